Source: an optimization exercise on an open RTL-to-GDS flow (aim: small area). Production flows keep margins and buffers that such runs may drop.
Where RTL was checked, it was by simulation tests only, not by an equivalence proof against the original.
Runs are listed by start time; runs that overlapped did not see each other's results, and the first one shown may already differ from the original design.
Not every run is shown, and edits may drop behaviour that the tests do not exercise.
Only the layout flow was run in runs 9 and 10; the RTL was not checked for function there.

--- flow/design.v ---
module vgalab1(
  input clk,             
  input rst_n,           
  input key_jump_n,      
  input key_restart_n,   
  input sw_gray,         
  output [0:6] HEX0, HEX1,   
  output VGA_HS,
  output VGA_VS,
  output VGA_BLANK,
  output [9:0] VGA_R,
  output [9:0] VGA_G,
  output [9:0] VGA_B
);
wire [9:0]	mVGA_R;
wire [9:0]	mVGA_G;
wire [9:0]	mVGA_B;
wire [9:0]	mCoord_X;
wire [9:0]	mCoord_Y;
wire [9:0] r, g, b;
background background(key_jump_n, clk, rst_n, key_restart_n, mCoord_X, mCoord_Y, r, g, b, HEX0, HEX1);
wire [9:0] gray = (mCoord_X<80 || mCoord_X>560? 10'h000:
	(mCoord_Y/15)<<5 | (mCoord_X-80)/15);
wire s = sw_gray;
assign mVGA_R = (s? gray: r);
assign mVGA_G = (s? gray: g);
assign mVGA_B = (s? gray: b);
vga_sync u1(
   .iCLK(clk),
   .iRST_N(rst_n),
   .iRed(mVGA_R),
   .iGreen(mVGA_G),
   .iBlue(mVGA_B),
   .px(mCoord_X),
   .py(mCoord_Y),
   .VGA_R(VGA_R),
   .VGA_G(VGA_G),
   .VGA_B(VGA_B),
   .VGA_H_SYNC(VGA_HS),
   .VGA_V_SYNC(VGA_VS),
   .VGA_BLANK(VGA_BLANK)
);
endmodule
module background #(
	parameter [25:0] TREE_DIV = 26'd200,     
	parameter [25:0] MONKEY_DIV = 26'd1200   
) (input jump, input clk, input rst_n, input reset, input [9:0] x, input [9:0] y,
	output [9:0] red, output [9:0] green, output [9:0] blue, output [0:6] HEX0, output [0:6] HEX1);
reg [2:0] idx;
reg [25:0] sclk;
reg [25:0] sclkk;
reg [25:0] sclkkk;
reg [25:0] sclkkkk;
reg tree1_clk;
reg tree2_clk;
reg tree3_clk;
reg hit;
reg disappear1;
reg disappear2;
reg disappear3;
wire [9:0] tree1_height_bin;
wire [9:0] tree2_height_bin;
wire [9:0] tree3_height_bin;
integer tree1_height;
integer tree2_height;
integer tree3_height;
integer tree1_x_left;
integer tree1_x_right;
integer tree2_x_left;
integer tree2_x_right;
integer tree3_x_left;
integer tree3_x_right;
integer banana1_left;
integer	banana1_right;
integer	banana1_top;
integer banana1_bottom;
integer banana2_left;
integer banana2_right;
integer banana2_top;
integer banana2_bottom;
integer banana3_left;
integer banana3_right;
integer banana3_top;
integer banana3_bottom;
integer monkey;
integer monkey_x;
reg [3:0] scoreFirst;
reg [3:0] scoreSecond;
wire tree1_rise = (sclk == TREE_DIV - 1) && (tree1_x_left <= 0) && !tree1_clk;
wire tree2_rise = (sclkk == TREE_DIV - 1) && (tree2_x_left <= 0) && !tree2_clk;
wire tree3_rise = (sclkkk == TREE_DIV - 1) && (tree3_x_left <= 0) && !tree3_clk;
always @(posedge clk or negedge rst_n)
	if (!rst_n) begin
		sclk <= 0;
		tree1_clk <= 1;
		tree1_x_left <= 120;
		tree1_x_right <= 200;
	end
	else if (sclk == TREE_DIV - 1)
			begin
				sclk <= 0;
				if (tree1_x_left <= 0) 
					begin 
					tree1_clk <= 1;
					tree1_x_left <= 640;
					end
				else if (tree1_x_right <= 0) 
					begin
					tree1_clk <= 0;
					tree1_x_right <= 640;
					end
				else begin
					tree1_clk <= 0;
					tree1_x_left <= tree1_x_left - 1;
					tree1_x_right <= tree1_x_right - 1; end
	end
	else sclk <= sclk + 1;
	random1 tree1 (clk, rst_n, tree1_rise, tree1_height_bin);
always @(posedge clk or negedge rst_n)
	if (!rst_n) begin
		sclkk <= 0;
		tree2_clk <= 1;
		tree2_x_left <= 330;
		tree2_x_right <= 410;
	end
	else if (sclkk == TREE_DIV - 1)
			begin
				sclkk <= 0;
				if (tree2_x_left <= 0) begin 
					tree2_x_left <= 640;
					tree2_clk <= 1; end
				else if (tree2_x_right <= 0) begin
					tree2_x_right <= 640;
					tree2_clk <= 0; end
				else begin
					tree2_x_left <= tree2_x_left - 1;
					tree2_x_right <= tree2_x_right - 1; 
					tree2_clk <= 0; end
	end
	else sclkk <= sclkk + 1;
	random2 tree2 (clk, rst_n, tree2_rise, tree2_height_bin);
always @(posedge clk or negedge rst_n)
	if (!rst_n) begin
		sclkkk <= 0;
		tree3_clk <= 1;
		tree3_x_left <= 544;
		tree3_x_right <= 628;
	end
	else if (sclkkk == TREE_DIV - 1)
			begin
				sclkkk <= 0;
				if (tree3_x_left <= 0) begin
					tree3_x_left <= 640;
					tree3_clk <= 1; end
				else if (tree3_x_right <= 0) begin
					tree3_x_right <= 640;
					tree3_clk <= 0; end
				else begin
					tree3_x_left <= tree3_x_left - 1;
					tree3_x_right <= tree3_x_right - 1; 
					tree3_clk <= 0; end
	end
	else sclkkk <= sclkkk + 1;
	random3 tree3 (clk, rst_n, tree3_rise, tree3_height_bin);
	always @* begin
		tree1_height = tree1_height_bin;
		tree2_height = tree2_height_bin;
		tree3_height = tree3_height_bin; end
	integer m, mx;
	reg h, d1, d2, d3;
	reg [3:0] sf, ss;
	always @(posedge clk or negedge rst_n)
		if (!rst_n) begin
			sclkkkk <= 0;
			monkey <= 85;
			monkey_x <= 305;
			hit <= 0;
			disappear1 <= 0;
			disappear2 <= 0;
			disappear3 <= 0;
			scoreFirst <= 0;
			scoreSecond <= 0;
		end
		else if (sclkkkk == MONKEY_DIV - 1)
				begin
				sclkkkk <= 0;
				m = monkey; mx = monkey_x; h = hit;
				d1 = disappear1; d2 = disappear2; d3 = disappear3;
				sf = scoreFirst; ss = scoreSecond;
				if (!jump && !hit)
					m = m - 10;
				else if (!reset) begin
					m = 85;
					h = 0;
					sf = 0; 
					ss = 0;
					mx = 305; end
				else if (m - 30 <= 50) begin
					m = 80;
					h = 1; end
				else if (m >= 400) begin
					m = 400;
					h = 1; end
				else if (tree1_x_left <= mx && tree1_x_right >= mx + 30 && tree1_height <= m) begin
					m = m;
					mx = tree1_x_left -30;
					h = 1; end
				else if (tree2_x_left <= mx && tree2_x_right >= mx + 30 && tree2_height <= m) begin
					m = m;
					mx = tree2_x_left -30;
					h = 1; end
				else if (tree3_x_left <= mx && tree3_x_right >= mx + 30 && tree3_height <= m) begin
					m = m;
					mx = tree3_x_left -30;
					h = 1; end
				else
					m = m + 5;
				if (tree1_x_right > 5)
					if (!hit && banana1_left <= mx && banana1_right >= mx + 30 && m >= banana1_top && !d1) begin
						d1 = 1;
						sf = scoreFirst + 1'b1;
						if (scoreFirst == 4'b1010) begin
							ss = scoreSecond + 1'b1;
							sf = 0; end end
				if (tree1_x_right < 5)
					d1 = 0;
				if (tree2_x_right > 5 )
					if ( !hit && banana2_left <= mx && banana2_right >= mx + 30 && m >= banana2_top && !d2) begin
						d2 = 1;
						sf = scoreFirst + 1'b1;
						if (scoreFirst == 4'b1010) begin
							ss = scoreSecond + 1'b1;
							sf = 0; end end
				if (tree2_x_right < 5)
					d2 = 0;
				if (tree3_x_right > 5)
					if (!hit &&  banana3_left <= mx && banana3_right >= mx + 30 && m >= banana3_top && !d3) begin
						d3 = 1;
						sf = scoreFirst + 1'b1;
						if (scoreFirst == 4'b1010) begin
							ss = scoreSecond + 1'b1;
							sf = 0; end end
				if (tree3_x_right < 5)
					d3 = 0;
				monkey <= m;
				monkey_x <= mx;
				hit <= h;
				disappear1 <= d1;
				disappear2 <= d2;
				disappear3 <= d3;
				scoreFirst <= sf;
				scoreSecond <= ss;
				end
		else sclkkkk <= sclkkkk + 1;
	BCD DisplayScoreFirst(scoreFirst, HEX0);
	BCD DisplayScoreSecond(scoreSecond, HEX1);
	always @* begin
		banana1_left = tree1_x_left + 20;
		banana1_right = tree1_x_right - 20;
		banana1_bottom = tree1_height - 30;
		banana1_top = tree1_height - 60;
		banana2_left = tree2_x_left + 20;
		banana2_right = tree2_x_right - 20;
		banana2_bottom = tree2_height - 30;
		banana2_top = tree2_height - 60;
		banana3_left = tree3_x_left + 20;
		banana3_right = tree3_x_right - 20;
		banana3_bottom = tree3_height - 30;
		banana3_top = tree3_height - 60;
	end
	always @*
	begin
		idx = 3'd6;  
		if (x >= 0 && x <= 640 && y >= 0 & y <= 480) idx = 3'd6;  
		if (x >= 0 && x <= 640 && y >= 400 && y <= 480) idx = 3'd2;  
		if (x >= 0 && x <= 640 && y >= 0 && y <= 50) idx = 3'd4;  
		else if (x >= monkey_x && x <= monkey_x + 30 && y >= monkey -30 && y <= monkey ) idx = 3'd5;  
		else if (x >= banana1_left && x <= banana1_right && y <= banana1_bottom && y >= banana1_top)
			if (disappear1) idx = 3'd6;
			else idx = 3'd3;
		else if (x >= tree1_x_left && x <= tree1_x_right && y >= tree1_height && y <= 400) idx = 3'd0;  
		else if (x >= banana2_left && x <= banana2_right && y <= banana2_bottom && y >= banana2_top)
			if (disappear2) idx = 3'd6;
			else idx = 3'd3;
	   else if (x >= tree2_x_left && x <= tree2_x_right && y >= tree2_height && y <= 400) idx = 3'd0;  
		else if (x >= banana3_left && x <= banana3_right && y <= banana3_bottom && y >= banana3_top)
			if (disappear3) idx = 3'd6;
			else idx = 3'd3;
		else if (x >= tree3_x_left && x <= tree3_x_right && y >= tree3_height && y <= 400) idx = 3'd0;  
		if (hit) begin 
			if (x >= 30 && x <= 610 && y >= 50 && y <= 450) idx = 3'd0;
			if (x >= 130 && x <=510 && y <= 400 && y >= 100) begin
				idx = 3'd7; 
				if (x >= 130 && x <= 170 && y <= 350 && y >= 100) idx = 3'd0;
				if (x >= 240 && x <= 410 && y >= 200 && y <= 250) idx = 3'd0;
				if (x >= 290 && x <= 337 && y >= 150 && y <= 350) idx = 3'd0;
				if (x >= 460 && x <= 560 && y <= 350 && y >= 100) idx = 3'd0; end
			end
	end
assign red = (idx[0]? 10'h3ff: 10'h000);
assign green = (idx[1]? 10'h3ff: 10'h000);
assign blue = (idx[2]? 10'h3ff: 10'h000);
endmodule
module random1(clk, rst_n, ccc, height);
  input clk, rst_n, ccc;
  output reg [9:0] height;
  reg [0:3] fib;
  always @ ( posedge clk or negedge rst_n )
    if (!rst_n) fib <= 4'b1111;
    else if (ccc) fib <= {fib[3]^fib[2], fib[0:2]};
  always @* begin
    case (fib)
      0 : height = 10'b0100101100;
      1 : height = 10'b0011011100;
      2 : height = 10'b0010101010;
      3 : height = 10'b0100100010;
      4 : height = 10'b0011111010;
      5 : height = 10'b0010110100;
      6 : height = 10'b0110000110;
      7 : height = 10'b0101010100;
      8 : height = 10'b0100110001;
      9 : height = 10'b0010010110;
      10 : height = 10'b0110010000;
      11 : height = 10'b0011011110;
      12 : height = 10'b0101001101;
      13 : height = 10'b0010100110;
      14 : height = 10'b0100010100;
      15 : height = 10'b0011000111;
    endcase
  end
endmodule
module random2(clk, rst_n, ccc, height);
  input clk, rst_n, ccc;
  output reg [9:0] height;
  reg [0:3] fib;
  always @ ( posedge clk or negedge rst_n )
    if (!rst_n) fib <= 4'b1111;
    else if (ccc) fib <= {fib[3]^fib[2], fib[0:2]};
  always @* begin
    case (fib)
      0 : height = 10'b0011000111;
      1 : height = 10'b0011011110;
      2 : height = 10'b0010101010;
      3 : height = 10'b0011111010;
      4 : height = 10'b0010010110;
      5 : height = 10'b0110010000;
      6 : height = 10'b0100110001;
      7 : height = 10'b0010100110;
      8 : height = 10'b0010110100;
      9 : height = 10'b0101010100;
      10 : height = 10'b0100100010;
      11 : height = 10'b0100101100;
      12 : height = 10'b0110000110;
      13 : height = 10'b0011011100;
      14 : height = 10'b0100010100;
      15 : height = 10'b0101001101;
    endcase
  end
endmodule
module random3(clk, rst_n, ccc, height);
  input clk, rst_n, ccc;
  output reg [9:0] height;
  reg [0:3] fib;
  always @ ( posedge clk or negedge rst_n )
    if (!rst_n) fib <= 4'b1111;
    else if (ccc) fib <= {fib[3]^fib[2], fib[0:2]};
  always @* begin
    case (fib)
      0 : height = 10'b0010111111;
      1 : height = 10'b0110010000;
      2 : height = 10'b0100010001;
      3 : height = 10'b0011110100;
      4 : height = 10'b0110000110;
      5 : height = 10'b0101000000;
      6 : height = 10'b0010110010;
      7 : height = 10'b0010100110;
      8 : height = 10'b0010110100;
      9 : height = 10'b0011001000;
      10 : height = 10'b0100100010;
      11 : height = 10'b0110000110;
      12 : height = 10'b0011011110;
      13 : height = 10'b0100100100;
      14 : height = 10'b0100110111;
      15 : height = 10'b0101010100;
    endcase
  end
endmodule
module BCD(m, Display0);
	input [3:0] m;
	output [0:6] Display0;
	assign Display0 [0:6] = (m[3:0] == 4'b0000) ? 7'b0000001:  
									(m[3:0] == 4'b0001) ? 7'b1001111:  
									(m[3:0] == 4'b0010) ? 7'b0010010:  
									(m[3:0] == 4'b0011) ? 7'b0000110:  
									(m[3:0] == 4'b0100) ? 7'b1001100:  
									(m[3:0] == 4'b0101) ? 7'b0100100:  
									(m[3:0] == 4'b0110) ? 7'b0100000:  
									(m[3:0] == 4'b0111) ? 7'b0001111:  
									(m[3:0] == 4'b1000) ? 7'b0000000: 7'b0000100;  
endmodule
module vga_sync(
   input iCLK,  
   input iRST_N,
   input [9:0] iRed,
   input [9:0] iGreen,
   input [9:0] iBlue,
   output [9:0] px,
   output [9:0] py,
   output  [9:0] VGA_R,
   output  [9:0] VGA_G,
   output  [9:0] VGA_B,
   output reg VGA_H_SYNC,
   output reg VGA_V_SYNC,
   output VGA_BLANK
);
assign	VGA_BLANK	=	VGA_H_SYNC & VGA_V_SYNC;
reg [9:0] h_count, v_count;
assign px = h_count;
assign py = v_count;
parameter H_SYNC_TOTAL = 800;
parameter H_PIXELS =     640;
parameter H_SYNC_START = 659;
parameter H_SYNC_WIDTH =  96;
always@(posedge iCLK or negedge iRST_N)
begin
   if(!iRST_N)
   begin
      h_count <= 10'h000;
      VGA_H_SYNC <= 1'b0;
   end
   else
   begin
      if (h_count < H_SYNC_TOTAL-1) h_count <= h_count + 1'b1;
      else h_count <= 10'h000;
      if (h_count >= H_SYNC_START && 
	h_count < H_SYNC_START+H_SYNC_WIDTH) VGA_H_SYNC <= 1'b0;
      else VGA_H_SYNC <= 1'b1;
   end
end
parameter V_SYNC_TOTAL = 525;
parameter V_PIXELS     = 480;
parameter V_SYNC_START = 493;
parameter V_SYNC_WIDTH =   2;
parameter H_START = 699;
always @(posedge iCLK or negedge iRST_N)
begin
   if (!iRST_N)
   begin
      v_count <= 10'h000;
      VGA_V_SYNC <= 1'b0;
   end
   else if (h_count == H_START)
   begin
      if (v_count < V_SYNC_TOTAL-1) v_count <= v_count + 1'b1;
      else v_count <= 10'h000;
      if (v_count >= V_SYNC_START && 
		v_count < V_SYNC_START+V_SYNC_WIDTH) VGA_V_SYNC <= 1'b0;
      else VGA_V_SYNC <= 1'b1;
   end
end
wire video_h_on = (h_count<H_PIXELS);
wire video_v_on = (v_count<V_PIXELS);
wire video_on = video_h_on & video_v_on;
assign VGA_R = (video_on? iRed: 10'h000);
assign VGA_G = (video_on? iGreen: 10'h000);
assign VGA_B = (video_on? iBlue: 10'h000);
endmodule
--- flow/run.sh ---
#!/bin/bash
# synth_recipe.tcl (not shown) runs the flow's synth.tcl, then flattens the netlist and writes it again
# the make line also repeats each setting of config.mk as NAME=value (left out here)
make -C /OpenROAD-flow-scripts/flow DESIGN_CONFIG=/design/flow/config.mk WORK_HOME=/design/flow/orfs CLKGATE_MAP_FILE= SYNTH_SCRIPT=/design/flow/synth_recipe.tcl finish
--- flow/config.mk ---
export PLATFORM = sky130hd
export DESIGN_NAME = vgalab1
export DESIGN_NICKNAME = vgalab1
export VERILOG_FILES = /design/flow/design.v
export SDC_FILE = /design/flow/constraint.sdc
export NUM_CORES = 4
export LEC_CHECK = 0
export CAP_MARGIN = 20
export CORE_MARGIN = 2
export CORE_UTILIZATION = 40
export SLEW_MARGIN = 20
--- flow/constraint.sdc ---
create_clock -name core_clock -period 12.0 [get_ports {clk}]
set_input_delay 2.4000 -clock core_clock [delete_from_list [all_inputs] [get_ports {clk}]]
set_output_delay 2.4000 -clock core_clock [all_outputs]
set_load 0.01 [all_outputs]
==> out/qor_table.md, run 1 <==
| Parameter | This run | Unit |
| --- | --- | --- |
| Hpwl dp | 161 | mm |
| Layout filler cell count | 12600 | - |
| Unrepaired setup endpoints after global routing | no | - |
| Post-Layout Cell Count | 8043 | - |
| Footprint of the multi-input gates | 0.0381 | mm² |
| #FFs+latches synth | 409 | - |
| Clock-pin slew on the worst setup and hold paths | 70 | ps |
| Number of design-rule violations left by the first detailed-router iteration | 5232 | - |
| TritonCTS clock tree | yes | - |
| Routability cong. | 1.07 | - |
| Initial core utilization | 40.2 | % |
| Most area-hungry cell type in the Yosys netlist | sky130_fd_sc_hd__ha_1 | - |
| Clk sink count | 409 | - |
| Synthesized cell area | 0.0505 | mm² |
| Clk_skew | 29.2 | ps |
| CP max stage delay | 580 | ps |
| Core box area | 0.126 | mm² |
| Post-detailed-placement cell area | 0.0531 | mm² |
| Number of enable flip-flop cells after synthesis | 0 | - |
| Area used by sequential logic in the layout | 0.0103 | mm² |
| H-Tree Level Count | 2 | - |
| Total Negative Setup Slacks | 0 | ps |
| Yosys warning count | 5 | - |
| DRC violation count after routing | 0 | - |
| Row count | 130 | - |
| Global-route wire length before repair | 304 | mm |
| CP Launch Type | flop | - |
| Max Cap Viol | 0 | - |
| List of most frequent post-synthesis cells | 815 x sky130_fd_sc_hd__ha_1, 593 x sky130_fd_sc_hd__nor2_1, 559 x sky130_fd_sc_hd__nand2_1 | - |
| Vias/cell | 6.17 | - |
| End-of-flow core utilization | 44.0 | % |
| Cell with the largest stage delay on the worst path | sky130_fd_sc_hd__dfrtp_1 | - |
| Number of top-level design ports | 52 | - |
| Share of async-settable or async-resettable flops after synthesis | 100 | % |
| Critical path class | flop to flop | - |
| Most frequent cell on the critical path | sky130_fd_sc_hd__a21o_1 | - |
| Count of final setup violators | 0 | - |
| Main synth FF type | sky130_fd_sc_hd__dfrtp_1 | - |
| Post-synthesis cell type count | 119 | - |
| Launch point of the critical path | background.monkey_x[12] | - |
| Maximum clock insertion buffer count | 3 | - |
| First-pass iteration count of the detailed router | 7 | - |
| Latest clock arrival within the worst-skew pair | 690 | ps |
| Routed wirelength normalized by instance count | 25.4 | µm |
| Hold Fails Final Rpt | 0 | - |
| Run status | timing/DRC/antenna clean | - |
| Beginning of the worst register-to-register path | background.monkey_x[12] | - |
| Root buffer selected by CTS | sky130_fd_sc_hd__clkbuf_16 | - |
| Vias in the first global route | 46700 | - |
| Data arrival time of the worst path | 12180 | ps |
| Number of buffers added on ports | 51 | - |
| Maximum number of pins on one net before global-route repair | 144 | - |
| Layout cell share with drive strength beyond 1 | 6.79 | % |
| Transition time at the pin with the least slew margin | 1240 | ps |
| Syn Area/Cell | 7.92 | µm² |
| Die extent in y | 359 | µm |
| Achievable clock frequency | 86.5 | MHz |
| Cell area after layout | 0.0552 | mm² |
| Gr ovfl total | 0 | - |
| Area contributors post-synth | sky130_fd_sc_hd__ha_1 20%, sky130_fd_sc_hd__dfrtp_1 18%, sky130_fd_sc_hd__xnor2_1 7.2% | - |
| Tightest Hold Check Type | flop to flop | - |
| Layout Nets | 7162 | - |
| Final Cycle Share | 96.4 | % |
| Number of buffers inserted for hold repair after clock tree synthesis | 0 | - |
| Num CTS Buffers | 55 | - |
| Final worst path period need | 11570 | ps |
| Horizontal die dimension | 359 | µm |
| Post-synthesis sequential area ratio | 20.4 | % |
| Total number of vias | 49600 | - |
| Critical hold path startpoint | background.sclkkkk[0] | - |
| Library cell with the highest instance count after synthesis | sky130_fd_sc_hd__ha_1 | - |
| Final Max Slew Viols | 0 | - |
| Cell count after placement | 7935 | - |
| Crit path max fanout | 11 | - |
| Die Footprint | 0.129 | mm² |
| Remaining antenna violation count after routing | 0 | - |
| Worst-case headroom to the max-slew limit | 16.3 | % |
| Total routed wirelength | 204 | mm |
| Crit path required time | 12610 | ps |
| Number of cells produced by synthesis | 6379 | - |
| Area added between synthesis and finish | 9.21 | % |
| Antenna violations before repair | 7 | - |
| Portion of synthesized cell area occupied by the leading cell type | 20.2 | % |
| GRT Util Overall | 30.6 | % |
| Type of element capturing the critical path | flop | - |
-- logic make-up (layout without fill, tap and decap cells) --
logic type	count (synthesis)	count (layout)	synth area share, %
xor+xnor	607	607	10.5
fa+ha+maj	817	817	20.2
compound gates	1439	1439	18.6
other cells	1	7	0.00742
buf+inv	579	587	4.45
flops	409	409	20.4
mux	42	42	0.904
simple gates	2485	2485	24.9
-- stage by stage --
| stage | setup WS (ps) | hold WS (ps) |
|---|---|---|
| 2_1_floorplan | 3110 | 424 |
| 5_1_grt | 5.04 | 483 |
| 3_5_place_dp | 549 | 445 |
| 4_1_cts | 460 | 457 |
| 6_report | 433 | 450 |
| 3_3_place_gp | 588 | 440 |
-- critical path, delay by kind of cell, from the launching register on --
family	cells	cell delay, ps
xor gates and xnor gates	1	320
muxes	2	1090
buffers and inverters	4	1210
adders and majority gates	3	860
AOI/OAI and AO/OA	20	4500
DFF	1	580
and+or+nand+nor	11	2920
-- layout by cell type, fill, tap and decap left out, drive strengths merged, types with 20 or more instances in the layout --
cell           count
nand3            250
o21a              83
nand2            560
dfrtp            363
nand2b            75
a21boi            20
clkdlybuf4s50     50
o211ai            39
and2              45
nor2             597
a2111oi           25
or3               83
a21o             165
nor3             207
a22o              21
o21ai            361
dfstp             46
xnor2            416
ha               815
nand4            199
nor4             140
and3              80
a31oi             46
xor2             191
or4               31
a21oi            355
inv              296
o31ai             32
mux2i             22
o22ai             23
nor2b             91
and4              20
or2               28
buf              140
a211oi            57
o21bai            26
nor3b             21
clkbuf            71
-- metal layers --
| layer | global-route usage, % | up-vias | wire, µm |
|---|---|---|---|
| met2 | 48.0 | 2093 | 89100 |
| met3 | 5.53 | 527 | 16600 |
| met4 | 16.0 | 6 | 12300 |
| li1 | - | 23100 | - |
| met1 | 40.0 | 23900 | 85900 |
| met5 | 0 | - | 41 |
-- final cells by class --
cell class                      instances  area share (%)
Inverter                              294            2.00
Multi-Input combinational cell       5392            69.0
Antenna cell                            5          0.0227
Tap cell                             1650            3.74
Clock inverter                         32           0.907
Sequential cell                       409            18.6
Timing Repair Buffer                  190            2.85
Clock buffer                           71            2.80
-- flip-flops by register name (all words and copies together), names as in the netlist, 4 cells and up --
register / cells
background.monkey: 32
background.monkey_x: 32
background.tree1_x_left: 32
background.tree1_x_right: 32
background.tree2_x_left: 32
background.tree2_x_right: 32
background.tree3_x_left: 32
background.tree3_x_right: 32
background.sclk: 26
background.sclkk: 26
background.sclkkk: 26
background.sclkkkk: 26
u1.h_count: 10
u1.v_count: 10
background.scoreFirst: 4
background.scoreSecond: 4
background.tree1.fib: 4
background.tree2.fib: 4
background.tree3.fib: 4
-- worst paths after layout --
kind	depth (start not counted)	end	slack (ps)
worst max-delay path	41	background.scoreFirst[1]	430
min in group asynchronous	1	background.sclkkkk[20]	1710
worst max register to register	41	background.scoreFirst[1]	430
worst min-delay path	1	background.sclkkkk[0]	450
worst min register to register	1	background.sclkkkk[0]	450
max in group asynchronous	3	background.tree2_x_right[9]	7900
-- repair_timing --
action | in CTS | in global routing
endpoints found under the setup margin | 0 | 9
resized for setup | 0 | 2
buffers inserted | 0 | 0
Power of run 1 is not shown: the default activity estimate is doubtful for this run.
==> inputs of run 2 (changes only) <==
==> flow/design.v (replaced) <==
module vgalab1(
  input clk,             
  input rst_n,           
  input key_jump_n,      
  input key_restart_n,   
  input sw_gray,         
  output [0:6] HEX0, HEX1,   
  output VGA_HS,
  output VGA_VS,
  output VGA_BLANK,
  output [9:0] VGA_R,
  output [9:0] VGA_G,
  output [9:0] VGA_B
);
wire [9:0] x, y;
wire [2:0] idx;
wire [9:0] gray;
wire video_on;
vga_sync u1(.clk(clk), .rst_n(rst_n), .h(x), .v(y), .hs(VGA_HS), .vs(VGA_VS));
background background(.clk(clk), .rst_n(rst_n), .jump(key_jump_n), .restart(key_restart_n),
  .x(x), .y(y), .idx(idx), .gray(gray), .video_on(video_on), .HEX0(HEX0), .HEX1(HEX1));
assign VGA_BLANK = VGA_HS & VGA_VS;
assign VGA_R = !video_on ? 10'h000 : sw_gray ? gray : {10{idx[0]}};
assign VGA_G = !video_on ? 10'h000 : sw_gray ? gray : {10{idx[1]}};
assign VGA_B = !video_on ? 10'h000 : sw_gray ? gray : {10{idx[2]}};
endmodule
module background(
	input clk, input rst_n, input jump, input restart,
	input [9:0] x, input [9:0] y,
	output reg [2:0] idx, output [9:0] gray, output video_on,
	output [0:6] HEX0, output [0:6] HEX1);
function automatic ge(input [10:0] a, input [10:0] b);
	integer i; reg r;
	begin
		r = 1'b1;
		for (i = 0; i < 11; i = i + 1) r = (a[i] ^ b[i]) ? a[i] : r;
		ge = r;
	end
endfunction
function automatic [10:0] sub(input [10:0] a, input [10:0] b);
	integer i; reg c; reg p;
	begin
		c = 1'b1;
		for (i = 0; i < 11; i = i + 1) begin
			p = a[i] ^ ~b[i];
			sub[i] = p ^ c;
			c = (a[i] & ~b[i]) | (c & p);
		end
	end
endfunction
function automatic [10:0] add(input [10:0] a, input [10:0] b);
	integer i; reg c; reg p;
	begin
		c = 1'b0;
		for (i = 0; i < 11; i = i + 1) begin
			p = a[i] ^ b[i];
			add[i] = p ^ c;
			c = (a[i] & b[i]) | (c & p);
		end
	end
endfunction
function automatic inr(input [10:0] v, input [10:0] lo, input [10:0] hi);
	inr = !v[10] && ge(v, lo) && ge(hi, v);
endfunction
function automatic [5:0] div15(input [8:0] n);
	reg [5:0] t; reg [1:0] k;
	begin
		t = add({6'd0, n[8:4]}, {7'd0, n[3:0]});
		k = ge(t, 45) ? 2'd3 : ge(t, 30) ? 2'd2 : ge(t, 15) ? 2'd1 : 2'd0;
		div15 = add({6'd0, n[8:4]}, {9'd0, k});
	end
endfunction
wire [10:0] X = {1'b0, x};
wire [10:0] Y = {1'b0, y};
assign video_on = !ge(X, 640) && !ge(Y, 480);
wire [5:0] gy = div15(y[8:0]);
wire [5:0] xa = sub({5'd0, x[9:4]}, 11'd5);
wire [5:0] gx = div15({xa[4:0], x[3:0]});
assign gray = (!ge(X, 80) || ge(X, 561)) ? 10'd0 : ({gy[4:0], 5'd0} | {4'd0, gx});
wire tt = (x == 10'd199) || (x == 10'd399) || (x == 10'd599) || (x == 10'd799);
reg [1:0] lc;  
always @(posedge clk or negedge rst_n)
	if (!rst_n) lc <= 2'd0;
	else if (x == 10'd799) lc <= {lc[0], !lc[0] && !lc[1]};
wire mt = (lc == 2'd1 && x == 10'd399) || (lc == 2'd2 && x == 10'd799);
reg [9:0] s1, s2, s3;
reg [3:0] f1, f2, f3;  
always @(posedge clk or negedge rst_n)
	if (!rst_n) begin
		s1 <= 10'd120; s2 <= 10'd330; s3 <= 10'd544;
		f1 <= 4'hf; f2 <= 4'hf; f3 <= 4'hf;
	end else if (tt) begin
		s1 <= (s1 == 10'd0) ? 10'd641 : sub(s1, 1);
		s2 <= (s2 == 10'd0) ? 10'd641 : sub(s2, 1);
		s3 <= (s3 == 10'd0) ? 10'd641 : sub(s3, 1);
		if (s1 == 10'd0) f1 <= {f1[0] ^ f1[1], f1[3:1]};
		if (s2 == 10'd0) f2 <= {f2[0] ^ f2[1], f2[3:1]};
		if (s3 == 10'd0) f3 <= {f3[0] ^ f3[1], f3[3:1]};
	end
function [8:0] ht1(input [3:0] f);
	case (f)
	0: ht1 = 300; 1: ht1 = 220; 2: ht1 = 170; 3: ht1 = 290;
	4: ht1 = 250; 5: ht1 = 180; 6: ht1 = 390; 7: ht1 = 340;
	8: ht1 = 305; 9: ht1 = 150; 10: ht1 = 400; 11: ht1 = 222;
	12: ht1 = 333; 13: ht1 = 166; 14: ht1 = 276; default: ht1 = 199;
	endcase
endfunction
function [8:0] ht2(input [3:0] f);
	case (f)
	0: ht2 = 199; 1: ht2 = 222; 2: ht2 = 170; 3: ht2 = 250;
	4: ht2 = 150; 5: ht2 = 400; 6: ht2 = 305; 7: ht2 = 166;
	8: ht2 = 180; 9: ht2 = 340; 10: ht2 = 290; 11: ht2 = 300;
	12: ht2 = 390; 13: ht2 = 220; 14: ht2 = 276; default: ht2 = 333;
	endcase
endfunction
function [8:0] ht3(input [3:0] f);
	case (f)
	0: ht3 = 191; 1: ht3 = 400; 2: ht3 = 273; 3: ht3 = 244;
	4: ht3 = 390; 5: ht3 = 320; 6: ht3 = 178; 7: ht3 = 166;
	8: ht3 = 180; 9: ht3 = 200; 10: ht3 = 290; 11: ht3 = 390;
	12: ht3 = 222; 13: ht3 = 292; 14: ht3 = 311; default: ht3 = 340;
	endcase
endfunction
wire [10:0] H1 = {2'd0, ht1(f1)};
wire [10:0] H2 = {2'd0, ht2(f2)};
wire [10:0] H3 = {2'd0, ht3(f3)};
wire n1 = !ge({1'b0, s1}, 561);
wire n2 = !ge({1'b0, s2}, 561);
wire n3 = !ge({1'b0, s3}, 557);
reg [8:0] m;
reg [9:0] mxo;
reg hit, dis1, dis2, dis3;
reg [3:0] sf, ss;
wire [10:0] M = {2'd0, m};
wire [10:0] MX = {1'b0, mxo};
wire [10:0] d1 = sub(MX, {1'b0, s1});
wire [10:0] d2 = sub(MX, {1'b0, s2});
wire [10:0] d3 = sub(MX, {1'b0, s3});
wire col1 = n1 && inr(d1, 30, 80) && ge(M, H1);
wire col2 = n2 && inr(d2, 30, 80) && ge(M, H2);
wire col3 = n3 && inr(d3, 30, 84) && ge(M, H3);
wire mlow = !ge(M, 81);
wire mhigh = ge(M, 400);
wire brA = !jump && !hit;
wire brB = !brA && !restart;
wire brC = !brA && restart && mlow;
wire brD = !brA && restart && !mlow && mhigh;
wire brE = !brA && restart && !mlow && !mhigh && (col1 || col2 || col3);
reg [8:0] mn;
always @* begin
	if (brA) mn = !ge(M, 10) ? m : sub(M, 10);
	else if (brB) mn = 9'd85;
	else if (brC) mn = 9'd80;
	else if (brD) mn = 9'd400;
	else if (brE) mn = m;
	else mn = add(M, 5);
end
wire [10:0] MN60 = add({2'd0, mn}, 60);
wire ben = !hit && !brE;
wire b1 = ben && !dis1 && n1 && inr(d1, 50, 60) && ge(MN60, H1);
wire b2 = ben && !dis2 && n2 && inr(d2, 50, 60) && ge(MN60, H2);
wire b3 = ben && !dis3 && n3 && inr(d3, 50, 64) && ge(MN60, H3);
wire c1 = !n1 && !ge({1'b0, s1}, 566);
wire c2 = !n2 && !ge({1'b0, s2}, 566);
wire c3 = !n3 && !ge({1'b0, s3}, 562);
wire bany = b1 || b2 || b3;
wire sf10 = sf == 4'd10;
always @(posedge clk or negedge rst_n)
	if (!rst_n) begin
		m <= 9'd85;
		mxo <= 10'd335;
		hit <= 1'b0;
		dis1 <= 1'b0; dis2 <= 1'b0; dis3 <= 1'b0;
		sf <= 4'd0; ss <= 4'd0;
	end else if (mt) begin
		m <= mn;
		if (brB) mxo <= 10'd335;
		else if (brE) mxo <= col1 ? s1 : col2 ? s2 : s3;
		if (brB) hit <= 1'b0;
		else if (brC || brD || brE) hit <= 1'b1;
		dis1 <= b1 ? 1'b1 : c1 ? 1'b0 : dis1;
		dis2 <= b2 ? 1'b1 : c2 ? 1'b0 : dis2;
		dis3 <= b3 ? 1'b1 : c3 ? 1'b0 : dis3;
		if (bany) begin
			sf <= sf10 ? 4'd0 : add(sf, 1);
			if (sf10) ss <= add(ss, 1);
		end else if (brB) begin
			sf <= 4'd0; ss <= 4'd0;
		end
	end
BCD DisplayScoreFirst(sf, HEX0);
BCD DisplayScoreSecond(ss, HEX1);
wire [10:0] ex1 = sub(X, {1'b0, s1});
wire [10:0] ex2 = sub(X, {1'b0, s2});
wire [10:0] ex3 = sub(X, {1'b0, s3});
wire tx1 = n1 && inr(ex1, 0, 80);
wire tx2 = n2 && inr(ex2, 0, 80);
wire tx3 = n3 && inr(ex3, 0, 84);
wire bx1 = n1 ? inr(ex1, 20, 60) : (!ge({1'b0, s1}, 581) && inr(ex1, 19, 1023));
wire bx2 = n2 ? inr(ex2, 20, 60) : (!ge({1'b0, s2}, 581) && inr(ex2, 19, 1023));
wire bx3 = n3 ? inr(ex3, 20, 64) : (!ge({1'b0, s3}, 577) && inr(ex3, 19, 1023));
wire [10:0] ey1 = sub(Y, H1);
wire [10:0] ey2 = sub(Y, H2);
wire [10:0] ey3 = sub(Y, H3);
wire y400 = !ge(Y, 401);
wire ty1 = !ey1[10] && y400;
wire ty2 = !ey2[10] && y400;
wire ty3 = !ey3[10] && y400;
wire by1 = ey1[10] && ge(ey1, 11'h7ff - 59) && ge(11'h7ff - 29, ey1);
wire by2 = ey2[10] && ge(ey2, 11'h7ff - 59) && ge(11'h7ff - 29, ey2);
wire by3 = ey3[10] && ge(ey3, 11'h7ff - 59) && ge(11'h7ff - 29, ey3);
wire [10:0] mdx = sub(MX, X);
wire [10:0] mdy = sub(M, Y);
wire mon = ge(MX, 30) && inr(mdx, 0, 30) && ge(M, 30) && inr(mdy, 0, 30);
always @* begin
	idx = 3'd6;
	if (ge(Y, 400)) idx = 3'd2;
	if (!ge(Y, 51)) idx = 3'd4;
	else if (mon) idx = 3'd5;
	else if (bx1 && by1) idx = dis1 ? 3'd6 : 3'd3;
	else if (tx1 && ty1) idx = 3'd0;
	else if (bx2 && by2) idx = dis2 ? 3'd6 : 3'd3;
	else if (tx2 && ty2) idx = 3'd0;
	else if (bx3 && by3) idx = dis3 ? 3'd6 : 3'd3;
	else if (tx3 && ty3) idx = 3'd0;
	if (hit) begin
		if (ge(X, 30) && ge(610, X) && ge(Y, 50) && ge(450, Y)) idx = 3'd0;
		if (ge(X, 130) && ge(510, X) && ge(400, Y) && ge(Y, 100)) begin
			idx = 3'd7;
			if (ge(170, X) && ge(350, Y)) idx = 3'd0;
			if (ge(X, 240) && ge(410, X) && ge(Y, 200) && ge(250, Y)) idx = 3'd0;
			if (ge(X, 290) && ge(337, X) && ge(Y, 150) && ge(350, Y)) idx = 3'd0;
			if (ge(X, 460) && ge(350, Y)) idx = 3'd0;
		end
	end
end
endmodule
module BCD(m, Display0);
	input [3:0] m;
	output [0:6] Display0;
	assign Display0 [0:6] = (m[3:0] == 4'b0000) ? 7'b0000001:  
									(m[3:0] == 4'b0001) ? 7'b1001111:  
									(m[3:0] == 4'b0010) ? 7'b0010010:  
									(m[3:0] == 4'b0011) ? 7'b0000110:  
									(m[3:0] == 4'b0100) ? 7'b1001100:  
									(m[3:0] == 4'b0101) ? 7'b0100100:  
									(m[3:0] == 4'b0110) ? 7'b0100000:  
									(m[3:0] == 4'b0111) ? 7'b0001111:  
									(m[3:0] == 4'b1000) ? 7'b0000000: 7'b0000100;  
endmodule
module vga_sync(
   input clk,
   input rst_n,
   output reg [9:0] h,
   output reg [9:0] v,
   output reg hs,
   output reg vs
);
function automatic [9:0] inc10(input [9:0] a);
   integer i; reg c;
   begin
      c = 1'b1;
      for (i = 0; i < 10; i = i + 1) begin inc10[i] = a[i] ^ c; c = a[i] & c; end
   end
endfunction
function automatic ge10(input [9:0] a, input [9:0] b);
   integer i; reg r;
   begin
      r = 1'b1;
      for (i = 0; i < 10; i = i + 1) r = (a[i] ^ b[i]) ? a[i] : r;
      ge10 = r;
   end
endfunction
wire h_end = h == 10'd799;
wire v_end = v == 10'd524;
wire h_v = h == 10'd699;
always @(posedge clk or negedge rst_n)
   if (!rst_n) begin
      h <= 10'd0;
      hs <= 1'b0;
   end else begin
      h <= h_end ? 10'd0 : inc10(h);
      hs <= !(ge10(h, 10'd659) && ge10(10'd754, h));
   end
always @(posedge clk or negedge rst_n)
   if (!rst_n) begin
      v <= 10'd0;
      vs <= 1'b0;
   end else if (h_v) begin
      v <= v_end ? 10'd0 : inc10(v);
      vs <= !(v == 10'd493 || v == 10'd494);
   end
endmodule
==> out/qor_table.md, run 2 <==
| Parameter | This run | Unit | Change |
| --- | --- | --- | --- |
| Highest-count cells in the layout ignoring fill and taps | 162 x sky130_fd_sc_hd__inv_1, 144 x sky130_fd_sc_hd__nor2_1, 129 x sky130_fd_sc_hd__nand2_1, 129 x sky130_fd_sc_hd__ha_1, 109 x sky130_fd_sc_hd__o21ai_0 | - |  |
| CP Launch Type | flop | - |  |
| TritonCTS clock tree | yes | - |  |
| H-Tree Level Count | 3 | - | +1 |
| Cell count after placement | 1893 | - | -76% |
| Post-synthesis sequential area ratio | 19.5 | % | -0.83 points |
| Maximum number of pins on one net before global-route repair | 61 | - | -58% |
| Most frequent cell on the critical path | sky130_fd_sc_hd__fa_1 | - |  |
| Crit path required time | 9600 | ps | -3010 ps |
| Row count | 65 | - | -50% |
| Horizontal die dimension | 182 | µm | -49% |
| Final Max Slew Viols | 0 | - | unchanged |
| Worst-case headroom to the max-slew limit | 41.5 | % | +25 points |
| Count of final setup violators | 0 | - | unchanged |
| Area contributors post-synth | sky130_fd_sc_hd__fa_1 16%, sky130_fd_sc_hd__dfrtp_1 13%, sky130_fd_sc_hd__ha_1 13% | - |  |
| Number of top-level design ports | 52 | - | unchanged |
| Die Footprint | 0.0330 | mm² | -74% |
| Minimum hold slack | 511 | ps | +61.4 ps |
| Global-route wire length before repair | 62.9 | mm | -79% |
| Most frequent standard cell in the layout excluding fill and tap cells | sky130_fd_sc_hd__inv_1 | - |  |
| Final worst path period need | 10290 | ps | -1280 ps |
| Run status | timing/DRC/antenna clean | - |  |
| First-pass iteration count of the detailed router | 5 | - | -2 |
| Vias in the first global route | 10900 | - | -77% |
| Clock-pin slew on the worst setup and hold paths | 90 | ps | +20 ps |
| Most area-hungry cell type in the Yosys netlist | sky130_fd_sc_hd__fa_1 | - |  |
| Clk_skew | 15.2 | ps | -14.0 ps |
| Core box area | 0.0313 | mm² | -75% |
| Num CTS Buffers | 9 | - | -84% |
| Number of design-rule violations left by the first detailed-router iteration | 968 | - | -81% |
| Diode count | 0 | - | -5 |
| Type of element capturing the critical path | output pin | - |  |
| Post-synthesis cell type count | 94 | - | -21% |
| Routability cong. | 0.957 | - | -11% |
| Layout Nets | 1739 | - | -76% |
| Clk sink count | 97 | - | -76% |
| Maximum clock insertion buffer count | 2 | - | -1 |
| Total number of vias | 11300 | - | -77% |
| Synthesized cell area | 0.0126 | mm² | -75% |
| End-of-flow core utilization | 43.9 | % | about the same |
| Remaining antenna violation count after routing | 0 | - | unchanged |
| Final Cycle Share | 85.7 | % | -11 points |
| Vias/cell | 5.93 | - | -3.9% |
| Total Negative Setup Slacks | 0 | ps | unchanged |
| Root buffer selected by CTS | sky130_fd_sc_hd__clkbuf_16 | - |  |
| #FFs+latches synth | 97 | - | -76% |
| Critical path cell sequence | inv_2, ha_1, nor2b_1, o21a_1, ha_1, fa_1, inv_1, fa_1, inv_1, fa_1, fa_1, fa_1, fa_1, fa_1, fa_1, ha_1, nor4_1, nand3b_1, a211o_1, mux2i_1, a31oi_1, nor2b_1, nor2_1, clkdlybuf4s50_1 | - |  |
| Setup fix buffers added after clock tree synthesis | 0 | - | unchanged |
| Unrepaired setup endpoints after global routing | no | - |  |
| Post-Layout Cell Count | 1909 | - | -76% |
| Number of buffers added on ports | 51 | - | unchanged |
| Critical path class | flop to output pin | - |  |
| Transition time at the pin with the least slew margin | 872 | ps | -372 ps |
| Tightest Hold Check Type | flop to flop | - |  |
| Hold Fails Final Rpt | 0 | - | unchanged |
| Layout cell share with drive strength beyond 1 | 7.50 | % | +0.70 points |
| Hpwl dp | 30.1 | mm | -81% |
| Latest clock arrival within the worst-skew pair | 380 | ps | -310 ps |
| Number of buffers inserted for hold repair after clock tree synthesis | 0 | - | unchanged |
| Initial core utilization | 40.3 | % | +0.093 points |
| Antenna violations before repair | 0 | - | -7 |
| Routed wirelength normalized by instance count | 20.6 | µm | -19% |
| Syn Area/Cell | 8.44 | µm² | +6.6% |
| List of most frequent post-synthesis cells | 162 x sky130_fd_sc_hd__inv_1, 144 x sky130_fd_sc_hd__nor2_1, 129 x sky130_fd_sc_hd__ha_1, 129 x sky130_fd_sc_hd__nand2_1, 109 x sky130_fd_sc_hd__o21ai_0 | - |  |
| Total routed wirelength | 39.3 | mm | -81% |
| Max Cap Viol | 0 | - | unchanged |
| CP max stage delay | 620 | ps | +40 ps |
| Gr ovfl total | 0 | - | unchanged |
| GRT Util Overall | 24.3 | % | -6.2 points |
| Main synth FF type | sky130_fd_sc_hd__dfrtp_1 | - |  |
| Library cell with the highest instance count after synthesis | sky130_fd_sc_hd__inv_1 | - |  |
| Die extent in y | 182 | µm | -49% |
| Share of async-settable or async-resettable flops after synthesis | 100 | % | unchanged |
| Area added between synthesis and finish | 8.93 | % |  |
| Number of cells produced by synthesis | 1496 | - | -77% |
| Yosys warning count | 2 | - | -3 |
| Crit path max fanout | 10 | - | -1 |
| DRC violation count after routing | 0 | - | unchanged |
| Data arrival time of the worst path | 7890 | ps | -4290 ps |
| Number of enable flip-flop cells after synthesis | 0 | - | unchanged |
| Portion of synthesized cell area occupied by the leading cell type | 16.3 | % | -3.9 points |
| Count of cells resized by post-cts repair | 0 | - | unchanged |
| Achievable clock frequency | 97.2 | MHz | +12% |
| Cell with the largest stage delay on the worst path | sky130_fd_sc_hd__dfstp_2 | - |  |
-- run 2: changes by cell type after synthesis, moves of 224 or more --
cell	previous run	this run
sky130_fd_sc_hd__nand3_1	249	25
sky130_fd_sc_hd__dfrtp_1	363	65
sky130_fd_sc_hd__xnor2_1	416	6
sky130_fd_sc_hd__nand2_1	559	129
sky130_fd_sc_hd__o21ai_0	344	109
sky130_fd_sc_hd__nor2_1	593	144
sky130_fd_sc_hd__ha_1	815	129
sky130_fd_sc_hd__a21oi_1	352	61
-- run 2: area by class of cell --
class	count	area (µm²)
clock buffers	9	225
clock inverters	7	109
fillers	3099	17600
inverters	166	623
multi-input cells	1165	9230
flip-flops and latches	97	2470
well taps	402	503
repair buffers	63	598
-- run 2: critical path: cells and delay by family (launching register included) --
family                     cells  cell delay (ps)
adders and majority gates     11             4210
and+or+nand+nor                5             1100
buffers and inverters          4              730
AOI/OAI and AO/OA              3              660
DFF                            1              620
muxes                          1              170
-- run 2: per-stage QoR --
stage / cell area (µm²) / setup WS [ps]
5_1_grt: 13800 / 1240
3_3_place_gp: 13400 / 2030
2_1_floorplan: 12600 / 3130
6_report: 13800 / 1710
4_1_cts: 13800 / 1700
3_5_place_dp: 13400 / 1940
-- run 2: layer usage --
metal | up-vias | track usage (%) | wire length [µm]
met5 | - | 0 | 0
met2 | 366 | 40.7 | 18600
li1 | 5315 | - | -
met3 | 63 | 3.27 | 2130
met1 | 5580 | 33.5 | 17700
met4 | 0 | 5.79 | 838
-- run 2: path summary, 6_finish.rpt --
| check | end | start | cells past startpoint | slack, ps |
|---|---|---|---|---|
| min in group asynchronous | background.m[7] | rst_n | 1 | 2030 |
| worst min register to register | u1.vs | u1.vs | 1 | 510 |
| worst max register to register | background.sf[2] | background.mxo[0] | 37 | 1750 |
| max in group asynchronous | background.s1[8] | rst_n | 2 | 8750 |
| worst max-delay path | VGA_B[6] | background.f1[0] | 24 | 1710 |
| worst min-delay path | u1.vs | u1.vs | 1 | 510 |
-- run 2: logic make-up (layout without fill, tap and decap cells) --
logic type,count (synthesis),count (layout),share of synthesized area [%]
AND/OR/NAND/NOR,522,522,20.6
flip-flops,97,97,19.5
adder cells (fa/ha/maj),235,235,29.4
XOR/XNOR,8,8,0.555
buffers and inverters,234,245,7.43
multiplexers,27,27,2.51
AO/OA/AOI/OAI,373,373,20.1
Power of run 2 is not shown: the default activity estimate is doubtful for this run.
==> inputs of run 3 (changes only) <==
==> flow/design.v (replaced) <==
module vgalab1(
  input clk,             
  input rst_n,           
  input key_jump_n,      
  input key_restart_n,   
  input sw_gray,         
  output [0:6] HEX0, HEX1,   
  output VGA_HS,
  output VGA_VS,
  output VGA_BLANK,
  output [9:0] VGA_R,
  output [9:0] VGA_G,
  output [9:0] VGA_B
);
wire [9:0] x;
wire [5:0] yq;
wire [3:0] yr;
wire [2:0] idx;
wire [9:0] gray;
wire video_on;
vga_sync u1(.clk(clk), .rst_n(rst_n), .h(x), .yq(yq), .yr(yr), .hs(VGA_HS), .vs(VGA_VS));
background background(.clk(clk), .rst_n(rst_n), .jump(key_jump_n), .restart(key_restart_n),
  .x(x), .yq(yq), .yr(yr), .idx(idx), .gray(gray), .video_on(video_on), .HEX0(HEX0), .HEX1(HEX1));
assign VGA_BLANK = VGA_HS & VGA_VS;
assign VGA_R = !video_on ? 10'h000 : sw_gray ? gray : {10{idx[0]}};
assign VGA_G = !video_on ? 10'h000 : sw_gray ? gray : {10{idx[1]}};
assign VGA_B = !video_on ? 10'h000 : sw_gray ? gray : {10{idx[2]}};
endmodule
module background(
	input clk, input rst_n, input jump, input restart,
	input [9:0] x, input [5:0] yq, input [3:0] yr,
	output reg [2:0] idx, output [9:0] gray, output video_on,
	output [0:6] HEX0, output [0:6] HEX1);
function automatic ge(input [10:0] a, input [10:0] b);
	integer i; reg r;
	begin
		r = 1'b1;
		for (i = 0; i < 11; i = i + 1) r = (a[i] ^ b[i]) ? a[i] : r;
		ge = r;
	end
endfunction
function automatic sge(input [10:0] a, input [10:0] b);
	sge = ge({~a[10], a[9:0]}, {~b[10], b[9:0]});
endfunction
function automatic sin(input [10:0] v, input [10:0] lo, input [10:0] hi);
	sin = sge(v, lo) && sge(hi, v);
endfunction
function automatic [10:0] sub(input [10:0] a, input [10:0] b);
	integer i; reg c; reg p;
	begin
		c = 1'b1;
		for (i = 0; i < 11; i = i + 1) begin
			p = a[i] ^ ~b[i];
			sub[i] = p ^ c;
			c = (a[i] & ~b[i]) | (c & p);
		end
	end
endfunction
function automatic [10:0] add(input [10:0] a, input [10:0] b);
	integer i; reg c; reg p;
	begin
		c = 1'b0;
		for (i = 0; i < 11; i = i + 1) begin
			p = a[i] ^ b[i];
			add[i] = p ^ c;
			c = (a[i] & b[i]) | (c & p);
		end
	end
endfunction
function automatic [10:0] pk(input integer v);
	pk = ((v / 15) << 4) | (v % 15);
endfunction
wire [10:0] X = {1'b0, x};
wire [10:0] Y = {1'b0, yq, yr};
assign video_on = !ge(X, 640) && !yq[5];
reg [5:0] gx;
reg [3:0] gr;
always @(posedge clk or negedge rst_n)
	if (!rst_n) begin
		gx <= 6'd0; gr <= 4'd0;
	end else if (x == 10'd79) begin
		gx <= 6'd0; gr <= 4'd0;
	end else if (gr == 4'd14) begin
		gx <= add(gx, 1); gr <= 4'd0;
	end else
		gr <= add(gr, 1);
assign gray = (!ge(X, 80) || ge(X, 561)) ? 10'd0 : ({yq[4:0], 5'd0} | {4'd0, gx});
wire tt = (x == 10'd199) || (x == 10'd399) || (x == 10'd599) || (x == 10'd799);
reg [1:0] lc;  
always @(posedge clk or negedge rst_n)
	if (!rst_n) lc <= 2'd0;
	else if (x == 10'd799) lc <= {lc[0], !lc[0] && !lc[1]};
wire mt = (lc == 2'd1 && x == 10'd399) || (lc == 2'd2 && x == 10'd799);
reg [9:0] s;
reg [4:0] lf;  
always @(posedge clk or negedge rst_n)
	if (!rst_n) begin
		s <= 10'd120;
		lf <= 5'b11110;
	end else if (tt) begin
		s <= (s == 10'd0) ? 10'd641 : sub(s, 1);
		if (s == 10'd0) lf <= {lf[1] ^ lf[2], lf[4:1]};
	end
wire [10:0] S = {1'b0, s};
wire n1 = !ge(S, 561);    
wire a2 = !ge(S, 432);    
wire n2a = !ge(S, 351);   
wire a3 = !ge(S, 218);    
wire n3a = !ge(S, 133);   
reg [4:0] mq;
reg [1:0] mc;
reg [9:0] mxo;
reg hit, dis1, dis2, dis3;
reg [3:0] sf, ss;
wire [10:0] M = {2'd0, mq, mc[1], mc[0], mc[1], mc[0]};
wire [10:0] MX = {1'b0, mxo};
reg ty1, ty2, ty3, by1, by2, by3, my;
reg g01, g02, g03, gA1, gA2, gA3, gH1, gH2, gH3;
wire [1:0] t = x[1:0];
wire usep = (t == 2'd1 && !a2) || (t == 2'd2 && !a3);
wire [3:0] fs = usep ? lf[3:0] : lf[4:1];
reg [8:0] htab;
always @*
	case ({t, fs})
	6'd0: htab = {5'd20, 4'd0};  
	6'd1: htab = {5'd14, 4'd10};  
	6'd2: htab = {5'd11, 4'd5};  
	6'd3: htab = {5'd19, 4'd5};  
	6'd4: htab = {5'd16, 4'd10};  
	6'd5: htab = {5'd12, 4'd0};  
	6'd6: htab = {5'd26, 4'd0};  
	6'd7: htab = {5'd22, 4'd10};  
	6'd8: htab = {5'd20, 4'd5};  
	6'd9: htab = {5'd10, 4'd0};  
	6'd10: htab = {5'd26, 4'd10};  
	6'd11: htab = {5'd14, 4'd12};  
	6'd12: htab = {5'd22, 4'd3};  
	6'd13: htab = {5'd11, 4'd1};  
	6'd14: htab = {5'd18, 4'd6};  
	6'd15: htab = {5'd13, 4'd4};  
	6'd16: htab = {5'd13, 4'd4};  
	6'd17: htab = {5'd14, 4'd12};  
	6'd18: htab = {5'd11, 4'd5};  
	6'd19: htab = {5'd16, 4'd10};  
	6'd20: htab = {5'd10, 4'd0};  
	6'd21: htab = {5'd26, 4'd10};  
	6'd22: htab = {5'd20, 4'd5};  
	6'd23: htab = {5'd11, 4'd1};  
	6'd24: htab = {5'd12, 4'd0};  
	6'd25: htab = {5'd22, 4'd10};  
	6'd26: htab = {5'd19, 4'd5};  
	6'd27: htab = {5'd20, 4'd0};  
	6'd28: htab = {5'd26, 4'd0};  
	6'd29: htab = {5'd14, 4'd10};  
	6'd30: htab = {5'd18, 4'd6};  
	6'd31: htab = {5'd22, 4'd3};  
	6'd32: htab = {5'd12, 4'd11};  
	6'd33: htab = {5'd26, 4'd10};  
	6'd34: htab = {5'd18, 4'd3};  
	6'd35: htab = {5'd16, 4'd4};  
	6'd36: htab = {5'd26, 4'd0};  
	6'd37: htab = {5'd21, 4'd5};  
	6'd38: htab = {5'd11, 4'd13};  
	6'd39: htab = {5'd11, 4'd1};  
	6'd40: htab = {5'd12, 4'd0};  
	6'd41: htab = {5'd13, 4'd5};  
	6'd42: htab = {5'd19, 4'd5};  
	6'd43: htab = {5'd26, 4'd0};  
	6'd44: htab = {5'd14, 4'd12};  
	6'd45: htab = {5'd19, 4'd7};  
	6'd46: htab = {5'd20, 4'd11};  
	6'd47: htab = {5'd22, 4'd10};  
	default: htab = 9'd0;
	endcase
reg [4:0] mqd;
reg [1:0] mcd;
wire [10:0] MD = {2'd0, mqd, mcd[1], mcd[0], mcd[1], mcd[0]};
wire [10:0] ua = (x[2] && t != 2'd3) ? M : Y;
wire [10:0] ub = (t == 2'd3) ? MD : {2'd0, htab};
wire [4:0] ur = sub({7'd0, ua[3:0]}, {7'd0, ub[3:0]});
wire [3:0] urc = ur[4] ? sub({7'd0, ur[3:0]}, 1) : ur[3:0];
wire [6:0] uq = sub({4'd0, ua[9:4]}, {4'd0, ub[9:4]} + ur[4]);
wire [10:0] ud = {uq, urc};
wire ud_ge0 = !uq[6];
wire ud_by = sin(ud, -64, -32);       
wire ud_my = sin(ud, -32, 0) && ge(MD, pk(30));
wire ud_gA = sge(ud, -54);            
wire ud_gH = sge(ud, -70);            
always @(posedge clk or negedge rst_n)
	if (!rst_n) begin
		{ty1, ty2, ty3, by1, by2, by3, my} <= 7'd0;
		{g01, g02, g03, gA1, gA2, gA3, gH1, gH2, gH3} <= 9'd0;
	end else
		case (x[2:0])
		3'd0: begin ty1 <= ud_ge0; by1 <= ud_by; end
		3'd1: begin ty2 <= ud_ge0; by2 <= ud_by; end
		3'd2: begin ty3 <= ud_ge0; by3 <= ud_by; end
		3'd4: begin g01 <= ud_ge0; gA1 <= ud_gA; gH1 <= ud_gH; end
		3'd5: begin g02 <= ud_ge0; gA2 <= ud_gA; gH2 <= ud_gH; end
		3'd6: begin g03 <= ud_ge0; gA3 <= ud_gA; gH3 <= ud_gH; end
		default: my <= ud_my;
		endcase
wire [10:0] d1 = sub(MX, S);
wire col1 = n1 && sin(d1, 30, 80) && g01;
wire col2 = (a2 ? (n2a && sin(d1, 240, 290)) : sin(d1, -402, -352)) && g02;
wire col3 = (a3 ? (n3a && sin(d1, 454, 508)) : sin(d1, -188, -134)) && g03;
wire bd1 = n1 && sin(d1, 50, 60);
wire bd2 = a2 ? (n2a && sin(d1, 260, 270)) : sin(d1, -382, -372);
wire bd3 = a3 ? (n3a && sin(d1, 474, 488)) : sin(d1, -168, -154);
wire colany = col1 || col2 || col3;
wire mlow = !ge(M, pk(81));
wire mhigh = ge(M, pk(400));
wire brA = !jump && !hit;
wire brB = !brA && !restart;
wire brC = !brA && restart && mlow;
wire brD = !brA && restart && !mlow && mhigh;
wire brE = !brA && restart && !mlow && !mhigh && colany;
wire brH = !brA && restart && !mlow && !mhigh && !colany;
reg [4:0] mqn;
reg [1:0] mcn;
always @* begin
	mqn = mq; mcn = mc;
	if (brA) begin
		if (mc == 2'd2) mcn = 2'd0;
		else if (mq != 5'd0) begin mqn = sub(mq, 1); mcn = {mc[0], !mc[0]}; end
	end else if (brB) begin mqn = 5'd5; mcn = 2'd2; end
	else if (brC) begin mqn = 5'd5; mcn = 2'd1; end
	else if (brD) begin mqn = 5'd26; mcn = 2'd2; end
	else if (brH) begin
		if (mc == 2'd2) begin mqn = add(mq, 1); mcn = 2'd0; end
		else mcn = {mc[0], !mc[0]};
	end
	mqd = mt ? mqn : mq;
	mcd = mt ? mcn : mc;
end
wire bok = !hit && (brA || brD || brH);
wire b1 = bok && !dis1 && bd1 && (brA ? gA1 : (brD || gH1));
wire b2 = bok && !dis2 && bd2 && (brA ? gA2 : (brD || gH2));
wire b3 = bok && !dis3 && bd3 && (brA ? gA3 : (brD || gH3));
wire c1 = ge(S, 561) && !ge(S, 566);
wire c2 = ge(S, 351) && !ge(S, 356);
wire c3 = ge(S, 133) && !ge(S, 138);
wire bany = b1 || b2 || b3;
wire sf10 = sf == 4'd10;
wire [9:0] kx = col1 ? 10'd0 : col2 ? (a2 ? 10'd210 : 10'd592) : (a3 ? 10'd424 : 10'd806);
always @(posedge clk or negedge rst_n)
	if (!rst_n) begin
		mxo <= 10'd335;
		hit <= 1'b0;
		dis1 <= 1'b0; dis2 <= 1'b0; dis3 <= 1'b0;
		sf <= 4'd0; ss <= 4'd0;
	end else if (mt) begin
		if (brB) mxo <= 10'd335;
		else if (brE) mxo <= add(S, {1'b0, kx});
		if (brB) hit <= 1'b0;
		else if (brC || brD || brE) hit <= 1'b1;
		dis1 <= b1 ? 1'b1 : c1 ? 1'b0 : dis1;
		dis2 <= b2 ? 1'b1 : c2 ? 1'b0 : dis2;
		dis3 <= b3 ? 1'b1 : c3 ? 1'b0 : dis3;
		if (bany) begin
			sf <= sf10 ? 4'd0 : add(sf, 1);
			if (sf10) ss <= add(ss, 1);
		end else if (brB) begin
			sf <= 4'd0; ss <= 4'd0;
		end
	end
always @(posedge clk or negedge rst_n)
	if (!rst_n) begin
		mq <= 5'd5; mc <= 2'd2;    
	end else begin
		mq <= mqd; mc <= mcd;
	end
BCD DisplayScoreFirst(sf, HEX0);
BCD DisplayScoreSecond(ss, HEX1);
wire [10:0] ex = sub(X, S);
wire tx1 = n1 && sin(ex, 0, 80);
wire tx2 = a2 ? (n2a && sin(ex, 210, 290)) : sin(ex, -432, -352);
wire tx3 = a3 ? (n3a && sin(ex, 424, 508)) : sin(ex, -218, -134);
wire bx1 = n1 ? sin(ex, 20, 60) : (!ge(S, 581) && sge(ex, 19));
wire bx2 = a2 ? (n2a ? sin(ex, 230, 270) : (!ge(S, 371) && sge(ex, 229))) : sin(ex, -412, -372);
wire bx3 = a3 ? (n3a ? sin(ex, 444, 488) : (!ge(S, 153) && sge(ex, 443))) : sin(ex, -198, -154);
wire y400 = !ge(Y, pk(401));
wire [10:0] mdx = sub(MX, X);
wire mon = ge(MX, 30) && sin(mdx, 0, 30) && my;
always @* begin
	idx = 3'd6;
	if (ge(Y, pk(400))) idx = 3'd2;
	if (!ge(Y, pk(51))) idx = 3'd4;
	else if (mon) idx = 3'd5;
	else if (bx1 && by1) idx = dis1 ? 3'd6 : 3'd3;
	else if (tx1 && ty1 && y400) idx = 3'd0;
	else if (bx2 && by2) idx = dis2 ? 3'd6 : 3'd3;
	else if (tx2 && ty2 && y400) idx = 3'd0;
	else if (bx3 && by3) idx = dis3 ? 3'd6 : 3'd3;
	else if (tx3 && ty3 && y400) idx = 3'd0;
	if (hit) begin
		if (ge(X, 30) && ge(610, X) && ge(Y, pk(50)) && ge(pk(450), Y)) idx = 3'd0;
		if (ge(X, 130) && ge(510, X) && ge(pk(400), Y) && ge(Y, pk(100))) begin
			idx = 3'd7;
			if (ge(170, X) && ge(pk(350), Y)) idx = 3'd0;
			if (ge(X, 240) && ge(410, X) && ge(Y, pk(200)) && ge(pk(250), Y)) idx = 3'd0;
			if (ge(X, 290) && ge(337, X) && ge(Y, pk(150)) && ge(pk(350), Y)) idx = 3'd0;
			if (ge(X, 460) && ge(pk(350), Y)) idx = 3'd0;
		end
	end
end
endmodule
module BCD(m, Display0);
	input [3:0] m;
	output [0:6] Display0;
	assign Display0 [0:6] = (m[3:0] == 4'b0000) ? 7'b0000001:  
									(m[3:0] == 4'b0001) ? 7'b1001111:  
									(m[3:0] == 4'b0010) ? 7'b0010010:  
									(m[3:0] == 4'b0011) ? 7'b0000110:  
									(m[3:0] == 4'b0100) ? 7'b1001100:  
									(m[3:0] == 4'b0101) ? 7'b0100100:  
									(m[3:0] == 4'b0110) ? 7'b0100000:  
									(m[3:0] == 4'b0111) ? 7'b0001111:  
									(m[3:0] == 4'b1000) ? 7'b0000000: 7'b0000100;  
endmodule
module vga_sync(
   input clk,
   input rst_n,
   output reg [9:0] h,
   output reg [5:0] yq,
   output reg [3:0] yr,
   output reg hs,
   output reg vs
);
function automatic [9:0] inc(input [9:0] a);
   integer i; reg c;
   begin
      c = 1'b1;
      for (i = 0; i < 10; i = i + 1) begin inc[i] = a[i] ^ c; c = a[i] & c; end
   end
endfunction
function automatic ge(input [9:0] a, input [9:0] b);
   integer i; reg r;
   begin
      r = 1'b1;
      for (i = 0; i < 10; i = i + 1) r = (a[i] ^ b[i]) ? a[i] : r;
      ge = r;
   end
endfunction
wire [9:0] yinc = inc({6'd0, yr});
wire [9:0] yqinc = inc({yq, 4'hf});
always @(posedge clk or negedge rst_n)
   if (!rst_n) begin
      h <= 10'd0;
      hs <= 1'b0;
   end else begin
      h <= (h == 10'd799) ? 10'd0 : inc(h);
      hs <= !(ge(h, 10'd659) && ge(10'd754, h));
   end
always @(posedge clk or negedge rst_n)
   if (!rst_n) begin
      yq <= 6'd0;
      yr <= 4'd0;
      vs <= 1'b0;
   end else if (h == 10'd699) begin
      if (yr == 4'd14) begin
         yr <= 4'd0;
         yq <= (yq == 6'd34) ? 6'd0 : yqinc[9:4];
      end else
         yr <= yinc[3:0];
      vs <= !(yq == 6'd32 && (yr == 4'd13 || yr == 4'd14));
   end
endmodule
==> out/qor_table.md, run 3 <==
| Parameter | This run | Unit | Change |
| --- | --- | --- | --- |
| Run status | timing/DRC/antenna clean | - |  |
| Area added between synthesis and finish | 9.33 | % |  |
| Number of cells traversed by the worst hold path | 2 | - | +1 |
| Hpwl dp | 23.8 | mm | -21% |
| Number of cells produced by synthesis | 1283 | - | -14% |
| Hold Fails Final Rpt | 0 | - | unchanged |
| Beginning of the worst register-to-register path | background.s[1] | - |  |
| Number of buffers added on ports | 51 | - | unchanged |
| List of most frequent post-synthesis cells | 144 x sky130_fd_sc_hd__nand2_1, 129 x sky130_fd_sc_hd__nor2_1, 91 x sky130_fd_sc_hd__o21ai_0 | - |  |
| Gr ovfl total | 0 | - | unchanged |
| Die Footprint | 0.0269 | mm² | -18% |
| R2R Setup Slk | 1430 | ps | -320 ps |
| Clk_skew | 9.95 | ps | -5.23 ps |
| Number of design-rule violations left by the first detailed-router iteration | 996 | - | +2.9% |
| Hold endpoint | background.gA3 | - |  |
| H-Tree Level Count | 3 | - | unchanged |
| Type of element capturing the critical path | flop | - |  |
| Vias in the first global route | 9318 | - | -15% |
| Yosys warning count | 2 | - | unchanged |
| Data arrival time of the worst path | 10860 | ps | +2970 ps |
| CP Launch Type | flop | - |  |
| Post-synthesis sequential area ratio | 23.1 | % | +3.6 points |
| Number of buffers inserted for hold repair after clock tree synthesis | 0 | - | unchanged |
| Final Cycle Share | 88.1 | % | +2.4 points |
| Clk sink count | 94 | - | -3.1% |
| Syn Area/Cell | 7.99 | µm² | -5.3% |
| Antenna violations before repair | 0 | - | unchanged |
| Routability cong. | 0.943 | - | -1.5% |
| Number of enable flip-flop cells after synthesis | 0 | - | unchanged |
| Maximum clock insertion buffer count | 2 | - | unchanged |
| Core box area | 0.0252 | mm² | -20% |
| Transition time at the pin with the least slew margin | 913 | ps | +41.7 ps |
| Die extent in y | 164 | µm | -9.7% |
| GRT Util Overall | 23.9 | % | -0.45 points |
| Setup fix buffers added after clock tree synthesis | 0 | - | unchanged |
| Kind of cell adding the most delay to the critical path | adder cells | - |  |
| Latest clock arrival within the worst-skew pair | 360 | ps | -20 ps |
| Synthesized cell area | 0.0103 | mm² | -19% |
| Horizontal die dimension | 164 | µm | -9.7% |
| Reg2reg end | background.my | - |  |
| Tightest Hold Check Type | flop to flop | - |  |
| Crit path max fanout | 7 | - | -3 |
| Crit path required time | 12290 | ps | +2690 ps |
| Most frequent cell on the critical path | sky130_fd_sc_hd__fa_1 | - |  |
| Layout cell share with drive strength beyond 1 | 7.90 | % | +0.40 points |
| Final worst path period need | 10570 | ps | +287 ps |
| Unrepaired setup endpoints after global routing | no | - |  |
| Total routed wirelength | 31.3 | mm | -20% |
| Share of async-settable or async-resettable flops after synthesis | 100 | % | unchanged |
| Routed wirelength normalized by instance count | 19.5 | µm | -5.6% |
| Area contributors post-synth | sky130_fd_sc_hd__dfrtp_1 19%, sky130_fd_sc_hd__fa_1 8.2%, sky130_fd_sc_hd__ha_1 8.2% | - |  |
| DRC violation count after routing | 0 | - | unchanged |
| Root buffer selected by CTS | sky130_fd_sc_hd__clkbuf_16 | - |  |
| Remaining antenna violation count after routing | 0 | - | unchanged |
| CP max stage delay | 560 | ps | -60 ps |
| Post-synthesis cell type count | 103 | - | +9.6% |
| Most area-hungry cell type in the Yosys netlist | sky130_fd_sc_hd__dfrtp_1 | - |  |
| Achievable clock frequency | 94.6 | MHz | -2.7% |
| Global-route wire length before repair | 50.9 | mm | -19% |
| Cells on worst reg2reg path | 42 | - | +14% |
| Count of final setup violators | 0 | - | unchanged |
| Most frequent standard cell in the layout excluding fill and tap cells | sky130_fd_sc_hd__nand2_1 | - |  |
| Leading registers by flop count | background.mxo (10), background.s (10), u1.h (10) | - |  |
| Number of top-level design ports | 52 | - | unchanged |
| Total number of vias | 9758 | - | -14% |
| #FFs+latches synth | 94 | - | -3.1% |
| Row count | 58 | - | -11% |
| Final Max Slew Viols | 0 | - | unchanged |
| Num CTS Buffers | 9 | - | unchanged |
| Critical hold path startpoint | background.gA3 | - |  |
| Library cell with the highest instance count after synthesis | sky130_fd_sc_hd__nand2_1 | - |  |
| Main synth FF type | sky130_fd_sc_hd__dfrtp_1 | - |  |
| Count of cells resized by post-cts repair | 0 | - | unchanged |
| Vias/cell | 6.06 | - | +2.2% |
| Clock-pin slew on the worst setup and hold paths | 80 | ps | about the same |
| Worst path bufs/invs | 7 | - | +3 |
| Maximum number of pins on one net before global-route repair | 54 | - | -11% |
| Max Cap Viol | 0 | - | unchanged |
| Portion of synthesized cell area occupied by the leading cell type | 18.8 | % | +2.5 points |
| Highest-count cells in the layout ignoring fill and taps | 144 x sky130_fd_sc_hd__nand2_1, 129 x sky130_fd_sc_hd__nor2_1, 91 x sky130_fd_sc_hd__o21ai_0 | - |  |
| First-pass iteration count of the detailed router | 6 | - | +1 |
| Critical path class | flop to flop | - |  |
| TritonCTS clock tree | yes | - |  |
| Layout Nets | 1388 | - | -20% |
| Total Negative Setup Slacks | 0 | ps | unchanged |
| Cell with the largest stage delay on the worst path | sky130_fd_sc_hd__nor4b_1 | - |  |
| Diode count | 0 | - | unchanged |
| Initial core utilization | 40.7 | % | +0.39 points |
| Worst-case headroom to the max-slew limit | 39.0 | % | -2.5 points |
[run 3: changes by cell type after synthesis, sizes merged, moves of 10 or more]
cell,before,now
ha,129,67
o21ai,114,99
nand3,26,44
o211ai,19,9
or3,23,5
nand2,129,145
dfrtp,65,77
nor2,145,130
inv,163,84
dfstp,32,17
fa,103,42
a211oi,8,22
[run 3: final cells by class]
| cell class | instances | area (µm²) |
|---|---|---|
| Fill cell | 2473 | 14000 |
| Tap cell | 330 | 413 |
| Clock inverter | 6 | 77.6 |
| Clock buffer | 10 | 239 |
| Timing Repair Buffer | 59 | 568 |
| Multi-Input combinational cell | 1024 | 7220 |
| Inverter | 86 | 323 |
| Sequential cell | 94 | 2370 |
[run 3: worst reg2reg max path, delay by kind of cell (launching register included)]
| family | cells | cell delay, ps |
|---|---|---|
| AO/OA/AOI/OAI | 6 | 870 |
| adder cells (fa/ha/maj) | 20 | 6580 |
| buffers and inverters | 7 | 580 |
| flip-flops | 1 | 520 |
| multiplexers | 1 | 350 |
| AND/OR/NAND/NOR | 8 | 1620 |
[run 3: how the worst max path moves through the flow]
stage | start | to | slack, ps | cells after the start
after detailed placement | background.s[1] | background.my | 1490 | 42
after CTS | background.s[1] | background.my | 1440 | 40
final | background.s[1] | background.my | 1430 | 42
after floorplan | background.mxo[0] | background.my | 2220 | 44
after global routing | background.s[1] | background.my | 610 | 42
after global placement | background.s[1] | background.my | 1690 | 40
[run 3: cell families (layout without fill, tap and decap cells)]
family | count (synthesis) | in the layout | share of synthesized area (%)
multiplexers | 34 | 34 | 3.56
AO/OA/AOI/OAI | 350 | 350 | 23.6
XOR/XNOR | 13 | 13 | 1.11
flip-flops | 94 | 94 | 23.1
buffers and inverters | 165 | 161 | 6.51
AND/OR/NAND/NOR | 517 | 517 | 25.6
adder cells (fa/ha/maj) | 110 | 110 | 16.5
[run 3: stage by stage]
step	setup slack (ps)	util, %	instance area, µm²	hold WS (ps)	instances
2_1_floorplan	2220	-	10300	450	1283
3_3_place_gp	1690	43.3	10900	472	1593
3_5_place_dp	1490	43.3	10900	474	1593
4_1_cts	1440	44.5	11200	490	1609
5_1_grt	607	44.5	11200	532	1609
6_report	1430	44.5	11200	486	1609
[run 3: per-layer routing]
| layer | wire length (µm) | track usage, % | up-vias |
|---|---|---|---|
| met3 | 2500 | 4.22 | 55 |
| met1 | 14400 | 34.0 | 4638 |
| met5 | 0 | 0 | - |
| met4 | 788 | 8.13 | 0 |
| li1 | - | - | 4639 |
| met2 | 13700 | 36.4 | 426 |
Power of run 3 is not shown: the default activity estimate is doubtful for this run.
==> inputs of run 4 (changes only) <==
--- a/flow/design.v
+++ b/flow/design.v
@@ -13,5 +13,6 @@
   output [9:0] VGA_B
 );
-wire [9:0] x;
+wire [5:0] xq;
+wire [3:0] xr;
 wire [5:0] yq;
 wire [3:0] yr;
@@ -19,7 +20,7 @@
 wire [9:0] gray;
 wire video_on;
-vga_sync u1(.clk(clk), .rst_n(rst_n), .h(x), .yq(yq), .yr(yr), .hs(VGA_HS), .vs(VGA_VS));
+vga_sync u1(.clk(clk), .rst_n(rst_n), .xq(xq), .xr(xr), .yq(yq), .yr(yr), .hs(VGA_HS), .vs(VGA_VS));
 background background(.clk(clk), .rst_n(rst_n), .jump(key_jump_n), .restart(key_restart_n),
-  .x(x), .yq(yq), .yr(yr), .idx(idx), .gray(gray), .video_on(video_on), .HEX0(HEX0), .HEX1(HEX1));
+  .xq(xq), .xr(xr), .yq(yq), .yr(yr), .idx(idx), .gray(gray), .video_on(video_on), .HEX0(HEX0), .HEX1(HEX1));
 assign VGA_BLANK = VGA_HS & VGA_VS;
 assign VGA_R = !video_on ? 10'h000 : sw_gray ? gray : {10{idx[0]}};
@@ -29,5 +30,5 @@
 module background(
 	input clk, input rst_n, input jump, input restart,
-	input [9:0] x, input [5:0] yq, input [3:0] yr,
+	input [5:0] xq, input [3:0] xr, input [5:0] yq, input [3:0] yr,
 	output reg [2:0] idx, output [9:0] gray, output video_on,
 	output [0:6] HEX0, output [0:6] HEX1);
@@ -71,41 +72,67 @@
 	pk = ((v / 15) << 4) | (v % 15);
 endfunction
-wire [10:0] X = {1'b0, x};
+function automatic [10:0] px(input integer v);
+	px = (((v + 160) / 15) << 4) | ((v + 160) % 15);
+endfunction
+function automatic [10:0] pd(input integer v);
+	integer q, r;
+	begin
+		q = v / 15;
+		r = v - q * 15;
+		if (r < 0) begin r = r + 15; q = q - 1; end
+		pd = q * 16 + r;
+	end
+endfunction
+function automatic [6:0] subc(input [6:0] a, input [6:0] b, input bin);
+	integer i; reg c; reg p;
+	begin
+		c = !bin;
+		for (i = 0; i < 7; i = i + 1) begin
+			p = a[i] ^ ~b[i];
+			subc[i] = p ^ c;
+			c = (a[i] & ~b[i]) | (c & p);
+		end
+	end
+endfunction
+function automatic [10:0] dsub(input [9:0] a, input [9:0] b);
+	reg [6:0] rd, rc, qd;
+	begin
+		rd = subc({3'd0, a[3:0]}, {3'd0, b[3:0]}, 1'b0);
+		rc = subc(rd, 7'd0, rd[4]);
+		qd = subc({1'b0, a[9:4]}, {1'b0, b[9:4]}, rd[4]);
+		dsub = {qd, rc[3:0]};
+	end
+endfunction
+wire [10:0] X = {1'b0, xq, xr};
 wire [10:0] Y = {1'b0, yq, yr};
-assign video_on = !ge(X, 640) && !yq[5];
-reg [5:0] gx;
-reg [3:0] gr;
-always @(posedge clk or negedge rst_n)
-	if (!rst_n) begin
-		gx <= 6'd0; gr <= 4'd0;
-	end else if (x == 10'd79) begin
-		gx <= 6'd0; gr <= 4'd0;
-	end else if (gr == 4'd14) begin
-		gx <= add(gx, 1); gr <= 4'd0;
-	end else
-		gr <= add(gr, 1);
-assign gray = (!ge(X, 80) || ge(X, 561)) ? 10'd0 : ({yq[4:0], 5'd0} | {4'd0, gx});
-wire tt = (x == 10'd199) || (x == 10'd399) || (x == 10'd599) || (x == 10'd799);
+assign video_on = !ge(X, px(640)) && !yq[5];
+wire [5:0] gx = {xq[5:4] - 2'd1, xq[3:0]};
+assign gray = (!ge(X, px(80)) || ge(X, px(561))) ? 10'd0 : ({yq[4:0], 5'd0} | {4'd0, gx});
+wire tt = (X == px(199)) || (X == px(399)) || (X == px(599)) || (X == px(799));
 reg [1:0] lc;  
 always @(posedge clk or negedge rst_n)
 	if (!rst_n) lc <= 2'd0;
-	else if (x == 10'd799) lc <= {lc[0], !lc[0] && !lc[1]};
-wire mt = (lc == 2'd1 && x == 10'd399) || (lc == 2'd2 && x == 10'd799);
+	else if (X == px(799)) lc <= {lc[0], !lc[0] && !lc[1]};
+wire mt = (lc == 2'd1 && X == px(399)) || (lc == 2'd2 && X == px(799));
 reg [9:0] s;
 reg [4:0] lf;  
+wire [10:0] ssq = sub({5'd0, s[9:4]}, 1);
+wire [10:0] ssr = sub({7'd0, s[3:0]}, 1);
 always @(posedge clk or negedge rst_n)
 	if (!rst_n) begin
-		s <= 10'd120;
+		s <= px(120);
 		lf <= 5'b11110;
 	end else if (tt) begin
-		s <= (s == 10'd0) ? 10'd641 : sub(s, 1);
-		if (s == 10'd0) lf <= {lf[1] ^ lf[2], lf[4:1]};
+		if (s == px(0)) s <= px(641);
+		else if (s[3:0] == 4'd0) s <= {ssq[5:0], 4'd14};
+		else s <= {s[9:4], ssr[3:0]};
+		if (s == px(0)) lf <= {lf[1] ^ lf[2], lf[4:1]};
 	end
 wire [10:0] S = {1'b0, s};
-wire n1 = !ge(S, 561);    
-wire a2 = !ge(S, 432);    
-wire n2a = !ge(S, 351);   
-wire a3 = !ge(S, 218);    
-wire n3a = !ge(S, 133);   
+wire n1 = !ge(S, px(561));    
+wire a2 = !ge(S, px(432));    
+wire n2a = !ge(S, px(351));   
+wire a3 = !ge(S, px(218));    
+wire n3a = !ge(S, px(133));   
 reg [4:0] mq;
 reg [1:0] mc;
@@ -117,5 +144,5 @@
 reg ty1, ty2, ty3, by1, by2, by3, my;
 reg g01, g02, g03, gA1, gA2, gA3, gH1, gH2, gH3;
-wire [1:0] t = x[1:0];
+wire [1:0] t = xr[1:0];
 wire usep = (t == 2'd1 && !a2) || (t == 2'd2 && !a3);
 wire [3:0] fs = usep ? lf[3:0] : lf[4:1];
@@ -175,14 +202,13 @@
 reg [4:0] mqd;
 reg [1:0] mcd;
-wire [10:0] MD = {2'd0, mqd, mcd[1], mcd[0], mcd[1], mcd[0]};
-wire [10:0] ua = (x[2] && t != 2'd3) ? M : Y;
-wire [10:0] ub = (t == 2'd3) ? MD : {2'd0, htab};
-wire [4:0] ur = sub({7'd0, ua[3:0]}, {7'd0, ub[3:0]});
-wire [3:0] urc = ur[4] ? sub({7'd0, ur[3:0]}, 1) : ur[3:0];
-wire [6:0] uq = sub({4'd0, ua[9:4]}, {4'd0, ub[9:4]} + ur[4]);
-wire [10:0] ud = {uq, urc};
-wire ud_ge0 = !uq[6];
+wire mt1 = (lc == 2'd1 && X == px(400)) || (lc == 2'd0 && X == px(0));
+wire slot_my = mt1 || t == 2'd3;
+wire [10:0] ua = (xr[2] && !slot_my) ? M : Y;
+wire [10:0] ub = slot_my ? M : {2'd0, htab};
+wire [10:0] ud = dsub(ua[9:0], ub[9:0]);
+wire uneg = ud[10];
+wire ud_ge0 = !uneg;
 wire ud_by = sin(ud, -64, -32);       
-wire ud_my = sin(ud, -32, 0) && ge(MD, pk(30));
+wire ud_my = sin(ud, -32, 0) && ge(M, pk(30));
 wire ud_gA = sge(ud, -54);            
 wire ud_gH = sge(ud, -70);            
@@ -191,6 +217,8 @@
 		{ty1, ty2, ty3, by1, by2, by3, my} <= 7'd0;
 		{g01, g02, g03, gA1, gA2, gA3, gH1, gH2, gH3} <= 9'd0;
-	end else
-		case (x[2:0])
+	end else if (slot_my)
+		my <= ud_my;
+	else if (!xr[3])
+		case (xr[2:0])
 		3'd0: begin ty1 <= ud_ge0; by1 <= ud_by; end
 		3'd1: begin ty2 <= ud_ge0; by2 <= ud_by; end
@@ -199,13 +227,13 @@
 		3'd5: begin g02 <= ud_ge0; gA2 <= ud_gA; gH2 <= ud_gH; end
 		3'd6: begin g03 <= ud_ge0; gA3 <= ud_gA; gH3 <= ud_gH; end
-		default: my <= ud_my;
+		default: ;
 		endcase
-wire [10:0] d1 = sub(MX, S);
-wire col1 = n1 && sin(d1, 30, 80) && g01;
-wire col2 = (a2 ? (n2a && sin(d1, 240, 290)) : sin(d1, -402, -352)) && g02;
-wire col3 = (a3 ? (n3a && sin(d1, 454, 508)) : sin(d1, -188, -134)) && g03;
-wire bd1 = n1 && sin(d1, 50, 60);
-wire bd2 = a2 ? (n2a && sin(d1, 260, 270)) : sin(d1, -382, -372);
-wire bd3 = a3 ? (n3a && sin(d1, 474, 488)) : sin(d1, -168, -154);
+wire [10:0] d1 = dsub(mxo, s);
+wire col1 = n1 && sin(d1, pd(30), pd(80)) && g01;
+wire col2 = (a2 ? (n2a && sin(d1, pd(240), pd(290))) : sin(d1, pd(-402), pd(-352))) && g02;
+wire col3 = (a3 ? (n3a && sin(d1, pd(454), pd(508))) : sin(d1, pd(-188), pd(-134))) && g03;
+wire bd1 = n1 && sin(d1, pd(50), pd(60));
+wire bd2 = a2 ? (n2a && sin(d1, pd(260), pd(270))) : sin(d1, pd(-382), pd(-372));
+wire bd3 = a3 ? (n3a && sin(d1, pd(474), pd(488))) : sin(d1, pd(-168), pd(-154));
 wire colany = col1 || col2 || col3;
 wire mlow = !ge(M, pk(81));
@@ -238,19 +266,23 @@
 wire b2 = bok && !dis2 && bd2 && (brA ? gA2 : (brD || gH2));
 wire b3 = bok && !dis3 && bd3 && (brA ? gA3 : (brD || gH3));
-wire c1 = ge(S, 561) && !ge(S, 566);
-wire c2 = ge(S, 351) && !ge(S, 356);
-wire c3 = ge(S, 133) && !ge(S, 138);
+wire c1 = ge(S, px(561)) && !ge(S, px(566));
+wire c2 = ge(S, px(351)) && !ge(S, px(356));
+wire c3 = ge(S, px(133)) && !ge(S, px(138));
 wire bany = b1 || b2 || b3;
 wire sf10 = sf == 4'd10;
-wire [9:0] kx = col1 ? 10'd0 : col2 ? (a2 ? 10'd210 : 10'd592) : (a3 ? 10'd424 : 10'd806);
+wire [9:0] kx = col1 ? 10'd0 : col2 ? (a2 ? {6'd14, 4'd0} : {6'd35, 4'd3}) : (a3 ? {6'd28, 4'd4} : {6'd49, 4'd7});
+wire [10:0] kr = add({7'd0, s[3:0]}, {7'd0, kx[3:0]});
+wire kc = ge(kr, 15);
+wire [10:0] krc = kc ? sub(kr, 15) : kr;
+wire [10:0] kq = add(add({5'd0, s[9:4]}, {5'd0, kx[9:4]}), {10'd0, kc});
 always @(posedge clk or negedge rst_n)
 	if (!rst_n) begin
-		mxo <= 10'd335;
+		mxo <= px(335);
 		hit <= 1'b0;
 		dis1 <= 1'b0; dis2 <= 1'b0; dis3 <= 1'b0;
 		sf <= 4'd0; ss <= 4'd0;
 	end else if (mt) begin
-		if (brB) mxo <= 10'd335;
-		else if (brE) mxo <= add(S, {1'b0, kx});
+		if (brB) mxo <= px(335);
+		else if (brE) mxo <= {kq[5:0], krc[3:0]};
 		if (brB) hit <= 1'b0;
 		else if (brC || brD || brE) hit <= 1'b1;
@@ -273,14 +305,14 @@
 BCD DisplayScoreFirst(sf, HEX0);
 BCD DisplayScoreSecond(ss, HEX1);
-wire [10:0] ex = sub(X, S);
-wire tx1 = n1 && sin(ex, 0, 80);
-wire tx2 = a2 ? (n2a && sin(ex, 210, 290)) : sin(ex, -432, -352);
-wire tx3 = a3 ? (n3a && sin(ex, 424, 508)) : sin(ex, -218, -134);
-wire bx1 = n1 ? sin(ex, 20, 60) : (!ge(S, 581) && sge(ex, 19));
-wire bx2 = a2 ? (n2a ? sin(ex, 230, 270) : (!ge(S, 371) && sge(ex, 229))) : sin(ex, -412, -372);
-wire bx3 = a3 ? (n3a ? sin(ex, 444, 488) : (!ge(S, 153) && sge(ex, 443))) : sin(ex, -198, -154);
+wire [10:0] ex = dsub(X[9:0], s);
+wire tx1 = n1 && sin(ex, pd(0), pd(80));
+wire tx2 = a2 ? (n2a && sin(ex, pd(210), pd(290))) : sin(ex, pd(-432), pd(-352));
+wire tx3 = a3 ? (n3a && sin(ex, pd(424), pd(508))) : sin(ex, pd(-218), pd(-134));
+wire bx1 = n1 ? sin(ex, pd(20), pd(60)) : (!ge(S, px(581)) && sge(ex, pd(19)));
+wire bx2 = a2 ? (n2a ? sin(ex, pd(230), pd(270)) : (!ge(S, px(371)) && sge(ex, pd(229)))) : sin(ex, pd(-412), pd(-372));
+wire bx3 = a3 ? (n3a ? sin(ex, pd(444), pd(488)) : (!ge(S, px(153)) && sge(ex, pd(443)))) : sin(ex, pd(-198), pd(-154));
 wire y400 = !ge(Y, pk(401));
-wire [10:0] mdx = sub(MX, X);
-wire mon = ge(MX, 30) && sin(mdx, 0, 30) && my;
+wire [10:0] mdx = dsub(mxo, X[9:0]);
+wire mon = ge(MX, px(30)) && sin(mdx, pd(0), pd(30)) && (mt1 ? ud_my : my);
 always @* begin
 	idx = 3'd6;
@@ -295,11 +327,11 @@
 	else if (tx3 && ty3 && y400) idx = 3'd0;
 	if (hit) begin
-		if (ge(X, 30) && ge(610, X) && ge(Y, pk(50)) && ge(pk(450), Y)) idx = 3'd0;
-		if (ge(X, 130) && ge(510, X) && ge(pk(400), Y) && ge(Y, pk(100))) begin
+		if (ge(X, px(30)) && ge(px(610), X) && ge(Y, pk(50)) && ge(pk(450), Y)) idx = 3'd0;
+		if (ge(X, px(130)) && ge(px(510), X) && ge(pk(400), Y) && ge(Y, pk(100))) begin
 			idx = 3'd7;
-			if (ge(170, X) && ge(pk(350), Y)) idx = 3'd0;
-			if (ge(X, 240) && ge(410, X) && ge(Y, pk(200)) && ge(pk(250), Y)) idx = 3'd0;
-			if (ge(X, 290) && ge(337, X) && ge(Y, pk(150)) && ge(pk(350), Y)) idx = 3'd0;
-			if (ge(X, 460) && ge(pk(350), Y)) idx = 3'd0;
+			if (ge(px(170), X) && ge(pk(350), Y)) idx = 3'd0;
+			if (ge(X, px(240)) && ge(px(410), X) && ge(Y, pk(200)) && ge(pk(250), Y)) idx = 3'd0;
+			if (ge(X, px(290)) && ge(px(337), X) && ge(Y, pk(150)) && ge(pk(350), Y)) idx = 3'd0;
+			if (ge(X, px(460)) && ge(pk(350), Y)) idx = 3'd0;
 		end
 	end
@@ -322,5 +354,6 @@
    input clk,
    input rst_n,
-   output reg [9:0] h,
+   output reg [5:0] xq,
+   output reg [3:0] xr,
    output reg [5:0] yq,
    output reg [3:0] yr,
@@ -328,9 +361,9 @@
    output reg vs
 );
-function automatic [9:0] inc(input [9:0] a);
+function automatic [5:0] inc(input [5:0] a);
    integer i; reg c;
    begin
       c = 1'b1;
-      for (i = 0; i < 10; i = i + 1) begin inc[i] = a[i] ^ c; c = a[i] & c; end
+      for (i = 0; i < 6; i = i + 1) begin inc[i] = a[i] ^ c; c = a[i] & c; end
    end
 endfunction
@@ -343,13 +376,24 @@
    end
 endfunction
-wire [9:0] yinc = inc({6'd0, yr});
-wire [9:0] yqinc = inc({yq, 4'hf});
+function automatic [9:0] px(input integer v);
+   px = (((v + 160) / 15) << 4) | ((v + 160) % 15);
+endfunction
+wire [9:0] X = {xq, xr};
+wire [5:0] xqi = inc(xq);
+wire [5:0] xri = inc({2'd0, xr});
+wire [5:0] yqi = inc(yq);
+wire [5:0] yri = inc({2'd0, yr});
 always @(posedge clk or negedge rst_n)
    if (!rst_n) begin
-      h <= 10'd0;
+      xq <= 6'd10;
+      xr <= 4'd10;
       hs <= 1'b0;
    end else begin
-      h <= (h == 10'd799) ? 10'd0 : inc(h);
-      hs <= !(ge(h, 10'd659) && ge(10'd754, h));
+      if (xr == 4'd14) begin
+         xr <= (xq == 6'd63) ? 4'd10 : 4'd0;
+         xq <= (xq == 6'd63) ? 6'd10 : xqi;
+      end else
+         xr <= xri[3:0];
+      hs <= !(ge(X, px(659)) && ge(px(754), X));
    end
 always @(posedge clk or negedge rst_n)
@@ -358,10 +402,10 @@
       yr <= 4'd0;
       vs <= 1'b0;
-   end else if (h == 10'd699) begin
+   end else if (X == px(699)) begin
       if (yr == 4'd14) begin
          yr <= 4'd0;
-         yq <= (yq == 6'd34) ? 6'd0 : yqinc[9:4];
+         yq <= (yq == 6'd34) ? 6'd0 : yqi;
       end else
-         yr <= yinc[3:0];
+         yr <= yri[3:0];
       vs <= !(yq == 6'd32 && (yr == 4'd13 || yr == 4'd14));
    end
==> flow/flow/run.sh (new file) <==
#!/bin/bash
# Own layout flow: the standard synthesis, then the combinational logic
# between the registers is mapped again by ABC for area (the registers are
# kept as they are, with their names and cells), then the standard
# layout with single-strength port buffers.
set -euo pipefail
W=$(pwd)
R=$W/orfs/results/$FLOW_PLATFORM/vgalab1/base
LIB=$FLOW_HOME/platforms/$FLOW_PLATFORM/lib/sky130_fd_sc_hd__tt_025C_1v80.lib

# 1. standard synthesis, up to the netlist
bash standard.sh $R/1_2_yosys.v > $W/std_synth.log 2>&1
cp $R/1_2_yosys.v $W/std_1_2_yosys.v

# 2. map the logic between registers again
DONT=""
for c in $(grep -o "\-dont_use [a-z0-9_]*" $W/orfs/logs/$FLOW_PLATFORM/vgalab1/base/1_2_yosys.log | awk '{print $2}' | sort -u); do
  DONT="$DONT -dont_use $c"
done
cat > $W/reabc.ys <<E2
read_liberty -ignore_miss_func -overwrite $LIB
read_verilog $W/std_1_2_yosys.v
hierarchy -top $FLOW_TOP
setattr -mod -set keep_hierarchy 1 sky130_fd_sc_hd__df* sky130_fd_sc_hd__conb_*
flatten
opt_clean -purge
tee -o $W/reabc_before.txt stat -liberty $LIB
abc -liberty $LIB $DONT -script $W/flow/area.abc
opt_clean -purge
splitnets
opt_clean -purge
hilomap -singleton -hicell sky130_fd_sc_hd__conb_1 HI -locell sky130_fd_sc_hd__conb_1 LO
insbuf -buf sky130_fd_sc_hd__buf_4 A X
opt_clean -purge
tee -o $W/reabc_after.txt stat -liberty $LIB
read_liberty -lib -ignore_miss_func -overwrite $LIB
check -assert
write_verilog -noattr -nohex -nodec $W/reabc_1_2_yosys.v
E2
yosys -l $W/reabc.log -q -s $W/reabc.ys > /dev/null 2>&1
cp $W/reabc_1_2_yosys.v $R/1_2_yosys.v

# 3. standard layout from the new netlist
bash standard.sh "BUFFER_PORTS_ARGS=-buffer_cell sky130_fd_sc_hd__buf_1" finish > $W/std_layout.log 2>&1
==> flow/flow/area.abc (new file) <==
strash; &get -n; &deepsyn -T 60; &put; dch -f; amap
==> flow/standard.sh (new file) <==
#!/bin/bash
# synth_recipe.tcl (not shown) runs the flow's synth.tcl, then flattens the netlist and writes it again
# the make line also repeats each setting of config.mk as NAME=value (left out here)
make -C /OpenROAD-flow-scripts/flow DESIGN_CONFIG=/design/flow/config.mk WORK_HOME=/design/flow/orfs CLKGATE_MAP_FILE= SYNTH_SCRIPT=/design/flow/synth_recipe.tcl "${@:-finish}"
--- a/flow/config.mk
+++ b/flow/config.mk
@@ -6,6 +6,8 @@
 export NUM_CORES = 4
 export LEC_CHECK = 0
+export ABC_AREA = 1
 export CAP_MARGIN = 20
 export CORE_MARGIN = 2
 export CORE_UTILIZATION = 40
+export CTS_BUF_LIST = sky130_fd_sc_hd__clkbuf_8
 export SLEW_MARGIN = 20
removed: flow/run.sh
==> out/qor_table.md, run 4 <==
| Parameter | This run | Unit | Change |
| --- | --- | --- | --- |
| Run status | timing/DRC/antenna clean | - |  |
| Total number of vias | 8884 | - | -9.0% |
| Number of cells produced by synthesis | 1145 | - | -11% |
| Count of cells resized by post-cts repair | 0 | - | unchanged |
| Synthesized cell area | 0.00743 | mm² | -28% |
| Die Footprint | 0.0197 | mm² | -27% |
| Antenna violations before repair | 1 | - | +1 |
| Number of top-level design ports | 52 | - | unchanged |
| Row count | 49 | - | -16% |
| Final Cycle Share | 91.1 | % | +3.0 points |
| Num CTS Buffers | 9 | - | unchanged |
| Final worst path period need | 10930 | ps | +358 ps |
| Horizontal die dimension | 140 | µm | -15% |
| Achievable clock frequency | 91.5 | MHz | -3.3% |
| Clock-pin slew on the worst setup and hold paths | 100 | ps | +20 ps |
| Hpwl dp | 22.0 | mm | -7.4% |
| Crit path required time | 9600 | ps | -2690 ps |
| Final Max Slew Viols | 0 | - | unchanged |
| Most frequent standard cell in the layout excluding fill and tap cells | sky130_fd_sc_hd__nor2_1 | - |  |
| CP Launch Type | flop | - |  |
| Root buffer selected by CTS | sky130_fd_sc_hd__clkbuf_8 | - |  |
| CP max stage delay | 490 | ps | -70 ps |
| Area added between synthesis and finish | 11.1 | % |  |
| Core box area | 0.0181 | mm² | -28% |
| Routed wirelength normalized by instance count | 19.3 | µm | -1.0% |
| Vias/cell | 6.11 | - | +0.75% |
| Diode count | 0 | - | unchanged |
| Hold Fails Final Rpt | 0 | - | unchanged |
| Vias in the first global route | 8203 | - | -12% |
| Routability cong. | 1.00 | - | +6.1% |
| Setup fix buffers added after clock tree synthesis | 0 | - | unchanged |
| Layout Nets | 1225 | - | -12% |
| Clk sink count | 84 | - | -11% |
| TritonCTS clock tree | yes | - |  |
| Type of element capturing the critical path | output pin | - |  |
| Latest clock arrival within the worst-skew pair | 400 | ps | +40 ps |
| Gr ovfl total | 0 | - | unchanged |
| Leading registers by flop count | background.mxo (10), background.s (10) | - |  |
| Worst path bufs/invs | 5 | - | -2 |
| Unrepaired setup endpoints after global routing | no | - |  |
| Worst path setup slack after routing | 1070 | ps | -358 ps |
| Global-route wire length before repair | 44.2 | mm | -13% |
| Number of design-rule violations left by the first detailed-router iteration | 786 | - | -21% |
| DRC violation count after routing | 0 | - | unchanged |
| Tightest Hold Check Type | flop to flop | - |  |
| Layout cell share with drive strength beyond 1 | 4.49 | % | -3.4 points |
| Die extent in y | 140 | µm | -15% |
| Max Cap Viol | 0 | - | unchanged |
| GRT Util Overall | 28.5 | % | +4.6 points |
| Kind of cell adding the most delay to the critical path | compound AO/OA/AOI/OAI gates | - |  |
| Number of buffers inserted for hold repair after clock tree synthesis | 0 | - | unchanged |
| Minimum hold slack | 500 | ps | +14.0 ps |
| Data arrival time of the worst path | 8530 | ps | -2330 ps |
| Transition time at the pin with the least slew margin | 1150 | ps | +235 ps |
| Count of final setup violators | 0 | - | unchanged |
| Syn Area/Cell | 6.49 | µm² | -19% |
| H-Tree Level Count | 3 | - | unchanged |
| Highest-count cells in the layout ignoring fill and taps | 271 x sky130_fd_sc_hd__nor2_1, 158 x sky130_fd_sc_hd__clkinv_1, 126 x sky130_fd_sc_hd__o21ai_0 | - |  |
| Total routed wirelength | 28.0 | mm | -11% |
| Maximum clock insertion buffer count | 2 | - | unchanged |
| Yosys warning count | 2 | - | unchanged |
| First-pass iteration count of the detailed router | 6 | - | unchanged |
| Remaining antenna violation count after routing | 0 | - | unchanged |
| Worst setup slack before clock tree synthesis | 1160 | ps | -329 ps |
| Initial core utilization | 41.1 | % | +0.37 points |
| Critical path class | flop to output pin | - |  |
| Maximum number of pins on one net before global-route repair | 60 | - | +11% |
| Total Negative Setup Slacks | 0 | ps | unchanged |
| Number of buffers added on ports | 51 | - | unchanged |
| Clk_skew | 17.3 | ps | +7.32 ps |
| Cell with the largest stage delay on the worst path | sky130_fd_sc_hd__dfrtp_1 | - |  |
| Crit path max fanout | 9 | - | +2 |
| Most frequent cell on the critical path | sky130_fd_sc_hd__nor2_1 | - |  |
| Worst-case headroom to the max-slew limit | 22.5 | % | -17 points |
## run 4: final cells by class
type / instances / area (µm²)
multi-input cells: 902 / 4750
clock buffers: 9 / 124
repair buffers: 64 / 293
inverters: 159 / 601
fillers: 1940 / 9830
clock inverters: 7 / 82.6
flip-flops and latches: 84 / 2120
well taps: 229 / 287
## run 4: per-stage QoR
| step | cell area (µm²) | instances | utilization [%] |
|---|---|---|---|
| 6_report | 8260 | 1454 | 45.7 |
| 5_1_grt | 8260 | 1454 | 45.7 |
| 4_1_cts | 8220 | 1454 | 45.4 |
| 3_5_place_dp | 8010 | 1438 | 44.3 |
| 3_3_place_gp | 8010 | 1438 | 44.3 |
| 2_1_floorplan | 7430 | 1145 | - |
## run 4: path summary, 6_finish.rpt
path	start	to	slack, ps	cells after the start
min in group asynchronous	rst_n	background.s[9]	1940	1
hold reg to reg	background.lf[4]	background.lf[4]	500	2
setup reg to reg	background.s[2]	background.mxo[9]	4260	37
setup / recovery	background.s[0]	VGA_B[1]	1070	43
hold / removal	background.lf[4]	background.lf[4]	500	2
max in group asynchronous	rst_n	background.sf[1]	8900	2
## run 4: layer usage
| metal | up-vias | wire [µm] | track usage, % |
|---|---|---|---|
| met5 | - | 0 | 0 |
| met4 | 0 | 1150 | 12.1 |
| met3 | 82 | 2430 | 5.44 |
| met2 | 434 | 12300 | 45.0 |
| met1 | 4072 | 12200 | 38.1 |
| li1 | 4296 | - | - |
## run 4: tightest hold or removal path, cell delays in order (launching register included)
cell	delay, ps
sky130_fd_sc_hd__dfstp_2	390
sky130_fd_sc_hd__nand2_1	50
sky130_fd_sc_hd__o21ai_0	70
Power of run 4 is not shown: the default activity estimate is doubtful for this run.
==> inputs of run 5 (changes only) <==
--- a/flow/design.v
+++ b/flow/design.v
@@ -110,9 +110,7 @@
 assign gray = (!ge(X, px(80)) || ge(X, px(561))) ? 10'd0 : ({yq[4:0], 5'd0} | {4'd0, gx});
 wire tt = (X == px(199)) || (X == px(399)) || (X == px(599)) || (X == px(799));
-reg [1:0] lc;  
-always @(posedge clk or negedge rst_n)
-	if (!rst_n) lc <= 2'd0;
-	else if (X == px(799)) lc <= {lc[0], !lc[0] && !lc[1]};
-wire mt = (lc == 2'd1 && X == px(399)) || (lc == 2'd2 && X == px(799));
+wire y1 = yr == 4'd1 || yr == 4'd4 || yr == 4'd7 || yr == 4'd10 || yr == 4'd13;
+wire y0 = yr == 4'd0 || yr == 4'd3 || yr == 4'd6 || yr == 4'd9 || yr == 4'd12;
+wire mt = (y1 && X == px(399)) || (y0 && X == px(799));
 reg [9:0] s;
 reg [4:0] lf;  
@@ -202,5 +200,5 @@
 reg [4:0] mqd;
 reg [1:0] mcd;
-wire mt1 = (lc == 2'd1 && X == px(400)) || (lc == 2'd0 && X == px(0));
+wire mt1 = (y1 && X == px(400)) || (y0 && X == px(0));
 wire slot_my = mt1 || t == 2'd3;
 wire [10:0] ua = (xr[2] && !slot_my) ? M : Y;
@@ -213,9 +211,6 @@
 wire ud_gA = sge(ud, -54);            
 wire ud_gH = sge(ud, -70);            
-always @(posedge clk or negedge rst_n)
-	if (!rst_n) begin
-		{ty1, ty2, ty3, by1, by2, by3, my} <= 7'd0;
-		{g01, g02, g03, gA1, gA2, gA3, gH1, gH2, gH3} <= 9'd0;
-	end else if (slot_my)
+always @(posedge clk)
+	if (slot_my)
 		my <= ud_my;
 	else if (!xr[3])
@@ -358,6 +353,6 @@
    output reg [5:0] yq,
    output reg [3:0] yr,
-   output reg hs,
-   output reg vs
+   output hs,
+   output vs
 );
 function automatic [5:0] inc(input [5:0] a);
@@ -388,5 +383,4 @@
       xq <= 6'd10;
       xr <= 4'd10;
-      hs <= 1'b0;
    end else begin
       if (xr == 4'd14) begin
@@ -395,11 +389,15 @@
       end else
          xr <= xri[3:0];
-      hs <= !(ge(X, px(659)) && ge(px(754), X));
    end
+reg first;
+always @(posedge clk or negedge rst_n)
+   if (!rst_n) first <= 1'b1;
+   else if (X == px(699)) first <= 1'b0;
+assign hs = !(ge(X, px(660)) && ge(px(755), X)) && !(first && X == px(0));
+assign vs = !first && !(yq == 6'd32 && yr == 4'd14) && !(yq == 6'd33 && yr == 4'd0);
 always @(posedge clk or negedge rst_n)
    if (!rst_n) begin
       yq <= 6'd0;
       yr <= 4'd0;
-      vs <= 1'b0;
    end else if (X == px(699)) begin
       if (yr == 4'd14) begin
@@ -408,5 +406,4 @@
       end else
          yr <= yri[3:0];
-      vs <= !(yq == 6'd32 && (yr == 4'd13 || yr == 4'd14));
    end
 endmodule
==> out/qor_table.md, run 5 <==
| Parameter | This run | Unit | Change |
| --- | --- | --- | --- |
| Run status | stopped before the end | - |  |
| Stage where the flow stopped | netlist read-in after synthesis (1_synth) | - |  |
| Yosys warning count | 2 | - | unchanged |
| Error | [ERROR STA-0171] /design/flow/orfs/results/sky130hd/vgalab1/base/1_2_yosys.v line 1060, syntax error | - |  |
==> inputs of run 6 (changes only) <==
--- a/flow/flow/run.sh
+++ b/flow/flow/run.sh
@@ -22,5 +22,5 @@
 read_verilog $W/std_1_2_yosys.v
 hierarchy -top $FLOW_TOP
-setattr -mod -set keep_hierarchy 1 sky130_fd_sc_hd__df* sky130_fd_sc_hd__conb_*
+setattr -mod -set keep_hierarchy 1 sky130_fd_sc_hd__df* sky130_fd_sc_hd__edf* sky130_fd_sc_hd__sdf* sky130_fd_sc_hd__dl* sky130_fd_sc_hd__conb_*
 flatten
 opt_clean -purge
--- a/flow/config.mk
+++ b/flow/config.mk
@@ -7,7 +7,9 @@
 export LEC_CHECK = 0
 export ABC_AREA = 1
-export CAP_MARGIN = 20
+export CAP_MARGIN = 0
 export CORE_MARGIN = 2
-export CORE_UTILIZATION = 40
-export CTS_BUF_LIST = sky130_fd_sc_hd__clkbuf_8
-export SLEW_MARGIN = 20
+export CORE_UTILIZATION = 55
+export CTS_BUF_LIST = sky130_fd_sc_hd__clkbuf_4 sky130_fd_sc_hd__clkbuf_8
+export GPL_TIMING_DRIVEN = 0
+export PLACE_DENSITY = 0.65
+export SLEW_MARGIN = 0
==> out/qor_table.md, run 6 <==
| Parameter | This run | Unit | Change |
| --- | --- | --- | --- |
| Run status | timing/DRC/antenna clean | - |  |
| Minimum hold slack | 473 | ps |  |
| Hold Fails Final Rpt | 0 | - |  |
| Yosys warning count | 2 | - | unchanged |
| Vias/cell | 6.51 | - |  |
| Final Max Slew Viols | 0 | - |  |
| Hpwl dp | 19.5 | mm |  |
| Leading registers by flop count | background.mxo (10), background.s (10) | - |  |
| Number of top-level design ports | 52 | - |  |
| Diode count | 0 | - |  |
| Total routed wirelength | 25.5 | mm |  |
| Launch point of the critical path | background.s[3] | - |  |
| Clk_skew | 15.2 | ps |  |
| Layout filler cell count | 1235 | - |  |
| Final Cycle Share | 93.7 | % |  |
| Root buffer selected by CTS | sky130_fd_sc_hd__clkbuf_8 | - |  |
| Core box area | 0.0127 | mm² |  |
| Layout cell share with drive strength beyond 1 | 4.32 | % |  |
| Number of cells traversed by the worst hold path | 2 | - |  |
| Tightest Hold Check Type | flop to flop | - |  |
| Achievable clock frequency | 88.9 | MHz |  |
| Antenna violations before repair | 0 | - |  |
| Total Negative Setup Slacks | 0 | ps |  |
| Remaining antenna violation count after routing | 0 | - |  |
| Reg2reg end | background.gH1 | - |  |
| Number of buffers inserted for hold repair after clock tree synthesis | 0 | - |  |
| GRT Util Overall | 35.9 | % |  |
| Most frequent cell on the critical path | sky130_fd_sc_hd__nor2_1 | - |  |
| Latest clock arrival within the worst-skew pair | 390 | ps |  |
| Vias in the first global route | 7832 | - |  |
| Area added between synthesis and finish | 10.7 | % |  |
| Initial core utilization | 56.9 | % |  |
| Global-route wire length before repair | 40.4 | mm |  |
| CP Launch Type | flop | - |  |
| Syn Area/Cell | 6.38 | µm² |  |
| Maximum clock insertion buffer count | 2 | - |  |
| Number of cells produced by synthesis | 1135 | - |  |
| Most frequent standard cell in the layout excluding fill and tap cells | sky130_fd_sc_hd__nor2_1 | - |  |
| Worst-case headroom to the max-slew limit | 11.7 | % |  |
| H-Tree Level Count | 3 | - |  |
| Number of design-rule violations left by the first detailed-router iteration | 1239 | - |  |
| Cell with the largest stage delay on the worst path | sky130_fd_sc_hd__dfstp_2 | - |  |
| Cell area after layout | 0.00801 | mm² |  |
| Hold endpoint | u1.first | - |  |
| Die Footprint | 0.0141 | mm² |  |
| Layout Nets | 1205 | - |  |
| DRC violation count after routing | 0 | - |  |
| Synthesized cell area | 0.00724 | mm² |  |
| Data arrival time of the worst path | 8850 | ps |  |
| CP max stage delay | 630 | ps |  |
| Clock-pin slew on the worst setup and hold paths | 100 | ps |  |
| Crit path required time | 9600 | ps |  |
| Critical path class | flop to output pin | - |  |
| Kind of cell adding the most delay to the critical path | compound AO/OA/AOI/OAI gates | - |  |
| Gr ovfl total | 0 | - |  |
| Row count | 41 | - |  |
| Total number of vias | 8961 | - |  |
| Beginning of the worst register-to-register path | background.s[3] | - |  |
| Horizontal die dimension | 119 | µm |  |
| Crit path max fanout | 10 | - |  |
| Critical hold path startpoint | u1.first | - |  |
| R2R Setup Slk | 4260 | ps |  |
| Count of final setup violators | 0 | - |  |
| Clk sink count | 81 | - |  |
| Die extent in y | 119 | µm |  |
| Routed wirelength normalized by instance count | 18.5 | µm |  |
| TritonCTS clock tree | yes | - |  |
| Maximum number of pins on one net before global-route repair | 35 | - |  |
| Highest-count cells in the layout ignoring fill and taps | 322 x sky130_fd_sc_hd__nor2_1, 146 x sky130_fd_sc_hd__clkinv_1, 110 x sky130_fd_sc_hd__o21ai_0 | - |  |
| Num CTS Buffers | 9 | - |  |
| Type of element capturing the critical path | output pin | - |  |
| Transition time at the pin with the least slew margin | 1310 | ps |  |
| Number of buffers added on ports | 51 | - |  |
| Final worst path period need | 11250 | ps |  |
| First-pass iteration count of the detailed router | 8 | - |  |
| Max Cap Viol | 0 | - |  |
| Routability cong. | 1.04 | - |  |
| Post-detailed-placement cell area | 0.00767 | mm² |  |
| Worst path bufs/invs | 6 | - |  |
| Cells on worst reg2reg path | 28 | - |  |
[run 6: per-stage QoR]
step | util (%) | worst slack, ps | cells
after global placement | 60.1 | -295 | 1358
after CTS | 62.3 | 59.7 | 1375
after detailed placement | 60.3 | -411 | 1359
after global routing | 63.0 | -0.197 | 1377
after floorplan | - | 2420 | 1135
final | 63.0 | 753 | 1377
[run 6: what timing repair did]
action / 4_1_cts / 5_1_grt
gates resized for setup: 6 / 14
pin swaps: 0 / 2
setup endpoints to repair: 30 / 30
buffers inserted: 0 / 2
[run 6: worst max-delay path by stage]
stage,endpoint,slack (ps),cells past startpoint
floorplan,VGA_G[0],2420,37
global placement,VGA_G[5],-300,39
detailed placement,VGA_G[2],-410,39
CTS,VGA_G[8],60,39
global route,VGA_B[0],-0.2,39
finish,VGA_B[5],750,37
[run 6: final cells by class]
cell class / instances / area, µm² / area share [%]
inverter: 146 / 548 / 6.84
clock inverter: 7 / 105 / 1.31
multi-input combinational: 908 / 4660 / 58.2
sequential: 81 / 2130 / 26.6
clock buffer: 9 / 124 / 1.55
tap: 172 / 215 / 2.69
timing repair buffer: 54 / 228 / 2.84
[run 6: worst min-delay path, delay by kind of cell (launching register included)]
kind,cells,cell delay [ps]
flops,1,370
buf+inv,1,60
simple gates,1,50
[run 6: metal layers]
layer / track usage (%) / vias to the layer above / wire [µm]
met1: 48.7 / 4031 / 10500
met2: 54.5 / 579 / 11200
met5: 0 / - / 0
met4: 19.3 / 0 / 1250
met3: 6.27 / 121 / 2600
li1: - / 4230 / -
Power of run 6 is not shown: the default activity estimate is doubtful for this run.
==> inputs of run 7 (changes only) <==
--- a/flow/config.mk
+++ b/flow/config.mk
@@ -9,7 +9,6 @@
 export CAP_MARGIN = 0
 export CORE_MARGIN = 2
-export CORE_UTILIZATION = 55
-export CTS_BUF_LIST = sky130_fd_sc_hd__clkbuf_4 sky130_fd_sc_hd__clkbuf_8
+export CORE_UTILIZATION = 40
+export CTS_BUF_LIST = sky130_fd_sc_hd__clkbuf_8
 export GPL_TIMING_DRIVEN = 0
-export PLACE_DENSITY = 0.65
 export SLEW_MARGIN = 0
==> out/qor_table.md, run 7 <==
| Parameter | This run | Unit | Change |
| --- | --- | --- | --- |
| Area added between synthesis and finish | 11.7 | % |  |
| Unrepaired setup endpoints after global routing | no | - |  |
| Total routed wirelength | 26.1 | mm | +2.3% |
| Layout filler cell count | 1916 | - | +55% |
| Diode count | 0 | - | unchanged |
| Routed wirelength normalized by instance count | 18.2 | µm | -1.9% |
| H-Tree Level Count | 3 | - | unchanged |
| Beginning of the worst register-to-register path | background.s[2] | - |  |
| R2R Setup Slk | 4300 | ps | +40 ps |
| Tightest Hold Check Type | flop to flop | - |  |
| Row count | 49 | - | +20% |
| Worst-case headroom to the max-slew limit | 10.8 | % | -0.90 points |
| Total Negative Setup Slacks | 0 | ps | unchanged |
| Clk sink count | 81 | - | unchanged |
| Hold Fails Final Rpt | 0 | - | unchanged |
| Area used by sequential logic in the layout | 0.00213 | mm² | unchanged |
| TritonCTS clock tree | yes | - |  |
| Most frequent standard cell in the layout excluding fill and tap cells | sky130_fd_sc_hd__nor2_1 | - |  |
| CP Launch Type | flop | - |  |
| Routability cong. | 0.975 | - | -6.4% |
| Layout cell share with drive strength beyond 1 | 4.73 | % | +0.41 points |
| Type of element capturing the critical path | output pin | - |  |
| Data arrival time of the worst path | 8790 | ps | -60 ps |
| Footprint of the multi-input gates | 0.00468 | mm² | +0.40% |
| Maximum number of pins on one net before global-route repair | 35 | - | unchanged |
| Final worst path period need | 11190 | ps | -59.4 ps |
| Kind of cell adding the most delay to the critical path | compound AO/OA/AOI/OAI gates | - |  |
| Num CTS Buffers | 9 | - | unchanged |
| Max Cap Viol | 0 | - | unchanged |
| GRT Util Overall | 27.3 | % | -8.6 points |
| Number of buffers inserted for hold repair after clock tree synthesis | 0 | - | unchanged |
| Clock-pin slew on the worst setup and hold paths | 90 | ps | about the same |
| Layout Nets | 1206 | - | +0.083% |
| Final Cycle Share | 93.2 | % | -0.49 points |
| Root buffer selected by CTS | sky130_fd_sc_hd__clkbuf_8 | - |  |
| Worst path bufs/invs | 5 | - | -1 |
| Launch point of the critical path | background.s[2] | - |  |
| Number of cells produced by synthesis | 1135 | - | unchanged |
| Number of top-level design ports | 52 | - | unchanged |
| Die extent in y | 139 | µm | +17% |
| Count of final setup violators | 0 | - | unchanged |
| Yosys warning count | 2 | - | unchanged |
| Cells on worst reg2reg path | 28 | - | unchanged |
| Gr ovfl total | 0 | - | unchanged |
| Leading registers by flop count | background.mxo (10), background.s (10) | - |  |
| CP max stage delay | 610 | ps | -20 ps |
| Run status | timing/DRC/antenna clean | - |  |
| Core box area | 0.0178 | mm² | +40% |
| DRC violation count after routing | 0 | - | unchanged |
| Syn Area/Cell | 6.38 | µm² | unchanged |
| Global-route wire length before repair | 42.4 | mm | +4.9% |
| Synthesized cell area | 0.00724 | mm² | unchanged |
| Number of buffers added on ports | 51 | - | unchanged |
| Horizontal die dimension | 139 | µm | +17% |
| Highest-count cells in the layout ignoring fill and taps | 322 x sky130_fd_sc_hd__nor2_1, 144 x sky130_fd_sc_hd__clkinv_1, 111 x sky130_fd_sc_hd__o21ai_0 | - |  |
| Reg2reg end | background.gH3 | - |  |
| Transition time at the pin with the least slew margin | 1320 | ps | +10.8 ps |
| Antenna violations before repair | 0 | - | unchanged |
| Hpwl dp | 20.3 | mm | +4.2% |
| Final Max Slew Viols | 0 | - | unchanged |
| Total number of vias | 8768 | - | -2.2% |
| Vias/cell | 6.11 | - | -6.1% |
| Clk_skew | 17.8 | ps | +2.66 ps |
| Maximum clock insertion buffer count | 2 | - | unchanged |
| Achievable clock frequency | 89.4 | MHz | +0.53% |
| Worst setup path endpoint | VGA_B[8] | - |  |
| Cell with the largest stage delay on the worst path | sky130_fd_sc_hd__dfrtp_1 | - |  |
| Number of design-rule violations left by the first detailed-router iteration | 984 | - | -21% |
| Remaining antenna violation count after routing | 0 | - | unchanged |
| Die Footprint | 0.0192 | mm² | +36% |
| Crit path required time | 9600 | ps | about the same |
| First-pass iteration count of the detailed router | 6 | - | -2 |
| Vias in the first global route | 7980 | - | +1.9% |
| Latest clock arrival within the worst-skew pair | 400 | ps | about the same |
| Number of stages on the worst setup path | 39 | - | +5.4% |
| Critical path class | flop to output pin | - |  |
| Crit path max fanout | 12 | - | +2 |
| Initial core utilization | 40.6 | % | -16 points |
| Most frequent cell on the critical path | sky130_fd_sc_hd__nor2_1 | - |  |
==> run 7: worst reg2reg max path: cells and delay by family (launching register included) <==
| kind | cells | cell delay [ps] |
|---|---|---|
| simple gates | 12 | 1880 |
| compound gates | 13 | 3960 |
| flops | 1 | 610 |
| buf+inv | 3 | 920 |
==> run 7: timing repair <==
item / in CTS / in global routing
pin swaps: 0 / 2
setup endpoints to repair: 30 / 30
setup buffers: 0 / 2
resized for setup: 7 / 19
==> run 7: through the flow <==
stage | hold slack [ps] | worst slack, ps | std cells | instance area, µm² | utilization, %
2_1_floorplan | 433 | 2420 | 1135 | 7240 | -
5_1_grt | 500 | 39.8 | 1435 | 8080 | 45.3
6_report | 483 | 813 | 1435 | 8080 | 45.3
3_5_place_dp | 469 | -559 | 1417 | 7740 | 43.4
4_1_cts | 485 | 104 | 1433 | 7960 | 44.6
3_3_place_gp | 464 | -526 | 1415 | 7720 | 43.2
==> run 7: cell type report <==
class,instances,area share [%]
repair buffers,55,3.03
inverters,146,6.87
clock buffers,9,1.53
flip-flops and latches,81,26.3
clock inverters,7,0.758
multi-input cells,908,57.9
well taps,229,3.54
==> run 7: how the worst min path moves through the flow <==
stage	start	endpoint	slack [ps]	cells past startpoint
2_1_floorplan	u1.first	u1.first	430	2
3_5_place_dp	u1.first	u1.first	470	2
4_1_cts	u1.first	u1.first	490	2
3_3_place_gp	u1.first	u1.first	460	2
5_1_grt	u1.first	u1.first	500	2
6_report	u1.first	u1.first	480	2
==> run 7: per-layer routing <==
metal  share of wire (%)  up-vias  track usage (%)
li1                    -     4236                -
met2                  46      393             44.7
met4                 3.3        0             8.65
met5                   0        -                0
met1                  44     4057             36.8
met3                 7.3       82             4.88
Power of run 7 is not shown: the default activity estimate is doubtful for this run.
==> inputs of run 8 (changes only) <==
--- a/flow/design.v
+++ b/flow/design.v
@@ -140,7 +140,15 @@
 wire [10:0] M = {2'd0, mq, mc[1], mc[0], mc[1], mc[0]};
 wire [10:0] MX = {1'b0, mxo};
-reg ty1, ty2, ty3, by1, by2, by3, my;
+wire [10:0] ex = dsub(X[9:0], s);
+wire tx1 = n1 && sin(ex, pd(0), pd(80));
+wire tx2 = a2 ? (n2a && sin(ex, pd(210), pd(290))) : sin(ex, pd(-432), pd(-352));
+wire tx3 = a3 ? (n3a && sin(ex, pd(424), pd(508))) : sin(ex, pd(-218), pd(-134));
+wire bx1 = n1 ? sin(ex, pd(20), pd(60)) : (!ge(S, px(581)) && sge(ex, pd(19)));
+wire bx2 = a2 ? (n2a ? sin(ex, pd(230), pd(270)) : (!ge(S, px(371)) && sge(ex, pd(229)))) : sin(ex, pd(-412), pd(-372));
+wire bx3 = a3 ? (n3a ? sin(ex, pd(444), pd(488)) : (!ge(S, px(153)) && sge(ex, pd(443)))) : sin(ex, pd(-198), pd(-154));
 reg g01, g02, g03, gA1, gA2, gA3, gH1, gH2, gH3;
-wire [1:0] t = xr[1:0];
+wire blank = ge(X, px(640));
+wire [1:0] tp = (tx2 || bx2) ? 2'd1 : (tx3 || bx3) ? 2'd2 : 2'd0;
+wire [1:0] t = blank ? xr[1:0] : tp;
 wire usep = (t == 2'd1 && !a2) || (t == 2'd2 && !a3);
 wire [3:0] fs = usep ? lf[3:0] : lf[4:1];
@@ -200,26 +208,16 @@
 reg [4:0] mqd;
 reg [1:0] mcd;
-wire mt1 = (y1 && X == px(400)) || (y0 && X == px(0));
-wire slot_my = mt1 || t == 2'd3;
-wire [10:0] ua = (xr[2] && !slot_my) ? M : Y;
-wire [10:0] ub = slot_my ? M : {2'd0, htab};
-wire [10:0] ud = dsub(ua[9:0], ub[9:0]);
-wire uneg = ud[10];
-wire ud_ge0 = !uneg;
+wire [10:0] ua = blank ? M : Y;
+wire [10:0] ud = dsub(ua[9:0], {1'b0, htab});
+wire ud_ge0 = !ud[10];
 wire ud_by = sin(ud, -64, -32);       
-wire ud_my = sin(ud, -32, 0) && ge(M, pk(30));
 wire ud_gA = sge(ud, -54);            
 wire ud_gH = sge(ud, -70);            
 always @(posedge clk)
-	if (slot_my)
-		my <= ud_my;
-	else if (!xr[3])
-		case (xr[2:0])
-		3'd0: begin ty1 <= ud_ge0; by1 <= ud_by; end
-		3'd1: begin ty2 <= ud_ge0; by2 <= ud_by; end
-		3'd2: begin ty3 <= ud_ge0; by3 <= ud_by; end
-		3'd4: begin g01 <= ud_ge0; gA1 <= ud_gA; gH1 <= ud_gH; end
-		3'd5: begin g02 <= ud_ge0; gA2 <= ud_gA; gH2 <= ud_gH; end
-		3'd6: begin g03 <= ud_ge0; gA3 <= ud_gA; gH3 <= ud_gH; end
+	if (blank && xr[3:2] == 2'd0)
+		case (xr[1:0])
+		2'd0: begin g01 <= ud_ge0; gA1 <= ud_gA; gH1 <= ud_gH; end
+		2'd1: begin g02 <= ud_ge0; gA2 <= ud_gA; gH2 <= ud_gH; end
+		2'd2: begin g03 <= ud_ge0; gA3 <= ud_gA; gH3 <= ud_gH; end
 		default: ;
 		endcase
@@ -300,14 +298,12 @@
 BCD DisplayScoreFirst(sf, HEX0);
 BCD DisplayScoreSecond(ss, HEX1);
-wire [10:0] ex = dsub(X[9:0], s);
-wire tx1 = n1 && sin(ex, pd(0), pd(80));
-wire tx2 = a2 ? (n2a && sin(ex, pd(210), pd(290))) : sin(ex, pd(-432), pd(-352));
-wire tx3 = a3 ? (n3a && sin(ex, pd(424), pd(508))) : sin(ex, pd(-218), pd(-134));
-wire bx1 = n1 ? sin(ex, pd(20), pd(60)) : (!ge(S, px(581)) && sge(ex, pd(19)));
-wire bx2 = a2 ? (n2a ? sin(ex, pd(230), pd(270)) : (!ge(S, px(371)) && sge(ex, pd(229)))) : sin(ex, pd(-412), pd(-372));
-wire bx3 = a3 ? (n3a ? sin(ex, pd(444), pd(488)) : (!ge(S, px(153)) && sge(ex, pd(443)))) : sin(ex, pd(-198), pd(-154));
 wire y400 = !ge(Y, pk(401));
 wire [10:0] mdx = dsub(mxo, X[9:0]);
-wire mon = ge(MX, px(30)) && sin(mdx, pd(0), pd(30)) && (mt1 ? ud_my : my);
+wire [10:0] mdy = dsub(M[9:0], Y[9:0]);
+wire mon = ge(MX, px(30)) && sin(mdx, pd(0), pd(30)) && ge(M, pk(30)) && sin(mdy, pd(0), pd(30));
+wire tsx = tx1 || tx2 || tx3;
+wire bsx = bx1 || bx2 || bx3;
+wire tsy = ud_ge0 && y400;
+wire dsel = (tp == 2'd1) ? dis2 : (tp == 2'd2) ? dis3 : dis1;
 always @* begin
 	idx = 3'd6;
@@ -315,10 +311,6 @@
 	if (!ge(Y, pk(51))) idx = 3'd4;
 	else if (mon) idx = 3'd5;
-	else if (bx1 && by1) idx = dis1 ? 3'd6 : 3'd3;
-	else if (tx1 && ty1 && y400) idx = 3'd0;
-	else if (bx2 && by2) idx = dis2 ? 3'd6 : 3'd3;
-	else if (tx2 && ty2 && y400) idx = 3'd0;
-	else if (bx3 && by3) idx = dis3 ? 3'd6 : 3'd3;
-	else if (tx3 && ty3 && y400) idx = 3'd0;
+	else if (bsx && ud_by) idx = dsel ? 3'd6 : 3'd3;
+	else if (tsx && tsy) idx = 3'd0;
 	if (hit) begin
 		if (ge(X, px(30)) && ge(px(610), X) && ge(Y, pk(50)) && ge(pk(450), Y)) idx = 3'd0;
==> out/qor_table.md, run 8 <==
| Parameter | This run | Unit | Change |
| --- | --- | --- | --- |
| Run status | failed layout checks | - |  |
| List of failed layout checks | negative setup slack | - |  |
| Maximum number of pins on one net before global-route repair | 31 | - | -11% |
| Horizontal die dimension | 137 | µm | -1.4% |
| TritonCTS clock tree | yes | - |  |
| Clk_skew | 16.0 | ps | -1.81 ps |
| Worst setup slack before clock tree synthesis | -2730 | ps | -2170 ps |
| Worst path bufs/invs | 52 | - | +47 |
| Critical path class | flop to output pin | - |  |
| Global-route wire length before repair | 45.3 | mm | +6.8% |
| Transition time at the pin with the least slew margin | 1280 | ps | -45.2 ps |
| Synthesized cell area | 0.00703 | mm² | -2.9% |
| First-pass iteration count of the detailed router | 6 | - | unchanged |
| Final Max Slew Viols | 0 | - | unchanged |
| Diode count | 0 | - | unchanged |
| Clk sink count | 74 | - | -8.6% |
| Root buffer selected by CTS | sky130_fd_sc_hd__clkbuf_8 | - |  |
| Clock-pin slew on the worst setup and hold paths | 90 | ps | about the same |
| Latest clock arrival within the worst-skew pair | 390 | ps | about the same |
| Total routed wirelength | 29.2 | mm | +12% |
| Gr ovfl total | 0 | - | unchanged |
| Kind of cell adding the most delay to the critical path | buffers and inverters | - |  |
| Crit path required time | 9600 | ps | about the same |
| GRT Util Overall | 30.9 | % | +3.6 points |
| Total number of vias | 9339 | - | +6.5% |
| CP Launch Type | flop | - |  |
| Leading registers by flop count | background.mxo (10), background.s (10) | - |  |
| Final Cycle Share | 113 | % | +19 points |
| Total Negative Setup Slacks | -36290 | ps | -36290 ps |
| Core box area | 0.0172 | mm² | -3.4% |
| Antenna violations before repair | 0 | - | unchanged |
| Initial core utilization | 40.8 | % | +0.21 points |
| Layout cell share with drive strength beyond 1 | 23.8 | % | +19 points |
| Hpwl dp | 19.8 | mm | -2.5% |
| CP max stage delay | 580 | ps | -30 ps |
| Yosys warning count | 2 | - | unchanged |
| Most frequent cell on the critical path | sky130_fd_sc_hd__buf_4 | - |  |
| Footprint of the multi-input gates | 0.00528 | mm² | +13% |
| Number of buffers inserted for hold repair after clock tree synthesis | 0 | - | unchanged |
| Die Footprint | 0.0187 | mm² | -2.8% |
| Maximum clock insertion buffer count | 2 | - | unchanged |
| Type of element capturing the critical path | output pin | - |  |
| Worst-case headroom to the max-slew limit | 13.9 | % | +3.0 points |
| Number of cells produced by synthesis | 1105 | - | -2.6% |
| Unrepaired setup endpoints after global routing | yes | - |  |
| Post-detailed-placement cell area | 0.00792 | mm² | +2.3% |
| Die extent in y | 137 | µm | -1.4% |
| Achievable clock frequency | 74.0 | MHz | -17% |
| Worst path setup slack after routing | -1510 | ps | -2320 ps |
| Final worst path period need | 13510 | ps | +2320 ps |
| Hold Fails Final Rpt | 0 | - | unchanged |
| Remaining antenna violation count after routing | 0 | - | unchanged |
| Number of design-rule violations left by the first detailed-router iteration | 939 | - | -4.6% |
| DRC violation count after routing | 0 | - | unchanged |
| Highest-count cells in the layout ignoring fill and taps | 260 x sky130_fd_sc_hd__nor2_1, 122 x sky130_fd_sc_hd__clkinv_1, 115 x sky130_fd_sc_hd__buf_4 | - |  |
| Syn Area/Cell | 6.36 | µm² | -0.25% |
| Max Cap Viol | 0 | - | unchanged |
| Data arrival time of the worst path | 11110 | ps | +2320 ps |
| Number of buffers added on ports | 51 | - | unchanged |
| H-Tree Level Count | 3 | - | unchanged |
| Routed wirelength normalized by instance count | 19.1 | µm | +5.1% |
| Cell with the largest stage delay on the worst path | sky130_fd_sc_hd__dfstp_2 | - |  |
| Vias in the first global route | 8795 | - | +10% |
| Most frequent standard cell in the layout excluding fill and tap cells | sky130_fd_sc_hd__nor2_1 | - |  |
| Tightest Hold Check Type | flop to flop | - |  |
| Layout Nets | 1304 | - | +8.1% |
| Layout filler cell count | 1608 | - | -16% |
| Row count | 48 | - | -2.0% |
| Number of top-level design ports | 52 | - | unchanged |
| Area used by sequential logic in the layout | 0.00192 | mm² | -9.7% |
| Routability cong. | 0.979 | - | +0.43% |
| Area added between synthesis and finish | 36.7 | % |  |
| Num CTS Buffers | 9 | - | unchanged |
| Count of final setup violators | 30 | - | +30 |
| Vias/cell | 6.11 | - | about the same |
| Cell area after layout | 0.00961 | mm² | +19% |
| Crit path max fanout | 5 | - | -7 |
-- run 8: routing by layer --
| layer | vias up | GRT usage [%] | wire length [µm] |
|---|---|---|---|
| li1 | 4375 | - | - |
| met1 | 4369 | 39.9 | 12100 |
| met2 | 478 | 49.8 | 13300 |
| met3 | 117 | 6.26 | 2500 |
| met4 | 0 | 13.8 | 1310 |
| met5 | - | 0 | 0 |
-- run 8: repair_timing --
item / in CTS / in global routing
setup buffers: 113 / 14
endpoints found under the setup margin: 30 / 30
pin swaps: 56 / 43
cloned: 4 / 0
gates resized for setup: 101 / 45
-- run 8: through the flow --
step                instances  hold slack (ps)  utilization [%]
finish                   1529              510             55.8
global route             1529              522             55.8
detailed placement       1384              501             45.9
global placement         1381              499             45.7
floorplan                1105              474                -
CTS                      1515              514             54.2
-- run 8: layout make-up --
class | instances | area share, %
clock buffer | 9 | 1.29
clock inverter | 7 | 0.859
inverter | 145 | 6.26
multi-input combinational | 890 | 55.0
sequential | 74 | 20.0
tap | 225 | 2.93
timing repair buffer | 179 | 13.7
-- run 8: worst paths after layout --
check	slack, ps	startpoint	cells after the start	endpoint
setup / recovery	-1510	background.s[1]	81	VGA_B[2]
hold / removal	510	background.lf[4]	2	background.lf[4]
setup reg to reg	1620	background.s[1]	58	background.gH3
hold reg to reg	510	background.lf[4]	2	background.lf[4]
max in group asynchronous	9250	rst_n	3	background.mxo[9]
min in group asynchronous	1950	rst_n	1	u1.yr[1]
-- run 8: worst min-delay path: stages (launching register included) --
cell and delay [ps]:
sky130_fd_sc_hd__dfstp_2 400, sky130_fd_sc_hd__clkinv_1 60, sky130_fd_sc_hd__a21oi_1 50
Power of run 8 is not shown: the default activity estimate is doubtful for this run.
==> inputs of run 9 (changes only) <==
--- a/flow/design.v
+++ b/flow/design.v
@@ -140,15 +140,12 @@
 wire [10:0] M = {2'd0, mq, mc[1], mc[0], mc[1], mc[0]};
 wire [10:0] MX = {1'b0, mxo};
-wire [10:0] ex = dsub(X[9:0], s);
-wire tx1 = n1 && sin(ex, pd(0), pd(80));
-wire tx2 = a2 ? (n2a && sin(ex, pd(210), pd(290))) : sin(ex, pd(-432), pd(-352));
-wire tx3 = a3 ? (n3a && sin(ex, pd(424), pd(508))) : sin(ex, pd(-218), pd(-134));
-wire bx1 = n1 ? sin(ex, pd(20), pd(60)) : (!ge(S, px(581)) && sge(ex, pd(19)));
-wire bx2 = a2 ? (n2a ? sin(ex, pd(230), pd(270)) : (!ge(S, px(371)) && sge(ex, pd(229)))) : sin(ex, pd(-412), pd(-372));
-wire bx3 = a3 ? (n3a ? sin(ex, pd(444), pd(488)) : (!ge(S, px(153)) && sge(ex, pd(443)))) : sin(ex, pd(-198), pd(-154));
-reg g01, g02, g03, gA1, gA2, gA3, gH1, gH2, gH3;
-wire blank = ge(X, px(640));
-wire [1:0] tp = (tx2 || bx2) ? 2'd1 : (tx3 || bx3) ? 2'd2 : 2'd0;
-wire [1:0] t = blank ? xr[1:0] : tp;
+reg ty1, ty2, ty3, by1, by2, by3, my;
+reg g0, gA, gH;
+wire [10:0] d1 = dsub(mxo, s);
+wire near2 = a2 ? sin(d1, pd(238), pd(294)) : sin(d1, pd(-404), pd(-348));
+wire near3 = a3 ? sin(d1, pd(452), pd(508)) : sin(d1, pd(-190), pd(-134));
+reg [1:0] tn;
+always @(posedge clk) tn <= near2 ? 2'd1 : near3 ? 2'd2 : 2'd0;
+wire [1:0] t = xr[2] ? tn : xr[1:0];
 wire usep = (t == 2'd1 && !a2) || (t == 2'd2 && !a3);
 wire [3:0] fs = usep ? lf[3:0] : lf[4:1];
@@ -208,22 +205,29 @@
 reg [4:0] mqd;
 reg [1:0] mcd;
-wire [10:0] ua = blank ? M : Y;
-wire [10:0] ud = dsub(ua[9:0], {1'b0, htab});
-wire ud_ge0 = !ud[10];
+wire mt1 = (y1 && X == px(400)) || (y0 && X == px(0));
+wire slot_my = mt1 || t == 2'd3;
+wire [10:0] ua = (xr[2] && !slot_my) ? M : Y;
+wire [10:0] ub = slot_my ? M : {2'd0, htab};
+wire [10:0] ud = dsub(ua[9:0], ub[9:0]);
+wire uneg = ud[10];
+wire ud_ge0 = !uneg;
 wire ud_by = sin(ud, -64, -32);       
+wire ud_my = sin(ud, -32, 0) && ge(M, pk(30));
 wire ud_gA = sge(ud, -54);            
 wire ud_gH = sge(ud, -70);            
 always @(posedge clk)
-	if (blank && xr[3:2] == 2'd0)
-		case (xr[1:0])
-		2'd0: begin g01 <= ud_ge0; gA1 <= ud_gA; gH1 <= ud_gH; end
-		2'd1: begin g02 <= ud_ge0; gA2 <= ud_gA; gH2 <= ud_gH; end
-		2'd2: begin g03 <= ud_ge0; gA3 <= ud_gA; gH3 <= ud_gH; end
+	if (slot_my)
+		my <= ud_my;
+	else if (!xr[3])
+		case (xr[2:0])
+		3'd0: begin ty1 <= ud_ge0; by1 <= ud_by; end
+		3'd1: begin ty2 <= ud_ge0; by2 <= ud_by; end
+		3'd2: begin ty3 <= ud_ge0; by3 <= ud_by; end
+		3'd4: begin g0 <= ud_ge0; gA <= ud_gA; gH <= ud_gH; end
 		default: ;
 		endcase
-wire [10:0] d1 = dsub(mxo, s);
-wire col1 = n1 && sin(d1, pd(30), pd(80)) && g01;
-wire col2 = (a2 ? (n2a && sin(d1, pd(240), pd(290))) : sin(d1, pd(-402), pd(-352))) && g02;
-wire col3 = (a3 ? (n3a && sin(d1, pd(454), pd(508))) : sin(d1, pd(-188), pd(-134))) && g03;
+wire col1 = n1 && sin(d1, pd(30), pd(80)) && g0;
+wire col2 = (a2 ? (n2a && sin(d1, pd(240), pd(290))) : sin(d1, pd(-402), pd(-352))) && g0;
+wire col3 = (a3 ? (n3a && sin(d1, pd(454), pd(508))) : sin(d1, pd(-188), pd(-134))) && g0;
 wire bd1 = n1 && sin(d1, pd(50), pd(60));
 wire bd2 = a2 ? (n2a && sin(d1, pd(260), pd(270))) : sin(d1, pd(-382), pd(-372));
@@ -256,7 +260,7 @@
 end
 wire bok = !hit && (brA || brD || brH);
-wire b1 = bok && !dis1 && bd1 && (brA ? gA1 : (brD || gH1));
-wire b2 = bok && !dis2 && bd2 && (brA ? gA2 : (brD || gH2));
-wire b3 = bok && !dis3 && bd3 && (brA ? gA3 : (brD || gH3));
+wire b1 = bok && !dis1 && bd1 && (brA ? gA : (brD || gH));
+wire b2 = bok && !dis2 && bd2 && (brA ? gA : (brD || gH));
+wire b3 = bok && !dis3 && bd3 && (brA ? gA : (brD || gH));
 wire c1 = ge(S, px(561)) && !ge(S, px(566));
 wire c2 = ge(S, px(351)) && !ge(S, px(356));
@@ -298,12 +302,14 @@
 BCD DisplayScoreFirst(sf, HEX0);
 BCD DisplayScoreSecond(ss, HEX1);
+wire [10:0] ex = dsub(X[9:0], s);
+wire tx1 = n1 && sin(ex, pd(0), pd(80));
+wire tx2 = a2 ? (n2a && sin(ex, pd(210), pd(290))) : sin(ex, pd(-432), pd(-352));
+wire tx3 = a3 ? (n3a && sin(ex, pd(424), pd(508))) : sin(ex, pd(-218), pd(-134));
+wire bx1 = n1 ? sin(ex, pd(20), pd(60)) : (!ge(S, px(581)) && sge(ex, pd(19)));
+wire bx2 = a2 ? (n2a ? sin(ex, pd(230), pd(270)) : (!ge(S, px(371)) && sge(ex, pd(229)))) : sin(ex, pd(-412), pd(-372));
+wire bx3 = a3 ? (n3a ? sin(ex, pd(444), pd(488)) : (!ge(S, px(153)) && sge(ex, pd(443)))) : sin(ex, pd(-198), pd(-154));
 wire y400 = !ge(Y, pk(401));
 wire [10:0] mdx = dsub(mxo, X[9:0]);
-wire [10:0] mdy = dsub(M[9:0], Y[9:0]);
-wire mon = ge(MX, px(30)) && sin(mdx, pd(0), pd(30)) && ge(M, pk(30)) && sin(mdy, pd(0), pd(30));
-wire tsx = tx1 || tx2 || tx3;
-wire bsx = bx1 || bx2 || bx3;
-wire tsy = ud_ge0 && y400;
-wire dsel = (tp == 2'd1) ? dis2 : (tp == 2'd2) ? dis3 : dis1;
+wire mon = ge(MX, px(30)) && sin(mdx, pd(0), pd(30)) && (mt1 ? ud_my : my);
 always @* begin
 	idx = 3'd6;
@@ -311,6 +317,10 @@
 	if (!ge(Y, pk(51))) idx = 3'd4;
 	else if (mon) idx = 3'd5;
-	else if (bsx && ud_by) idx = dsel ? 3'd6 : 3'd3;
-	else if (tsx && tsy) idx = 3'd0;
+	else if (bx1 && by1) idx = dis1 ? 3'd6 : 3'd3;
+	else if (tx1 && ty1 && y400) idx = 3'd0;
+	else if (bx2 && by2) idx = dis2 ? 3'd6 : 3'd3;
+	else if (tx2 && ty2 && y400) idx = 3'd0;
+	else if (bx3 && by3) idx = dis3 ? 3'd6 : 3'd3;
+	else if (tx3 && ty3 && y400) idx = 3'd0;
 	if (hit) begin
 		if (ge(X, px(30)) && ge(px(610), X) && ge(Y, pk(50)) && ge(pk(450), Y)) idx = 3'd0;
==> flow/flow/area.abc (replaced) <==
strash; &get -n; &deepsyn -T 60; &put; dch -f; amap; topo; buffer -p; upsize -D 6000; dnsize -D 6000
--- a/flow/config.mk
+++ b/flow/config.mk
@@ -11,4 +11,6 @@
 export CORE_UTILIZATION = 40
 export CTS_BUF_LIST = sky130_fd_sc_hd__clkbuf_8
+export CTS_CLUSTER_DIAMETER = 60
+export CTS_CLUSTER_SIZE = 20
 export GPL_TIMING_DRIVEN = 0
 export SLEW_MARGIN = 0
==> out/qor_table.md, run 9 <==
| Parameter | This run | Unit | Change |
| --- | --- | --- | --- |
| Cell with the largest stage delay on the worst path | sky130_fd_sc_hd__dfstp_2 | - |  |
| Final worst path period need | 11170 | ps | -2340 ps |
| Critical hold path startpoint | background.ss[0] | - |  |
| Hpwl dp | 19.6 | mm | -1.1% |
| Layout cell share with drive strength beyond 1 | 4.66 | % | -19 points |
| Final Max Slew Viols | 0 | - | unchanged |
| Max Cap Viol | 0 | - | unchanged |
| Worst-case headroom to the max-slew limit | 31.3 | % | +17 points |
| Horizontal die dimension | 138 | µm | +1.3% |
| Global-route wire length before repair | 39.8 | mm | -12% |
| Row count | 49 | - | +2.1% |
| Launch point of the critical path | background.s[3] | - |  |
| Layout Nets | 1201 | - | -7.9% |
| GRT Util Overall | 25.5 | % | -5.4 points |
| Synthesized cell area | 0.00722 | mm² | +2.7% |
| Antenna violations before repair | 0 | - | unchanged |
| H-Tree Level Count | 3 | - | unchanged |
| Root buffer selected by CTS | sky130_fd_sc_hd__clkbuf_8 | - |  |
| Cell count after placement | 1413 | - | +2.1% |
| DRC violation count after routing | 0 | - | unchanged |
| Die extent in y | 138 | µm | +1.3% |
| Worst path setup slack after routing | 835 | ps | +2340 ps |
| Kind of cell adding the most delay to the critical path | compound AO/OA/AOI/OAI gates | - |  |
| Total routed wirelength | 24.9 | mm | -15% |
| Number of design-rule violations left by the first detailed-router iteration | 730 | - | -22% |
| Most frequent standard cell in the layout excluding fill and tap cells | sky130_fd_sc_hd__nor2_1 | - |  |
| Gr ovfl total | 0 | - | unchanged |
| Remaining antenna violation count after routing | 0 | - | unchanged |
| CP Launch Type | flop | - |  |
| Latest clock arrival within the worst-skew pair | 380 | ps | about the same |
| Initial core utilization | 40.4 | % | -0.34 points |
| Most frequent cell on the critical path | sky130_fd_sc_hd__nor2_1 | - |  |
| CP max stage delay | 670 | ps | +90 ps |
| Count of final setup violators | 0 | - | -100% |
| Critical path class | flop to output pin | - |  |
| Clock-pin slew on the worst setup and hold paths | 70 | ps | -20 ps |
| Maximum number of pins on one net before global-route repair | 40 | - | +29% |
| Vias in the first global route | 7606 | - | -14% |
| Number of stages on the worst setup path | 42 | - | -48% |
| Num CTS Buffers | 9 | - | unchanged |
| Total number of vias | 8541 | - | -8.5% |
| Vias/cell | 5.97 | - | -2.2% |
| Worst setup path endpoint | VGA_G[9] | - |  |
| Achievable clock frequency | 89.6 | MHz | +21% |
| Reg2reg end | background.mxo[8] | - |  |
| Die Footprint | 0.0191 | mm² | +2.6% |
| Worst path bufs/invs | 9 | - | -83% |
| Number of buffers added on ports | 51 | - | unchanged |
| Unrepaired setup endpoints after global routing | no | - |  |
| Highest-count cells in the layout ignoring fill and taps | 266 x sky130_fd_sc_hd__nor2_1, 157 x sky130_fd_sc_hd__inv_1, 116 x sky130_fd_sc_hd__o21ai_0 | - |  |
| Cells on worst reg2reg path | 40 | - | -31% |
| Clk_skew | 20.4 | ps | +4.38 ps |
| Post-Layout Cell Count | 1430 | - | -6.5% |
| Routed wirelength normalized by instance count | 17.4 | µm | -8.7% |
| Number of cells produced by synthesis | 1132 | - | +2.4% |
| Transition time at the pin with the least slew margin | 1020 | ps | -256 ps |
| Data arrival time of the worst path | 8770 | ps | -2340 ps |
| Yosys warning count | 2 | - | unchanged |
| Diode count | 0 | - | unchanged |
| Footprint of the multi-input gates | 0.00465 | mm² | -12% |
| TritonCTS clock tree | yes | - |  |
| Clk sink count | 77 | - | +4.1% |
| R2R Setup Slk | 4430 | ps | +2810 ps |
| Run status | timing/DRC/antenna clean | - |  |
| Maximum clock insertion buffer count | 2 | - | unchanged |
| Type of element capturing the critical path | output pin | - |  |
| Routability cong. | 0.971 | - | -0.88% |
| Final Cycle Share | 93.0 | % | -20 points |
| Number of top-level design ports | 52 | - | unchanged |
| Worst setup slack before clock tree synthesis | 612 | ps | +3340 ps |
| Hold Fails Final Rpt | 0 | - | unchanged |
| Crit path max fanout | 10 | - | +5 |
| Crit path required time | 9600 | ps | about the same |
| Total Negative Setup Slacks | 0 | ps | +36290 ps |
| Syn Area/Cell | 6.37 | µm² | +0.20% |
| Layout filler cell count | 1852 | - | +15% |
| Tightest Hold Check Type | flop to flop | - |  |
| Area used by sequential logic in the layout | 0.00199 | mm² | +3.4% |
| Leading registers by flop count | background.mxo (10), background.s (10) | - |  |
| First-pass iteration count of the detailed router | 5 | - | -1 |
| Beginning of the worst register-to-register path | background.s[1] | - |  |
| Area added between synthesis and finish | 10.4 | % |  |
| Core box area | 0.0178 | mm² | +3.5% |
run 9: changes by cell type in the layout (fill, tap and decap cells not counted), sizes merged, moves of 11 or more:
cell    delta
clkinv   -133
o21ai     -12
a21oi     +16
clkbuf    +11
a31oi     -11
nand2     +18
inv      +147
buf      -126
o22ai     +16
run 9: timing repair:
| action | 4_1_cts | 5_1_grt |
|---|---|---|
| hold buffers | 0 | 0 |
| endpoints found under the hold margin | 0 | 0 |
| resized for setup | 0 | 13 |
| setup endpoints to repair | 0 | 30 |
| setup buffers | 0 | 1 |
run 9: layer usage:
metal | global-route usage, % | vias to the layer above | wire [µm]
li1 | - | 4184 | -
met1 | 36.3 | 3905 | 11300
met2 | 39.4 | 397 | 11000
met3 | 3.50 | 55 | 1930
met4 | 9.51 | 0 | 695
met5 | 0 | - | 0
run 9: area by class of cell:
cell class | count | share of cell area, %
buffer | 9 | 0.424
clock buffer | 11 | 1.90
clock inverter | 5 | 0.565
inverter | 158 | 7.44
multi-input combinational | 888 | 58.3
sequential | 77 | 25.0
tap | 229 | 3.60
timing repair buffer | 53 | 2.76
run 9: worst register-to-register path: cells and delay by family, from the launching register on:
family / cells / cell delay, ps
compound gates: 20 / 3980
simple gates: 13 / 2050
flops: 1 / 610
buf+inv: 7 / 840
run 9: worst min path at each step:
stage | end | slack, ps | cells after the start
after floorplan | u1.yq[5] | 440 | 1
after global placement | background.ss[0] | 480 | 1
after detailed placement | background.lf[0] | 490 | 2
after CTS | background.ss[0] | 500 | 1
after global routing | background.ss[0] | 510 | 1
final | background.ss[0] | 490 | 1
run 9: per-stage QoR:
stage	hold WS, ps	area (µm²)	utilization, %
finish	494	7970	44.7
global route	514	7970	44.7
CTS	498	7910	44.3
detailed placement	489	7710	43.2
global placement	479	7690	43.1
floorplan	440	7220	-
Power of run 9 is not shown: the default activity estimate is doubtful for this run.
==> inputs of run 10 (changes only) <==
--- a/flow/config.mk
+++ b/flow/config.mk
@@ -11,6 +11,4 @@
 export CORE_UTILIZATION = 40
 export CTS_BUF_LIST = sky130_fd_sc_hd__clkbuf_8
-export CTS_CLUSTER_DIAMETER = 60
-export CTS_CLUSTER_SIZE = 20
 export GPL_TIMING_DRIVEN = 0
 export SLEW_MARGIN = 0
==> out/qor_table.md, run 10 <==
| Parameter | This run | Unit | Change |
| --- | --- | --- | --- |
| Run status | timing/DRC/antenna clean | - |  |
| Root buffer selected by CTS | sky130_fd_sc_hd__clkbuf_8 | - |  |
| Maximum number of pins on one net before global-route repair | 40 | - | unchanged |
| Number of top-level design ports | 52 | - | unchanged |
| Achievable clock frequency | 89.6 | MHz | unchanged |
| Initial core utilization | 40.4 | % | unchanged |
| Critical path class | flop to output pin | - |  |
| Post-Layout Cell Count | 1430 | - | unchanged |
| Layout cell share with drive strength beyond 1 | 4.66 | % | unchanged |
| Final worst path period need | 11170 | ps | unchanged |
| Transition time at the pin with the least slew margin | 1020 | ps | unchanged |
| H-Tree Level Count | 3 | - | unchanged |
| Gr ovfl total | 0 | - | unchanged |
| Clk_skew | 20.4 | ps | unchanged |
| Diode count | 0 | - | unchanged |
| Type of element capturing the critical path | output pin | - |  |
| Horizontal die dimension | 138 | µm | unchanged |
| Wire length on met1 | 11.3 | mm | unchanged |
| Beginning of the worst register-to-register path | background.s[1] | - |  |
| Number of design-rule violations left by the first detailed-router iteration | 730 | - | unchanged |
| Synthesized cell area | 0.00722 | mm² | unchanged |
| Remaining antenna violation count after routing | 0 | - | unchanged |
| Total length of routed met2 wires | 11.0 | mm | unchanged |
| Most frequent standard cell in the layout excluding fill and tap cells | sky130_fd_sc_hd__nor2_1 | - |  |
| Hold Fails Final Rpt | 0 | - | unchanged |
| Number of buffers added on ports | 51 | - | unchanged |
| Hpwl dp | 19.6 | mm | unchanged |
| Cell count after placement | 1413 | - | unchanged |
| Routed wirelength normalized by instance count | 17.4 | µm | unchanged |
| Number of buffers inserted for hold repair after clock tree synthesis | 0 | - | unchanged |
| Core box area | 0.0178 | mm² | unchanged |
| Routability cong. | 0.971 | - | unchanged |
| Data arrival time of the worst path | 8770 | ps | about the same |
| Final Max Slew Viols | 0 | - | unchanged |
| Clock-pin slew on the worst setup and hold paths | 70 | ps | about the same |
| Cell with the largest stage delay on the worst path | sky130_fd_sc_hd__dfstp_2 | - |  |
| Max layer used | met4 | - |  |
| Layout Nets | 1201 | - | unchanged |
| Highest-count cells in the layout ignoring fill and taps | 266 x sky130_fd_sc_hd__nor2_1, 157 x sky130_fd_sc_hd__inv_1, 116 x sky130_fd_sc_hd__o21ai_0 | - |  |
| Global-route wire length before repair | 39.8 | mm | unchanged |
| Antenna violations before repair | 0 | - | unchanged |
| Max Cap Viol | 0 | - | unchanged |
| Die Footprint | 0.0191 | mm² | unchanged |
| Maximum clock insertion buffer count | 2 | - | unchanged |
| Crit path max fanout | 10 | - | unchanged |
| Most frequent cell on the critical path | sky130_fd_sc_hd__nor2_1 | - |  |
| Tightest Hold Check Type | flop to flop | - |  |
| DRC violation count after routing | 0 | - | unchanged |
| Worst-case headroom to the max-slew limit | 31.3 | % | unchanged |
| Number of cells produced by synthesis | 1132 | - | unchanged |
| Die extent in y | 138 | µm | unchanged |
| Clk sink count | 77 | - | unchanged |
| Area added between synthesis and finish | 10.4 | % | unchanged |
| Unrepaired setup endpoints after global routing | no | - |  |
| Critical hold path startpoint | background.ss[0] | - |  |
| Total routed wirelength | 24.9 | mm | unchanged |
| Crit path required time | 9600 | ps | about the same |
| CP max stage delay | 670 | ps | about the same |
| Num CTS Buffers | 9 | - | unchanged |
| TritonCTS clock tree | yes | - |  |
| Count of final setup violators | 0 | - | unchanged |
| Row count | 49 | - | unchanged |
| Met3 layer wire length in the routed design | 1.93 | mm | unchanged |
| First-pass iteration count of the detailed router | 5 | - | unchanged |
| Layout filler cell count | 1852 | - | unchanged |
| Vias in the first global route | 7606 | - | unchanged |
| Vias/cell | 5.97 | - | unchanged |
| Total Negative Setup Slacks | 0 | ps | unchanged |
| Leading registers by flop count | background.mxo (10), background.s (10) | - |  |
| Final Cycle Share | 93.0 | % | unchanged |
| CP Launch Type | flop | - |  |
| Total number of vias | 8541 | - | unchanged |
| Latest clock arrival within the worst-skew pair | 380 | ps | about the same |
| Syn Area/Cell | 6.37 | µm² | unchanged |
| Launch point of the critical path | background.s[3] | - |  |
| Yosys warning count | 2 | - | unchanged |
| GRT Util Overall | 25.5 | % | unchanged |
[run 10: final cells by class]
| cell class | instances | area [µm²] | area share [%] |
|---|---|---|---|
| multi-input combinational | 888 | 4650 | 58.3 |
| sequential | 77 | 1990 | 25.0 |
| inverter | 158 | 593 | 7.44 |
| tap | 229 | 287 | 3.60 |
| timing repair buffer | 53 | 220 | 2.76 |
| clock buffer | 11 | 151 | 1.90 |
| clock inverter | 5 | 45.0 | 0.565 |
| buffer | 9 | 33.8 | 0.424 |
[run 10: worst paths after layout]
kind,end,slack (ps),cells after the start
worst max-delay path,VGA_G[9],830,42
worst min-delay path,background.ss[0],490,1
worst max register to register,background.mxo[8],4430,40
worst min register to register,background.ss[0],490,1
max in group asynchronous,background.mq[0],9200,2
min in group asynchronous,background.s[9],2060,1
[run 10: per-layer routing]
layer / global-route usage, % / up-vias
li1: - / 4184
met1: 36.3 / 3905
met2: 39.4 / 397
met3: 3.50 / 55
met4: 9.51 / 0
met5: 0 / -
[run 10: what timing repair did]
action	in CTS	in global routing
endpoints found under the setup margin	0	30
setup buffers	0	1
resized for setup	0	13
[run 10: worst max-delay path: cells and delay by family, from the launching register on]
family | cells | cell delay, ps
compound gates | 18 | 4000
buf+inv | 9 | 1280
flops | 1 | 670
simple gates | 15 | 2440
[run 10: metrics by stage]
stage	worst slack [ps]	instance area (µm²)	util, %	hold WS (ps)
finish	835	7970	44.7	494
CTS	158	7910	44.3	498
detailed placement	612	7710	43.2	489
global placement	596	7690	43.1	479
global route	6.18	7970	44.7	514
floorplan	2790	7220	-	440
Power of run 10 is not shown: the default activity estimate is doubtful for this run.
==> inputs of run 11 (changes only) <==
--- a/flow/design.v
+++ b/flow/design.v
@@ -142,9 +142,18 @@
 reg ty1, ty2, ty3, by1, by2, by3, my;
 reg g0, gA, gH;
-wire [10:0] d1 = dsub(mxo, s);
-wire near2 = a2 ? sin(d1, pd(238), pd(294)) : sin(d1, pd(-404), pd(-348));
-wire near3 = a3 ? sin(d1, pd(452), pd(508)) : sin(d1, pd(-190), pd(-134));
 reg [1:0] tn;
-always @(posedge clk) tn <= near2 ? 2'd1 : near3 ? 2'd2 : 2'd0;
+wire [9:0] kx = (tn == 2'd1) ? (a2 ? {6'd14, 4'd0} : {6'd35, 4'd3}) :
+                (tn == 2'd2) ? (a3 ? {6'd28, 4'd4} : {6'd49, 4'd7}) : 10'd0;
+wire [10:0] kr = add({7'd0, s[3:0]}, {7'd0, kx[3:0]});
+wire kc = ge(kr, 15);
+wire [10:0] krc = kc ? sub(kr, 15) : kr;
+wire [10:0] kq = add(add({5'd0, s[9:4]}, {5'd0, kx[9:4]}), {10'd0, kc});
+wire [9:0] sn = {kq[5:0], krc[3:0]};
+wire [10:0] dn = dsub(mxo, sn);
+wire w84 = tn == 2'd2;
+wire nn = (tn == 2'd1) ? (!a2 || n2a) : (tn == 2'd2) ? (!a3 || n3a) : n1;
+always @(posedge clk or negedge rst_n)
+	if (!rst_n) tn <= 2'd0;
+	else if (!sin(dn, pd(30), pd(84))) tn <= (tn == 2'd2) ? 2'd0 : tn + 2'd1;
 wire [1:0] t = xr[2] ? tn : xr[1:0];
 wire usep = (t == 2'd1 && !a2) || (t == 2'd2 && !a3);
@@ -227,11 +236,6 @@
 		default: ;
 		endcase
-wire col1 = n1 && sin(d1, pd(30), pd(80)) && g0;
-wire col2 = (a2 ? (n2a && sin(d1, pd(240), pd(290))) : sin(d1, pd(-402), pd(-352))) && g0;
-wire col3 = (a3 ? (n3a && sin(d1, pd(454), pd(508))) : sin(d1, pd(-188), pd(-134))) && g0;
-wire bd1 = n1 && sin(d1, pd(50), pd(60));
-wire bd2 = a2 ? (n2a && sin(d1, pd(260), pd(270))) : sin(d1, pd(-382), pd(-372));
-wire bd3 = a3 ? (n3a && sin(d1, pd(474), pd(488))) : sin(d1, pd(-168), pd(-154));
-wire colany = col1 || col2 || col3;
+wire colany = nn && sin(dn, pd(30), w84 ? pd(84) : pd(80)) && g0;
+wire bdn = nn && sin(dn, pd(50), w84 ? pd(64) : pd(60));
 wire mlow = !ge(M, pk(81));
 wire mhigh = ge(M, pk(400));
@@ -260,17 +264,13 @@
 end
 wire bok = !hit && (brA || brD || brH);
-wire b1 = bok && !dis1 && bd1 && (brA ? gA : (brD || gH));
-wire b2 = bok && !dis2 && bd2 && (brA ? gA : (brD || gH));
-wire b3 = bok && !dis3 && bd3 && (brA ? gA : (brD || gH));
+wire dn_dis = (tn == 2'd1) ? dis2 : (tn == 2'd2) ? dis3 : dis1;
+wire bany = bok && !dn_dis && bdn && (brA ? gA : (brD || gH));
+wire b1 = bany && tn == 2'd0;
+wire b2 = bany && tn == 2'd1;
+wire b3 = bany && tn == 2'd2;
 wire c1 = ge(S, px(561)) && !ge(S, px(566));
 wire c2 = ge(S, px(351)) && !ge(S, px(356));
 wire c3 = ge(S, px(133)) && !ge(S, px(138));
-wire bany = b1 || b2 || b3;
 wire sf10 = sf == 4'd10;
-wire [9:0] kx = col1 ? 10'd0 : col2 ? (a2 ? {6'd14, 4'd0} : {6'd35, 4'd3}) : (a3 ? {6'd28, 4'd4} : {6'd49, 4'd7});
-wire [10:0] kr = add({7'd0, s[3:0]}, {7'd0, kx[3:0]});
-wire kc = ge(kr, 15);
-wire [10:0] krc = kc ? sub(kr, 15) : kr;
-wire [10:0] kq = add(add({5'd0, s[9:4]}, {5'd0, kx[9:4]}), {10'd0, kc});
 always @(posedge clk or negedge rst_n)
 	if (!rst_n) begin
@@ -281,5 +281,5 @@
 	end else if (mt) begin
 		if (brB) mxo <= px(335);
-		else if (brE) mxo <= {kq[5:0], krc[3:0]};
+		else if (brE) mxo <= sn;
 		if (brB) hit <= 1'b0;
 		else if (brC || brD || brE) hit <= 1'b1;
==> out/qor_table.md, run 11 <==
| Parameter | This run | Unit | Change |
| --- | --- | --- | --- |
| Layout Nets | 1160 | - | -3.4% |
| Tightest Hold Check Type | flop to flop | - |  |
| H-Tree Level Count | 3 | - | unchanged |
| Clk_skew | 17.6 | ps | -2.80 ps |
| Number of buffers added on ports | 51 | - | unchanged |
| Fraction of met3 tracks used by global routing | 3.32 | % | -0.18 points |
| Row count | 48 | - | -2.0% |
| Final Cycle Share | 93.3 | % | +0.27 points |
| Global-route wire length before repair | 37.3 | mm | -6.2% |
| Transition time at the pin with the least slew margin | 1280 | ps | +256 ps |
| Cell with the largest stage delay on the worst path | sky130_fd_sc_hd__a2111oi_0 | - |  |
| Unrepaired setup endpoints after global routing | no | - |  |
| Highest-count cells in the layout ignoring fill and taps | 262 x sky130_fd_sc_hd__nor2_1, 144 x sky130_fd_sc_hd__inv_1, 117 x sky130_fd_sc_hd__o21ai_0 | - |  |
| DRC violation count after routing | 0 | - | unchanged |
| Run status | timing/DRC/antenna clean | - |  |
| Remaining antenna violation count after routing | 0 | - | unchanged |
| Maximum number of pins on one net before global-route repair | 33 | - | -18% |
| Setup fix buffers added after clock tree synthesis | 0 | - | unchanged |
| Leading registers by flop count | background.mxo (10), background.s (10) | - |  |
| Maximum clock insertion buffer count | 2 | - | unchanged |
| Latest clock arrival within the worst-skew pair | 400 | ps | +20 ps |
| Crit path required time | 9600 | ps | about the same |
| GRT Util Overall | 25.6 | % | +0.090 points |
| Data arrival time of the worst path | 8800 | ps | +30 ps |
| Total number of vias | 8215 | - | -3.8% |
| Worst-case headroom to the max-slew limit | 14.1 | % | -17 points |
| Syn Area/Cell | 6.37 | µm² | about the same |
| Number of cells produced by synthesis | 1091 | - | -3.6% |
| Clock-pin slew on the worst setup and hold paths | 100 | ps | +30 ps |
| Met2 GRT Util | 41.3 | % | +1.9 points |
| Initial core utilization | 40.6 | % | +0.18 points |
| CP Launch Type | flop | - |  |
| Routed wirelength normalized by instance count | 17.0 | µm | -2.6% |
| Hold Fails Final Rpt | 0 | - | unchanged |
| Root buffer selected by CTS | sky130_fd_sc_hd__clkbuf_8 | - |  |
| Vias in the first global route | 7083 | - | -6.9% |
| Crit path max fanout | 9 | - | -1 |
| Routability cong. | 0.949 | - | -2.3% |
| First-pass iteration count of the detailed router | 8 | - | +3 |
| Total routed wirelength | 23.5 | mm | -5.7% |
| Area added between synthesis and finish | 11.7 | % |  |
| Die extent in y | 136 | µm | -1.8% |
| Launch point of the critical path | background.s[1] | - |  |
| Clk sink count | 77 | - | unchanged |
| Horizontal die dimension | 136 | µm | -1.8% |
| Critical path class | flop to output pin | - |  |
| Yosys warning count | 2 | - | unchanged |
| Core box area | 0.0171 | mm² | -4.1% |
| Global-route met1 utilization | 35.3 | % | -1.0 points |
| Hpwl dp | 18.3 | mm | -6.4% |
| Number of top-level design ports | 52 | - | unchanged |
| Critical hold path startpoint | u1.first | - |  |
| Most frequent cell on the critical path | sky130_fd_sc_hd__nor2_1 | - |  |
| Antenna violations before repair | 0 | - | unchanged |
| TritonCTS clock tree | yes | - |  |
| Max Cap Viol | 0 | - | unchanged |
| Beginning of the worst register-to-register path | background.s[1] | - |  |
| Num CTS Buffers | 9 | - | unchanged |
| Count of final setup violators | 0 | - | unchanged |
| Vias/cell | 5.93 | - | -0.69% |
| Total Negative Setup Slacks | 0 | ps | unchanged |
| Most Crowded Layer GR | met2 | - |  |
| Synthesized cell area | 0.00695 | mm² | -3.6% |
| CP max stage delay | 670 | ps | about the same |
| Achievable clock frequency | 89.3 | MHz | -0.29% |
| Most frequent standard cell in the layout excluding fill and tap cells | sky130_fd_sc_hd__nor2_1 | - |  |
| Final Max Slew Viols | 0 | - | unchanged |
| Layout cell share with drive strength beyond 1 | 5.95 | % | +1.3 points |
| Die Footprint | 0.0185 | mm² | -3.5% |
| Final worst path period need | 11200 | ps | +32.7 ps |
| Gr ovfl total | 0 | - | unchanged |
| Diode count | 0 | - | unchanged |
| Type of element capturing the critical path | output pin | - |  |
| Number of design-rule violations left by the first detailed-router iteration | 739 | - | +1.2% |
[run 11: cell type report]
| type | count | area [µm²] |
|---|---|---|
| repair buffers | 53 | 240 |
| multi-input cells | 849 | 4380 |
| clock buffers | 9 | 124 |
| plain buffers | 16 | 60.1 |
| well taps | 225 | 282 |
| fillers | 1804 | 9350 |
| flip-flops and latches | 77 | 2000 |
| clock inverters | 7 | 121 |
| inverters | 149 | 559 |
[run 11: worst max-delay path: cells and delay by family (launching register included)]
kind                   cells  cell delay (ps)
buffers and inverters      7             1090
and+or+nand+nor           11             1630
DFF                        1              650
AOI/OAI and AO/OA         18             5050
[run 11: metrics by stage]
step | utilization (%) | instance area (µm²) | hold WS (ps) | setup WS, ps | cells
after floorplan | - | 6950 | 446 | 2970 | 1091
final | 45.4 | 7770 | 475 | 802 | 1385
after global routing | 45.4 | 7770 | 505 | 58.2 | 1385
after global placement | 43.4 | 7430 | 469 | 800 | 1367
after CTS | 45.1 | 7720 | 479 | 402 | 1385
after detailed placement | 43.7 | 7480 | 464 | 857 | 1369
[run 11: repair_timing]
action | in CTS | in global routing
resized for setup | 0 | 12
hold buffers | 0 | 0
setup endpoints to repair | 0 | 30
[run 11: per-layer routing]
layer | vias to the layer above | part of all wire [%]
met4 | 0 | 2.7
met5 | - | 0
met1 | 3791 | 44
met2 | 364 | 46
li1 | 4015 | -
met3 | 45 | 7.1
[run 11: worst paths after layout]
kind | end | slack (ps) | cells past startpoint
setup reg to reg | background.ss[3] | 4310 | 39
setup / recovery | VGA_B[7] | 800 | 36
min in group asynchronous | background.mq[1] | 1980 | 1
max in group asynchronous | u1.xq[1] | 9390 | 2
hold reg to reg | u1.first | 480 | 2
hold / removal | u1.first | 480 | 2
Power of run 11 is not shown: the default activity estimate is doubtful for this run.
==> inputs of run 12 (changes only) <==
--- a/flow/flow/run.sh
+++ b/flow/flow/run.sh
@@ -42,3 +42,3 @@
 
 # 3. standard layout from the new netlist
-bash standard.sh "BUFFER_PORTS_ARGS=-buffer_cell sky130_fd_sc_hd__buf_1" finish > $W/std_layout.log 2>&1
+bash standard.sh "BUFFER_PORTS_ARGS=-buffer_cell sky130_fd_sc_hd__buf_1" "CTS_ARGS=-sink_clustering_enable -repair_clock_nets -buf_list sky130_fd_sc_hd__clkbuf_4 -root_buf sky130_fd_sc_hd__clkbuf_8 -sink_clustering_size 10 -sink_clustering_max_diameter 40" finish > $W/std_layout.log 2>&1
==> out/qor_table.md, run 12 <==
| Parameter | This run | Unit | Change |
| --- | --- | --- | --- |
| Run status | timing/DRC/antenna clean | - |  |
| Reg2reg end | background.ss[3] | - |  |
| Hold Fails Final Rpt | 0 | - | unchanged |
| Routed wirelength normalized by instance count | 17.0 | µm | unchanged |
| Yosys warning count | 2 | - | unchanged |
| Most frequent cell on the critical path | sky130_fd_sc_hd__nor2_1 | - |  |
| Number of buffers added on ports | 51 | - | unchanged |
| Kind of cell adding the most delay to the critical path | compound AO/OA/AOI/OAI gates | - |  |
| Final Max Slew Viols | 0 | - | unchanged |
| Maximum number of pins on one net before global-route repair | 33 | - | unchanged |
| Remaining antenna violation count after routing | 0 | - | unchanged |
| Leading registers by flop count | background.mxo (10), background.s (10) | - |  |
| Num CTS Buffers | 9 | - | unchanged |
| Type of element capturing the critical path | output pin | - |  |
| Worst path bufs/invs | 7 | - | unchanged |
| Layout Nets | 1160 | - | unchanged |
| Beginning of the worst register-to-register path | background.s[1] | - |  |
| H-Tree Level Count | 3 | - | unchanged |
| Clk sink count | 77 | - | unchanged |
| Total number of vias | 8215 | - | unchanged |
| Layout cell share with drive strength beyond 1 | 5.95 | % | unchanged |
| R2R Setup Slk | 4310 | ps | about the same |
| Clk_skew | 17.6 | ps | unchanged |
| Most frequent standard cell in the layout excluding fill and tap cells | sky130_fd_sc_hd__nor2_1 | - |  |
| Antenna violations before repair | 0 | - | unchanged |
| Tightest Hold Check Type | flop to flop | - |  |
| Synthesized cell area | 0.00695 | mm² | unchanged |
| Global-route wire length before repair | 37.3 | mm | unchanged |
| Achievable clock frequency | 89.3 | MHz | unchanged |
| Area added between synthesis and finish | 11.7 | % | unchanged |
| Worst setup slack before clock tree synthesis | 857 | ps | unchanged |
| DRC violation count after routing | 0 | - | unchanged |
| Cell with the largest stage delay on the worst path | sky130_fd_sc_hd__a2111oi_0 | - |  |
| Die extent in y | 136 | µm | unchanged |
| Cells on worst reg2reg path | 39 | - | unchanged |
| Critical path class | flop to output pin | - |  |
| Count of final setup violators | 0 | - | unchanged |
| Gr ovfl total | 0 | - | unchanged |
| Initial core utilization | 40.6 | % | unchanged |
| CP Launch Type | flop | - |  |
| Number of cells produced by synthesis | 1091 | - | unchanged |
| Setup fix buffers added after clock tree synthesis | 0 | - | unchanged |
| Highest-count cells in the layout ignoring fill and taps | 262 x sky130_fd_sc_hd__nor2_1, 144 x sky130_fd_sc_hd__inv_1, 117 x sky130_fd_sc_hd__o21ai_0 | - |  |
| Number of design-rule violations left by the first detailed-router iteration | 739 | - | unchanged |
| Crit path required time | 9600 | ps | about the same |
| Die Footprint | 0.0185 | mm² | unchanged |
| Final Cycle Share | 93.3 | % | unchanged |
| CP max stage delay | 670 | ps | about the same |
| Unrepaired setup endpoints after global routing | no | - |  |
| Horizontal die dimension | 136 | µm | unchanged |
| Minimum hold slack | 475 | ps | unchanged |
| Vias in the first global route | 7083 | - | unchanged |
| Root buffer selected by CTS | sky130_fd_sc_hd__clkbuf_8 | - |  |
| Vias/cell | 5.93 | - | unchanged |
| Latest clock arrival within the worst-skew pair | 400 | ps | about the same |
| Maximum clock insertion buffer count | 2 | - | unchanged |
| Number of top-level design ports | 52 | - | unchanged |
| Worst setup path endpoint | VGA_B[7] | - |  |
| Routability cong. | 0.949 | - | unchanged |
| Row count | 48 | - | unchanged |
| Core box area | 0.0171 | mm² | unchanged |
| Number of stages on the worst setup path | 36 | - | unchanged |
| Crit path max fanout | 9 | - | unchanged |
| Launch point of the critical path | background.s[1] | - |  |
| Transition time at the pin with the least slew margin | 1280 | ps | unchanged |
| TritonCTS clock tree | yes | - |  |
| Hpwl dp | 18.3 | mm | unchanged |
| Total routed wirelength | 23.5 | mm | unchanged |
| Final worst path period need | 11200 | ps | unchanged |
| Worst-case headroom to the max-slew limit | 14.1 | % | unchanged |
| Data arrival time of the worst path | 8800 | ps | about the same |
| Total Negative Setup Slacks | 0 | ps | unchanged |
| Worst path setup slack after routing | 802 | ps | unchanged |
| Syn Area/Cell | 6.37 | µm² | unchanged |
| Clock-pin slew on the worst setup and hold paths | 100 | ps | about the same |
| GRT Util Overall | 25.6 | % | unchanged |
| Max Cap Viol | 0 | - | unchanged |
| First-pass iteration count of the detailed router | 8 | - | unchanged |
| Diode count | 0 | - | unchanged |
run 12: cell type report:
class / count / area, µm²
timing repair buffer: 53 / 240
tap: 225 / 282
multi-input combinational: 849 / 4380
inverter: 149 / 559
clock inverter: 7 / 121
sequential: 77 / 2000
buffer: 16 / 60.1
fill: 1804 / 9350
clock buffer: 9 / 124
run 12: worst min-delay path by stage:
stage | to | from | cells after the start
floorplan | u1.first | u1.first | 2
finish | u1.first | u1.first | 2
global route | u1.first | u1.first | 2
detailed placement | u1.first | u1.first | 2
global placement | u1.first | u1.first | 2
CTS | u1.first | u1.first | 2
run 12: routing by layer:
layer / global-route usage [%] / part of all wire [%] / up-vias / wire length [µm]
li1: - / - / 4015 / -
met1: 35.3 / 44 / 3791 / 10400
met2: 41.3 / 46 / 364 / 10900
met3: 3.32 / 7.1 / 45 / 1680
met4: 8.56 / 2.7 / 0 / 626
met5: 0 / 0 / - / 0
run 12: tightest hold or removal path, stage by stage (launching register included):
cell	delay (ps)
sky130_fd_sc_hd__dfstp_2	380
sky130_fd_sc_hd__inv_1	60
sky130_fd_sc_hd__nor2_1	40
run 12: timing repair:
item	4_1_cts	5_1_grt
setup endpoints to repair	0	30
endpoints found under the hold margin	0	0
hold buffers	0	0
resized for setup	0	12
run 12: metrics by stage:
step	instances	instance area, µm²	util (%)
2_1_floorplan	1091	6950	-
3_3_place_gp	1367	7430	43.4
3_5_place_dp	1369	7480	43.7
4_1_cts	1385	7720	45.1
5_1_grt	1385	7770	45.4
6_report	1385	7770	45.4
Power of run 12 is not shown: the default activity estimate is doubtful for this run.
==> inputs of run 13 (changes only) <==
--- a/flow/design.v
+++ b/flow/design.v
@@ -113,17 +113,19 @@
 wire y0 = yr == 4'd0 || yr == 4'd3 || yr == 4'd6 || yr == 4'd9 || yr == 4'd12;
 wire mt = (y1 && X == px(399)) || (y0 && X == px(799));
-reg [9:0] s;
-reg [4:0] lf;  
+reg [9:0] s_k;
+reg [4:0] lf_k;
+wire [9:0] s = s_k ^ px(120);
+wire [4:0] lf = lf_k ^ 5'b11110;  
 wire [10:0] ssq = sub({5'd0, s[9:4]}, 1);
 wire [10:0] ssr = sub({7'd0, s[3:0]}, 1);
 always @(posedge clk or negedge rst_n)
 	if (!rst_n) begin
-		s <= px(120);
-		lf <= 5'b11110;
+		s_k <= 10'd0;
+		lf_k <= 5'd0;
 	end else if (tt) begin
-		if (s == px(0)) s <= px(641);
-		else if (s[3:0] == 4'd0) s <= {ssq[5:0], 4'd14};
-		else s <= {s[9:4], ssr[3:0]};
-		if (s == px(0)) lf <= {lf[1] ^ lf[2], lf[4:1]};
+		if (s == px(0)) s_k <= px(641) ^ px(120);
+		else if (s[3:0] == 4'd0) s_k <= {ssq[5:0], 4'd14} ^ px(120);
+		else s_k <= {s[9:4], ssr[3:0]} ^ px(120);
+		if (s == px(0)) lf_k <= {lf[1] ^ lf[2], lf[4:1]} ^ 5'b11110;
 	end
 wire [10:0] S = {1'b0, s};
@@ -133,7 +135,10 @@
 wire a3 = !ge(S, px(218));    
 wire n3a = !ge(S, px(133));   
-reg [4:0] mq;
-reg [1:0] mc;
-reg [9:0] mxo;
+reg [4:0] mq_k;
+reg [1:0] mc_k;
+reg [9:0] mxo_k;
+wire [4:0] mq = mq_k ^ 5'd5;
+wire [1:0] mc = mc_k ^ 2'd2;
+wire [9:0] mxo = mxo_k ^ px(335);
 reg hit, dis1, dis2, dis3;
 reg [3:0] sf, ss;
@@ -275,11 +280,11 @@
 always @(posedge clk or negedge rst_n)
 	if (!rst_n) begin
-		mxo <= px(335);
+		mxo_k <= 10'd0;
 		hit <= 1'b0;
 		dis1 <= 1'b0; dis2 <= 1'b0; dis3 <= 1'b0;
 		sf <= 4'd0; ss <= 4'd0;
 	end else if (mt) begin
-		if (brB) mxo <= px(335);
-		else if (brE) mxo <= sn;
+		if (brB) mxo_k <= 10'd0;
+		else if (brE) mxo_k <= sn ^ px(335);
 		if (brB) hit <= 1'b0;
 		else if (brC || brD || brE) hit <= 1'b1;
@@ -296,7 +301,7 @@
 always @(posedge clk or negedge rst_n)
 	if (!rst_n) begin
-		mq <= 5'd5; mc <= 2'd2;    
+		mq_k <= 5'd0; mc_k <= 2'd0;    
 	end else begin
-		mq <= mqd; mc <= mcd;
+		mq_k <= mqd ^ 5'd5; mc_k <= mcd ^ 2'd2;
 	end
 BCD DisplayScoreFirst(sf, HEX0);
@@ -351,6 +356,6 @@
    input clk,
    input rst_n,
-   output reg [5:0] xq,
-   output reg [3:0] xr,
+   output [5:0] xq,
+   output [3:0] xr,
    output reg [5:0] yq,
    output reg [3:0] yr,
@@ -376,4 +381,8 @@
    px = (((v + 160) / 15) << 4) | ((v + 160) % 15);
 endfunction
+reg [5:0] xq_k;
+reg [3:0] xr_k;
+assign xq = xq_k ^ 6'd10;
+assign xr = xr_k ^ 4'd10;
 wire [9:0] X = {xq, xr};
 wire [5:0] xqi = inc(xq);
@@ -383,17 +392,18 @@
 always @(posedge clk or negedge rst_n)
    if (!rst_n) begin
-      xq <= 6'd10;
-      xr <= 4'd10;
+      xq_k <= 6'd0;
+      xr_k <= 4'd0;
    end else begin
       if (xr == 4'd14) begin
-         xr <= (xq == 6'd63) ? 4'd10 : 4'd0;
-         xq <= (xq == 6'd63) ? 6'd10 : xqi;
+         xr_k <= ((xq == 6'd63) ? 4'd10 : 4'd0) ^ 4'd10;
+         xq_k <= ((xq == 6'd63) ? 6'd10 : xqi) ^ 6'd10;
       end else
-         xr <= xri[3:0];
+         xr_k <= xri[3:0] ^ 4'd10;
    end
-reg first;
+reg first_k;
+wire first = !first_k;
 always @(posedge clk or negedge rst_n)
-   if (!rst_n) first <= 1'b1;
-   else if (X == px(699)) first <= 1'b0;
+   if (!rst_n) first_k <= 1'b0;
+   else if (X == px(699)) first_k <= 1'b1;
 assign hs = !(ge(X, px(660)) && ge(px(755), X)) && !(first && X == px(0));
 assign vs = !first && !(yq == 6'd32 && yr == 4'd14) && !(yq == 6'd33 && yr == 4'd0);
==> flow/flow/run.sh (replaced) <==
#!/bin/bash
# Own layout flow: the standard synthesis, then the combinational logic
# between the registers is mapped again by ABC for area (the registers are
# kept as they are, with their names and cells), then the standard
# layout with single-strength port buffers.
set -euo pipefail
W=$(pwd)
R=$W/orfs/results/$FLOW_PLATFORM/vgalab1/base
LIB=$FLOW_HOME/platforms/$FLOW_PLATFORM/lib/sky130_fd_sc_hd__tt_025C_1v80.lib

# 1. standard synthesis, up to the netlist
bash standard.sh $R/1_2_yosys.v > $W/std_synth.log 2>&1
cp $R/1_2_yosys.v $W/std_1_2_yosys.v

# 2. map the logic between registers again, with four seeds; keep the
#    smallest
DONT=""
for c in $(grep -o "\-dont_use [a-z0-9_]*" $W/orfs/logs/$FLOW_PLATFORM/vgalab1/base/1_2_yosys.log | awk '{print $2}' | sort -u); do
  DONT="$DONT -dont_use $c"
done
reabc() {
  local n=$1
  sed "s/@SEED@/$n/" $W/flow/area.abc > $W/area_$n.abc
  cat > $W/reabc_$n.ys <<E2
read_liberty -ignore_miss_func -overwrite $LIB
read_verilog $W/std_1_2_yosys.v
hierarchy -top $FLOW_TOP
setattr -mod -set keep_hierarchy 1 sky130_fd_sc_hd__df* sky130_fd_sc_hd__edf* sky130_fd_sc_hd__sdf* sky130_fd_sc_hd__dl* sky130_fd_sc_hd__conb_*
flatten
opt_clean -purge
tee -o $W/reabc_before_$n.txt stat -liberty $LIB
abc -liberty $LIB $DONT -script $W/area_$n.abc
opt_clean -purge
splitnets
opt_clean -purge
hilomap -singleton -hicell sky130_fd_sc_hd__conb_1 HI -locell sky130_fd_sc_hd__conb_1 LO
insbuf -buf sky130_fd_sc_hd__buf_4 A X
opt_clean -purge
tee -o $W/reabc_after_$n.txt stat -liberty $LIB
read_liberty -lib -ignore_miss_func -overwrite $LIB
check -assert
write_verilog -noattr -nohex -nodec $W/reabc_$n.v
E2
  yosys -l $W/reabc_$n.log -q -s $W/reabc_$n.ys > /dev/null 2>&1 || true
}
for n in 1 2 3 4; do reabc $n & done
wait
best=""
bestarea=""
for n in 1 2 3 4; do
  [ -s $W/reabc_$n.v ] || continue
  a=$(grep "Chip area for top module" $W/reabc_after_$n.txt | awk '{print $NF}')
  if [ -z "$best" ] || awk "BEGIN{exit !($a < $bestarea)}"; then best=$n; bestarea=$a; fi
done
echo "seed $best area $bestarea" > $W/reabc_choice.txt
cp $W/reabc_$best.v $R/1_2_yosys.v

# 3. standard layout from the new netlist
bash standard.sh "BUFFER_PORTS_ARGS=-buffer_cell sky130_fd_sc_hd__buf_1" finish > $W/std_layout.log 2>&1
==> flow/flow/area.abc (replaced) <==
strash; &get -n; &deepsyn -T 60 -S @SEED@; &put; dch -f; amap; topo; buffer -p; upsize -D 6000; dnsize -D 6000
==> out/qor_table.md, run 13 <==
| Parameter | This run | Unit | Change |
| --- | --- | --- | --- |
| Run status | timing/DRC/antenna clean | - |  |
| Layout cell share with drive strength beyond 1 | 3.87 | % | -2.1 points |
| Clk sink count | 77 | - | unchanged |
| Most frequent standard cell in the layout excluding fill and tap cells | sky130_fd_sc_hd__nor2_1 | - |  |
| Diode count | 0 | - | unchanged |
| Final Max Slew Viols | 0 | - | unchanged |
| Layout Nets | 1137 | - | -2.0% |
| Final Cycle Share | 93.0 | % | -0.30 points |
| Root buffer selected by CTS | sky130_fd_sc_hd__clkbuf_8 | - |  |
| Core box area | 0.0171 | mm² | unchanged |
| Row count | 48 | - | unchanged |
| Crit path max fanout | 10 | - | +1 |
| CP Launch Type | flop | - |  |
| DRC violation count after routing | 0 | - | unchanged |
| Hold endpoint | u1.first_k | - |  |
| Routability cong. | 0.913 | - | -3.8% |
| Tightest Hold Check Type | flop to flop | - |  |
| Number of top-level design ports | 52 | - | unchanged |
| Latest clock arrival within the worst-skew pair | 380 | ps | -20 ps |
| Transition time at the pin with the least slew margin | 1280 | ps | +0.994 ps |
| Reg2reg end | background.ss[3] | - |  |
| Vias/cell | 6.05 | - | +1.9% |
| First-pass iteration count of the detailed router | 6 | - | -2 |
| R2R Setup Slk | 4250 | ps | -60 ps |
| Area added between synthesis and finish | 11.2 | % |  |
| Number of cells produced by synthesis | 1068 | - | -2.1% |
| Syn Area/Cell | 6.51 | µm² | +2.1% |
| GRT Util Overall | 26.3 | % | +0.75 points |
| H-Tree Level Count | 3 | - | unchanged |
| Highest-count cells in the layout ignoring fill and taps | 219 x sky130_fd_sc_hd__nor2_1, 138 x sky130_fd_sc_hd__inv_1, 132 x sky130_fd_sc_hd__o21ai_0 | - |  |
| Horizontal die dimension | 136 | µm | about the same |
| Max Cap Viol | 0 | - | unchanged |
| Worst path bufs/invs | 7 | - | unchanged |
| Data arrival time of the worst path | 8760 | ps | -40 ps |
| Crit path required time | 9600 | ps | about the same |
| Yosys warning count | 2 | - | unchanged |
| Cells on worst reg2reg path | 39 | - | unchanged |
| Maximum number of pins on one net before global-route repair | 31 | - | -6.1% |
| Achievable clock frequency | 89.6 | MHz | +0.32% |
| Vias in the first global route | 7306 | - | +3.1% |
| Area used by sequential logic in the layout | 0.00198 | mm² | -1.1% |
| Critical path class | flop to output pin | - |  |
| Synthesized cell area | 0.00695 | mm² | about the same |
| Beginning of the worst register-to-register path | background.s_k[6] | - |  |
| Antenna violations before repair | 1 | - | +1 |
| Global-route wire length before repair | 38.1 | mm | +2.2% |
| Number of buffers inserted for hold repair after clock tree synthesis | 0 | - | unchanged |
| Type of element capturing the critical path | output pin | - |  |
| Number of buffers added on ports | 51 | - | unchanged |
| Setup fix buffers added after clock tree synthesis | 0 | - | unchanged |
| Launch point of the critical path | u1.xr_k[1] | - |  |
| Minimum hold slack | 503 | ps | +28.1 ps |
| Leading registers by flop count | background.mxo_k (10), background.s_k (10) | - |  |
| Clk_skew | 19.6 | ps | +2.00 ps |
| Hold Fails Final Rpt | 0 | - | unchanged |
| Remaining antenna violation count after routing | 0 | - | unchanged |
| Number of cells traversed by the worst hold path | 1 | - | -1 |
| Worst-case headroom to the max-slew limit | 14.1 | % | -0.067 points |
| Total Negative Setup Slacks | 0 | ps | unchanged |
| Cell count after placement | 1346 | - | -1.7% |
| Number of stages on the worst setup path | 35 | - | -2.8% |
| Die Footprint | 0.0184 | mm² | about the same |
| Clock-pin slew on the worst setup and hold paths | 90 | ps | about the same |
| Die extent in y | 136 | µm | about the same |
| Num CTS Buffers | 9 | - | unchanged |
| Final worst path period need | 11160 | ps | -35.9 ps |
| Gr ovfl total | 0 | - | unchanged |
| Cell area after layout | 0.00773 | mm² | -0.50% |
| Most frequent cell on the critical path | sky130_fd_sc_hd__nor2_1 | - |  |
| CP max stage delay | 560 | ps | -110 ps |
| Number of design-rule violations left by the first detailed-router iteration | 1082 | - | +46% |
| Footprint of the multi-input gates | 0.00442 | mm² | +0.94% |
| Hpwl dp | 18.6 | mm | +1.3% |
| Maximum clock insertion buffer count | 2 | - | unchanged |
| Routed wirelength normalized by instance count | 17.6 | µm | +3.9% |
| Layout filler cell count | 1815 | - | +0.61% |
| Initial core utilization | 40.6 | % | about the same |
| Total routed wirelength | 24.0 | mm | +2.1% |
| Total number of vias | 8236 | - | +0.26% |
| Unrepaired setup endpoints after global routing | no | - |  |
| TritonCTS clock tree | yes | - |  |
| Post-detailed-placement cell area | 0.00746 | mm² | -0.15% |
| Count of cells resized by post-cts repair | 0 | - | unchanged |
| Post-Layout Cell Count | 1362 | - | -1.7% |
| Kind of cell adding the most delay to the critical path | simple AND/OR/NAND/NOR gates | - |  |
| Cell with the largest stage delay on the worst path | sky130_fd_sc_hd__or4_1 | - |  |
| Critical hold path startpoint | u1.first_k | - |  |
| Count of final setup violators | 0 | - | unchanged |
-- run 13: cell types whose count changed in the layout (fill, tap and decap cells not counted), sizes merged, moves of 5 or more --
| cell | before | now |
|---|---|---|
| inv | 148 | 139 |
| o32ai | 3 | 8 |
| dfrtp | 49 | 67 |
| o31ai | 9 | 4 |
| o21ai | 119 | 134 |
| o21a | 10 | 18 |
| a2111oi | 6 | 1 |
| a311oi | 2 | 7 |
| nor2 | 264 | 219 |
| o311ai | 6 | 1 |
| dfstp | 18 | 0 |
| a21oi | 69 | 58 |
-- run 13: layout make-up --
class / instances / share of cell area (%)
flip-flops and latches: 77 / 25.6
clock inverters: 6 / 1.33
plain buffers: 14 / 0.680
clock buffers: 10 / 1.78
repair buffers: 53 / 3.01
multi-input cells: 838 / 57.2
well taps: 225 / 3.64
inverters: 139 / 6.75
-- run 13: worst register-to-register path: cells and delay by family (launching register included) --
family	cells	cell delay, ps
AND/OR/NAND/NOR	19	3320
AO/OA/AOI/OAI	11	2520
buffers and inverters	9	1250
flip-flops	1	470
-- run 13: stage by stage --
stage | util, % | setup WS (ps)
2_1_floorplan | - | 3190
3_3_place_gp | 43.4 | 1100
3_5_place_dp | 43.6 | 1140
4_1_cts | 45.0 | 689
5_1_grt | 45.1 | 67.8
6_report | 45.1 | 838
-- run 13: how the worst max path moves through the flow --
stage / endpoint / slack [ps]
floorplan: VGA_B[5] / 3190
global placement: VGA_B[7] / 1100
detailed placement: VGA_B[7] / 1140
CTS: VGA_B[7] / 690
global route: VGA_B[7] / 70
finish: VGA_B[7] / 840
-- run 13: layer usage --
metal  GRT usage (%)  vias up  part of all wire (%)  wire length, µm
li1                -     3981                     -                -
met2            41.8      372                    45            10800
met3            5.11       55                   7.5             1800
met5               0        -                     0                0
met4            8.97        0                   2.6              618
met1            35.9     3828                    45            10800
Power of run 13 is not shown: the default activity estimate is doubtful for this run.
==> inputs of run 14 (changes only) <==
--- a/flow/flow/run.sh
+++ b/flow/flow/run.sh
@@ -56,4 +56,4 @@
 cp $W/reabc_$best.v $R/1_2_yosys.v
 
-# 3. standard layout from the new netlist
-bash standard.sh "BUFFER_PORTS_ARGS=-buffer_cell sky130_fd_sc_hd__buf_1" finish > $W/std_layout.log 2>&1
+# 3. standard layout from the new netlist (no dummy clock loads)
+bash standard.sh "BUFFER_PORTS_ARGS=-buffer_cell sky130_fd_sc_hd__buf_1" "CTS_ARGS=-sink_clustering_enable -repair_clock_nets -buf_list sky130_fd_sc_hd__clkbuf_8 -dont_use_dummy_load" finish > $W/std_layout.log 2>&1
==> out/qor_table.md, run 14 <==
| Parameter | This run | Unit | Change |
| --- | --- | --- | --- |
| Remaining antenna violation count after routing | 0 | - | unchanged |
| Layout Nets | 1137 | - | unchanged |
| Maximum number of pins on one net before global-route repair | 31 | - | unchanged |
| TritonCTS clock tree | yes | - |  |
| Vias/cell | 6.01 | - | -0.53% |
| Die extent in y | 136 | µm | unchanged |
| CP max stage delay | 550 | ps | about the same |
| Diode count | 0 | - | unchanged |
| Synthesized cell area | 0.00695 | mm² | unchanged |
| Hold Fails Final Rpt | 0 | - | unchanged |
| Data arrival time of the worst path | 8770 | ps | about the same |
| Highest-count cells in the layout ignoring fill and taps | 219 x sky130_fd_sc_hd__nor2_1, 136 x sky130_fd_sc_hd__inv_1, 132 x sky130_fd_sc_hd__o21ai_0 | - |  |
| Antenna violations before repair | 1 | - | unchanged |
| Global-route wire length before repair | 38.0 | mm | -0.22% |
| DRC violation count after routing | 0 | - | unchanged |
| Area added between synthesis and finish | 9.50 | % |  |
| Routed wirelength normalized by instance count | 17.6 | µm | -0.26% |
| Setup fix buffers added after clock tree synthesis | 0 | - | unchanged |
| Root buffer selected by CTS | sky130_fd_sc_hd__clkbuf_8 | - |  |
| Final worst path period need | 11170 | ps | +6.13 ps |
| Critical path class | flop to output pin | - |  |
| Latest clock arrival within the worst-skew pair | 380 | ps | about the same |
| Initial core utilization | 40.6 | % | unchanged |
| Number of buffers added on ports | 51 | - | unchanged |
| Gr ovfl total | 0 | - | unchanged |
| Clk_skew | 29.2 | ps | +9.60 ps |
| Total routed wirelength | 23.8 | mm | -0.77% |
| Number of cells produced by synthesis | 1068 | - | unchanged |
| Syn Area/Cell | 6.51 | µm² | unchanged |
| Vias in the first global route | 7284 | - | -0.30% |
| Count of final setup violators | 0 | - | unchanged |
| Number of design-rule violations left by the first detailed-router iteration | 1009 | - | -6.7% |
| GRT Util Overall | 26.2 | % | -0.071 points |
| Total number of vias | 8150 | - | -1.0% |
| Type of element capturing the critical path | output pin | - |  |
| Most frequent cell on the critical path | sky130_fd_sc_hd__nor2_1 | - |  |
| Achievable clock frequency | 89.5 | MHz | about the same |
| Routability cong. | 0.913 | - | unchanged |
| Leading registers by flop count | background.mxo_k (10), background.s_k (10) | - |  |
| Tightest Hold Check Type | flop to flop | - |  |
| Total Negative Setup Slacks | 0 | ps | unchanged |
| Hpwl dp | 18.6 | mm | unchanged |
| Run status | timing/DRC/antenna clean | - |  |
| Maximum clock insertion buffer count | 2 | - | unchanged |
| Clk sink count | 77 | - | unchanged |
| Die Footprint | 0.0184 | mm² | unchanged |
| Yosys warning count | 2 | - | unchanged |
| Cell with the largest stage delay on the worst path | sky130_fd_sc_hd__or4_1 | - |  |
| Core box area | 0.0171 | mm² | unchanged |
| Horizontal die dimension | 136 | µm | unchanged |
| Transition time at the pin with the least slew margin | 1230 | ps | -45.0 ps |
| CP Launch Type | flop | - |  |
| Max Cap Viol | 0 | - | unchanged |
| Worst-case headroom to the max-slew limit | 17.1 | % | +3.0 points |
| Clock-pin slew on the worst setup and hold paths | 80 | ps | about the same |
| Layout filler cell count | 1822 | - | +0.39% |
| H-Tree Level Count | 3 | - | unchanged |
| Most frequent standard cell in the layout excluding fill and tap cells | sky130_fd_sc_hd__nor2_1 | - |  |
| First-pass iteration count of the detailed router | 6 | - | unchanged |
| Final Cycle Share | 93.1 | % | about the same |
| Crit path required time | 9600 | ps | about the same |
| Unrepaired setup endpoints after global routing | no | - |  |
| Final Max Slew Viols | 0 | - | unchanged |
| Number of top-level design ports | 52 | - | unchanged |
| Row count | 48 | - | unchanged |
| Layout cell share with drive strength beyond 1 | 3.45 | % | -0.42 points |
| Crit path max fanout | 10 | - | unchanged |
| Num CTS Buffers | 9 | - | unchanged |
## run 14: worst paths after layout
path	from	end	slack [ps]	cells past startpoint
worst max-delay path	u1.xr_k[1]	VGA_B[7]	830	35
worst min-delay path	u1.first_k	u1.first_k	500	1
worst max register to register	background.s_k[6]	background.ss[3]	4300	41
worst min register to register	u1.first_k	u1.first_k	500	1
max in group asynchronous	rst_n	asynchronous set/reset pin	9350	3
min in group asynchronous	rst_n	background.s_k[0]	1920	1
## run 14: stage by stage
step	util, %	hold slack, ps	setup WS, ps	area [µm²]	instances
2_1_floorplan	-	451	3190	6950	1068
3_3_place_gp	43.4	484	1100	7420	1344
3_5_place_dp	43.6	486	1140	7460	1346
4_1_cts	44.3	505	712	7590	1355
5_1_grt	44.5	521	114	7610	1355
6_report	44.5	500	832	7610	1355
## run 14: metal layers
layer  share of wire [%]  vias up  GRT usage (%)
met5                   0        -              0
met4                 2.8        0           8.91
met3                 7.0       58           5.41
met2                  45      315           41.6
met1                  45     3804           35.6
li1                    -     3973              -
## run 14: timing repair
| item | in CTS | in global routing |
|---|---|---|
| endpoints found under the setup margin | 0 | 18 |
| hold buffers | 0 | 0 |
| hold endpoints to repair | 0 | 0 |
| gates resized for setup | 0 | 4 |
## run 14: layout make-up
class | instances | area, µm² | area share (%)
Multi-Input combinational cell | 838 | 4420 | 58.1
Tap cell | 225 | 282 | 3.70
Buffer | 14 | 52.6 | 0.690
Timing Repair Buffer | 53 | 233 | 3.06
Inverter | 139 | 522 | 6.86
Sequential cell | 77 | 1980 | 26.0
Clock buffer | 9 | 124 | 1.63
## run 14: critical path: cells and delay by family (launching register included)
family | cells | cell delay, ps
simple gates | 18 | 3850
compound gates | 10 | 2620
buf+inv | 7 | 1370
flops | 1 | 500
Power of run 14 is not shown: the default activity estimate is doubtful for this run.
==> inputs of run 15 (changes only) <==
--- a/flow/flow/run.sh
+++ b/flow/flow/run.sh
@@ -13,5 +13,5 @@
 cp $R/1_2_yosys.v $W/std_1_2_yosys.v
 
-# 2. map the logic between registers again, with four seeds; keep the
+# 2. map the logic between registers again, with several seeds; keep the
 #    smallest
 DONT=""
@@ -20,9 +20,9 @@
 done
 reabc() {
-  local n=$1
+  local n=$1 src=$2
   sed "s/@SEED@/$n/" $W/flow/area.abc > $W/area_$n.abc
   cat > $W/reabc_$n.ys <<E2
 read_liberty -ignore_miss_func -overwrite $LIB
-read_verilog $W/std_1_2_yosys.v
+read_verilog $src
 hierarchy -top $FLOW_TOP
 setattr -mod -set keep_hierarchy 1 sky130_fd_sc_hd__df* sky130_fd_sc_hd__edf* sky130_fd_sc_hd__sdf* sky130_fd_sc_hd__dl* sky130_fd_sc_hd__conb_*
@@ -44,14 +44,22 @@
   yosys -l $W/reabc_$n.log -q -s $W/reabc_$n.ys > /dev/null 2>&1 || true
 }
-for n in 1 2 3 4; do reabc $n & done
+# the smallest of the given runs' netlists
+pick() {
+  local best="" bestarea="" n a
+  for n in "$@"; do
+    [ -s $W/reabc_$n.v ] || continue
+    a=$(grep "Chip area for top module" $W/reabc_after_$n.txt | awk '{print $NF}')
+    if [ -z "$best" ] || awk "BEGIN{exit !($a < $bestarea)}"; then best=$n; bestarea=$a; fi
+  done
+  echo $best
+}
+# two rounds of four seeds, the second from the first's best
+for n in 1 2 3 4; do reabc $n $W/std_1_2_yosys.v & done
 wait
-best=""
-bestarea=""
-for n in 1 2 3 4; do
-  [ -s $W/reabc_$n.v ] || continue
-  a=$(grep "Chip area for top module" $W/reabc_after_$n.txt | awk '{print $NF}')
-  if [ -z "$best" ] || awk "BEGIN{exit !($a < $bestarea)}"; then best=$n; bestarea=$a; fi
-done
-echo "seed $best area $bestarea" > $W/reabc_choice.txt
+b1=$(pick 1 2 3 4)
+for n in 5 6 7 8; do reabc $n $W/reabc_$b1.v & done
+wait
+best=$(pick $b1 5 6 7 8)
+echo "chosen: run $best, area $(grep 'Chip area for top module' $W/reabc_after_$best.txt | awk '{print $NF}')" > $W/reabc_choice.txt
 cp $W/reabc_$best.v $R/1_2_yosys.v
 
==> out/qor_table.md, run 15 <==
| Parameter | This run | Unit | Change |
| --- | --- | --- | --- |
| Run status | timing/DRC/antenna clean | - |  |
| Total routed wirelength | 24.3 | mm | +1.8% |
| Crit path required time | 9600 | ps | about the same |
| Total Negative Setup Slacks | 0 | ps | unchanged |
| Vias in the first global route | 7335 | - | +0.70% |
| GRT Util Overall | 26.8 | % | +0.52 points |
| Count of final setup violators | 0 | - | unchanged |
| Root buffer selected by CTS | sky130_fd_sc_hd__clkbuf_8 | - |  |
| Tightest Hold Check Type | flop to flop | - |  |
| Remaining antenna violation count after routing | 0 | - | unchanged |
| CP max stage delay | 930 | ps | +380 ps |
| Synthesized cell area | 0.00691 | mm² | -0.63% |
| DRC violation count after routing | 0 | - | unchanged |
| Leading registers by flop count | background.mxo_k (10), background.s_k (10) | - |  |
| Routability cong. | 0.985 | - | +7.9% |
| Antenna violations before repair | 0 | - | -1 |
| Routed wirelength normalized by instance count | 17.9 | µm | +1.5% |
| Yosys warning count | 2 | - | unchanged |
| Global-route wire length before repair | 38.6 | mm | +1.5% |
| Initial core utilization | 40.4 | % | -0.26 points |
| Die Footprint | 0.0183 | mm² | -0.62% |
| Layout Nets | 1141 | - | +0.35% |
| Area used by sequential logic in the layout | 0.00198 | mm² | unchanged |
| Number of buffers added on ports | 51 | - | unchanged |
| Num CTS Buffers | 9 | - | unchanged |
| Horizontal die dimension | 135 | µm | -0.31% |
| Area added between synthesis and finish | 9.02 | % |  |
| Maximum clock insertion buffer count | 2 | - | unchanged |
| Most frequent standard cell in the layout excluding fill and tap cells | sky130_fd_sc_hd__nor2_1 | - |  |
| Hpwl dp | 18.8 | mm | +1.3% |
| Hold Fails Final Rpt | 0 | - | unchanged |
| Count of cells resized by post-cts repair | 0 | - | unchanged |
| Final Max Slew Viols | 0 | - | unchanged |
| Footprint of the multi-input gates | 0.00433 | mm² | -2.1% |
| Number of cells produced by synthesis | 1073 | - | +0.47% |
| Clk sink count | 77 | - | unchanged |
| Worst-case headroom to the max-slew limit | 26.1 | % | +9.0 points |
| Latest clock arrival within the worst-skew pair | 380 | ps | about the same |
| Gr ovfl total | 0 | - | unchanged |
| Number of top-level design ports | 52 | - | unchanged |
| Cell with the largest stage delay on the worst path | sky130_fd_sc_hd__o21ai_0 | - |  |
| Transition time at the pin with the least slew margin | 1100 | ps | -138 ps |
| Row count | 48 | - | unchanged |
| Total number of vias | 8119 | - | -0.38% |
| Setup fix buffers added after clock tree synthesis | 0 | - | unchanged |
| Clock-pin slew on the worst setup and hold paths | 90 | ps | about the same |
| Final worst path period need | 11350 | ps | +177 ps |
| Diode count | 0 | - | unchanged |
| First-pass iteration count of the detailed router | 6 | - | unchanged |
| H-Tree Level Count | 3 | - | unchanged |
| Critical path class | flop to output pin | - |  |
| Data arrival time of the worst path | 8950 | ps | +180 ps |
| Highest-count cells in the layout ignoring fill and taps | 207 x sky130_fd_sc_hd__nor2_1, 145 x sky130_fd_sc_hd__inv_1, 145 x sky130_fd_sc_hd__o21ai_0 | - |  |
| Number of design-rule violations left by the first detailed-router iteration | 911 | - | -9.7% |
| Type of element capturing the critical path | output pin | - |  |
| Die extent in y | 135 | µm | -0.31% |
| Max Cap Viol | 0 | - | unchanged |
| Achievable clock frequency | 88.1 | MHz | -1.6% |
| CP Launch Type | flop | - |  |
| Layout cell share with drive strength beyond 1 | 3.09 | % | -0.36 points |
| Core box area | 0.0171 | mm² | unchanged |
| Crit path max fanout | 10 | - | unchanged |
| Maximum number of pins on one net before global-route repair | 37 | - | +19% |
| Clk_skew | 18.0 | ps | -11.2 ps |
| Unrepaired setup endpoints after global routing | no | - |  |
| Final Cycle Share | 94.5 | % | +1.5 points |
| Vias/cell | 5.97 | - | -0.67% |
| Number of buffers inserted for hold repair after clock tree synthesis | 0 | - | unchanged |
| TritonCTS clock tree | yes | - |  |
| Syn Area/Cell | 6.44 | µm² | -1.1% |
| Layout filler cell count | 1868 | - | +2.5% |
## run 15: worst paths after layout
| kind | depth (start not counted) | slack (ps) | from | end |
|---|---|---|---|---|
| min | 1 | 480 | background.ss[3] | background.ss[3] |
| max in group asynchronous | 2 | 9190 | rst_n | u1.yq[5] |
| min in group asynchronous | 1 | 2090 | rst_n | background.ss[2] |
| max reg2reg | 37 | 4130 | background.s_k[2] | background.ss[3] |
| max | 32 | 650 | u1.xr_k[2] | VGA_B[8] |
| min reg2reg | 1 | 480 | background.ss[3] | background.ss[3] |
## run 15: cell type report
cell class | count | share of cell area, %
plain buffers | 13 | 0.648
inverters | 148 | 7.38
multi-input cells | 835 | 57.5
repair buffers | 52 | 2.82
well taps | 225 | 3.74
clock buffers | 9 | 1.65
flip-flops and latches | 77 | 26.3
## run 15: stage by stage
stage / instance area [µm²] / std cells / hold slack (ps) / setup WS [ps] / utilization, %
3_5_place_dp: 7410 / 1350 / 461 / 1390 / 43.3
4_1_cts: 7530 / 1359 / 478 / 960 / 44.0
2_1_floorplan: 6910 / 1073 / 436 / 3290 / -
3_3_place_gp: 7380 / 1349 / 461 / 1240 / 43.1
6_report: 7530 / 1359 / 480 / 655 / 44.0
5_1_grt: 7530 / 1359 / 502 / 149 / 44.0
## run 15: worst max-delay path: cells and delay by family (launching register included)
family,cells,cell delay [ps]
flops,1,640
buf+inv,6,1240
compound gates,15,4790
simple gates,11,1910
## run 15: metal layers
layer	track usage, %	vias to the layer above	routed length (µm)
met5	0	-	0
met4	7.87	0	489
met3	4.15	46	1640
met2	43.5	320	11400
met1	36.9	3808	10800
li1	-	3945	-
Power of run 15 is not shown: the default activity estimate is doubtful for this run.
==> inputs of run 16 (changes only) <==
--- a/flow/config.mk
+++ b/flow/config.mk
@@ -9,6 +9,7 @@
 export CAP_MARGIN = 0
 export CORE_MARGIN = 2
-export CORE_UTILIZATION = 40
+export CORE_UTILIZATION = 60
 export CTS_BUF_LIST = sky130_fd_sc_hd__clkbuf_8
 export GPL_TIMING_DRIVEN = 0
+export PLACE_DENSITY = 0.7
 export SLEW_MARGIN = 0
==> out/qor_table.md, run 16 <==
| Parameter | This run | Unit | Change |
| --- | --- | --- | --- |
| Number of buffers added on ports | 51 | - | unchanged |
| Number of stages on the worst setup path | 39 | - | +22% |
| Routed wirelength normalized by instance count | 17.0 | µm | -4.7% |
| CP Launch Type | flop | - |  |
| Setup fix buffers added after clock tree synthesis | 0 | - | unchanged |
| Clk_skew | 19.3 | ps | +1.32 ps |
| Routability cong. | 0.985 | - | about the same |
| Number of cells produced by synthesis | 1088 | - | +1.4% |
| Number of design-rule violations left by the first detailed-router iteration | 1109 | - | +22% |
| Final worst path period need | 11120 | ps | -223 ps |
| Antenna violations before repair | 0 | - | unchanged |
| Launch point of the critical path | background.s_k[2] | - |  |
| DRC violation count after routing | 0 | - | unchanged |
| H-Tree Level Count | 3 | - | unchanged |
| Unrepaired setup endpoints after global routing | no | - |  |
| Worst setup path endpoint | VGA_R[2] | - |  |
| Final Cycle Share | 92.7 | % | -1.9 points |
| Maximum clock insertion buffer count | 2 | - | unchanged |
| Maximum number of pins on one net before global-route repair | 41 | - | +11% |
| Total routed wirelength | 22.0 | mm | -9.4% |
| TritonCTS clock tree | yes | - |  |
| Row count | 39 | - | -19% |
| Reg2reg end | background.ss[3] | - |  |
| Num CTS Buffers | 9 | - | unchanged |
| Cells on worst reg2reg path | 43 | - | +16% |
| Initial core utilization | 61.0 | % | +21 points |
| Final Max Slew Viols | 0 | - | unchanged |
| Leading registers by flop count | background.mxo_k (10), background.s_k (10) | - |  |
| Type of element capturing the critical path | output pin | - |  |
| Critical path class | flop to output pin | - |  |
| CP max stage delay | 470 | ps | -460 ps |
| Vias in the first global route | 7276 | - | -0.80% |
| Total Negative Setup Slacks | 0 | ps | unchanged |
| Most frequent cell on the critical path | sky130_fd_sc_hd__nor2_1 | - |  |
| Core box area | 0.0114 | mm² | -34% |
| Beginning of the worst register-to-register path | background.s_k[0] | - |  |
| Met3 layer wire length in the routed design | 1.95 | mm | +19% |
| Hpwl dp | 17.0 | mm | -9.4% |
| Max layer used | met4 | - |  |
| Total length of routed met2 wires | 9.81 | mm | -14% |
| Crit path max fanout | 10 | - | unchanged |
| First-pass iteration count of the detailed router | 7 | - | +1 |
| Gr ovfl total | 0 | - | unchanged |
| Vias/cell | 6.38 | - | +6.8% |
| Clock-pin slew on the worst setup and hold paths | 70 | ps | -20 ps |
| Diode count | 0 | - | unchanged |
| Syn Area/Cell | 6.37 | µm² | -1.0% |
| Area added between synthesis and finish | 7.54 | % |  |
| Die Footprint | 0.0124 | mm² | -32% |
| Run status | timing/DRC/antenna clean | - |  |
| Synthesized cell area | 0.00693 | mm² | +0.38% |
| Max Cap Viol | 0 | - | unchanged |
| Layout cell share with drive strength beyond 1 | 2.61 | % | -0.48 points |
| Total number of vias | 8240 | - | +1.5% |
| Latest clock arrival within the worst-skew pair | 390 | ps | about the same |
| Achievable clock frequency | 89.9 | MHz | +2.0% |
| Number of top-level design ports | 52 | - | unchanged |
| Worst-case headroom to the max-slew limit | 24.6 | % | -1.5 points |
| GRT Util Overall | 35.4 | % | +8.6 points |
| Remaining antenna violation count after routing | 0 | - | unchanged |
| Worst path bufs/invs | 8 | - | +2 |
| Wire length on met1 | 9.54 | mm | -12% |
| Clk sink count | 77 | - | unchanged |
| Tightest Hold Check Type | flop to flop | - |  |
| Root buffer selected by CTS | sky130_fd_sc_hd__clkbuf_8 | - |  |
| Kind of cell adding the most delay to the critical path | compound AO/OA/AOI/OAI gates | - |  |
| Most frequent standard cell in the layout excluding fill and tap cells | sky130_fd_sc_hd__nor2_1 | - |  |
| R2R Setup Slk | 4380 | ps | +250 ps |
| Yosys warning count | 2 | - | unchanged |
| Horizontal die dimension | 111 | µm | -18% |
| Crit path required time | 9600 | ps | about the same |
| Layout Nets | 1156 | - | +1.3% |
| Global-route wire length before repair | 35.7 | mm | -7.4% |
| Transition time at the pin with the least slew margin | 1120 | ps | +25.8 ps |
| Highest-count cells in the layout ignoring fill and taps | 252 x sky130_fd_sc_hd__nor2_1, 145 x sky130_fd_sc_hd__inv_1, 118 x sky130_fd_sc_hd__o21ai_0 | - |  |
| Hold Fails Final Rpt | 0 | - | unchanged |
| Cell with the largest stage delay on the worst path | sky130_fd_sc_hd__o21ai_1 | - |  |
| Die extent in y | 111 | µm | -18% |
| Data arrival time of the worst path | 8720 | ps | -230 ps |
| Count of final setup violators | 0 | - | unchanged |
run 16: cell types whose count changed in the layout (fill, tap and decap cells not counted), moves of 6 or more:
cell,delta
sky130_fd_sc_hd__nor2_1,+45
sky130_fd_sc_hd__o21ai_0,-27
sky130_fd_sc_hd__a21oi_1,+11
sky130_fd_sc_hd__or2_2,-9
sky130_fd_sc_hd__nor3_1,-8
sky130_fd_sc_hd__o32ai_1,-7
sky130_fd_sc_hd__nor4_1,-6
run 16: area by class of cell:
cell class / count / area, µm²
buffer: 10 / 37.5
clock buffer: 9 / 124
fill: 1080 / 3910
inverter: 154 / 578
multi-input combinational: 847 / 4350
sequential: 77 / 1980
tap: 143 / 179
timing repair buffer: 52 / 213
run 16: repair_timing:
item	CTS	global route
hold buffers	0	0
resized for setup	0	6
setup endpoints to repair	0	27
run 16: layer usage:
metal  vias up  global-route usage, %
met5         -                      0
met4         0                   14.9
met3        60                   7.08
met2       434                   54.3
met1      3728                   49.2
li1       4018                      -
run 16: worst min-delay path by stage:
stage	endpoint	slack (ps)	startpoint	cells after the start
floorplan	u1.first_k	440	u1.first_k	2
global placement	u1.first_k	460	u1.first_k	2
detailed placement	u1.first_k	460	u1.first_k	2
CTS	u1.first_k	480	u1.first_k	2
global route	u1.first_k	510	u1.first_k	2
finish	u1.first_k	480	u1.first_k	2
run 16: worst register-to-register path, delay by kind of cell, from the launching register on:
kind / cells / cell delay, ps
and+or+nand+nor: 26 / 4310
AOI/OAI and AO/OA: 10 / 1940
buffers and inverters: 7 / 880
DFF: 1 / 390
run 16: stage by stage:
step | hold slack [ps] | area, µm² | std cells | setup WS [ps] | util, %
final | 480 | 7460 | 1292 | 877 | 65.6
after global routing | 511 | 7460 | 1292 | 63.3 | 65.6
after CTS | 484 | 7450 | 1292 | 515 | 65.5
after detailed placement | 465 | 7320 | 1283 | 946 | 64.4
after global placement | 458 | 7300 | 1282 | 1040 | 64.2
after floorplan | 440 | 6930 | 1088 | 3110 | -
Power of run 16 is not shown: the default activity estimate is doubtful for this run.
==> inputs of run 17 (changes only) <==
--- a/flow/design.v
+++ b/flow/design.v
@@ -146,5 +146,4 @@
 wire [10:0] MX = {1'b0, mxo};
 reg ty1, ty2, ty3, by1, by2, by3, my;
-reg g0, gA, gH;
 reg [1:0] tn;
 wire [9:0] kx = (tn == 2'd1) ? (a2 ? {6'd14, 4'd0} : {6'd35, 4'd3}) :
@@ -228,6 +227,7 @@
 wire ud_by = sin(ud, -64, -32);       
 wire ud_my = sin(ud, -32, 0) && ge(M, pk(30));
-wire ud_gA = sge(ud, -54);            
-wire ud_gH = sge(ud, -70);            
+wire g0 = ud_ge0;
+wire gA = sge(ud, -54);            
+wire gH = sge(ud, -70);            
 always @(posedge clk)
 	if (slot_my)
@@ -238,5 +238,4 @@
 		3'd1: begin ty2 <= ud_ge0; by2 <= ud_by; end
 		3'd2: begin ty3 <= ud_ge0; by3 <= ud_by; end
-		3'd4: begin g0 <= ud_ge0; gA <= ud_gA; gH <= ud_gH; end
 		default: ;
 		endcase
--- a/flow/config.mk
+++ b/flow/config.mk
@@ -9,7 +9,6 @@
 export CAP_MARGIN = 0
 export CORE_MARGIN = 2
-export CORE_UTILIZATION = 60
+export CORE_UTILIZATION = 40
 export CTS_BUF_LIST = sky130_fd_sc_hd__clkbuf_8
 export GPL_TIMING_DRIVEN = 0
-export PLACE_DENSITY = 0.7
 export SLEW_MARGIN = 0
==> out/qor_table.md, run 17 <==
| Parameter | This run | Unit | Change |
| --- | --- | --- | --- |
| Run status | timing/DRC/antenna clean | - |  |
| Diode count | 0 | - | unchanged |
| Maximum clock insertion buffer count | 2 | - | unchanged |
| Hold Fails Final Rpt | 0 | - | unchanged |
| Layout Nets | 1132 | - | -2.1% |
| Die extent in y | 134 | µm | +21% |
| Syn Area/Cell | 6.40 | µm² | +0.47% |
| Unrepaired setup endpoints after global routing | no | - |  |
| H-Tree Level Count | 3 | - | unchanged |
| Worst setup slack before clock tree synthesis | 543 | ps | -403 ps |
| Most frequent standard cell in the layout excluding fill and tap cells | sky130_fd_sc_hd__nor2_1 | - |  |
| Root buffer selected by CTS | sky130_fd_sc_hd__clkbuf_8 | - |  |
| Die Footprint | 0.0181 | mm² | +45% |
| TritonCTS clock tree | yes | - |  |
| Row count | 47 | - | +21% |
| Final Max Slew Viols | 0 | - | unchanged |
| Highest-count cells in the layout ignoring fill and taps | 233 x sky130_fd_sc_hd__nor2_1, 144 x sky130_fd_sc_hd__inv_1, 132 x sky130_fd_sc_hd__o21ai_0 | - |  |
| Number of cells produced by synthesis | 1063 | - | -2.3% |
| Tightest Hold Check Type | flop to flop | - |  |
| Clk_skew | 21.0 | ps | +1.64 ps |
| Layout cell share with drive strength beyond 1 | 2.76 | % | +0.14 points |
| Horizontal die dimension | 134 | µm | +21% |
| Total routed wirelength | 23.4 | mm | +6.3% |
| Transition time at the pin with the least slew margin | 1110 | ps | -15.7 ps |
| CP max stage delay | 590 | ps | +120 ps |
| CP Launch Type | flop | - |  |
| GRT Util Overall | 25.8 | % | -9.6 points |
| Count of final setup violators | 0 | - | unchanged |
| Vias in the first global route | 7169 | - | -1.5% |
| Antenna violations before repair | 0 | - | unchanged |
| Total Negative Setup Slacks | 0 | ps | unchanged |
| Gr ovfl total | 0 | - | unchanged |
| Yosys warning count | 2 | - | unchanged |
| Number of buffers inserted for hold repair after clock tree synthesis | 0 | - | unchanged |
| Clk sink count | 74 | - | -3.9% |
| Total number of vias | 8085 | - | -1.9% |
| Achievable clock frequency | 88.4 | MHz | -1.6% |
| Worst path setup slack after routing | 692 | ps | -185 ps |
| Final Cycle Share | 94.2 | % | +1.5 points |
| Max Cap Viol | 0 | - | unchanged |
| Type of element capturing the critical path | output pin | - |  |
| Number of design-rule violations left by the first detailed-router iteration | 883 | - | -20% |
| DRC violation count after routing | 0 | - | unchanged |
| Global-route wire length before repair | 37.2 | mm | +4.2% |
| Maximum number of pins on one net before global-route repair | 30 | - | -27% |
| Synthesized cell area | 0.00681 | mm² | -1.8% |
| Cell with the largest stage delay on the worst path | sky130_fd_sc_hd__a21oi_1 | - |  |
| Crit path required time | 9600 | ps | about the same |
| Vias/cell | 6.01 | - | -5.7% |
| Critical path class | flop to output pin | - |  |
| Final worst path period need | 11310 | ps | +185 ps |
| Latest clock arrival within the worst-skew pair | 370 | ps | -20 ps |
| Routability cong. | 0.910 | - | -7.7% |
| Data arrival time of the worst path | 8910 | ps | +190 ps |
| Num CTS Buffers | 9 | - | unchanged |
| Hpwl dp | 18.5 | mm | +8.4% |
| Number of buffers added on ports | 51 | - | unchanged |
| Routed wirelength normalized by instance count | 17.4 | µm | +2.1% |
| First-pass iteration count of the detailed router | 6 | - | -1 |
| Remaining antenna violation count after routing | 0 | - | unchanged |
| Worst-case headroom to the max-slew limit | 24.3 | % | -0.28 points |
| Number of top-level design ports | 52 | - | unchanged |
| Leading registers by flop count | background.mxo_k (10), background.s_k (10) | - |  |
| Cell area after layout | 0.00745 | mm² | about the same |
| Initial core utilization | 41.0 | % | -20 points |
| Area added between synthesis and finish | 9.47 | % |  |
| Core box area | 0.0166 | mm² | +46% |
| Crit path max fanout | 10 | - | unchanged |
| Clock-pin slew on the worst setup and hold paths | 80 | ps | about the same |
| Post-detailed-placement cell area | 0.00732 | mm² | about the same |
## run 17: cell count changes in the layout (fill, tap and decap cells not counted), sizes merged, moves of 5 or more
cell / change
nor2: -19
o21ai: +12
a21oi: -9
nand2: -6
nor3: -6
o32a: +5
o41ai: +5
## run 17: worst paths after layout
check | from | end | slack (ps) | cells after the start
min reg2reg | background.lf_k[0] | background.lf_k[0] | 510 | 2
max in group asynchronous | rst_n | background.s_k[1] | 9510 | 2
max | u1.xr_k[1] | VGA_B[7] | 690 | 37
min | background.lf_k[0] | background.lf_k[0] | 510 | 2
max reg2reg | u1.xr_k[1] | background.ss[3] | 3540 | 38
min in group asynchronous | rst_n | background.lf_k[0] | 1950 | 1
## run 17: critical path, delay by kind of cell (launching register included)
family,cells,cell delay (ps)
buffers and inverters,8,1550
and+or+nand+nor,10,1640
DFF,1,500
AOI/OAI and AO/OA,19,4820
## run 17: final cells by class
| type | instances | area [µm²] |
|---|---|---|
| Timing Repair Buffer | 53 | 233 |
| Sequential cell | 74 | 1890 |
| Multi-Input combinational cell | 830 | 4330 |
| Inverter | 149 | 559 |
| Fill cell | 1825 | 9130 |
| Tap cell | 220 | 275 |
| Clock buffer | 9 | 124 |
| Buffer | 10 | 37.5 |
## run 17: layer usage
metal	vias to the layer above	share of wire, %	GRT usage [%]	wire length [µm]
li1	3948	-	-	-
met1	3758	47	37.0	10900
met2	335	44	40.5	10400
met3	44	6.8	3.93	1580
met4	0	2.2	7.19	510
met5	-	0	0	0
## run 17: timing repair
item / 4_1_cts / 5_1_grt
setup buffers: 0 / 0
resized for setup: 0 / 3
endpoints found under the setup margin: 0 / 30
## run 17: metrics by stage
stage	hold slack [ps]	util, %	cells
5_1_grt	520	44.9	1345
3_3_place_gp	468	43.9	1334
4_1_cts	502	44.9	1345
6_report	506	44.9	1345
2_1_floorplan	451	-	1063
3_5_place_dp	481	44.1	1336
Power of run 17 is not shown: the default activity estimate is doubtful for this run.
==> inputs of run 18 (changes only) <==
--- a/flow/flow/run.sh
+++ b/flow/flow/run.sh
@@ -54,11 +54,13 @@
   echo $best
 }
-# two rounds of four seeds, the second from the first's best
+# eight seeds from the standard netlist, then four from the best of them
 for n in 1 2 3 4; do reabc $n $W/std_1_2_yosys.v & done
 wait
-b1=$(pick 1 2 3 4)
-for n in 5 6 7 8; do reabc $n $W/reabc_$b1.v & done
+for n in 5 6 7 8; do reabc $n $W/std_1_2_yosys.v & done
 wait
-best=$(pick $b1 5 6 7 8)
+b1=$(pick 1 2 3 4 5 6 7 8)
+for n in 9 10 11 12; do reabc $n $W/reabc_$b1.v & done
+wait
+best=$(pick $b1 9 10 11 12)
 echo "chosen: run $best, area $(grep 'Chip area for top module' $W/reabc_after_$best.txt | awk '{print $NF}')" > $W/reabc_choice.txt
 cp $W/reabc_$best.v $R/1_2_yosys.v
==> out/qor_table.md, run 18 <==
| Parameter | This run | Unit | Change |
| --- | --- | --- | --- |
| Run status | timing/DRC/antenna clean | - |  |
| Critical path class | flop to output pin | - |  |
| Number of cells produced by synthesis | 1065 | - | +0.19% |
| Layout filler cell count | 1766 | - | -3.2% |
| Cell with the largest stage delay on the worst path | sky130_fd_sc_hd__nor4_1 | - |  |
| Number of stages on the worst setup path | 36 | - | -2.7% |
| Initial core utilization | 40.9 | % | -0.14 points |
| Final worst path period need | 11320 | ps | +7.48 ps |
| Crit path max fanout | 10 | - | unchanged |
| R2R Setup Slk | 2520 | ps | -1020 ps |
| Most frequent cell on the critical path | sky130_fd_sc_hd__nor2_1 | - |  |
| Layout Nets | 1134 | - | +0.18% |
| Final Max Slew Viols | 0 | - | unchanged |
| Max Cap Viol | 0 | - | unchanged |
| Area added between synthesis and finish | 9.74 | % |  |
| Latest clock arrival within the worst-skew pair | 380 | ps | about the same |
| Yosys warning count | 2 | - | unchanged |
| Syn Area/Cell | 6.37 | µm² | -0.52% |
| Footprint of the multi-input gates | 0.00433 | mm² | about the same |
| First-pass iteration count of the detailed router | 5 | - | -1 |
| Worst path bufs/invs | 3 | - | -5 |
| Root buffer selected by CTS | sky130_fd_sc_hd__clkbuf_8 | - |  |
| Routability cong. | 0.897 | - | -1.4% |
| Die extent in y | 134 | µm | -0.16% |
| Remaining antenna violation count after routing | 0 | - | unchanged |
| Tightest Hold Check Type | flop to flop | - |  |
| Leading registers by flop count | background.mxo_k (10), background.s_k (10) | - |  |
| End-of-flow core utilization | 44.9 | % | about the same |
| Worst path setup slack after routing | 685 | ps | -7.48 ps |
| DRC violation count after routing | 0 | - | unchanged |
| TritonCTS clock tree | yes | - |  |
| Horizontal die dimension | 134 | µm | -0.16% |
| Layout cell share with drive strength beyond 1 | 2.75 | % | -0.0049 points |
| Global-route wire length before repair | 38.7 | mm | +3.9% |
| Worst setup slack before clock tree synthesis | 935 | ps | +392 ps |
| Clock-pin slew on the worst setup and hold paths | 70 | ps | about the same |
| Reg2reg end | background.ss[3] | - |  |
| Worst setup path endpoint | VGA_R[4] | - |  |
| Hold Fails Final Rpt | 0 | - | unchanged |
| Routed wirelength normalized by instance count | 17.9 | µm | +3.1% |
| Number of buffers added on ports | 51 | - | unchanged |
| Kind of cell adding the most delay to the critical path | compound AO/OA/AOI/OAI gates | - |  |
| Unrepaired setup endpoints after global routing | no | - |  |
| Number of design-rule violations left by the first detailed-router iteration | 950 | - | +7.6% |
| Row count | 47 | - | unchanged |
| Maximum clock insertion buffer count | 2 | - | unchanged |
| Type of element capturing the critical path | output pin | - |  |
| Total Negative Setup Slacks | 0 | ps | unchanged |
| Synthesized cell area | 0.00678 | mm² | -0.33% |
| Clk_skew | 27.5 | ps | +6.51 ps |
| Data arrival time of the worst path | 8920 | ps | about the same |
| Launch point of the critical path | background.s_k[2] | - |  |
| Die Footprint | 0.0180 | mm² | -0.32% |
| Crit path required time | 9600 | ps | about the same |
| Hpwl dp | 18.7 | mm | +1.1% |
| GRT Util Overall | 27.0 | % | +1.1 points |
| Count of final setup violators | 0 | - | unchanged |
| Setup fix buffers added after clock tree synthesis | 0 | - | unchanged |
| Most frequent standard cell in the layout excluding fill and tap cells | sky130_fd_sc_hd__nor2_1 | - |  |
| Core box area | 0.0166 | mm² | unchanged |
| Gr ovfl total | 0 | - | unchanged |
| H-Tree Level Count | 3 | - | unchanged |
| Cell area after layout | 0.00744 | mm² | about the same |
| Number of top-level design ports | 52 | - | unchanged |
| Achievable clock frequency | 88.4 | MHz | about the same |
| Final Cycle Share | 94.3 | % | about the same |
| Diode count | 0 | - | unchanged |
| Transition time at the pin with the least slew margin | 988 | ps | -118 ps |
| Post-detailed-placement cell area | 0.00728 | mm² | -0.48% |
| Vias/cell | 5.98 | - | -0.56% |
| Maximum number of pins on one net before global-route repair | 39 | - | +30% |
| Antenna violations before repair | 0 | - | unchanged |
| Cells on worst reg2reg path | 42 | - | +11% |
| Clk sink count | 74 | - | unchanged |
| CP Launch Type | flop | - |  |
| Vias in the first global route | 7424 | - | +3.6% |
| Highest-count cells in the layout ignoring fill and taps | 269 x sky130_fd_sc_hd__nor2_1, 148 x sky130_fd_sc_hd__inv_1, 99 x sky130_fd_sc_hd__o21ai_0 | - |  |
| Area used by sequential logic in the layout | 0.00189 | mm² | unchanged |
| Beginning of the worst register-to-register path | background.s_k[2] | - |  |
| Worst-case headroom to the max-slew limit | 33.3 | % | +8.9 points |
| Total number of vias | 8052 | - | -0.41% |
| CP max stage delay | 690 | ps | +100 ps |
| Num CTS Buffers | 9 | - | unchanged |
| Total routed wirelength | 24.1 | mm | +3.2% |
-- run 18: cell types whose count changed in the layout (fill, tap and decap cells not counted), moves of 6 or more --
cell / delta
sky130_fd_sc_hd__o21ai_0: -33
sky130_fd_sc_hd__or2_2: -6
sky130_fd_sc_hd__a31oi_1: +6
sky130_fd_sc_hd__nand2_1: -15
sky130_fd_sc_hd__nand4_1: +6
sky130_fd_sc_hd__nor2_1: +36
sky130_fd_sc_hd__o21a_1: +7
sky130_fd_sc_hd__nor3_1: +12
-- run 18: worst min path at each step --
stage                             from                  to  slack, ps  cells after the start
floorplan           background.lf_k[1]  background.lf_k[0]        460                      1
global placement    background.lf_k[1]  background.lf_k[0]        500                      1
detailed placement  background.lf_k[1]  background.lf_k[0]        510                      1
CTS                 background.lf_k[1]  background.lf_k[0]        530                      1
global route                u1.first_k          u1.first_k        550                      1
finish              background.lf_k[1]  background.lf_k[0]        530                      1
-- run 18: what timing repair did --
| item | in CTS | in global routing |
|---|---|---|
| endpoints found under the setup margin | 0 | 30 |
| gates resized for setup | 0 | 7 |
| hold endpoints to repair | 0 | 0 |
| hold buffers | 0 | 0 |
-- run 18: cell type report --
type                            instances  area share, %
Buffer                                  7          0.353
Clock buffer                            9           1.66
Inverter                              154           7.77
Multi-Input combinational cell        830           58.2
Sequential cell                        74           25.3
Tap cell                              220           3.70
Timing Repair Buffer                   53           2.96
-- run 18: routing by layer --
layer	track usage [%]	share of wire (%)	vias to the layer above
li1	-	-	3921
met1	36.1	44	3705
met2	43.9	45	367
met3	4.72	7.8	59
met4	9.42	3.3	0
met5	0	0	-
-- run 18: worst register-to-register path: cells and delay by family (launching register included) --
family,cells,cell delay (ps)
AOI/OAI and AO/OA,15,4260
and+or+nand+nor,23,3980
DFF,1,470
buffers and inverters,4,670
-- run 18: per-stage QoR --
step           hold WS (ps)  cells
3_3_place_gp            504   1336
3_5_place_dp            510   1338
5_1_grt                 551   1347
4_1_cts                 526   1347
2_1_floorplan           462   1065
6_report                526   1347
Power of run 18 is not shown: the default activity estimate is doubtful for this run.
==> inputs of run 19 (changes only) <==
--- a/flow/flow/run.sh
+++ b/flow/flow/run.sh
@@ -54,16 +54,14 @@
   echo $best
 }
-# eight seeds from the standard netlist, then four from the best of them
+# two rounds of four seeds, the second from the first's best
 for n in 1 2 3 4; do reabc $n $W/std_1_2_yosys.v & done
 wait
-for n in 5 6 7 8; do reabc $n $W/std_1_2_yosys.v & done
+b1=$(pick 1 2 3 4)
+for n in 5 6 7 8; do reabc $n $W/reabc_$b1.v & done
 wait
-b1=$(pick 1 2 3 4 5 6 7 8)
-for n in 9 10 11 12; do reabc $n $W/reabc_$b1.v & done
-wait
-best=$(pick $b1 9 10 11 12)
+best=$(pick $b1 5 6 7 8)
 echo "chosen: run $best, area $(grep 'Chip area for top module' $W/reabc_after_$best.txt | awk '{print $NF}')" > $W/reabc_choice.txt
 cp $W/reabc_$best.v $R/1_2_yosys.v
 
 # 3. standard layout from the new netlist (no dummy clock loads)
-bash standard.sh "BUFFER_PORTS_ARGS=-buffer_cell sky130_fd_sc_hd__buf_1" "CTS_ARGS=-sink_clustering_enable -repair_clock_nets -buf_list sky130_fd_sc_hd__clkbuf_8 -dont_use_dummy_load" finish > $W/std_layout.log 2>&1
+bash standard.sh "BUFFER_PORTS_ARGS=-buffer_cell sky130_fd_sc_hd__buf_1" "CTS_ARGS=-sink_clustering_enable -repair_clock_nets -buf_list {sky130_fd_sc_hd__clkbuf_4 sky130_fd_sc_hd__clkbuf_8} -dont_use_dummy_load" finish > $W/std_layout.log 2>&1
==> out/qor_table.md, run 19 <==
| Parameter | This run | Unit | Change |
| --- | --- | --- | --- |
| Final Cycle Share | 94.2 | % | about the same |
| Highest-count cells in the layout ignoring fill and taps | 233 x sky130_fd_sc_hd__nor2_1, 144 x sky130_fd_sc_hd__inv_1, 132 x sky130_fd_sc_hd__o21ai_0 | - |  |
| Initial core utilization | 41.0 | % | +0.14 points |
| GRT Util Overall | 25.8 | % | -1.1 points |
| Final worst path period need | 11310 | ps | -7.48 ps |
| Gr ovfl total | 0 | - | unchanged |
| Cell with the largest stage delay on the worst path | sky130_fd_sc_hd__a21oi_1 | - |  |
| Critical path class | flop to output pin | - |  |
| CP Launch Type | flop | - |  |
| Worst-case headroom to the max-slew limit | 24.3 | % | -8.9 points |
| Total Negative Setup Slacks | 0 | ps | unchanged |
| Setup fix buffers added after clock tree synthesis | 0 | - | unchanged |
| Core box area | 0.0166 | mm² | unchanged |
| Routed wirelength normalized by instance count | 17.4 | µm | -3.0% |
| Clock-pin slew on the worst setup and hold paths | 80 | ps | about the same |
| Row count | 47 | - | unchanged |
| Horizontal die dimension | 134 | µm | +0.16% |
| Count of final setup violators | 0 | - | unchanged |
| Yosys warning count | 2 | - | unchanged |
| Latest clock arrival within the worst-skew pair | 370 | ps | about the same |
| Clk_skew | 21.0 | ps | -6.51 ps |
| Layout Nets | 1132 | - | -0.18% |
| Antenna violations before repair | 0 | - | unchanged |
| First-pass iteration count of the detailed router | 6 | - | +1 |
| Achievable clock frequency | 88.4 | MHz | about the same |
| Hold Fails Final Rpt | 0 | - | unchanged |
| Layout cell share with drive strength beyond 1 | 2.76 | % | +0.0049 points |
| Run status | timing/DRC/antenna clean | - |  |
| Leading registers by flop count | background.mxo_k (10), background.s_k (10) | - |  |
| Transition time at the pin with the least slew margin | 1110 | ps | +118 ps |
| Number of design-rule violations left by the first detailed-router iteration | 883 | - | -7.1% |
| Clk sink count | 74 | - | unchanged |
| Kind of cell adding the most delay to the critical path | compound AO/OA/AOI/OAI gates | - |  |
| Vias in the first global route | 7169 | - | -3.4% |
| DRC violation count after routing | 0 | - | unchanged |
| Crit path max fanout | 10 | - | unchanged |
| Die extent in y | 134 | µm | +0.16% |
| Syn Area/Cell | 6.40 | µm² | +0.52% |
| Vias/cell | 6.01 | - | +0.56% |
| Tightest Hold Check Type | flop to flop | - |  |
| Synthesized cell area | 0.00681 | mm² | +0.33% |
| Crit path required time | 9600 | ps | about the same |
| H-Tree Level Count | 3 | - | unchanged |
| Area added between synthesis and finish | 9.47 | % |  |
| Data arrival time of the worst path | 8910 | ps | about the same |
| Hpwl dp | 18.5 | mm | -1.1% |
| Total number of vias | 8085 | - | +0.41% |
| Unrepaired setup endpoints after global routing | no | - |  |
| Worst path bufs/invs | 8 | - | +5 |
| Die Footprint | 0.0181 | mm² | +0.32% |
| Number of cells produced by synthesis | 1063 | - | -0.19% |
| Worst setup slack before clock tree synthesis | 543 | ps | -392 ps |
| Number of buffers added on ports | 51 | - | unchanged |
| Remaining antenna violation count after routing | 0 | - | unchanged |
| Number of top-level design ports | 52 | - | unchanged |
| Root buffer selected by CTS | sky130_fd_sc_hd__clkbuf_8 | - |  |
| Routability cong. | 0.910 | - | +1.4% |
| TritonCTS clock tree | yes | - |  |
| Worst path setup slack after routing | 692 | ps | +7.48 ps |
| Global-route wire length before repair | 37.2 | mm | -3.8% |
| Type of element capturing the critical path | output pin | - |  |
| Total routed wirelength | 23.4 | mm | -3.1% |
| Minimum hold slack | 506 | ps | -20.5 ps |
| CP max stage delay | 590 | ps | -100 ps |
| Final Max Slew Viols | 0 | - | unchanged |
| Max Cap Viol | 0 | - | unchanged |
| Maximum number of pins on one net before global-route repair | 30 | - | -23% |
| Maximum clock insertion buffer count | 2 | - | unchanged |
| Most frequent standard cell in the layout excluding fill and tap cells | sky130_fd_sc_hd__nor2_1 | - |  |
| Diode count | 0 | - | unchanged |
| Num CTS Buffers | 9 | - | unchanged |
## run 19: cell types whose count changed in the layout (fill, tap and decap cells not counted), moves of 6 or more
cell / previous run / this run
sky130_fd_sc_hd__o21a_1: 19 / 12
sky130_fd_sc_hd__o21ai_0: 99 / 132
sky130_fd_sc_hd__nor2_1: 269 / 233
sky130_fd_sc_hd__a31oi_1: 20 / 14
sky130_fd_sc_hd__nand4_1: 8 / 2
sky130_fd_sc_hd__nand2_1: 77 / 92
sky130_fd_sc_hd__nor3_1: 49 / 37
sky130_fd_sc_hd__or2_2: 7 / 13
## run 19: final timing paths
check	depth (start not counted)	startpoint	endpoint	slack, ps
max	37	u1.xr_k[1]	VGA_B[7]	690
min	2	background.lf_k[0]	background.lf_k[0]	510
max reg2reg	38	u1.xr_k[1]	background.ss[3]	3540
min reg2reg	2	background.lf_k[0]	background.lf_k[0]	510
max in group asynchronous	2	rst_n	background.s_k[1]	9510
min in group asynchronous	1	rst_n	background.lf_k[0]	1950
## run 19: per-layer routing
metal	part of all wire (%)	GRT usage, %
met1	47	37.0
met2	44	40.5
met3	6.8	3.93
met4	2.2	7.19
met5	0	0
## run 19: final cells by class
type                       count  area, µm²
sequential                    74       1890
multi-input combinational    830       4330
clock buffer                   9        124
inverter                     149        559
fill                        1825       9130
tap                          220        275
timing repair buffer          53        233
buffer                        10       37.5
## run 19: metrics by stage
stage                     area, µm²  instances  utilization, %
final                          7450       1345            44.9
after global routing           7450       1345            44.9
after CTS                      7440       1345            44.9
after detailed placement       7320       1336            44.1
after global placement         7270       1334            43.9
after floorplan                6810       1063               -
## run 19: worst min-delay path, stage by stage (launching register included)
cell	delay, ps
sky130_fd_sc_hd__dfrtp_1	350
sky130_fd_sc_hd__nand2_1	50
sky130_fd_sc_hd__o21ai_0	70
## run 19: what timing repair did
item,4_1_cts,5_1_grt
setup endpoints to repair,0,30
hold buffers,0,0
resized for setup,0,3
Power of run 19 is not shown: the default activity estimate is doubtful for this run.
==> inputs of run 20 (changes only) <==
--- a/flow/flow/run.sh
+++ b/flow/flow/run.sh
@@ -54,14 +54,17 @@
   echo $best
 }
-# two rounds of four seeds, the second from the first's best
-for n in 1 2 3 4; do reabc $n $W/std_1_2_yosys.v & done
+# sixteen seeds from the standard netlist, four at a time, then four from
+# the best of them
+for r in 0 4 8 12; do
+  for n in 1 2 3 4; do reabc $((r + n)) $W/std_1_2_yosys.v & done
+  wait
+done
+b1=$(pick $(seq 1 16))
+for n in 17 18 19 20; do reabc $n $W/reabc_$b1.v & done
 wait
-b1=$(pick 1 2 3 4)
-for n in 5 6 7 8; do reabc $n $W/reabc_$b1.v & done
-wait
-best=$(pick $b1 5 6 7 8)
+best=$(pick $b1 17 18 19 20)
 echo "chosen: run $best, area $(grep 'Chip area for top module' $W/reabc_after_$best.txt | awk '{print $NF}')" > $W/reabc_choice.txt
 cp $W/reabc_$best.v $R/1_2_yosys.v
 
 # 3. standard layout from the new netlist (no dummy clock loads)
-bash standard.sh "BUFFER_PORTS_ARGS=-buffer_cell sky130_fd_sc_hd__buf_1" "CTS_ARGS=-sink_clustering_enable -repair_clock_nets -buf_list {sky130_fd_sc_hd__clkbuf_4 sky130_fd_sc_hd__clkbuf_8} -dont_use_dummy_load" finish > $W/std_layout.log 2>&1
+bash standard.sh "BUFFER_PORTS_ARGS=-buffer_cell sky130_fd_sc_hd__buf_1" "CTS_ARGS=-sink_clustering_enable -repair_clock_nets -buf_list sky130_fd_sc_hd__clkbuf_8 -dont_use_dummy_load" finish > $W/std_layout.log 2>&1
==> out/qor_table.md, run 20 <==
| Parameter | This run | Unit | Change |
| --- | --- | --- | --- |
| Total number of vias | 8052 | - | -0.41% |
| First-pass iteration count of the detailed router | 5 | - | -1 |
| CP max stage delay | 690 | ps | +100 ps |
| DRC violation count after routing | 0 | - | unchanged |
| Maximum number of pins on one net before global-route repair | 39 | - | +30% |
| Worst-case headroom to the max-slew limit | 33.3 | % | +8.9 points |
| Most frequent cell on the critical path | sky130_fd_sc_hd__nor2_1 | - |  |
| Diode count | 0 | - | unchanged |
| Total routed wirelength | 24.1 | mm | +3.2% |
| Number of top-level design ports | 52 | - | unchanged |
| Highest-count cells in the layout ignoring fill and taps | 269 x sky130_fd_sc_hd__nor2_1, 148 x sky130_fd_sc_hd__inv_1, 99 x sky130_fd_sc_hd__o21ai_0 | - |  |
| Vias/cell | 5.98 | - | -0.56% |
| Die extent in y | 134 | µm | -0.16% |
| Data arrival time of the worst path | 8920 | ps | about the same |
| TritonCTS clock tree | yes | - |  |
| Achievable clock frequency | 88.4 | MHz | about the same |
| Remaining antenna violation count after routing | 0 | - | unchanged |
| Die Footprint | 0.0180 | mm² | -0.32% |
| Transition time at the pin with the least slew margin | 988 | ps | -118 ps |
| Cells on worst reg2reg path | 42 | - | +11% |
| Vias in the first global route | 7424 | - | +3.6% |
| Crit path required time | 9600 | ps | about the same |
| Final Cycle Share | 94.3 | % | about the same |
| Synthesized cell area | 0.00678 | mm² | -0.33% |
| Maximum clock insertion buffer count | 2 | - | unchanged |
| GRT Util Overall | 27.0 | % | +1.1 points |
| Yosys warning count | 2 | - | unchanged |
| Layout Nets | 1134 | - | +0.18% |
| Final worst path period need | 11320 | ps | +7.48 ps |
| Root buffer selected by CTS | sky130_fd_sc_hd__clkbuf_8 | - |  |
| Hold Fails Final Rpt | 0 | - | unchanged |
| Layout cell share with drive strength beyond 1 | 2.75 | % | -0.0049 points |
| Run status | timing/DRC/antenna clean | - |  |
| Routability cong. | 0.897 | - | -1.4% |
| Global-route wire length before repair | 38.7 | mm | +3.9% |
| Clk sink count | 74 | - | unchanged |
| Max Cap Viol | 0 | - | unchanged |
| Syn Area/Cell | 6.37 | µm² | -0.52% |
| Total Negative Setup Slacks | 0 | ps | unchanged |
| Horizontal die dimension | 134 | µm | -0.16% |
| H-Tree Level Count | 3 | - | unchanged |
| Number of design-rule violations left by the first detailed-router iteration | 950 | - | +7.6% |
| Latest clock arrival within the worst-skew pair | 380 | ps | about the same |
| Clk_skew | 27.5 | ps | +6.51 ps |
| Number of cells produced by synthesis | 1065 | - | +0.19% |
| Clock-pin slew on the worst setup and hold paths | 70 | ps | about the same |
| Routed wirelength normalized by instance count | 17.9 | µm | +3.1% |
| Tightest Hold Check Type | flop to flop | - |  |
| Core box area | 0.0166 | mm² | unchanged |
| Final Max Slew Viols | 0 | - | unchanged |
| Area added between synthesis and finish | 9.74 | % |  |
| Antenna violations before repair | 0 | - | unchanged |
| Unrepaired setup endpoints after global routing | no | - |  |
| Type of element capturing the critical path | output pin | - |  |
| Most frequent standard cell in the layout excluding fill and tap cells | sky130_fd_sc_hd__nor2_1 | - |  |
| Cell with the largest stage delay on the worst path | sky130_fd_sc_hd__nor4_1 | - |  |
| Hpwl dp | 18.7 | mm | +1.1% |
| CP Launch Type | flop | - |  |
| Count of final setup violators | 0 | - | unchanged |
| Leading registers by flop count | background.mxo_k (10), background.s_k (10) | - |  |
| Row count | 47 | - | unchanged |
| Number of cells traversed by the worst hold path | 1 | - | -1 |
| Gr ovfl total | 0 | - | unchanged |
| Layout filler cell count | 1766 | - | -3.2% |
| Initial core utilization | 40.9 | % | -0.14 points |
| Critical path class | flop to output pin | - |  |
| Crit path max fanout | 10 | - | unchanged |
| Num CTS Buffers | 9 | - | unchanged |
| Number of buffers added on ports | 51 | - | unchanged |
-- run 20: cell type report --
class / instances / area [µm²] / share of cell area (%)
tap: 220 / 275 / 3.70
timing repair buffer: 53 / 220 / 2.96
buffer: 7 / 26.3 / 0.353
multi-input combinational: 830 / 4330 / 58.2
inverter: 154 / 578 / 7.77
sequential: 74 / 1890 / 25.3
clock buffer: 9 / 124 / 1.66
-- run 20: metal layers --
layer  wire, µm  share of wire (%)  track usage [%]
met5          0                  0                0
met4        788                3.3             9.42
met3       1890                7.8             4.72
met2      10900                 45             43.9
met1      10500                 44             36.1
-- run 20: critical path: cells and delay by family (launching register included) --
family	cells	cell delay (ps)
and+or+nand+nor	18	2690
DFF	1	470
AOI/OAI and AO/OA	15	4870
buffers and inverters	3	500
-- run 20: timing repair --
action,4_1_cts,5_1_grt
endpoints found under the hold margin,0,0
setup buffers,0,0
hold buffers,0,0
resized for setup,0,7
setup endpoints to repair,0,30
-- run 20: final timing paths --
check	startpoint	end	slack (ps)
setup / recovery	background.s_k[2]	VGA_R[4]	680
hold / removal	background.lf_k[1]	background.lf_k[0]	530
setup reg to reg	background.s_k[2]	background.ss[3]	2520
hold reg to reg	background.lf_k[1]	background.lf_k[0]	530
max in group asynchronous	rst_n	background.hit	9230
min in group asynchronous	rst_n	u1.yr[0]	2070
-- run 20: per-stage QoR --
stage	cell area (µm²)	hold slack [ps]	std cells	setup WS [ps]	util (%)
2_1_floorplan	6780	462	1065	3400	-
3_3_place_gp	7250	504	1336	803	43.7
3_5_place_dp	7280	510	1338	935	43.9
4_1_cts	7410	526	1347	526	44.7
5_1_grt	7440	551	1347	127	44.9
6_report	7440	526	1347	685	44.9
Power of run 20 is not shown: the default activity estimate is doubtful for this run.
==> inputs of run 21 (changes only) <==
==> flow/flow/area.abc (replaced) <==
strash; &get -n; &deepsyn -T 60 -S @SEED@; &put; dch -f; amap; topo; buffer -p; upsize -D 6500; dnsize -D 6500
==> out/qor_table.md, run 21 <==
| Parameter | This run | Unit | Change |
| --- | --- | --- | --- |
| Run status | timing/DRC/antenna clean | - |  |
| Antenna violations before repair | 0 | - | unchanged |
| Setup fix buffers added after clock tree synthesis | 0 | - | unchanged |
| Die extent in y | 134 | µm | about the same |
| Remaining antenna violation count after routing | 0 | - | unchanged |
| DRC violation count after routing | 0 | - | unchanged |
| Achievable clock frequency | 91.5 | MHz | +3.6% |
| Maximum clock insertion buffer count | 2 | - | unchanged |
| Crit path required time | 9600 | ps | about the same |
| Final Max Slew Viols | 0 | - | unchanged |
| Layout cell share with drive strength beyond 1 | 2.38 | % | -0.37 points |
| Clk_skew | 25.6 | ps | -1.88 ps |
| Hpwl dp | 18.4 | mm | -1.4% |
| Root buffer selected by CTS | sky130_fd_sc_hd__clkbuf_8 | - |  |
| Critical path class | flop to output pin | - |  |
| Layout Nets | 1140 | - | +0.53% |
| Number of buffers added on ports | 51 | - | unchanged |
| Num CTS Buffers | 9 | - | unchanged |
| Max Cap Viol | 0 | - | unchanged |
| Latest clock arrival within the worst-skew pair | 380 | ps | about the same |
| Yosys warning count | 2 | - | unchanged |
| Unrepaired setup endpoints after global routing | no | - |  |
| Area added between synthesis and finish | 9.67 | % | about the same |
| Gr ovfl total | 0 | - | unchanged |
| Total Negative Setup Slacks | 0 | ps | unchanged |
| Count of final setup violators | 0 | - | unchanged |
| Cell with the largest stage delay on the worst path | sky130_fd_sc_hd__dfrtp_1 | - |  |
| Minimum hold slack | 496 | ps | -30.1 ps |
| Worst path bufs/invs | 5 | - | +2 |
| Synthesized cell area | 0.00678 | mm² | about the same |
| Number of cells produced by synthesis | 1071 | - | +0.56% |
| Number of buffers inserted for hold repair after clock tree synthesis | 0 | - | unchanged |
| Total number of vias | 8130 | - | +0.97% |
| Leading registers by flop count | background.mxo_k (10), background.s_k (10) | - |  |
| Kind of cell adding the most delay to the critical path | compound AO/OA/AOI/OAI gates | - |  |
| Vias in the first global route | 7084 | - | -4.6% |
| Number of design-rule violations left by the first detailed-router iteration | 797 | - | -16% |
| Initial core utilization | 40.9 | % | about the same |
| Worst setup slack before clock tree synthesis | 510 | ps | -425 ps |
| Total routed wirelength | 23.5 | mm | -2.8% |
| Highest-count cells in the layout ignoring fill and taps | 267 x sky130_fd_sc_hd__nor2_1, 141 x sky130_fd_sc_hd__inv_1, 96 x sky130_fd_sc_hd__o21ai_0 | - |  |
| Type of element capturing the critical path | output pin | - |  |
| Cells on worst reg2reg path | 41 | - | -2.4% |
| Number of top-level design ports | 52 | - | unchanged |
| Worst path setup slack after routing | 1070 | ps | +388 ps |
| Data arrival time of the worst path | 8530 | ps | -390 ps |
| Horizontal die dimension | 134 | µm | about the same |
| Critical hold path startpoint | u1.first_k | - |  |
| Number of cells traversed by the worst hold path | 2 | - | +1 |
| Diode count | 0 | - | unchanged |
| Die Footprint | 0.0180 | mm² | about the same |
| Hold endpoint | u1.first_k | - |  |
| R2R Setup Slk | 3230 | ps | +710 ps |
| Hold Fails Final Rpt | 0 | - | unchanged |
| Beginning of the worst register-to-register path | background.s_k[2] | - |  |
| Core box area | 0.0166 | mm² | unchanged |
| Syn Area/Cell | 6.33 | µm² | -0.62% |
| First-pass iteration count of the detailed router | 5 | - | unchanged |
| Clock-pin slew on the worst setup and hold paths | 70 | ps | about the same |
| Tightest Hold Check Type | flop to flop | - |  |
| Crit path max fanout | 11 | - | +1 |
| H-Tree Level Count | 3 | - | unchanged |
| Reg2reg end | background.ss[3] | - |  |
| Vias/cell | 6.01 | - | +0.52% |
| Worst-case headroom to the max-slew limit | 19.4 | % | -14 points |
| CP Launch Type | flop | - |  |
| Transition time at the pin with the least slew margin | 1190 | ps | +205 ps |
| Launch point of the critical path | u1.xr_k[2] | - |  |
| Global-route wire length before repair | 37.0 | mm | -4.4% |
| Most frequent cell on the critical path | sky130_fd_sc_hd__nor2_1 | - |  |
| Final Cycle Share | 91.1 | % | -3.2 points |
| TritonCTS clock tree | yes | - |  |
| Maximum number of pins on one net before global-route repair | 36 | - | -7.7% |
| Final worst path period need | 10930 | ps | -388 ps |
| Clk sink count | 74 | - | unchanged |
| GRT Util Overall | 25.8 | % | -1.1 points |
| Row count | 47 | - | unchanged |
| Routed wirelength normalized by instance count | 17.3 | µm | -3.2% |
| Most frequent standard cell in the layout excluding fill and tap cells | sky130_fd_sc_hd__nor2_1 | - |  |
| Routability cong. | 0.941 | - | +4.9% |
| CP max stage delay | 570 | ps | -120 ps |
-- run 21: changes by cell type in the layout (fill, tap and decap cells not counted), moves of 4 or more --
cell / delta
sky130_fd_sc_hd__inv_1: -7
sky130_fd_sc_hd__a21o_1: -7
sky130_fd_sc_hd__o32a_1: -4
sky130_fd_sc_hd__clkbuf_1: -4
sky130_fd_sc_hd__o211ai_1: +6
sky130_fd_sc_hd__a21oi_1: +17
sky130_fd_sc_hd__nand2_1: +15
sky130_fd_sc_hd__o311ai_0: -4
sky130_fd_sc_hd__nand3_1: -8
-- run 21: cell type report --
class / instances / area [µm²]
Buffer: 3 / 11.3
Clock buffer: 9 / 124
Fill cell: 1800 / 9150
Inverter: 145 / 544
Multi-Input combinational cell: 849 / 4370
Sequential cell: 74 / 1890
Tap cell: 220 / 275
Timing Repair Buffer: 53 / 220
-- run 21: what timing repair did --
| item | CTS | global route |
|---|---|---|
| endpoints found under the hold margin | 0 | 0 |
| resized for setup | 0 | 9 |
| setup endpoints to repair | 0 | 30 |
-- run 21: per-stage QoR --
stage	util (%)	cells	cell area, µm²
floorplan	-	1071	6780
global placement	43.7	1342	7250
detailed placement	43.9	1344	7280
CTS	44.7	1353	7400
global route	44.8	1353	7430
finish	44.8	1353	7430
-- run 21: tightest hold or removal path, cell delays in order (launching register included) --
cell	delay (ps)
sky130_fd_sc_hd__dfrtp_1	350
sky130_fd_sc_hd__inv_1	70
sky130_fd_sc_hd__nand2_1	50
-- run 21: routing by layer --
layer	wire (µm)	track usage [%]	up-vias
li1	-	-	3966
met1	10500	36.5	3704
met2	10300	39.6	397
met3	1800	3.59	63
met4	775	10.9	0
met5	0	0	-
-- run 21: worst max-delay path by stage --
stage	end	slack [ps]	depth (start not counted)
CTS	VGA_R[3]	100	34
floorplan	VGA_R[0]	3290	33
global route	VGA_R[5]	80	35
detailed placement	VGA_R[3]	510	34
finish	VGA_R[3]	1070	35
global placement	VGA_R[3]	440	34
Power of run 21 is not shown: the default activity estimate is doubtful for this run.
==> inputs of run 22 (changes only) <==
==> flow/flow/area.abc (replaced) <==
strash; &get -n; &deepsyn -T 60 -S @SEED@; &put; dch -f; amap; topo; buffer -p; upsize -D 7000; dnsize -D 7000
==> out/qor_table.md, run 22 <==
| Parameter | This run | Unit | Change |
| --- | --- | --- | --- |
| Clock-pin slew on the worst setup and hold paths | 70 | ps | about the same |
| Row count | 47 | - | unchanged |
| Critical hold path startpoint | u1.first_k | - |  |
| Syn Area/Cell | 6.33 | µm² | unchanged |
| Most frequent standard cell in the layout excluding fill and tap cells | sky130_fd_sc_hd__nor2_1 | - |  |
| Layout cell share with drive strength beyond 1 | 2.38 | % | unchanged |
| Vias/cell | 6.01 | - | unchanged |
| Max Cap Viol | 0 | - | unchanged |
| TritonCTS clock tree | yes | - |  |
| Post-Layout Cell Count | 1353 | - | unchanged |
| Maximum clock insertion buffer count | 2 | - | unchanged |
| Beginning of the worst register-to-register path | background.s_k[2] | - |  |
| Count of final setup violators | 0 | - | unchanged |
| Final Max Slew Viols | 0 | - | unchanged |
| Crit path required time | 9600 | ps | about the same |
| GRT Util Overall | 25.8 | % | unchanged |
| Cell count after placement | 1344 | - | unchanged |
| Diode count | 0 | - | unchanged |
| Remaining antenna violation count after routing | 0 | - | unchanged |
| DRC violation count after routing | 0 | - | unchanged |
| Final worst path period need | 10930 | ps | unchanged |
| Hpwl dp | 18.4 | mm | unchanged |
| Number of design-rule violations left by the first detailed-router iteration | 797 | - | unchanged |
| Clk_skew | 25.6 | ps | unchanged |
| Horizontal die dimension | 134 | µm | unchanged |
| CP max stage delay | 570 | ps | about the same |
| Yosys warning count | 2 | - | unchanged |
| Unrepaired setup endpoints after global routing | no | - |  |
| Total routed wirelength | 23.5 | mm | unchanged |
| Final Cycle Share | 91.1 | % | unchanged |
| Crit path max fanout | 11 | - | unchanged |
| Maximum number of pins on one net before global-route repair | 36 | - | unchanged |
| Number of buffers added on ports | 51 | - | unchanged |
| Routed wirelength normalized by instance count | 17.3 | µm | unchanged |
| Latest clock arrival within the worst-skew pair | 380 | ps | about the same |
| Total number of vias | 8130 | - | unchanged |
| First-pass iteration count of the detailed router | 5 | - | unchanged |
| Worst-case headroom to the max-slew limit | 19.4 | % | unchanged |
| Area added between synthesis and finish | 9.67 | % | unchanged |
| Gr ovfl total | 0 | - | unchanged |
| Initial core utilization | 40.9 | % | unchanged |
| Type of element capturing the critical path | output pin | - |  |
| Die Footprint | 0.0180 | mm² | unchanged |
| Core box area | 0.0166 | mm² | unchanged |
| Achievable clock frequency | 91.5 | MHz | unchanged |
| Root buffer selected by CTS | sky130_fd_sc_hd__clkbuf_8 | - |  |
| Total Negative Setup Slacks | 0 | ps | unchanged |
| Layout Nets | 1140 | - | unchanged |
| Clk sink count | 74 | - | unchanged |
| Setup fix buffers added after clock tree synthesis | 0 | - | unchanged |
| Data arrival time of the worst path | 8530 | ps | about the same |
| Launch point of the critical path | u1.xr_k[2] | - |  |
| Antenna violations before repair | 0 | - | unchanged |
| Num CTS Buffers | 9 | - | unchanged |
| Leading registers by flop count | background.mxo_k (10), background.s_k (10) | - |  |
| Cell with the largest stage delay on the worst path | sky130_fd_sc_hd__dfrtp_1 | - |  |
| Hold Fails Final Rpt | 0 | - | unchanged |
| Critical path class | flop to output pin | - |  |
| Die extent in y | 134 | µm | unchanged |
| Synthesized cell area | 0.00678 | mm² | unchanged |
| Run status | timing/DRC/antenna clean | - |  |
| Most frequent cell on the critical path | sky130_fd_sc_hd__nor2_1 | - |  |
| CP Launch Type | flop | - |  |
| Highest-count cells in the layout ignoring fill and taps | 267 x sky130_fd_sc_hd__nor2_1, 141 x sky130_fd_sc_hd__inv_1, 96 x sky130_fd_sc_hd__o21ai_0 | - |  |
| Transition time at the pin with the least slew margin | 1190 | ps | unchanged |
| Vias in the first global route | 7084 | - | unchanged |
| Number of top-level design ports | 52 | - | unchanged |
| Routability cong. | 0.941 | - | unchanged |
| H-Tree Level Count | 3 | - | unchanged |
| Number of cells produced by synthesis | 1071 | - | unchanged |
| Global-route wire length before repair | 37.0 | mm | unchanged |
| Tightest Hold Check Type | flop to flop | - |  |
-- run 22: worst paths after layout --
kind	endpoint	slack, ps	cells past startpoint
worst max-delay path	VGA_R[3]	1070	35
worst min-delay path	u1.first_k	500	2
worst max register to register	background.ss[3]	3230	41
worst min register to register	u1.first_k	500	2
max in group asynchronous	u1.xq_k[2]	9170	2
min in group asynchronous	asynchronous set/reset pin	2130	1
-- run 22: routing by layer --
metal / global-route usage [%] / routed length, µm
met1: 36.5 / 10500
met2: 39.6 / 10300
met3: 3.59 / 1800
met4: 10.9 / 775
met5: 0 / 0
-- run 22: layout make-up --
class	count	area (µm²)
flip-flops and latches	74	1890
plain buffers	3	11.3
well taps	220	275
multi-input cells	849	4370
fillers	1800	9150
clock buffers	9	124
inverters	145	544
repair buffers	53	220
-- run 22: worst max-delay path, delay by kind of cell, from the launching register on --
| kind | cells | cell delay, ps |
|---|---|---|
| DFF | 1 | 570 |
| AOI/OAI and AO/OA | 18 | 4720 |
| buffers and inverters | 5 | 1050 |
| and+or+nand+nor | 12 | 1830 |
-- run 22: metrics by stage --
| step | instance area, µm² | worst slack, ps | hold slack (ps) | util, % |
|---|---|---|---|---|
| 5_1_grt | 7430 | 79.4 | 523 | 44.8 |
| 2_1_floorplan | 6780 | 3290 | 440 | - |
| 3_5_place_dp | 7280 | 510 | 469 | 43.9 |
| 4_1_cts | 7400 | 101 | 491 | 44.7 |
| 3_3_place_gp | 7250 | 441 | 464 | 43.7 |
| 6_report | 7430 | 1070 | 496 | 44.8 |
-- run 22: repair_timing --
| item | in CTS | in global routing |
|---|---|---|
| gates resized for setup | 0 | 9 |
| hold buffers | 0 | 0 |
| endpoints found under the setup margin | 0 | 30 |
Power of run 22 is not shown: the default activity estimate is doubtful for this run.
==> inputs of run 23 (changes only) <==
--- a/flow/flow/run.sh
+++ b/flow/flow/run.sh
@@ -21,5 +21,5 @@
 reabc() {
   local n=$1 src=$2
-  sed "s/@SEED@/$n/" $W/flow/area.abc > $W/area_$n.abc
+  sed "s/@SEED@/$((n + 20))/" $W/flow/area.abc > $W/area_$n.abc
   cat > $W/reabc_$n.ys <<E2
 read_liberty -ignore_miss_func -overwrite $LIB
==> out/qor_table.md, run 23 <==
| Parameter | This run | Unit | Change |
| --- | --- | --- | --- |
| Run status | timing/DRC/antenna clean | - |  |
| Total number of vias | 8047 | - | -1.0% |
| Number of design-rule violations left by the first detailed-router iteration | 852 | - | +6.9% |
| Data arrival time of the worst path | 8590 | ps | +60 ps |
| Max Cap Viol | 0 | - | unchanged |
| Area added between synthesis and finish | 9.91 | % |  |
| Post-detailed-placement cell area | 0.00731 | mm² | +0.38% |
| CP max stage delay | 450 | ps | -120 ps |
| Worst-case headroom to the max-slew limit | 10.3 | % | -9.1 points |
| Row count | 47 | - | unchanged |
| Gr ovfl total | 0 | - | unchanged |
| Layout cell share with drive strength beyond 1 | 3.66 | % | +1.3 points |
| Final Max Slew Viols | 0 | - | unchanged |
| CP Launch Type | flop | - |  |
| Clock-pin slew on the worst setup and hold paths | 70 | ps | about the same |
| Transition time at the pin with the least slew margin | 1330 | ps | +142 ps |
| Clk sink count | 74 | - | unchanged |
| Latest clock arrival within the worst-skew pair | 380 | ps | about the same |
| Setup fix buffers added after clock tree synthesis | 0 | - | unchanged |
| Global-route wire length before repair | 38.0 | mm | +2.6% |
| Synthesized cell area | 0.00679 | mm² | +0.20% |
| Cell area after layout | 0.00747 | mm² | +0.42% |
| Die Footprint | 0.0180 | mm² | +0.20% |
| Number of top-level design ports | 52 | - | unchanged |
| Most frequent cell on the critical path | sky130_fd_sc_hd__nor2_1 | - |  |
| Hpwl dp | 18.3 | mm | -0.31% |
| Vias in the first global route | 7282 | - | +2.8% |
| Count of final setup violators | 0 | - | unchanged |
| Achievable clock frequency | 91.0 | MHz | -0.55% |
| Leading registers by flop count | background.mxo_k (10), background.s_k (10) | - |  |
| Type of element capturing the critical path | output pin | - |  |
| Total routed wirelength | 23.6 | mm | +0.67% |
| Diode count | 0 | - | unchanged |
| Root buffer selected by CTS | sky130_fd_sc_hd__clkbuf_8 | - |  |
| Maximum clock insertion buffer count | 2 | - | unchanged |
| Final Cycle Share | 91.6 | % | +0.50 points |
| Routed wirelength normalized by instance count | 17.6 | µm | +1.6% |
| Final worst path period need | 10990 | ps | +60.5 ps |
| Crit path required time | 9600 | ps | about the same |
| Antenna violations before repair | 0 | - | unchanged |
| Die extent in y | 134 | µm | +0.10% |
| Remaining antenna violation count after routing | 0 | - | unchanged |
| Vias/cell | 6.01 | - | about the same |
| GRT Util Overall | 26.3 | % | +0.48 points |
| End-of-flow core utilization | 45.0 | % | +0.19 points |
| Routability cong. | 0.939 | - | -0.22% |
| Total Negative Setup Slacks | 0 | ps | unchanged |
| Hold Fails Final Rpt | 0 | - | unchanged |
| DRC violation count after routing | 0 | - | unchanged |
| Most frequent standard cell in the layout excluding fill and tap cells | sky130_fd_sc_hd__nor2_1 | - |  |
| H-Tree Level Count | 3 | - | unchanged |
| Syn Area/Cell | 6.42 | µm² | +1.4% |
| Tightest Hold Check Type | flop to flop | - |  |
| TritonCTS clock tree | yes | - |  |
| First-pass iteration count of the detailed router | 6 | - | +1 |
| Clk_skew | 22.6 | ps | -2.95 ps |
| Num CTS Buffers | 9 | - | unchanged |
| Highest-count cells in the layout ignoring fill and taps | 239 x sky130_fd_sc_hd__nor2_1, 125 x sky130_fd_sc_hd__inv_1, 116 x sky130_fd_sc_hd__o21ai_0 | - |  |
| Layout Nets | 1127 | - | -1.1% |
| Yosys warning count | 2 | - | unchanged |
| Critical path class | flop to output pin | - |  |
| Horizontal die dimension | 134 | µm | +0.10% |
| Number of buffers added on ports | 51 | - | unchanged |
| Number of cells produced by synthesis | 1058 | - | -1.2% |
| Initial core utilization | 41.0 | % | +0.083 points |
| Cell with the largest stage delay on the worst path | sky130_fd_sc_hd__a2111oi_0 | - |  |
| Core box area | 0.0166 | mm² | unchanged |
| Unrepaired setup endpoints after global routing | no | - |  |
| Crit path max fanout | 9 | - | -2 |
| Maximum number of pins on one net before global-route repair | 27 | - | -25% |
run 23: metrics by stage:
stage	hold WS, ps	instances	setup WS [ps]
6_report	516	1340	1010
3_3_place_gp	499	1329	981
4_1_cts	513	1340	695
2_1_floorplan	459	1058	2940
3_5_place_dp	496	1331	1120
5_1_grt	538	1340	116
run 23: layer usage:
metal  track usage (%)  wire length, µm  vias to the layer above
met1              36.6            10700                     3748
met5                 0                0                        -
li1                  -                -                     3949
met2              41.8            10800                      291
met4              9.18              652                        0
met3              3.89             1420                       59
run 23: cell type report:
class	instances	area [µm²]
tap	220	275
multi-input combinational	842	4410
timing repair buffer	53	240
fill	1770	9120
clock buffer	9	124
sequential	74	1890
buffer	11	42.5
inverter	131	492
run 23: critical path: cells and delay by family (launching register included):
kind	cells	cell delay, ps
buffers and inverters	5	880
DFF	1	440
and+or+nand+nor	21	3120
AOI/OAI and AO/OA	16	3780
run 23: timing repair:
item / CTS / global route
hold buffers: 0 / 0
setup endpoints to repair: 0 / 27
gates resized for setup: 0 / 9
run 23: path summary, 6_finish.rpt:
kind	start	end	slack, ps	cells after the start
setup / recovery	background.s_k[2]	VGA_R[5]	1010	42
hold / removal	background.dis1	background.dis1	520	2
setup reg to reg	background.s_k[2]	background.ss[3]	2270	44
hold reg to reg	background.dis1	background.dis1	520	2
max in group asynchronous	rst_n	u1.xq_k[2]	9390	2
min in group asynchronous	rst_n	background.s_k[7]	2030	1
Power of run 23 is not shown: the default activity estimate is doubtful for this run.

-- port drivers added, routing unchanged --
The flow's constraints put no driver on any port. The routed layouts listed below were extracted and timed again, unchanged, in two steps.
Step 1 (the two cells are an assumption about what drives the block):
set clk [get_ports {clk}]
set_driving_cell -lib_cell sky130_fd_sc_hd__clkbuf_16 $clk
set_driving_cell -lib_cell sky130_fd_sc_hd__buf_2 [delete_from_list [all_inputs] $clk]
Step 2 adds t to the input delays and takes it off the output delays; t is the mean of the earliest and latest rising clock arrival at the registers after step 1. Input paths then give back, and output paths get back, about the clock's delay inside the block.
a / b / c = no drivers / after step 1 / after step 2; a / b = the first two.
run	t, ns	setup slack, ns	hold WS [ns]	latest minus earliest clock arrival (ns)
run 1	0.752	0.433 / 0.433 / 0.433	0.450 / 0.450 / 0.450	0.029 / 0.029
run 2	0.417	1.712 / 1.666 / 1.754	0.511 / 0.511 / 0.511	0.016 / 0.015
run 3	0.404	1.425 / 1.425 / 1.425	0.486 / 0.486 / 0.486	0.011 / 0.011
run 4	0.431	1.068 / 1.026 / 1.457	0.500 / 0.500 / 0.500	0.017 / 0.018
run 6	0.426	0.753 / 0.712 / 1.139	0.473 / 0.473 / 0.473	0.015 / 0.015
run 7	0.429	0.813 / 0.774 / 1.203	0.483 / 0.483 / 0.483	0.018 / 0.018
run 8	0.420	-1.506 / -1.546 / -1.126	0.510 / 0.510 / 0.510	0.016 / 0.016
run 9	0.414	0.835 / 0.793 / 1.207	0.494 / 0.494 / 0.494	0.020 / 0.020
run 10	0.414	0.835 / 0.793 / 1.207	0.494 / 0.494 / 0.494	0.020 / 0.020
run 11	0.428	0.802 / 0.761 / 1.189	0.475 / 0.475 / 0.475	0.018 / 0.018
run 12	0.428	0.802 / 0.761 / 1.189	0.475 / 0.475 / 0.475	0.018 / 0.018
run 13	0.413	0.838 / 0.797 / 1.210	0.503 / 0.503 / 0.503	0.019 / 0.020
run 14	0.405	0.832 / 0.792 / 1.197	0.500 / 0.500 / 0.500	0.029 / 0.029
run 15	0.414	0.655 / 0.613 / 1.027	0.480 / 0.480 / 0.480	0.018 / 0.018
run 16	0.419	0.877 / 0.838 / 1.257	0.480 / 0.480 / 0.480	0.020 / 0.019
run 17	0.404	0.692 / 0.652 / 1.056	0.506 / 0.506 / 0.506	0.021 / 0.021
run 18	0.404	0.685 / 0.644 / 1.048	0.526 / 0.526 / 0.526	0.027 / 0.028
run 19	0.404	0.692 / 0.652 / 1.056	0.506 / 0.506 / 0.506	0.021 / 0.021
run 20	0.404	0.685 / 0.644 / 1.048	0.526 / 0.526 / 0.526	0.027 / 0.028
run 21	0.407	1.073 / 1.031 / 1.438	0.496 / 0.496 / 0.496	0.026 / 0.026
run 22	0.407	1.073 / 1.031 / 1.438	0.496 / 0.496 / 0.496	0.026 / 0.026
run 23	0.406	1.012 / 0.977 / 1.383	0.516 / 0.516 / 0.516	0.023 / 0.022
